Background: an optimization exercise with open tools, aiming at small area. Do not read the settings as production practice.
The RTL was checked by simulation tests, not by an equivalence proof against the original design.
The runs stand in the order in which they began. Some may have run side by side, so a run need not build on the results above it, and the first need not be the original design.
The series may have gaps, and a smaller design here may also do less where the tests do not look.

[flow/run.sh]
#!/bin/bash
# synth_recipe.tcl (not shown) runs the flow's synth.tcl, then flattens the netlist and writes it again
# the make line also repeats each setting of config.mk as NAME=value (left out here)
make -C /OpenROAD-flow-scripts/flow DESIGN_CONFIG=/design/flow/config.mk WORK_HOME=/design/flow/orfs CLKGATE_MAP_FILE= SYNTH_SCRIPT=/design/flow/synth_recipe.tcl finish
[flow/design.v]
module ram_1r1w_sync
  #(parameter [31:0] width_p = 8
  ,parameter [31:0] depth_p = 512
  /*verilator lint_off UNUSEDPARAM*/
  ,parameter filename_p = "memory_init_file.bin")
  /*verilator lint_on UNUSEDPARAM*/
  (input [0:0] clk_i
  ,input [0:0] reset_i
  ,input [0:0] wr_valid_i
  ,input [width_p-1:0] wr_data_i
  ,input [$clog2(depth_p) - 1 : 0] wr_addr_i
  ,input [0:0] rd_valid_i
  ,input [$clog2(depth_p) - 1 : 0] rd_addr_i
  ,output [width_p-1:0] rd_data_o);
  logic [width_p-1:0] ram [depth_p-1:0];
  logic [width_p-1:0] rd_data_l;
  always_ff @(posedge clk_i) begin
    if (~reset_i && rd_valid_i)
      rd_data_l <= ram[rd_addr_i];
    if (~reset_i && wr_valid_i) 
      ram[wr_addr_i] <= wr_data_i;
  end
  assign rd_data_o = rd_data_l;
endmodule
module delaybuffer
  #(parameter [31:0] width_p = 16
   ,parameter [31:0] delay_p = 64
   )
  (input [0:0] clk_i
  ,input [0:0] reset_i
  ,input [width_p-1:0] data_i
  ,input [0:0] ready_i
  ,input [0:0] valid_i
  ,output [0:0] ready_o 
  ,output [0:0] valid_o 
  ,output [width_p-1:0] data_o 
  );
  localparam depth_log2_p = $clog2(delay_p + 2);
  localparam [depth_log2_p-1:0] delay_lp = delay_p[depth_log2_p-1:0];
  logic [depth_log2_p-1:0] wr_ptr;
  logic [depth_log2_p-1:0] rd_ptr;
  logic valid_l;
  assign ready_o = ready_i | ~valid_l;
  logic wr_en;  
  assign wr_en = ready_o & valid_i;
  logic rd_en;
  assign rd_en = ready_i & valid_o;
  always_ff @(posedge clk_i) begin
  if (reset_i) begin
    wr_ptr <= delay_lp;
  end
  else if (wr_en) begin
      wr_ptr <= wr_ptr + 1;
    end
  end
  always_ff @(posedge clk_i) begin
  if (reset_i) begin
    rd_ptr <= '0;
  end
  else if (rd_en) begin
      rd_ptr <= rd_ptr + 1;
    end
  end
  always_ff @(posedge clk_i) begin
  if (reset_i) begin
    valid_l <= '0;
  end
  else if (wr_en)
    valid_l <= 1'b1;
  else if (ready_o & ~valid_i)
    valid_l <= '0;
  end
  assign valid_o = valid_l;
  logic [depth_log2_p-1:0] mux;
  assign mux = (rd_en) ? (rd_ptr + 1) : rd_ptr;
  logic [width_p-1:0] rd_addr_l;
  ram_1r1w_sync #(
    .width_p(width_p),
    .depth_p(1 << depth_log2_p),
    .filename_p("")
  ) ram_inst (
    .clk_i(clk_i),
    .reset_i(reset_i),
    .wr_valid_i(wr_en),
    .wr_data_i(data_i),
    .wr_addr_i(wr_ptr),
    .rd_valid_i(1'b1),
    .rd_addr_i(mux),
    .rd_data_o(rd_addr_l)
  );  
  assign data_o = rd_addr_l;
endmodule
[flow/constraint.sdc]
create_clock -name core_clock -period 5.0 [get_ports {clk_i}]
set_input_delay 1.0000 -clock core_clock [delete_from_list [all_inputs] [get_ports {clk_i}]]
set_output_delay 1.0000 -clock core_clock [all_outputs]
set_load 0.01 [all_outputs]
[flow/config.mk]
export PLATFORM = sky130hd
export DESIGN_NAME = delaybuffer
export DESIGN_NICKNAME = delaybuffer
export VERILOG_FILES = /design/flow/design.v
export SDC_FILE = /design/flow/constraint.sdc
export NUM_CORES = 4
export LEC_CHECK = 0
export CAP_MARGIN = 20
export CORE_MARGIN = 2
export CORE_UTILIZATION = 50
export SLEW_MARGIN = 20
==> run notes, run 1 <==
The run finished with no timing, DRC or antenna violations. The data arrival time of the worst path came out at 5230 ps. The number of different library cells used by synthesis comes to 86.

Among all stages on the critical path, the largest delay is contributed by sky130_fd_sc_hd__o221ai_1. For this run, global-route usage on met2 was measured as 43.8%. The number of antenna violations at the first check in global routing came out at 6. For this run, design rule violations remaining after detail routing come to 0. The worst setup path is of the flop to flop kind. Global routing consumed, over all layers together, 27.6% of the routing resources. After synthesis, the most frequently instantiated cells are 2064 x sky130_fd_sc_hd__edfxtp_1, 755 x sky130_fd_sc_hd__mux2i_1, 404 x sky130_fd_sc_hd__mux4_2, 351 x sky130_fd_sc_hd__nand2_1, 150 x sky130_fd_sc_hd__nor2_1. The chip width is 423 microns. The number of vias per cell after detailed routing came out at 6.35. The aggregate negative setup slack is 0 ps.

The area of the mapped netlist is 87900 sq um. The area of the die came out at 179000 sq um. The clock net in this run drives a total of 2079 sinks.

The area of the multi-input gates is 24200 sq um. Entering global routing, the biggest net connects 129 pins. No sink is reached through more buffers than the 3 on the longest clock path.

Counting I/O delays and the setup requirement, the final critical path takes 4640 ps. The synthesized design spends more area on one cell type than any other, namely sky130_fd_sc_hd__edfxtp_1. The first-pass GRT wire length came out at 352000 microns. Setup repair after global routing left no endpoint under its margin. The mean area per synthesized cell is 18.3 sq um.

The net count reported at finish came out at 5161. The initial utilization of the core area, before any placement, comes to 50.4%. The area of the core region is 174000 sq um.

The worst setup path is captured at a flop. The final estimated routing congestion in global placement is 0.920. The instance count of the mapped netlist is 4816. The maximum fanout along the worst path is 75. The via count came out at 48600. For this run, asynchronously set or reset flops after synthesis account for 0%. The worst setup slack before clock tree synthesis is -325 ps. After clock tree synthesis, the clock-pin slew on the worst setup and hold paths is 60 ps. The final layout contains routed wiring with a total length of 247000 microns. Cells fill 57.5% of the core in the end. The start of the worst register-to-register path is rd_ptr[1]. Once placement completed, the tool counted placed cells totaling 7250.

In this run the worst setup path begins at rd_ptr[1]. The area share of the largest cell type after synthesis is 70.5%. In this run, synthesis produced a sequential element count of 2079.

After detailed routing, the average wire length per cell comes to 32.3 microns. The fraction of layout instances using a drive strength above 1 is 23.5%. For the worst-skew pair, the clock arrives at the later sink with an insertion delay of 860 ps.

The number of synthesis warnings came out at 2. Yosys attributes the largest share of cell area to sky130_fd_sc_hd__edfxtp_1 70%, sky130_fd_sc_hd__mux4_2 10%, sky130_fd_sc_hd__mux2i_1 8.6%. The dominant register cell in the synthesized netlist is sky130_fd_sc_hd__edfxtp_1. CTS built an H-tree with a depth of 4.

The startpoint of the lowest-slack hold path is data_i[8]. The signal on the critical path passes through buf_12, a21bo_1, nand2_8, buf_12, buf_4, mux4_2, nand2_1, a31oi_1, o221ai_1, buf_4, o31ai_2. The buffer and inverter count on the worst path is 4. After layout, the worst path uses 92.7% of the clock period. When the netlist entered floorplanning its net count stood at 4838.

The worst min-delay path category is input pin to flop. For this run, the top clock speed supported by timing is 216 MHz. The relative slew slack is 24.2%. The detail route stage leaves a number of antenna-violating nets equal to 0. The global routing met3 resource utilization is 4.22%. Across all register-to-register paths, the minimum setup slack is 360 ps. The final number of max-transition violations is 0. The number of search-and-repair iterations in the first detailed-routing pass came out at 7. At the worst endpoint, the required time is 5600 ps. The layer flagged by global routing as most heavily used is met2. The setup slack of the critical path after layout came out at 363 ps. After floorplanning, the core was divided into 153 placement rows. The startpoint type of the worst setup path is a flop.

The top-level port count came out at 38. The via count of the first global-routing pass came out at 47800. The height of the chip came out at 423 microns. TritonCTS built the clock tree. The half-perimeter wire length after detailed placement is 153000 microns. On the worst path, the slowest cell contributes a delay of 860 ps.

The total congestion overflow after global routing is 0. The clock tree root buffer cell is sky130_fd_sc_hd__clkbuf_16. Global routing used 38.7% of the available met1 tracks. Among cell families on the critical path, the largest total delay comes from compound AO/OA/AOI/OAI gates. Buffers placed on the I/O ports in this run total 37. The transition time at the pin with the least slew margin is 1130 ps. Yosys mapped a number of flops with a built-in enable equal to 2064. By instance count, the leading cell after synthesis is sky130_fd_sc_hd__edfxtp_1. The post-route non-filler standard cell count is 7653. The final-report setup violation count is 0. The layout filler cell count came out at 13100. The max-capacitance violation count is 0. The number of hold buffers added after CTS was 0. The part of the Yosys area used for sequential elements is 70.8%. The number of buffers created by CTS came out at 212. The hold violation total from the final report came out at 0. In this run the post-CTS setup repair buffer count came out at 0. The count of instances resized after the clock tree is built came out at 0.

The worst clock skew on the final layout came out at 41.2 ps. The footprint of the flip-flops and latches came out at 62300 sq um. The area growth from synthesis to layout is 13.9%. The iteration-0 DRC count of the detailed router came out at 6073.
## per-layer routing
layer,vias to the layer above,wire length (microns)
met1,25700,101000
met4,2,10400
met5,-,10
met2,2161,118000
li1,20300,-
met3,424,18600
## worst paths after layout
check / end / cells after the start
setup reg to reg: ram_inst.rd_data_l[10] / 11
hold / removal: ram_inst.ram[65][8] / 1
hold reg to reg: wr_ptr[2] / 2
setup / recovery: ram_inst.rd_data_l[10] / 11
## cells by family (layout without fill, tap and decap cells)
| logic type | after synthesis | count (layout) | share of synthesized area [%] |
|---|---|---|---|
| AOI/OAI and AO/OA | 389 | 389 | 3.23 |
| buffers and inverters | 319 | 830 | 2.05 |
| xor gates and xnor gates | 11 | 11 | 0.139 |
| and+or+nand+nor | 826 | 826 | 4.32 |
| adders and majority gates | 2 | 2 | 0.0285 |
| other | 0 | 1 | 0 |
| DFF | 2079 | 2079 | 70.8 |
| muxes | 1190 | 1190 | 19.4 |
## metrics by stage
stage	hold slack (ps)	cell area (sq um)
finish	406	100000
detailed placement	539	93300
global route	374	100000
CTS	355	100000
global placement	524	93300
floorplan	494	87900
## state kept, by name, summed over array words and instances, names as in the netlist
register and cells:
rd_ptr 7, wr_ptr 7, ram_inst.rd_data_l 16, ram_inst.ram 2048
valid_l 1
## area by class of cell
cell class | count | share of cell area, %
inverters | 4 | 0.0150
flip-flops and latches | 2079 | 62.2
diodes | 1 | 0.00250
repair buffers | 424 | 3.85
multi-input cells | 2418 | 24.2
clock inverters | 142 | 1.38
clock buffers | 260 | 5.50
well taps | 2325 | 2.90
## layout by cell type, fill, tap and decap left out, types with 50 or more instances in the layout
master                         n
sky130_fd_sc_hd__clkinv_1     50
sky130_fd_sc_hd__nor2_1      131
sky130_fd_sc_hd__mux2i_1     755
sky130_fd_sc_hd__o21ai_0      54
sky130_fd_sc_hd__nand3_1     130
sky130_fd_sc_hd__a21oi_1      55
sky130_fd_sc_hd__nand2_1     348
sky130_fd_sc_hd__nor3_2       53
sky130_fd_sc_hd__buf_4       353
sky130_fd_sc_hd__edfxtp_1   2064
sky130_fd_sc_hd__mux4_2      404
sky130_fd_sc_hd__clkinv_2     52
sky130_fd_sc_hd__buf_12       50
sky130_fd_sc_hd__clkbuf_16   213
Power of run 1 is not shown: the default activity estimate is doubtful for this run.
==> run 2: changes to the inputs <==
==> flow/design.v (replaced) <==
module ram_1r1w_sync
  #(parameter [31:0] width_p = 8
  ,parameter [31:0] depth_p = 512
  /*verilator lint_off UNUSEDPARAM*/
  ,parameter filename_p = "memory_init_file.bin")
  /*verilator lint_on UNUSEDPARAM*/
  (input [0:0] clk_i
  ,input [0:0] reset_i
  ,input [0:0] wr_valid_i
  ,input [width_p-1:0] wr_data_i
  ,input [$clog2(depth_p) - 1 : 0] wr_addr_i
  ,input [0:0] rd_valid_i
  ,input [$clog2(depth_p) - 1 : 0] rd_addr_i
  ,output [width_p-1:0] rd_data_o);
  logic [width_p-1:0] ram [depth_p-1:0];
  logic [width_p-1:0] rd_data_l;
  always_ff @(posedge clk_i) begin
    if (~reset_i && rd_valid_i)
      rd_data_l <= ram[rd_addr_i];
    if (~reset_i && wr_valid_i) 
      ram[wr_addr_i] <= wr_data_i;
  end
  assign rd_data_o = rd_data_l;
endmodule
module delaybuffer
  #(parameter [31:0] width_p = 16
   ,parameter [31:0] delay_p = 64
   )
  (input [0:0] clk_i
  ,input [0:0] reset_i
  ,input [width_p-1:0] data_i
  ,input [0:0] ready_i
  ,input [0:0] valid_i
  ,output [0:0] ready_o 
  ,output [0:0] valid_o 
  ,output [width_p-1:0] data_o 
  );
  logic valid_l;
  assign ready_o = ready_i | ~valid_l;
  logic wr_en;
  assign wr_en = ready_o & valid_i;
  always_ff @(posedge clk_i) begin
    if (reset_i)
      valid_l <= 1'b0;
    else if (ready_o)
      valid_l <= valid_i;
  end
  assign valid_o = valid_l;
  logic [width_p-1:0] sr_r [0:delay_p];
  always_ff @(posedge clk_i) begin
    if (wr_en) begin
      sr_r[0] <= data_i;
      for (int i = 1; i <= delay_p; i++)
        sr_r[i] <= sr_r[i-1];
    end
  end
  assign data_o = sr_r[delay_p];
endmodule
==> run notes, run 2 <==
The flow ran to the end and the layout has no timing, DRC or antenna violations. The layout overhead on the synthesized area came out at 15.2%. The number of search-and-repair iterations in the first detailed-routing pass came out at 6 (-1).

The aggregate routed wire length is 32800 microns (-87%). The biggest area contributor in the post-synthesis netlist is sky130_fd_sc_hd__edfxtp_1. The async set-reset flop share out of synthesis is 0% (unchanged). The top cell types in the final layout, fill and taps aside, are 1040 x sky130_fd_sc_hd__edfxtp_1, 102 x sky130_fd_sc_hd__clkbuf_16, 37 x sky130_fd_sc_hd__clkdlybuf4s50_1. The count of standard-cell rows came out at 91 (-41%). The via count is 10000 (-79%). The initial cell density of the core is 50.6% (+0.18 points).

The hold violation total from the final report is 0 (unchanged). The depth of the CTS H-tree is 3 (-1). The shortest clock period the worst path allows after layout is 3120 ps (-1520 ps).

The number of flops mapped to enable cells by yosys is 1040 (-50%). The number of buffers added on ports came to 37 (unchanged). The number of synthesis warnings is 2 (unchanged). The height of the chip is 254 microns (-40%). The count of instances resized after the clock tree is built is 0 (unchanged). The data required time at the worst endpoint came to 4000 ps (-1600 ps).

The number of antenna violations at the first check in global routing was 0 (-6). The area share of the largest cell type after synthesis came out at 99.8% (+29 points). The count of inserted antenna diode cells is 0 (-1).

The relative slew slack came out at 48.0% (+24 points). The transition time at the pin with the least slew margin came out at 780 ps (-353 ps). The number of synthesized register bits is 1041 (-50%). The maximum fanout along the worst path came out at 3 (-96%). The insertion delay to the later sink of the worst-skew pair is 630 ps (-230 ps). The iteration-0 DRC count of the detailed router came to 783 (-87%). Setup repair after global routing left no endpoint under its margin. The area of the mapped netlist came out at 31300 sq um (-64%). The portion of the clock cycle consumed by the worst path in the final layout is 62.4% (-30 points). In the final layout, the registers with the most flip-flops are sr_r (1040), valid_l (1). The count of buffers added by post-CTS timing repair for setup came out at 0 (unchanged).

The count of cell types in the netlist came out at 6 (-93%). The root buffer cell chosen for the clock tree is sky130_fd_sc_hd__clkbuf_16. The number of nets in the synthesized netlist came out at 1065 (-78%).

The part of the Yosys area used for sequential elements came out at 99.9% (+29 points). The number of flip-flops in the largest register came to 1040 (-49%). The dominant register cell in the synthesized netlist is sky130_fd_sc_hd__edfxtp_1. The via count of the first global-routing pass is 10000 (-79%). The most critical setup path has its endpoint at ready_o[0]. The first-pass GRT wire length is 52300 microns (-85%). The data arrival time of the worst path is 2120 ps (-3110 ps). The critical path is of the input pin to output port type.

The mean area per synthesized cell is 29.9 sq um (+64%). By area the synthesized netlist is led by sky130_fd_sc_hd__edfxtp_1 100%, sky130_fd_sc_hd__dfxtp_1 0.064%, sky130_fd_sc_hd__nand2b_4 0.044%. The largest register by flop count is sr_r. The count of antenna-violating nets left after detailed routing came to 0 (unchanged). The area of the die came out at 64600 sq um (-64%). The number of cell instances on the worst register-to-register path is 3 (-8). The net count reported at finish came out at 1229 (-76%).

The flop-to-flop setup slack came to 2860 ps (+2500 ps). The final number of max-transition violations was 0 (unchanged). The maximum clock frequency came out at 320 MHz (+49%). The path class of the tightest hold or removal check is flop to flop. The final-report setup violation count came to 0 (unchanged). The final estimated routing congestion in global placement is 0.648 (-30%).

The end-of-flow core utilization came to 58.3% (+0.86 points). In this run the critical register-to-register path is captured at sr_r[12][6]. The number of buffers inserted by hold repair at cts came out at 0 (unchanged).

The half-perimeter wire length after detailed placement came out at 13400 microns (-91%). The top-level port count is 38 (unchanged). The area of the core region is 61800 sq um (-65%). The total number of clock tree sinks is 1041 (-50%). The final routed DRC violation total came out at 0 (unchanged). The number of buffers created by CTS came out at 100 (-53%).

The most instantiated library cell after synthesis is sky130_fd_sc_hd__edfxtp_1. The startpoint type of the worst setup path is an input pin. The instance count of the mapped netlist was 1045 (-78%).

In this run the worst setup path begins at ready_i[0]. The clock tree from TritonCTS is done. The largest buffer count on any clock path came out at 3 (unchanged). The maximum number of pins on one net before global-route repair came out at 159 (+23%). The nature of the critical path endpoint is an output port. The total congestion overflow after global routing is 0 (unchanged). The start of the worst register-to-register path is valid_l.

The worst clock skew on the final layout came out at 14.3 ps (-26.8 ps). The number of vias per cell after detailed routing was 4.73 (-25%). The fraction of layout instances using a drive strength above 1 was 12.8% (-11 points). The most frequent standard cell in the layout excluding fill and tap cells is sky130_fd_sc_hd__edfxtp_1.

The chip width came out at 254 microns (-40%). The global router's overall resource usage came out at 10.2% (-17 points). The layout filler cell count came out at 4336 (-67%). The post-CTS clock slew at the launch and capture registers of the worst setup and hold paths came to 60 ps (about the same).

The routed wirelength normalized by instance count came out at 15.5 microns (-52%). The max-capacitance violation count came out at 0 (unchanged).
==> run 2: changes by cell type in the layout (fill, tap and decap cells not counted), sizes merged, moves of 134 or more <==
| cell | delta |
|---|---|
| edfxtp | -1024 |
| mux4 | -408 |
| nand2 | -354 |
| buf | -379 |
| nor2 | -153 |
| mux2i | -755 |
| nand3 | -134 |
| clkbuf | -138 |
==> run 2: cells by family (layout without fill, tap and decap cells) <==
group	after synthesis	after routing	synth area share [%]
compound gates	1	1	0.0280
simple gates	2	2	0.0720
flops	1041	1041	99.9
buf+inv	1	238	0.0120
==> run 2: worst max-delay path, cell delays in order <==
cell and delay, ps:
sky130_fd_sc_hd__clkdlybuf4s50_1 460, sky130_fd_sc_hd__nand2b_4 130, sky130_fd_sc_hd__clkdlybuf4s50_1 530
==> run 2: final cells by class <==
type,instances,area [sq um],share of cell area (%)
flip-flops and latches,1041,31300,86.7
clock buffers,122,2630,7.29
well taps,837,1050,2.90
repair buffers,62,696,1.93
clock inverters,53,398,1.10
multi-input cells,3,31.3,0.0868
inverters,1,3.75,0.0104
==> run 2: metrics by stage <==
step	cells	TNS [ps]	instance area, sq um	setup WS [ps]	hold slack [ps]
after floorplan	1045	-3934330	31300	-3780	400
after global placement	1944	0	33000	1710	400
after detailed placement	1944	0	33000	1660	405
after CTS	2119	0	36100	1870	409
after global routing	2119	0	36100	1850	417
final	2119	0	36100	1880	408
==> run 2: how the worst min path moves through the flow <==
stage	startpoint	endpoint	slack [ps]	cells past startpoint
floorplan	sr_r[9][0]	sr_r[10][0]	400	0
global placement	sr_r[17][4]	sr_r[18][4]	400	0
detailed placement	sr_r[9][15]	sr_r[10][15]	400	0
CTS	sr_r[33][9]	sr_r[34][9]	410	0
global route	sr_r[9][15]	sr_r[10][15]	420	0
finish	sr_r[9][15]	sr_r[10][15]	410	0
==> run 2: metal layers <==
metal / vias to the layer above / track usage (%) / share of wire, %
met2: 154 / 13.3 / 41
met1: 5167 / 15.8 / 52
li1: 4618 / - / -
met4: 0 / 4.91 / 3.1
met5: - / 0 / 0
met3: 86 / 3.24 / 4.3
Power of run 2 is not shown: the default activity estimate is doubtful for this run.
==> run 3: changes to the inputs <==
--- a/flow/config.mk
+++ b/flow/config.mk
@@ -9,3 +9,6 @@
 export CORE_MARGIN = 2
-export CORE_UTILIZATION = 50
+export CORE_UTILIZATION = 70
+export CTS_BUF_LIST = sky130_fd_sc_hd__clkbuf_16
+export CTS_CLUSTER_DIAMETER = 80
+export CTS_CLUSTER_SIZE = 40
 export SLEW_MARGIN = 20
==> run notes, run 3 <==
The part of the Yosys area used for sequential elements is 99.9% (unchanged). The number of cells after detailed placement came to 1692 (-13%). The fraction of layout instances using a drive strength above 1 is 7.14% (-5.7 points).

The count of inserted antenna diode cells is 0 (unchanged). The total number of clock tree sinks was 1041 (unchanged). The aggregate routed wire length is 29500 microns (-10%). TritonCTS built the clock tree. The max-capacitance violation count was 0 (unchanged). The flow ran to the end and the layout has no timing, DRC or antenna violations. From synthesis to final layout, the design area changed by 8.11%. The async set-reset flop share out of synthesis is 0% (unchanged).

The maximum number of pins on one net before global-route repair is 151 (-5.0%). The top cell types in the final layout, fill and taps aside, are 1040 x sky130_fd_sc_hd__edfxtp_1, 37 x sky130_fd_sc_hd__clkbuf_16, 37 x sky130_fd_sc_hd__clkdlybuf4s50_1. The data arrival time of the worst path is 2120 ps (about the same). The half-perimeter wire length after detailed placement is 12900 microns (-3.8%). The dominant register cell in the synthesized netlist is sky130_fd_sc_hd__edfxtp_1. The total congestion overflow after global routing is 0 (unchanged). The final-report setup violation count came out at 0 (unchanged). The portion of the clock cycle consumed by the worst path in the final layout is 62.5% (about the same). The first-pass GRT wire length came to 46600 microns (-11%). The number of buffers added on ports came out at 37 (unchanged).

The net count reported at finish came to 1159 (-5.7%). The maximum fanout along the worst path is 3 (unchanged). The critical path in this run is classified as input pin to output port. The number of buffers inserted by hold repair at cts came out at 0 (unchanged). The number of search-and-repair iterations in the first detailed-routing pass is 4 (-2).

The iteration-0 DRC count of the detailed router came to 811 (+3.6%). The count of standard-cell rows came out at 77 (-15%). The final routed DRC violation total is 0 (unchanged). The area of the multi-input gates was 31.3 sq um (unchanged). The chip width is 215 microns (-15%). The largest registers in the layout are sr_r (1040), valid_l (1). The library cell used most frequently in the layout, excluding fill and tap cells, is sky130_fd_sc_hd__edfxtp_1. The number of synthesis warnings is 2 (unchanged). The number of synthesized register bits is 1041 (unchanged). The number of buffers created by CTS is 37 (-63%).

The largest register by flop count is sr_r. The largest buffer count on any clock path came out at 3 (unchanged). The tightest min-delay check is of the flop to flop type.

The most instantiated library cell after synthesis is sky130_fd_sc_hd__edfxtp_1. The final number of max-transition violations is 0 (unchanged). In the post-synthesis netlist, the biggest area contributors are sky130_fd_sc_hd__edfxtp_1 100%, sky130_fd_sc_hd__dfxtp_1 0.064%, sky130_fd_sc_hd__nand2b_4 0.044%. The area share of the largest cell type after synthesis is 99.8% (unchanged). The insertion delay to the later sink of the worst-skew pair was 590 ps (-40 ps). The number of flip-flops in the largest register came out at 1040 (unchanged). The number of antenna violations at the first check in global routing came out at 0 (unchanged). The data required time at the worst endpoint is 4000 ps (about the same).

The area of the core region is 44100 sq um (-29%). The nature of the critical path endpoint is an output port. The routed wirelength normalized by instance count came out at 16.8 microns (+8.6%).

The mean area per synthesized cell is 29.9 sq um (unchanged). The worst setup path is launched from an input pin. The worst clock skew on the final layout is 15.0 ps (+0.645 ps). The count of cell types in the netlist is 6 (unchanged). The number of vias per cell after detailed routing came out at 5.32 (+13%).

The via count of the first global-routing pass was 8772 (-13%). The aggregate negative setup slack is 0 ps (unchanged). In this run the clock root is driven by a sky130_fd_sc_hd__clkbuf_16. The height of the chip is 215 microns (-15%). The count of antenna-violating nets left after detailed routing is 0 (unchanged). The final estimated routing congestion in global placement came out at 0.668 (+3.1%). Setup repair after global routing left no endpoint under its margin. The leading area contributor after synthesis is sky130_fd_sc_hd__edfxtp_1. The number of nets in the synthesized netlist is 1065 (unchanged). The shortest clock period the worst path allows after layout is 3120 ps (+2.70 ps). The area of the mapped netlist came out at 31300 sq um (unchanged). The transition time at the pin with the least slew margin came out at 755 ps (-25.9 ps). The area of the die is 46400 sq um (-28%). The count of buffers added by post-CTS timing repair for setup is 0 (unchanged). The footprint of the flip-flops and latches is 31300 sq um (unchanged). The post-route non-filler standard cell count came out at 1755 (-17%). The top-level port count came out at 38 (unchanged).

The maximum clock frequency came out at 320 MHz (about the same). The global router's overall resource usage came out at 12.8% (+2.6 points). The initial cell density of the core came to 70.9% (+20 points). The post-CTS clock slew at the launch and capture registers of the worst setup and hold paths was 120 ps (+60 ps). The via count is 9343 (-6.8%). The number of flops mapped to enable cells by yosys came out at 1040 (unchanged). The hold violation total from the final report is 0 (unchanged). The worst hold-check slack came out at 419 ps (+11.4 ps). The relative slew slack came out at 49.7% (+1.7 points). The count of instances resized after the clock tree is built came out at 0 (unchanged).

The layout filler cell count came out at 2338 (-46%). The instance count of the mapped netlist is 1045 (unchanged). The depth of the CTS H-tree came to 2 (-1).
-- run 3: layout make-up --
| type | count | share of cell area, % |
|---|---|---|
| repair buffers | 55 | 1.83 |
| multi-input cells | 3 | 0.0925 |
| inverters | 1 | 0.0111 |
| clock inverters | 26 | 0.747 |
| flip-flops and latches | 1041 | 92.4 |
| well taps | 592 | 2.19 |
| clock buffers | 37 | 2.74 |
-- run 3: logic make-up after synthesis --
kind of cell / Yosys count / share of synthesized area, %
and+or+nand+nor: 2 / 0.0720
DFF: 1041 / 99.9
buffers and inverters: 1 / 0.0120
AOI/OAI and AO/OA: 1 / 0.0280
-- run 3: worst paths after layout --
kind                     start      endpoint  slack [ps]  depth (start not counted)
setup / recovery    ready_i[0]    ready_o[0]        1880                          3
hold / removal    sr_r[16][15]  sr_r[17][15]         420                          0
setup reg to reg       valid_l  sr_r[11][15]        2920                          3
hold reg to reg   sr_r[16][15]  sr_r[17][15]         420                          0
-- run 3: per-stage QoR --
| stage | util [%] | worst slack, ps | instance area (sq um) |
|---|---|---|---|
| floorplan | - | -3780 | 31300 |
| global placement | 74.0 | 1780 | 32600 |
| detailed placement | 74.0 | 1740 | 32600 |
| CTS | 76.7 | 1870 | 33800 |
| global route | 76.7 | 1840 | 33800 |
| finish | 76.7 | 1880 | 33800 |
-- run 3: critical path, stage by stage --
cell	delay [ps]
sky130_fd_sc_hd__clkdlybuf4s50_1	460
sky130_fd_sc_hd__nand2b_4	130
sky130_fd_sc_hd__clkdlybuf4s50_1	530
-- run 3: metal layers --
| layer | global-route usage [%] | routed length [microns] | up-vias |
|---|---|---|---|
| li1 | - | - | 4414 |
| met1 | 22.1 | 15700 | 4798 |
| met2 | 16.8 | 12200 | 86 |
| met3 | 3.06 | 1040 | 45 |
| met4 | 3.82 | 653 | 0 |
| met5 | 0 | 0 | - |
Power of run 3 is not shown: the default activity estimate is doubtful for this run.
==> run 4: changes to the inputs <==
--- a/flow/config.mk
+++ b/flow/config.mk
@@ -10,5 +10,5 @@
 export CORE_UTILIZATION = 70
-export CTS_BUF_LIST = sky130_fd_sc_hd__clkbuf_16
-export CTS_CLUSTER_DIAMETER = 80
-export CTS_CLUSTER_SIZE = 40
+export CTS_BUF_LIST = sky130_fd_sc_hd__clkbuf_8
+export CTS_CLUSTER_DIAMETER = 60
+export CTS_CLUSTER_SIZE = 20
 export SLEW_MARGIN = 20
==> run notes, run 4 <==
The run finished with no timing, DRC or antenna violations. STA classifies the critical path endpoint as an output port. The dominant register cell in the synthesized netlist is sky130_fd_sc_hd__edfxtp_1. The via count came out at 9447 (+1.1%). The shortest clock period the worst path allows after layout came to 3120 ps (+0.490 ps).

The initial cell density of the core was 70.9% (unchanged). The first-pass GRT wire length is 47400 microns (+1.6%). The cell sitting at the root of the clock tree is a sky130_fd_sc_hd__clkbuf_8. The hold violation total from the final report came out at 0 (unchanged).

The cell family contributing the most delay on the critical path is buffers and inverters. The routed wirelength normalized by instance count was 17.0 microns (+1.2%). The data arrival time of the worst path is 2120 ps (about the same). The area of the mapped netlist is 31300 sq um (unchanged). The largest buffer count on any clock path came to 3 (unchanged). The layout filler cell count is 2337 (-0.043%). The number of search-and-repair iterations in the first detailed-routing pass came out at 5 (+1). Traced cell by cell, the critical path runs through clkdlybuf4s50_1, nand2b_4, clkdlybuf4s50_1.

In the final layout, the registers with the most flip-flops are sr_r (1040), valid_l (1). The number of synthesis warnings is 2 (unchanged). The number of flops mapped to enable cells by yosys is 1040 (unchanged). In the layout the commonest cells are 1040 x sky130_fd_sc_hd__edfxtp_1, 59 x sky130_fd_sc_hd__clkbuf_8, 37 x sky130_fd_sc_hd__clkdlybuf4s50_1.

sky130_fd_sc_hd__edfxtp_1 takes more of the synthesized area than any other cell. The total number of clock tree sinks came out at 1041 (unchanged). The relative slew slack came out at 46.9% (-2.8 points).

The count of inserted antenna diode cells is 0 (unchanged). The buffer and inverter count on the worst path was 2 (unchanged). The worst setup slack before clock tree synthesis is 1740 ps (unchanged). The aggregate routed wire length came out at 30100 microns (+1.9%).

The number of buffers added on ports is 37 (unchanged). The count of antenna-violating nets left after detailed routing is 0 (unchanged). The number of nets in the synthesized netlist came out at 1065 (unchanged). The worst hold-check slack came to 414 ps (-5.54 ps). The insertion delay to the later sink of the worst-skew pair was 680 ps (+90 ps).

From synthesis to final layout, the design area changed by 7.27%. Setup repair after global routing left no endpoint under its margin. The final-report setup violation count came out at 0 (unchanged).

The number of synthesized register bits was 1041 (unchanged). The area of the core region came out at 44100 sq um (unchanged). The number of buffers created by CTS was 58 (+57%).

The count of standard-cell rows came out at 77 (unchanged). The flop-to-flop setup slack is 2900 ps (-20 ps). The worst clock skew on the final layout came out at 22.2 ps (+7.23 ps). The count of cell types in the netlist came out at 6 (unchanged). The async set-reset flop share out of synthesis came out at 0% (unchanged).

The depth of the CTS H-tree was 2 (unchanged). The total congestion overflow after global routing was 0 (unchanged). The maximum number of pins on one net before global-route repair came out at 151 (unchanged). The max-capacitance violation count came to 0 (unchanged). The delay contributed by the slowest stage of the critical path came out at 530 ps (about the same). The data required time at the worst endpoint came to 4000 ps (about the same). By area the synthesized netlist is led by sky130_fd_sc_hd__edfxtp_1 100%, sky130_fd_sc_hd__dfxtp_1 0.064%, sky130_fd_sc_hd__nand2b_4 0.044%.

The transition time at the pin with the least slew margin came out at 797 ps (+41.9 ps). The top-level port count is 38 (unchanged). The setup path with the least slack is of type input pin to output port. The global router's overall resource usage was 13.0% (+0.20 points). The post-CTS clock slew at the launch and capture registers of the worst setup and hold paths was 110 ps (about the same).

The area of the die is 46400 sq um (unchanged). The area share of the largest cell type after synthesis came out at 99.8% (unchanged). The area of the multi-input gates is 31.3 sq um (unchanged).

The fraction of layout instances using a drive strength above 1 is 7.15% (+0.012 points). The footprint of the flip-flops and latches is 31300 sq um (unchanged). The worst hold path belongs to the class flop to flop. The number of flip-flops in the largest register came out at 1040 (unchanged). The iteration-0 DRC count of the detailed router came to 843 (+3.9%). The maximum clock frequency came out at 320 MHz (about the same). The setup slack of the critical path after layout is 1880 ps (-0.490 ps). The final number of max-transition violations is 0 (unchanged). The largest individual stage delay along the critical path comes from the cell sky130_fd_sc_hd__clkdlybuf4s50_1. Among the stages of the critical path, the cell type that occurs most often is sky130_fd_sc_hd__clkdlybuf4s50_1.

The worst setup path is launched from an input pin. The net count reported at finish was 1180 (+1.8%). The count of buffers added by post-CTS timing repair for setup is 0 (unchanged). The portion of the clock cycle consumed by the worst path in the final layout was 62.5% (about the same).

The largest register by flop count is sr_r. The instance count of the mapped netlist is 1045 (unchanged). The count of instances resized after the clock tree is built is 0 (unchanged). The via count of the first global-routing pass came out at 8987 (+2.5%). The maximum fanout along the worst path came to 3 (unchanged). The number of antenna violations at the first check in global routing is 0 (unchanged).

The final routed DRC violation total came out at 0 (unchanged). The part of the Yosys area used for sequential elements came to 99.9% (unchanged). The chip width came to 215 microns (unchanged). The number of buffers inserted by hold repair at cts is 0 (unchanged).

The number of vias per cell after detailed routing came out at 5.35 (+0.43%). The final estimated routing congestion in global placement was 0.668 (unchanged). The half-perimeter wire length after detailed placement came out at 12900 microns (unchanged). The mean area per synthesized cell is 29.9 sq um (unchanged).

Yosys instantiated no cell more often than sky130_fd_sc_hd__edfxtp_1. The height of the chip is 215 microns (unchanged). The clock tree from TritonCTS is done. The library cell used most frequently in the layout, excluding fill and tap cells, is sky130_fd_sc_hd__edfxtp_1.
==> run 4: changes by cell type in the layout (fill, tap and decap cells not counted), moves of 4 or more <==
cell and change:
sky130_fd_sc_hd__inv_1 +11, sky130_fd_sc_hd__inv_8 -4, sky130_fd_sc_hd__clkinv_4 -6, sky130_fd_sc_hd__clkbuf_16 -37, sky130_fd_sc_hd__clkinvlp_4 -5, sky130_fd_sc_hd__clkbuf_8 +59
==> run 4: per-stage QoR <==
stage | setup TNS, ps | cell area [sq um] | utilization (%) | cells
after detailed placement | 0 | 32600 | 74.0 | 1692
final | 0 | 33600 | 76.1 | 1767
after floorplan | -3934330 | 31300 | - | 1045
after global routing | 0 | 33600 | 76.1 | 1767
after global placement | 0 | 32600 | 74.0 | 1692
after CTS | 0 | 33600 | 76.1 | 1767
==> run 4: logic make-up after synthesis <==
group | Yosys count | share of synthesized area (%)
flip-flops | 1041 | 99.9
AND/OR/NAND/NOR | 2 | 0.0720
AO/OA/AOI/OAI | 1 | 0.0280
buffers and inverters | 1 | 0.0120
==> run 4: path summary, 6_finish.rpt <==
kind                      from            to  depth (start not counted)
setup / recovery    ready_i[0]    ready_o[0]                          3
hold / removal    sr_r[49][13]  sr_r[50][13]                          0
setup reg to reg       valid_l  sr_r[10][15]                          3
hold reg to reg   sr_r[49][13]  sr_r[50][13]                          0
==> run 4: routing by layer <==
metal,wire [microns],up-vias,track usage (%)
met2,12000,134,16.6
met4,706,0,4.28
met1,16100,4827,22.5
li1,-,4427,-
met3,1280,59,3.48
met5,0,-,0
==> run 4: final cells by class <==
| cell class | instances | share of cell area, % |
|---|---|---|
| inverters | 1 | 0.0112 |
| clock buffers | 59 | 2.42 |
| repair buffers | 55 | 1.84 |
| flip-flops and latches | 1041 | 93.1 |
| clock inverters | 16 | 0.309 |
| well taps | 592 | 2.21 |
| multi-input cells | 3 | 0.0932 |
==> run 4: worst register-to-register path: stages, from the launching register on <==
cell and delay, ps:
sky130_fd_sc_hd__dfxtp_1 350, sky130_fd_sc_hd__nand2b_4 90, sky130_fd_sc_hd__and2_4 510, sky130_fd_sc_hd__buf_12 610
Power of run 4 is not shown: the default activity estimate is doubtful for this run.
==> run 5: changes to the inputs <==
--- a/flow/config.mk
+++ b/flow/config.mk
@@ -9,6 +9,7 @@
 export CORE_MARGIN = 2
-export CORE_UTILIZATION = 70
+export CORE_UTILIZATION = 85
 export CTS_BUF_LIST = sky130_fd_sc_hd__clkbuf_8
-export CTS_CLUSTER_DIAMETER = 60
-export CTS_CLUSTER_SIZE = 20
+export CTS_CLUSTER_DIAMETER = 50
+export CTS_CLUSTER_SIZE = 22
+export PLACE_DENSITY = 0.9
 export SLEW_MARGIN = 20
==> run notes, run 5 <==
The number of nets in the synthesized netlist came to 1065 (unchanged). The tool reported: "Error: detail_place.tcl, 38 bad optional access". The biggest area contributor in the post-synthesis netlist is sky130_fd_sc_hd__edfxtp_1. The async set-reset flop share out of synthesis came out at 0% (unchanged). The initial cell density of the core came to 85.9% (+15 points).

The number of synthesis warnings is 2 (unchanged). The number of buffers added on ports is 37 (unchanged). The number of flops mapped to enable cells by yosys is 1040 (unchanged).

The part of the Yosys area used for sequential elements came to 99.9% (unchanged). The count of standard-cell rows came out at 70 (-9.1%). The mean area per synthesized cell was 29.9 sq um (unchanged). The top-level port count is 38 (unchanged).

The area of the mapped netlist was 31300 sq um (unchanged). The most used flip-flop cell after synthesis is sky130_fd_sc_hd__edfxtp_1. The final estimated routing congestion in global placement came out at 0.685 (+2.6%). The height of the chip came out at 196 microns (-9.1%). The chip width is 196 microns (-9.1%). The terminating stage of the flow is detailed placement (3_5_place_dp). The number of synthesized register bits came out at 1041 (unchanged). The count of cell types in the netlist came out at 6 (unchanged). The most instantiated library cell after synthesis is sky130_fd_sc_hd__edfxtp_1. By area the synthesized netlist is led by sky130_fd_sc_hd__edfxtp_1 100%, sky130_fd_sc_hd__dfxtp_1 0.064%, sky130_fd_sc_hd__nand2b_4 0.044%.

The run stopped with a tool error. The instance count of the mapped netlist is 1045 (unchanged). The area share of the largest cell type after synthesis is 99.8% (unchanged).
[run 5: how the worst max path moves through the flow]
stage,startpoint,to,slack [ps],cells after the start
global placement,ready_i[0],sr_r[64][6],1650,4
floorplan,ready_i[0],sr_r[0][0],-3780,2
[run 5: kinds of logic after synthesis]
| logic type | share of synthesized area [%] |
|---|---|
| compound gates | 0.0280 |
| buf+inv | 0.0120 |
| flops | 99.9 |
| simple gates | 0.0720 |
[run 5: stage by stage]
| stage | cell area [sq um] | setup WS [ps] | instances | hold slack (ps) | setup TNS [ps] |
|---|---|---|---|---|---|
| 3_3_place_gp | 32500 | 1650 | 1567 | 401 | 0 |
| 2_1_floorplan | 31300 | -3780 | 1045 | 400 | -3934330 |
==> run 6: changes to the inputs <==
--- a/flow/config.mk
+++ b/flow/config.mk
@@ -9,7 +9,6 @@
 export CORE_MARGIN = 2
-export CORE_UTILIZATION = 85
-export CTS_BUF_LIST = sky130_fd_sc_hd__clkbuf_8
+export CORE_UTILIZATION = 70
+export CTS_BUF_LIST = sky130_fd_sc_hd__clkbuf_16
 export CTS_CLUSTER_DIAMETER = 50
-export CTS_CLUSTER_SIZE = 22
-export PLACE_DENSITY = 0.9
+export CTS_CLUSTER_SIZE = 30
 export SLEW_MARGIN = 20
==> run notes, run 6 <==
The run finished with no timing, DRC or antenna violations. The hold violation total from the final report came out at 0. The area of the mapped netlist is 31300 sq um (unchanged).

Of all nets on the critical path, the largest fanout is 3. The part of the Yosys area used for sequential elements is 99.9% (unchanged). The final number of max-transition violations is 0.

The final route contains 9573 vias. For the final database, setup skew stands at 15.0 ps. The worst setup path is of the input pin to output port kind. The total congestion overflow after global routing is 0. The number of flip-flops in the largest register is 1040. The number of antenna violations at the first check in global routing was 0. The number of vias per cell after detailed routing is 5.33. The number of buffers added on ports was 37 (unchanged).

Among all stages on the critical path, the largest delay is contributed by sky130_fd_sc_hd__clkdlybuf4s50_1. The net count reported at finish came out at 1178. The count of buffers added by post-CTS timing repair for setup is 0. The top cell types in the final layout, fill and taps aside, are 1040 x sky130_fd_sc_hd__edfxtp_1, 57 x sky130_fd_sc_hd__clkbuf_16, 37 x sky130_fd_sc_hd__clkdlybuf4s50_1. The worst hold-check slack came out at 413 ps. After legalization and detailed placement, the total HPWL measured 12900 microns. The end-of-flow core utilization came out at 78.7%. The count of standard-cell rows came out at 77 (+10%).

Compared with the post-synthesis result, the final layout area differs by 10.9%. The area share of the largest cell type after synthesis was 99.8% (unchanged). The placed instance area is 32600 sq um. After synthesis, the largest family of logic cells by area is simple AND/OR/NAND/NOR gates. The initial cell density of the core came out at 70.9% (-15 points). The number of synthesis warnings came out at 2 (unchanged). The largest register by flop count is sr_r.

The height of the chip came out at 215 microns (+10%). The final estimated routing congestion in global placement was 0.668 (-2.5%). sky130_fd_sc_hd__edfxtp_1 is the most common cell in the netlist. In this run the number of H-tree levels came out at 2. Traced cell by cell, the critical path runs through clkdlybuf4s50_1, nand2b_4, clkdlybuf4s50_1.

For this run, the leading register cell type out of synthesis is sky130_fd_sc_hd__edfxtp_1. The largest buffer count on any clock path came out at 3. The worst hold path belongs to the class flop to flop. The number of nets in the synthesized netlist is 1065 (unchanged). The routed design has 31300 microns of wire. The multiplexer fraction of the synthesized cell area is 0% (unchanged). The flop-to-flop setup slack is 2930 ps. The mean area per synthesized cell came out at 29.9 sq um (unchanged). The area of the multi-input gates came out at 31.3 sq um. The critical path ends at ready_o[0]. The data required time at the worst endpoint is 4000 ps. The largest total area in the synthesized netlist belongs to sky130_fd_sc_hd__edfxtp_1. The basic-gate share of the synthesized area counting and, or, nand and nor cells came to 0.0720% (unchanged). The total number of clock tree sinks is 1041. The count of antenna-violating nets left after detailed routing came out at 0. The instance count of the mapped netlist is 1045 (unchanged).

After routing the design area is 34700 sq um. The number of hold buffers added after CTS was 0. The adder and majority gate portion of the synthesized area came out at 0% (unchanged).

The number of flops mapped to enable cells by yosys is 1040 (unchanged). The library cell used most frequently in the layout, excluding fill and tap cells, is sky130_fd_sc_hd__edfxtp_1. The first TritonRoute pass finished after 4 iterations. The maximum clock frequency is 320 MHz. The transition time at the pin with the least slew margin came out at 743 ps. The worst setup path is launched from an input pin. TritonCTS built the clock tree. The number of synthesized register bits is 1041 (unchanged). The start of the worst register-to-register path is valid_l. STA classifies the critical path endpoint as an output port.

The smallest clock period supported by the final layout is computed as 3130 ps. The area fraction in compound gates after synthesis is 0.0280% (unchanged). After the first detailed-routing iteration, the DRC count stood at 902. On the worst path, the slowest cell contributes a delay of 530 ps.

The number of buffers created by CTS is 56. Measured against its own limit, the worst slew margin works out to 50.5%. The layout filler cell count came out at 2204.

After synthesis, the cell types taking the most area are sky130_fd_sc_hd__edfxtp_1 100%, sky130_fd_sc_hd__dfxtp_1 0.064%, sky130_fd_sc_hd__nand2b_4 0.044%. The startpoint of the lowest-slack hold path is sr_r[46][15]. After detailed routing, the average wire length per cell comes to 17.4 microns. The via count of the first global-routing pass came out at 9125. The die covers 46400 sq um. The async set-reset flop share out of synthesis was 0% (unchanged). The final routed DRC violation total is 0.

The launching element of the worst setup path is ready_i[0]. Setup repair after global routing left no endpoint under its margin. The worst setup slack before clock tree synthesis is 1740 ps.

The xor/xnor cell area share of the yosys netlist is 0% (unchanged). The data arrival time of the worst path came out at 2130 ps. The worst hold path passes through 0 cells. The area of the core region came out at 44100 sq um.

The top-level port count is 38 (unchanged). Clock tree synthesis selected as its root buffer the cell sky130_fd_sc_hd__clkbuf_16. The count of cell types in the netlist is 6 (unchanged). The maximum number of pins on one net before global-route repair is 151. The setup slack of the critical path after layout came out at 1870 ps.

The count of instances resized after the clock tree is built is 0. The first global-routing pass estimated 49300 microns of wire. Setup violations remaining at the end of the flow were counted as 0. The largest registers in the layout are sr_r (1040), valid_l (1). The chip width came out at 215 microns (+10%). The portion of the clock cycle consumed by the worst path in the final layout came out at 62.5%. By instance count, the cell type seen most on the critical path is sky130_fd_sc_hd__clkdlybuf4s50_1. For the worst-skew pair, the clock arrives at the later sink with an insertion delay of 630 ps. The fraction of layout instances using a drive strength above 1 is 10.3%. The number of cell instances on the worst register-to-register path came out at 3. The max-capacitance violation count came out at 0. The count of inserted antenna diode cells is 0. The post-CTS clock slew at the launch and capture registers of the worst setup and hold paths is 90 ps. Global routing used 13.7% of the available tracks across all layers. The end of the worst register-to-register path is sr_r[13][15]. The sequential cells in the finished layout cover a total of 31300 sq um.
## run 6: cell counts after synthesis
No cell type changed its count.
## run 6: area by class of cell
class,count,share of cell area (%)
flip-flops and latches,1041,90.0
clock buffers,57,4.11
well taps,592,2.13
clock inverters,46,1.84
repair buffers,55,1.78
multi-input cells,3,0.0901
inverters,1,0.0108
## run 6: how the worst min path moves through the flow
| stage | slack (ps) | to |
|---|---|---|
| 6_report | 410 | sr_r[47][15] |
| 5_1_grt | 420 | sr_r[39][4] |
| 4_1_cts | 410 | sr_r[39][4] |
| 3_5_place_dp | 400 | sr_r[10][12] |
| 3_3_place_gp | 400 | sr_r[2][11] |
| 2_1_floorplan | 400 | sr_r[10][0] |
## run 6: kinds of logic (layout without fill, tap and decap cells)
kind of cell | count (synthesis) | in the layout
simple gates | 2 | 2
compound gates | 1 | 1
buf+inv | 1 | 159
flops | 1041 | 1041
## run 6: critical path, delay by kind of cell
| family | cells | cell delay, ps |
|---|---|---|
| buf+inv | 2 | 990 |
| simple gates | 1 | 130 |
## run 6: through the flow
step | std cells | TNS, ps
floorplan | 1045 | -3934330
global placement | 1692 | 0
detailed placement | 1692 | 0
CTS | 1795 | 0
global route | 1795 | 0
finish | 1795 | 0
## run 6: layer usage
metal	GRT usage (%)	up-vias	wire, microns
met5	0	-	0
met4	4.46	0	699
met3	3.58	52	1300
met2	18.6	119	13400
met1	22.5	4910	15900
li1	-	4492	-
Power of run 6 is not shown: the default activity estimate is doubtful for this run.
==> run 7: changes to the inputs <==
--- a/flow/config.mk
+++ b/flow/config.mk
@@ -9,6 +9,6 @@
 export CORE_MARGIN = 2
-export CORE_UTILIZATION = 70
-export CTS_BUF_LIST = sky130_fd_sc_hd__clkbuf_16
-export CTS_CLUSTER_DIAMETER = 50
-export CTS_CLUSTER_SIZE = 30
+export CORE_UTILIZATION = 78
+export CTS_BUF_LIST = sky130_fd_sc_hd__clkbuf_8
+export CTS_CLUSTER_DIAMETER = 60
+export CTS_CLUSTER_SIZE = 20
 export SLEW_MARGIN = 20
==> run notes, run 7 <==
The flow did not finish. The terminating stage of the flow is detailed placement (3_5_place_dp). The tool reported: "[ERROR DPL-0033] detailed placement checks failed during check placement". The count of standard-cell rows is 73 (-5.2%).

The most used flip-flop cell after synthesis is sky130_fd_sc_hd__edfxtp_1. The number of nets in the synthesized netlist came out at 1065 (unchanged). The count of cell types in the netlist is 6 (unchanged). The async set-reset flop share out of synthesis is 0% (unchanged). The number of buffers added on ports is 37 (unchanged). The part of the Yosys area used for sequential elements is 99.9% (unchanged). The number of synthesis warnings is 2 (unchanged). The mean area per synthesized cell is 29.9 sq um (unchanged).

Ranked by total cell area, the synthesized netlist is headed by sky130_fd_sc_hd__edfxtp_1 100%, sky130_fd_sc_hd__dfxtp_1 0.064%, sky130_fd_sc_hd__nand2b_4 0.044%. The instance count of the mapped netlist came out at 1045 (unchanged). The chip width came out at 204 microns (-5.2%).

The number of flops mapped to enable cells by yosys came out at 1040 (unchanged). The area share of the largest cell type after synthesis came out at 99.8% (unchanged). The final estimated routing congestion in global placement is 0.668 (unchanged). The half-perimeter wire length after detailed placement is 22000 microns (+71%). The area of the mapped netlist came to 31300 sq um (unchanged). The height of the chip came out at 204 microns (-5.2%). The initial cell density of the core is 78.9% (+8.0 points). The largest total area in the synthesized netlist belongs to sky130_fd_sc_hd__edfxtp_1. The number of synthesized register bits came out at 1041 (unchanged). The most instantiated library cell after synthesis is sky130_fd_sc_hd__edfxtp_1. The top-level port count is 38 (unchanged).
[run 7: cell counts after synthesis]
Identical to the previous run, type by type.
[run 7: logic make-up after synthesis]
logic type             synth area share, %
flip-flops                            99.9
AND/OR/NAND/NOR                     0.0720
AO/OA/AOI/OAI                       0.0280
buffers and inverters               0.0120
[run 7: through the flow]
stage                   hold WS (ps)   TNS, ps
after floorplan                  400  -3934330
after global placement           401         0
[run 7: how the worst max path moves through the flow]
stage	slack [ps]	from	end
floorplan	-3780	ready_i[0]	sr_r[0][0]
global placement	1830	ready_i[0]	sr_r[63][15]
==> run 8: changes to the inputs <==
--- a/flow/config.mk
+++ b/flow/config.mk
@@ -9,4 +9,4 @@
 export CORE_MARGIN = 2
-export CORE_UTILIZATION = 78
-export CTS_BUF_LIST = sky130_fd_sc_hd__clkbuf_8
+export CORE_UTILIZATION = 70
+export CTS_BUF_LIST = sky130_fd_sc_hd__clkbuf_4 sky130_fd_sc_hd__clkbuf_8
 export CTS_CLUSTER_DIAMETER = 60
==> run notes, run 8 <==
In this run the deepest clock path goes through 3 buffers. The first global-routing pass estimated 47400 microns of wire. The maximum number of pins on one net before global-route repair came out at 151.

The final route contains 9480 vias. The routed wirelength normalized by instance count is 16.9 microns. The worst hold-check slack is 416 ps. The delay contributed by the slowest stage of the critical path is 530 ps. The number of buffers inserted by hold repair at cts came out at 0. The number of buffers added on ports is 37 (unchanged).

The fraction of layout instances using a drive strength above 1 came out at 8.17%. The count of instances resized after the clock tree is built is 0. CTS saw 1041 sinks. At the end of the flow, the number of nets in the layout was 1180. The shortest clock period the worst path allows after layout is 3120 ps. The relative slew slack came out at 49.1%. The count of standard-cell rows is 77 (+5.5%). The nature of the critical path endpoint is an output port. The number of nets in the synthesized netlist came out at 1065 (unchanged). At the worst endpoint, the arrival time is 2120 ps. The met2 demand-to-capacity share in global routing is 16.6%. The height of the chip is 215 microns (+5.5%). The area of the die came out at 46400 sq um.

The initial cell density of the core was 70.9% (-8.0 points). The final layout contains routed wiring with a total length of 29900 microns. The hold violation total from the final report came out at 0.

The final estimated routing congestion in global placement came out at 0.668 (unchanged). The global routing met3 resource utilization is 3.48%. The run finished with no timing, DRC or antenna violations.

For the pin with the worst max-slew slack, the measured transition is 764 ps. The depth of the CTS H-tree came out at 2. The portion of the clock cycle consumed by the worst path in the final layout came out at 62.5%. The async set-reset flop share out of synthesis is 0% (unchanged).

The number of antenna violations at the first check in global routing came to 0. The library cell used most frequently in the layout, excluding fill and tap cells, is sky130_fd_sc_hd__edfxtp_1. The maximum clock frequency is 320 MHz. At the later pin of the worst-skew pair, clock insertion delay measures 680 ps. Setup repair after global routing left no endpoint under its margin. For the worst setup path, the data required time is 4000 ps. The chip width is 215 microns (+5.5%).

After floorplanning, the core was sized to cover 44100 sq um. The count of buffers added by post-CTS timing repair for setup came out at 0. The top-level port count came to 38 (unchanged). The instance count of the mapped netlist came out at 1045 (unchanged). The count of antenna-violating nets left after detailed routing is 0. The top cell types in the final layout, fill and taps aside, are 1040 x sky130_fd_sc_hd__edfxtp_1, 59 x sky130_fd_sc_hd__clkbuf_8, 37 x sky130_fd_sc_hd__clkdlybuf4s50_1.

Along the worst path, the maximum fanout reaches 3. The number of synthesis warnings came out at 2 (unchanged). The number of flops mapped to enable cells by yosys came to 1040 (unchanged). The area share of the largest cell type after synthesis is 99.8% (unchanged).

The part of the Yosys area used for sequential elements was 99.9% (unchanged). The worst clock skew on the final layout is 22.0 ps. The max-capacitance violation count is 0. The layout overhead on the synthesized area is 7.41%. The area of the mapped netlist came out at 31300 sq um (unchanged).

The total congestion overflow after global routing came out at 0. Across every metal layer, demand over resource in global routing totals 13.0%. The iteration-0 DRC count of the detailed router came out at 796.

In the post-synthesis netlist, the biggest area contributors are sky130_fd_sc_hd__edfxtp_1 100%, sky130_fd_sc_hd__dfxtp_1 0.064%, sky130_fd_sc_hd__nand2b_4 0.044%. STA classifies the critical path startpoint as an input pin. The number of synthesized register bits came out at 1041 (unchanged). The number of flip-flops in the largest register came out at 1040. CTS placed an instance of sky130_fd_sc_hd__clkbuf_8 at the clock tree root. Setup violations remaining at the end of the flow were counted as 0.

The count of cell types in the netlist is 6 (unchanged). Buffers inserted during clock tree synthesis total 58. The most used routing layer in global routing is met1. The most instantiated library cell after synthesis is sky130_fd_sc_hd__edfxtp_1.

The met1 track demand over resource is 22.5%. The cell repeated most along the worst path is sky130_fd_sc_hd__clkdlybuf4s50_1. The largest registers in the layout are sr_r (1040), valid_l (1).

The leading area contributor after synthesis is sky130_fd_sc_hd__edfxtp_1. TritonCTS built the clock tree. For this design, the slowest cell found on the critical path is sky130_fd_sc_hd__clkdlybuf4s50_1. The signal on the critical path passes through clkdlybuf4s50_1, nand2b_4, clkdlybuf4s50_1.

The final number of max-transition violations came out at 0. The mean area per synthesized cell is 29.9 sq um (unchanged). Clock-pin slew was measured on the worst setup and hold paths at 110 ps. The via count of the first global-routing pass is 8988. The half-perimeter wire length after detailed placement is 12900 microns (-41%). After detailed routing, the number of remaining DRC violations is 0.

The number of search-and-repair iterations in the first detailed-routing pass is 5. Counting flops per register, the top entry is sr_r. In this run the worst hold path is classified as flop to flop. The count of inserted antenna diode cells came out at 0. For this run, the leading register cell type out of synthesis is sky130_fd_sc_hd__edfxtp_1. After detailed routing, the number of vias per cell comes to 5.37. The critical path class is input pin to output port.
## run 8: worst max-delay path, delay by kind of cell
| kind | cells | cell delay (ps) |
|---|---|---|
| buf+inv | 2 | 990 |
| simple gates | 1 | 130 |
## run 8: kinds of logic after synthesis
| logic type | after synthesis | share of synthesized area, % |
|---|---|---|
| flops | 1041 | 99.9 |
| compound gates | 1 | 0.0280 |
| buf+inv | 1 | 0.0120 |
| simple gates | 2 | 0.0720 |
## run 8: path summary, 6_finish.rpt
kind | from | slack (ps) | cells past startpoint | endpoint
min reg2reg | sr_r[49][13] | 420 | 0 | sr_r[50][13]
min | sr_r[49][13] | 420 | 0 | sr_r[50][13]
max | ready_i[0] | 1880 | 3 | ready_o[0]
max reg2reg | valid_l | 2920 | 3 | sr_r[10][15]
## run 8: per-layer routing
layer	vias to the layer above	part of all wire, %
met3	59	4.3
li1	4426	-
met2	129	41
met1	4866	53
met5	-	0
met4	0	2.4
## run 8: area by class of cell
cell class,count,area [sq um]
Sequential cell,1041,31300
Timing Repair Buffer,55,618
Inverter,1,3.75
Clock buffer,71,902
Multi-Input combinational cell,3,31.3
Fill cell,2330,10500
Tap cell,592,741
Clock inverter,4,58.8
## run 8: metrics by stage
stage,instances,util [%],TNS [ps],cell area (sq um),worst slack (ps)
final,1767,76.2,0,33600,1880
after global routing,1767,76.2,0,33600,1840
after CTS,1767,76.2,0,33600,1870
after detailed placement,1692,74.0,0,32600,1740
after global placement,1692,74.0,0,32600,1780
after floorplan,1045,-,-3934330,31300,-3780
Power of run 8 is not shown: the default activity estimate is doubtful for this run.
==> run 9: changes to the inputs <==
--- a/flow/config.mk
+++ b/flow/config.mk
@@ -10,5 +10,5 @@
 export CORE_UTILIZATION = 70
-export CTS_BUF_LIST = sky130_fd_sc_hd__clkbuf_4 sky130_fd_sc_hd__clkbuf_8
-export CTS_CLUSTER_DIAMETER = 60
-export CTS_CLUSTER_SIZE = 20
+export CTS_BUF_LIST = sky130_fd_sc_hd__clkbuf_8
+export CTS_CLUSTER_DIAMETER = 45
+export CTS_CLUSTER_SIZE = 25
 export SLEW_MARGIN = 20
==> run notes, run 9 <==
The global routing met3 resource utilization came out at 3.74% (+0.25 points). The run finished with no timing, DRC or antenna violations. The height of the chip was 215 microns (unchanged). The count of inserted antenna diode cells was 0 (unchanged).

The maximum number of pins on one net before global-route repair is 151 (unchanged). The portion of the clock cycle consumed by the worst path in the final layout was 62.5% (about the same). The dominant register cell in the synthesized netlist is sky130_fd_sc_hd__edfxtp_1. The min-delay analysis places its worst path in the category flop to flop. The net count reported at finish came out at 1194 (+1.2%). The data arrival time of the worst path is 2130 ps (about the same). The layout filler cell count is 2240 (-3.9%). The number of synthesized register bits came out at 1041 (unchanged). The startpoint type of the worst setup path is an input pin. The number of buffers inserted by hold repair at cts came to 0 (unchanged).

In the layout the commonest cells are 1040 x sky130_fd_sc_hd__edfxtp_1, 73 x sky130_fd_sc_hd__clkbuf_8, 37 x sky130_fd_sc_hd__clkdlybuf4s50_1. The first-pass GRT wire length came out at 47900 microns (+1.0%). The final-report setup violation count came out at 0 (unchanged).

The via count is 9609 (+1.4%). The chip width is 215 microns (unchanged). The half-perimeter wire length after detailed placement came to 12900 microns (unchanged). The largest buffer count on any clock path is 3 (unchanged). The routed wirelength normalized by instance count is 16.7 microns (-1.2%). The startpoint of the lowest-slack hold path is sr_r[39][15]. The data required time at the worst endpoint is 4000 ps (about the same). The depth of the CTS H-tree is 3 (+1). The met2 demand-to-capacity share in global routing came out at 16.9% (+0.33 points). The end of the worst register-to-register path is sr_r[23][1]. The global router's overall resource usage is 13.2% (+0.23 points).

The area of the core region is 44100 sq um (unchanged). The total congestion overflow after global routing was 0 (unchanged). The number of search-and-repair iterations in the first detailed-routing pass came to 4 (-1).

The max-capacitance violation count was 0 (unchanged). The adder and majority gate portion of the synthesized area was 0% (unchanged). The combinational family with the most area after synthesis is simple AND/OR/NAND/NOR gates. The transition time at the pin with the least slew margin came out at 752 ps (-11.8 ps). The hold path depth came out at 0 (unchanged). The xor/xnor cell area share of the yosys netlist came to 0% (unchanged). The final estimated routing congestion in global placement came out at 0.668 (unchanged). The area share of the largest cell type after synthesis is 99.8% (unchanged).

The count of instances resized after the clock tree is built came out at 0 (unchanged). The layout overhead on the synthesized area came out at 9.43%. The shortest clock period the worst path allows after layout came to 3130 ps (+0.660 ps). The tree is rooted in a sky130_fd_sc_hd__clkbuf_8.

For hold timing, the worst endpoint is sr_r[40][15]. The maximum clock frequency is 320 MHz (about the same). The number of buffers created by CTS is 72 (+24%). The area of the die came out at 46400 sq um (unchanged). The mean area per synthesized cell is 29.9 sq um (unchanged). The fraction of layout instances using a drive strength above 1 is 11.4% (+3.2 points).

The insertion delay to the later sink of the worst-skew pair came to 660 ps (-20 ps). The met1 track demand over resource came out at 22.3% (-0.22 points). The instance count of the mapped netlist came out at 1045 (unchanged). The total number of clock tree sinks is 1041 (unchanged). The initial cell density of the core came to 70.9% (unchanged). The part of the Yosys area used for sequential elements came to 99.9% (unchanged). The number of buffers added on ports was 37 (unchanged).

The final routed DRC violation total came out at 0 (unchanged). The cell repeated most along the worst path is sky130_fd_sc_hd__clkdlybuf4s50_1. The number of synthesis warnings came out at 2 (unchanged).

The count of cell types in the netlist came to 6 (unchanged). The post-CTS clock slew at the launch and capture registers of the worst setup and hold paths is 120 ps (about the same). The worst setup path is captured at an output port. Setup repair after global routing left no endpoint under its margin. The worst hold-check slack came out at 410 ps (-6.10 ps). In the final layout, the registers with the most flip-flops are sr_r (1040), valid_l (1). In this run the critical register-to-register path is launched from valid_l. The area fraction in compound gates after synthesis came out at 0.0280% (unchanged). The number of vias per cell after detailed routing came out at 5.29 (-1.5%). TritonCTS built the clock tree.

The count of buffers added by post-CTS timing repair for setup is 0 (unchanged). After synthesis, the cell types taking the most area are sky130_fd_sc_hd__edfxtp_1 100%, sky130_fd_sc_hd__dfxtp_1 0.064%, sky130_fd_sc_hd__nand2b_4 0.044%. The leading area contributor after synthesis is sky130_fd_sc_hd__edfxtp_1.

The flop-to-flop setup slack came out at 2940 ps (+20 ps). The iteration-0 DRC count of the detailed router is 786 (-1.3%). The final number of max-transition violations came to 0 (unchanged). The async set-reset flop share out of synthesis came out at 0% (unchanged). The worst clock skew on the final layout came out at 24.0 ps (+2.04 ps). The area of the mapped netlist came out at 31300 sq um (unchanged). The largest individual stage delay along the critical path comes from the cell sky130_fd_sc_hd__clkdlybuf4s50_1. The top-level port count is 38 (unchanged). The number of flops mapped to enable cells by yosys is 1040 (unchanged). The number of antenna violations at the first check in global routing is 0 (unchanged). The count of antenna-violating nets left after detailed routing came out at 0 (unchanged). Ranked by flip-flop count, first place goes to sr_r. The maximum fanout along the worst path came out at 3 (unchanged).

The delay contributed by the slowest stage of the critical path came out at 530 ps (about the same). The number of nets in the synthesized netlist came out at 1065 (unchanged). The hold violation total from the final report came out at 0 (unchanged).

The number of cell instances on the worst register-to-register path is 3 (unchanged). The critical path class is input pin to output port. The aggregate routed wire length is 30400 microns (+1.7%). The via count of the first global-routing pass came to 9181 (+2.1%). The global routing stage identified its most utilized layer as met1. sky130_fd_sc_hd__edfxtp_1 is the most common cell in the netlist.

The critical path goes through clkdlybuf4s50_1, nand2b_4, clkdlybuf4s50_1. The basic-gate share of the synthesized area counting and, or, nand and nor cells is 0.0720% (unchanged). The number of flip-flops in the largest register came out at 1040 (unchanged). The multiplexer fraction of the synthesized cell area came out at 0% (unchanged). The relative slew slack is 49.9% (+0.78 points). Leaving out fill and tap cells, the most frequent cell in the layout is sky130_fd_sc_hd__edfxtp_1. The count of standard-cell rows is 77 (unchanged).
## run 9: worst max path at each step
stage,slack [ps],to,cells past startpoint,from
2_1_floorplan,-3780,sr_r[0][0],2,ready_i[0]
3_3_place_gp,1780,sr_r[26][7],5,ready_i[0]
3_5_place_dp,1740,sr_r[64][5],5,ready_i[0]
4_1_cts,1870,ready_o[0],3,ready_i[0]
5_1_grt,1840,ready_o[0],3,ready_i[0]
6_report,1870,ready_o[0],3,ready_i[0]
## run 9: routing by layer
metal / share of wire [%] / vias to the layer above
met5: 0 / -
met4: 2.9 / 0
met3: 4.0 / 67
met2: 40 / 114
met1: 53 / 4906
li1: - / 4522
## run 9: cells by family (layout without fill, tap and decap cells)
| logic type | count (synthesis) | in the layout |
|---|---|---|
| simple gates | 2 | 2 |
| buf+inv | 1 | 182 |
| flops | 1041 | 1041 |
| compound gates | 1 | 1 |
## run 9: cell type report
| class | instances | area, sq um | area share, % |
|---|---|---|---|
| clock inverter | 53 | 587 | 1.71 |
| clock buffer | 73 | 1000 | 2.93 |
| tap | 592 | 741 | 2.16 |
| inverter | 1 | 3.75 | 0.0110 |
| multi-input combinational | 3 | 31.3 | 0.0914 |
| sequential | 1041 | 31300 | 91.3 |
| timing repair buffer | 55 | 618 | 1.81 |
## run 9: critical path: cells and delay by family
kind / cells / cell delay (ps)
simple gates: 1 / 130
buf+inv: 2 / 990
## run 9: through the flow
step | utilization [%] | TNS (ps) | cell area (sq um) | worst slack (ps) | instances
finish | 77.6 | 0 | 34200 | 1870 | 1818
global route | 77.6 | 0 | 34200 | 1840 | 1818
CTS | 77.6 | 0 | 34200 | 1870 | 1818
detailed placement | 74.0 | 0 | 32600 | 1740 | 1692
global placement | 74.0 | 0 | 32600 | 1780 | 1692
floorplan | - | -3934330 | 31300 | -3780 | 1045
Power of run 9 is not shown: the default activity estimate is doubtful for this run.
==> run 10: changes to the inputs <==
--- a/flow/config.mk
+++ b/flow/config.mk
@@ -11,4 +11,4 @@
 export CTS_BUF_LIST = sky130_fd_sc_hd__clkbuf_8
-export CTS_CLUSTER_DIAMETER = 45
-export CTS_CLUSTER_SIZE = 25
+export CTS_CLUSTER_DIAMETER = 40
+export CTS_CLUSTER_SIZE = 22
 export SLEW_MARGIN = 20
==> run notes, run 10 <==
The count of buffers added by post-CTS timing repair for setup came out at 0 (unchanged). The first-pass GRT wire length came out at 49200 microns (+2.9%). The fraction of layout instances using a drive strength above 1 came out at 14.1% (+2.7 points).

The area of the multi-input gates is 31.3 sq um (unchanged). The final estimated routing congestion in global placement is 0.668 (unchanged). The routed wirelength normalized by instance count is 16.8 microns (+0.28%).

The delay contributed by the slowest stage of the critical path came out at 530 ps (about the same). The maximum clock frequency came out at 320 MHz (-0.11%). The area of the die came out at 46400 sq um (unchanged).

The footprint of the flip-flops and latches is 31300 sq um (unchanged). The async set-reset flop share out of synthesis came to 0% (unchanged). The instance count of the mapped netlist is 1045 (unchanged). The maximum number of pins on one net before global-route repair was 151 (unchanged).

The aggregate routed wire length is 31200 microns (+2.5%). The buffer and inverter count on the worst path is 2 (unchanged). The number of buffers inserted by hold repair at cts is 0 (unchanged). The total congestion overflow after global routing was 0 (unchanged). The category of cells accounting for the largest share of critical-path delay is buffers and inverters. Counting flops per register, the top entry is sr_r. By area the synthesized netlist is led by sky130_fd_sc_hd__edfxtp_1 100%, sky130_fd_sc_hd__dfxtp_1 0.064%, sky130_fd_sc_hd__nand2b_4 0.044%. The largest registers in the layout are sr_r (1040), valid_l (1). The final number of max-transition violations came out at 0 (unchanged). In this run the clock root is driven by a sky130_fd_sc_hd__clkbuf_8. The iteration-0 DRC count of the detailed router is 856 (+8.9%). The net count reported at finish is 1212 (+1.5%). The count of inserted antenna diode cells came to 0 (unchanged). The critical path class is input pin to output port. The library cell used most frequently in the layout, excluding fill and tap cells, is sky130_fd_sc_hd__edfxtp_1. The largest buffer count on any clock path came out at 3 (unchanged). The transition time at the pin with the least slew margin is 775 ps (+23.4 ps). The count of cell types in the netlist came out at 6 (unchanged). The number of synthesis warnings came out at 2 (unchanged). The largest individual stage delay along the critical path comes from the cell sky130_fd_sc_hd__clkdlybuf4s50_1. The portion of the clock cycle consumed by the worst path in the final layout is 62.6% (+0.071 points).

The global router's overall resource usage came out at 13.7% (+0.42 points). The post-route non-filler standard cell count came out at 1859 (+2.3%). The hold violation total from the final report is 0 (unchanged). The insertion delay to the later sink of the worst-skew pair is 690 ps (+30 ps). The area of the core region came out at 44100 sq um (unchanged). The count of antenna-violating nets left after detailed routing came out at 0 (unchanged). The top-level port count came out at 38 (unchanged). The clock tree from TritonCTS is done. The count of standard-cell rows came out at 77 (unchanged). The depth of the CTS H-tree is 3 (unchanged). For this run, the leading register cell type out of synthesis is sky130_fd_sc_hd__edfxtp_1.

The worst setup path is captured at an output port. The layout overhead on the synthesized area is 11.1%. The chip width is 215 microns (unchanged).

The via count is 9747 (+1.4%). The count of instances resized after the clock tree is built came out at 0 (unchanged). The number of flip-flops in the largest register was 1040 (unchanged). The min-delay analysis places its worst path in the category flop to flop. The number of buffers added on ports came to 37 (unchanged).

The leading area contributor after synthesis is sky130_fd_sc_hd__edfxtp_1. The worst clock skew on the final layout is 32.1 ps (+8.13 ps). The number of nets in the synthesized netlist came out at 1065 (unchanged). The library cells used most frequently in the layout, excluding fill and tap cells, are 1040 x sky130_fd_sc_hd__edfxtp_1, 92 x sky130_fd_sc_hd__clkbuf_8, 37 x sky130_fd_sc_hd__clkdlybuf4s50_1. The number of flops mapped to enable cells by yosys came to 1040 (unchanged). Setup repair after global routing left no endpoint under its margin. The number of vias per cell after detailed routing is 5.24 (-0.80%).

The final routed DRC violation total came to 0 (unchanged). The max-capacitance violation count is 0 (unchanged). The number of cells after detailed placement is 1692 (unchanged). The data arrival time of the worst path came out at 2130 ps (about the same).

The number of antenna violations at the first check in global routing came out at 0 (unchanged). The maximum fanout along the worst path came out at 3 (unchanged). The area of the mapped netlist was 31300 sq um (unchanged). The height of the chip came out at 215 microns (unchanged). The relative slew slack came out at 48.3% (-1.6 points).

The half-perimeter wire length after detailed placement is 12900 microns (unchanged). The initial cell density of the core is 70.9% (unchanged). The worst hold-check slack came out at 402 ps (-7.04 ps).

The startpoint type of the worst setup path is an input pin. The cell repeated most along the worst path is sky130_fd_sc_hd__clkdlybuf4s50_1. The data required time at the worst endpoint came out at 4000 ps (about the same).

The number of synthesized register bits is 1041 (unchanged). The post-CTS clock slew at the launch and capture registers of the worst setup and hold paths is 110 ps (about the same). The most instantiated library cell after synthesis is sky130_fd_sc_hd__edfxtp_1. The part of the Yosys area used for sequential elements came out at 99.9% (unchanged). The area share of the largest cell type after synthesis came out at 99.8% (unchanged). The via count of the first global-routing pass is 9396 (+2.3%). The total number of clock tree sinks came out at 1041 (unchanged). The final-report setup violation count came to 0 (unchanged). The flow ran to the end and the layout has no timing, DRC or antenna violations. Walking the worst path, the cells encountered are clkdlybuf4s50_1, nand2b_4, clkdlybuf4s50_1. The layout filler cell count is 2200 (-1.8%). The number of buffers created by CTS came out at 90 (+25%). The shortest clock period the worst path allows after layout came out at 3130 ps (+3.56 ps). The number of search-and-repair iterations in the first detailed-routing pass is 4 (unchanged).

The mean area per synthesized cell was 29.9 sq um (unchanged).
run 10: cell counts after synthesis:
No cell type changed its count.
run 10: logic make-up after synthesis:
kind of cell,share of synthesized area [%]
flip-flops,99.9
buffers and inverters,0.0120
AO/OA/AOI/OAI,0.0280
AND/OR/NAND/NOR,0.0720
run 10: cell type report:
class | instances | share of cell area, %
well taps | 592 | 2.13
clock inverters | 75 | 2.48
flip-flops and latches | 1041 | 89.9
clock buffers | 92 | 3.64
inverters | 1 | 0.0108
repair buffers | 55 | 1.78
multi-input cells | 3 | 0.0900
run 10: per-layer routing:
metal | wire length (microns) | GRT usage (%) | vias to the layer above
li1 | - | - | 4576
met1 | 16400 | 23.2 | 4959
met2 | 12600 | 17.1 | 138
met3 | 1140 | 3.83 | 74
met4 | 989 | 5.77 | 0
met5 | 0 | 0 | -
run 10: final timing paths:
check	startpoint	slack (ps)	to	depth (start not counted)
worst min register to register	sr_r[18][5]	400	sr_r[19][5]	0
worst min-delay path	sr_r[18][5]	400	sr_r[19][5]	0
worst max-delay path	ready_i[0]	1870	ready_o[0]	3
worst max register to register	valid_l	2930	sr_r[59][1]	3
run 10: per-stage QoR:
stage,area [sq um],setup TNS (ps),setup WS (ps),utilization [%]
after global routing,34800,0,1840,78.8
after floorplan,31300,-3934330,-3780,-
after CTS,34800,0,1870,78.8
after global placement,32600,0,1780,74.0
after detailed placement,32600,0,1740,74.0
final,34800,0,1870,78.8
Power of run 10 is not shown: the default activity estimate is doubtful for this run.
==> run 11: changes to the inputs <==
--- a/flow/config.mk
+++ b/flow/config.mk
@@ -7,3 +7,3 @@
 export LEC_CHECK = 0
-export CAP_MARGIN = 20
+export CAP_MARGIN = 0
 export CORE_MARGIN = 2
@@ -11,4 +11,4 @@
 export CTS_BUF_LIST = sky130_fd_sc_hd__clkbuf_8
-export CTS_CLUSTER_DIAMETER = 40
-export CTS_CLUSTER_SIZE = 22
-export SLEW_MARGIN = 20
+export CTS_CLUSTER_DIAMETER = 60
+export CTS_CLUSTER_SIZE = 20
+export SLEW_MARGIN = 0
==> run notes, run 11 <==
The number of buffers inserted by hold repair at cts was 0 (unchanged). The multiplexer fraction of the synthesized cell area is 0% (unchanged). The number of buffers created by CTS was 58 (-36%).

The async set-reset flop share out of synthesis came out at 0% (unchanged). The area of the mapped netlist came out at 31300 sq um (unchanged). The number of antenna violations at the first check in global routing is 0 (unchanged).

The transition time at the pin with the least slew margin was 797 ps (+21.3 ps). The count of buffers added by post-CTS timing repair for setup came out at 0 (unchanged). The worst clock skew on the final layout came to 22.2 ps (-9.93 ps). The depth of the CTS H-tree is 2 (-1). The insertion delay to the later sink of the worst-skew pair was 680 ps (about the same). The count of inserted antenna diode cells is 0 (unchanged). The aggregate routed wire length is 30100 microns (-3.4%).

The worst min-delay path category is flop to flop. The largest buffer count on any clock path came out at 3 (unchanged). TritonCTS built the clock tree. The most instantiated library cell after synthesis is sky130_fd_sc_hd__edfxtp_1. The post-CTS clock slew at the launch and capture registers of the worst setup and hold paths is 110 ps (about the same). The nature of the critical path endpoint is an output port. The layout filler cell count is 2337 (+6.2%).

The portion of the clock cycle consumed by the worst path in the final layout came out at 62.5% (-0.086 points). The routed wirelength normalized by instance count is 17.0 microns (+1.6%). The top-level port count was 38 (unchanged). The area fraction in compound gates after synthesis came to 0.0280% (unchanged). The flop-to-flop setup slack came out at 2900 ps (-30 ps). The data arrival time of the worst path came out at 2120 ps (about the same). The data required time at the worst endpoint is 4000 ps (about the same). The number of synthesized register bits is 1041 (unchanged).

The iteration-0 DRC count of the detailed router was 843 (-1.5%). The area of the core region came out at 44100 sq um (unchanged). The count of antenna-violating nets left after detailed routing is 0 (unchanged).

The initial cell density of the core came out at 70.9% (unchanged). The number of nets in the synthesized netlist came out at 1065 (unchanged). The area share of the largest cell type after synthesis came out at 99.8% (unchanged). The height of the chip came out at 215 microns (unchanged). Setup repair after global routing left no endpoint under its margin. The global router's overall resource usage came to 13.0% (-0.65 points).

Leaving out fill and tap cells, the most frequent cell in the layout is sky130_fd_sc_hd__edfxtp_1. The half-perimeter wire length after detailed placement is 12900 microns (unchanged). The number of search-and-repair iterations in the first detailed-routing pass is 5 (+1). The number of flops mapped to enable cells by yosys is 1040 (unchanged).

The setup slack of the critical path after layout came to 1880 ps (+4.30 ps). The final estimated routing congestion in global placement is 0.668 (unchanged). The maximum number of pins on one net before global-route repair came out at 151 (unchanged). The number of flip-flops in the largest register is 1040 (unchanged).

The final routed DRC violation total came out at 0 (unchanged). The net count reported at finish is 1180 (-2.6%). The root buffer cell chosen for the clock tree is sky130_fd_sc_hd__clkbuf_8. The number of vias per cell after detailed routing is 5.35 (+2.0%). The final-report setup violation count is 0 (unchanged).

The count of standard-cell rows came out at 77 (unchanged). The total number of clock tree sinks is 1041 (unchanged). The maximum clock frequency is 320 MHz (+0.14%). The critical path class is input pin to output port. The via count of the first global-routing pass is 8987 (-4.4%). The count of cell types in the netlist is 6 (unchanged). The total congestion overflow after global routing is 0 (unchanged). The adder and majority gate portion of the synthesized area came out at 0% (unchanged). The mean area per synthesized cell is 29.9 sq um (unchanged). The xor/xnor cell area share of the yosys netlist came to 0% (unchanged).

The area of the die came to 46400 sq um (unchanged). The part of the Yosys area used for sequential elements came out at 99.9% (unchanged). The largest registers in the layout are sr_r (1040), valid_l (1). The shortest clock period the worst path allows after layout was 3120 ps (-4.30 ps).

STA classifies the critical path startpoint as an input pin. The relative slew slack came out at 46.9% (-1.4 points). The aggregate negative setup slack came out at 0 ps (unchanged). In the synthesized netlist the dominant register cell turns out to be sky130_fd_sc_hd__edfxtp_1.

The number of synthesis warnings came to 2 (unchanged). The chip width came out at 215 microns (unchanged). The final number of max-transition violations came out at 0 (unchanged).

Leaving out fill and tap cells, the most frequent cells in the layout are 1040 x sky130_fd_sc_hd__edfxtp_1, 59 x sky130_fd_sc_hd__clkbuf_8, 37 x sky130_fd_sc_hd__clkdlybuf4s50_1. The first-pass GRT wire length is 47400 microns (-3.8%). The register with the most flip-flops in the final layout is sr_r. The via count is 9447 (-3.1%).

By area the synthesized netlist is led by sky130_fd_sc_hd__edfxtp_1 100%, sky130_fd_sc_hd__dfxtp_1 0.064%, sky130_fd_sc_hd__nand2b_4 0.044%. The number of buffers added on ports was 37 (unchanged). The count of instances resized after the clock tree is built came to 0 (unchanged). The basic-gate share of the synthesized area counting and, or, nand and nor cells came out at 0.0720% (unchanged). By area, the combinational part of the netlist is dominated by simple AND/OR/NAND/NOR gates. The run finished with no timing, DRC or antenna violations. The max-capacitance violation count is 0 (unchanged). The fraction of layout instances using a drive strength above 1 was 7.15% (-7.0 points). The layout overhead on the synthesized area is 7.27%. The synthesized design spends more area on one cell type than any other, namely sky130_fd_sc_hd__edfxtp_1.

The maximum fanout along the worst path is 3 (unchanged). The instance count of the mapped netlist came out at 1045 (unchanged). The worst setup slack before clock tree synthesis is 1740 ps (unchanged). The hold violation total from the final report was 0 (unchanged).
==> run 11: cell counts after synthesis <==
No cell type changed its count.
==> run 11: kinds of logic after synthesis <==
| group | count (synthesis) |
|---|---|
| DFF | 1041 |
| and+or+nand+nor | 2 |
| AOI/OAI and AO/OA | 1 |
| buffers and inverters | 1 |
==> run 11: layer usage <==
layer	GRT usage, %	routed length [microns]
met1	22.5	16100
met2	16.6	12000
met3	3.48	1280
met4	4.28	706
met5	0	0
==> run 11: area by class of cell <==
| type | count | area (sq um) | share of cell area [%] |
|---|---|---|---|
| Sequential cell | 1041 | 31300 | 93.1 |
| Clock buffer | 59 | 812 | 2.42 |
| Tap cell | 592 | 741 | 2.21 |
| Timing Repair Buffer | 55 | 618 | 1.84 |
| Clock inverter | 16 | 104 | 0.309 |
| Multi-Input combinational cell | 3 | 31.3 | 0.0932 |
| Inverter | 1 | 3.75 | 0.0112 |
==> run 11: final timing paths <==
| check | start | to | cells past startpoint |
|---|---|---|---|
| max reg2reg | valid_l | sr_r[10][15] | 3 |
| max | ready_i[0] | ready_o[0] | 3 |
| min reg2reg | sr_r[49][13] | sr_r[50][13] | 0 |
| min | sr_r[49][13] | sr_r[50][13] | 0 |
==> run 11: critical path, cell delays in order <==
cell,delay (ps)
sky130_fd_sc_hd__clkdlybuf4s50_1,460
sky130_fd_sc_hd__nand2b_4,130
sky130_fd_sc_hd__clkdlybuf4s50_1,530
==> run 11: through the flow <==
stage | cells | cell area (sq um) | hold slack (ps) | utilization [%]
after floorplan | 1045 | 31300 | 400 | -
after global routing | 1767 | 33600 | 423 | 76.1
final | 1767 | 33600 | 414 | 76.1
after global placement | 1692 | 32600 | 401 | 74.0
after detailed placement | 1692 | 32600 | 405 | 74.0
after CTS | 1767 | 33600 | 415 | 76.1
Power of run 11 is not shown: the default activity estimate is doubtful for this run.
==> run 12: changes to the inputs <==
--- a/flow/config.mk
+++ b/flow/config.mk
@@ -7,3 +7,3 @@
 export LEC_CHECK = 0
-export CAP_MARGIN = 0
+export CAP_MARGIN = 20
 export CORE_MARGIN = 2
@@ -11,4 +11,4 @@
 export CTS_BUF_LIST = sky130_fd_sc_hd__clkbuf_8
-export CTS_CLUSTER_DIAMETER = 60
+export CTS_CLUSTER_DIAMETER = 80
 export CTS_CLUSTER_SIZE = 20
-export SLEW_MARGIN = 0
+export SLEW_MARGIN = 20
==> run notes, run 12 <==
By area, the combinational part of the netlist is dominated by simple AND/OR/NAND/NOR gates. The count of antenna-violating nets left after detailed routing came out at 0 (unchanged). The count of inserted antenna diode cells is 0 (unchanged). The top-level port count came to 38 (unchanged).

The net count reported at finish came out at 1180 (unchanged). The depth of the CTS H-tree is 2 (unchanged). The worst setup path is launched from an input pin. The largest buffer count on any clock path is 3 (unchanged). The area share of the largest cell type after synthesis came out at 99.8% (unchanged). The number of search-and-repair iterations in the first detailed-routing pass came out at 4 (-1).

The hold violation total from the final report is 0 (unchanged). The met1 track demand over resource is 22.3% (-0.14 points). The total congestion overflow after global routing came out at 0 (unchanged).

The end-of-flow core utilization is 76.0% (about the same). The worst hold-check slack is 414 ps (+0.272 ps). The critical path class is input pin to output port. Setup repair after global routing left no endpoint under its margin. Leaving out fill and tap cells, the most frequent cell in the layout is sky130_fd_sc_hd__edfxtp_1. The clock tree root buffer cell is sky130_fd_sc_hd__clkbuf_8. The area of the mapped netlist was 31300 sq um (unchanged). The adder and majority gate portion of the synthesized area was 0% (unchanged). The worst register-to-register path ends at sr_r[11][15]. The number of buffers created by CTS came to 58 (unchanged).

The global routing met3 resource utilization was 2.83% (-0.65 points). The worst clock skew on the final layout is 21.9 ps (-0.341 ps). The number of vias per cell after detailed routing came out at 5.33 (-0.35%). The fraction of layout instances using a drive strength above 1 is 6.98% (-0.17 points). The multiplexer fraction of the synthesized cell area is 0% (unchanged). The critical path depth is 3 (unchanged).

The synthesized design spends more area on one cell type than any other, namely sky130_fd_sc_hd__edfxtp_1. The tightest min-delay check is of the flop to flop type. The global router's overall resource usage is 13.0% (about the same). The final estimated routing congestion in global placement is 0.668 (unchanged).

The count of cell types in the netlist is 6 (unchanged). The height of the chip came out at 215 microns (unchanged). The placed instance area came out at 32600 sq um (unchanged). The startpoint of the lowest-slack hold path is sr_r[49][13]. The count of instances resized after the clock tree is built was 0 (unchanged).

The number of antenna violations at the first check in global routing came to 0 (unchanged). The number of nets in the synthesized netlist came to 1065 (unchanged). The basic-gate share of the synthesized area counting and, or, nand and nor cells came to 0.0720% (unchanged). The start of the worst register-to-register path is valid_l. The shortest clock period the worst path allows after layout is 3120 ps (+0.130 ps).

The maximum clock frequency came out at 320 MHz (about the same). The flow ran to the end and the layout has no timing, DRC or antenna violations. The routed wirelength normalized by instance count is 17.0 microns (-0.17%). The number of synthesized register bits is 1041 (unchanged). In the layout the commonest cells are 1040 x sky130_fd_sc_hd__edfxtp_1, 59 x sky130_fd_sc_hd__clkbuf_8, 37 x sky130_fd_sc_hd__clkdlybuf4s50_1. The initial cell density of the core came out at 70.9% (unchanged). The final routed DRC violation total is 0 (unchanged). The number of flops mapped to enable cells by yosys is 1040 (unchanged).

The portion of the clock cycle consumed by the worst path in the final layout came out at 62.5% (about the same). The number of synthesis warnings is 2 (unchanged). The number of flip-flops in the largest register was 1040 (unchanged).

met1 is the most crowded layer. The number of cell instances on the worst register-to-register path is 3 (unchanged). The data required time at the worst endpoint is 4000 ps (about the same). TritonCTS built the clock tree. The post-CTS clock slew at the launch and capture registers of the worst setup and hold paths came to 110 ps (about the same). The dominant register cell in the synthesized netlist is sky130_fd_sc_hd__edfxtp_1. sr_r holds more flip-flops than any other register. The buffer and inverter count on the worst path came to 2 (unchanged). The chip width was 215 microns (unchanged). The data arrival time of the worst path is 2120 ps (about the same).

The category of cells accounting for the largest share of critical-path delay is buffers and inverters. The mean area per synthesized cell is 29.9 sq um (unchanged). The final-report setup violation count was 0 (unchanged). Traced cell by cell, the critical path runs through clkdlybuf4s50_1, nand2b_4, clkdlybuf4s50_1. The flop-to-flop setup slack came out at 2940 ps (+40 ps). The max-capacitance violation count came out at 0 (unchanged).

The first-pass GRT wire length came to 47400 microns (about the same). The area fraction in compound gates after synthesis is 0.0280% (unchanged). The maximum number of pins on one net before global-route repair came out at 151 (unchanged).

Among the stages of the critical path, the cell type that occurs most often is sky130_fd_sc_hd__clkdlybuf4s50_1. The area of all placed cells without fillers was 33500 sq um (about the same). STA classifies the critical path endpoint as an output port.

The async set-reset flop share out of synthesis came out at 0% (unchanged). The met2 demand-to-capacity share in global routing came out at 16.8% (+0.20 points). The total number of clock tree sinks was 1041 (unchanged). The number of buffers inserted by hold repair at cts came to 0 (unchanged). The via count came to 9414 (-0.35%). The largest registers in the layout are sr_r (1040), valid_l (1). sky130_fd_sc_hd__edfxtp_1 is the most common cell in the netlist. The slowest cell on the critical path is sky130_fd_sc_hd__clkdlybuf4s50_1. The number of buffers added on ports is 37 (unchanged).

The delay contributed by the slowest stage of the critical path came to 530 ps (about the same). The insertion delay to the later sink of the worst-skew pair is 680 ps (about the same). The iteration-0 DRC count of the detailed router is 864 (+2.5%). The area of the core region came to 44100 sq um (unchanged). The instance count of the mapped netlist is 1045 (unchanged). Ranked by total cell area, the synthesized netlist is headed by sky130_fd_sc_hd__edfxtp_1 100%, sky130_fd_sc_hd__dfxtp_1 0.064%, sky130_fd_sc_hd__nand2b_4 0.044%. The count of standard-cell rows is 77 (unchanged). The via count of the first global-routing pass is 9029 (+0.47%). The aggregate routed wire length is 30100 microns (-0.17%).

The path with the worst hold slack has its endpoint at sr_r[50][13]. The xor/xnor cell area share of the yosys netlist is 0% (unchanged). The count of buffers added by post-CTS timing repair for setup is 0 (unchanged). The half-perimeter wire length after detailed placement is 12900 microns (unchanged). The maximum fanout along the worst path came out at 3 (unchanged).

The hold path depth came to 0 (unchanged). The part of the Yosys area used for sequential elements came out at 99.9% (unchanged). The area of the die was 46400 sq um (unchanged). The layout overhead on the synthesized area is 7.19% (about the same). The transition time at the pin with the least slew margin is 741 ps (-55.1 ps).

The relative slew slack is 50.6% (+3.7 points). The final number of max-transition violations was 0 (unchanged).
run 12: changes by cell type in the layout (fill, tap and decap cells not counted), sizes merged:
cell / delta
bufinv: -1
clkinv: -2
inv: +3
run 12: stage by stage:
stage	cells	setup WS, ps	setup TNS (ps)
global placement	1692	1780	0
detailed placement	1692	1740	0
global route	1767	1840	0
finish	1767	1880	0
CTS	1767	1870	0
floorplan	1045	-3780	-3934330
run 12: per-layer routing:
metal / vias up / wire (microns) / part of all wire [%]
li1: 4427 / - / -
met1: 4809 / 16000 / 53
met2: 120 / 12200 / 41
met3: 58 / 1120 / 3.7
met4: 0 / 739 / 2.5
met5: - / 0 / 0
run 12: cell families (layout without fill, tap and decap cells):
kind of cell	count (synthesis)	after routing
compound gates	1	1
flops	1041	1041
buf+inv	1	131
simple gates	2	2
run 12: worst max path at each step:
stage / from / to
floorplan: ready_i[0] / sr_r[0][0]
global placement: ready_i[0] / sr_r[26][7]
detailed placement: ready_i[0] / sr_r[64][5]
CTS: ready_i[0] / ready_o[0]
global route: ready_i[0] / ready_o[0]
finish: ready_i[0] / ready_o[0]
run 12: layout make-up:
cell class / count / area [sq um]
clock buffer: 59 / 812
clock inverter: 16 / 80.1
fill: 2339 / 10600
inverter: 1 / 3.75
multi-input combinational: 3 / 31.3
sequential: 1041 / 31300
tap: 592 / 741
timing repair buffer: 55 / 618
Power of run 12 is not shown: the default activity estimate is doubtful for this run.
==> run 13: changes to the inputs <==
--- a/flow/config.mk
+++ b/flow/config.mk
@@ -12,3 +12,3 @@
 export CTS_CLUSTER_DIAMETER = 80
-export CTS_CLUSTER_SIZE = 20
+export CTS_CLUSTER_SIZE = 18
 export SLEW_MARGIN = 20
==> run notes, run 13 <==
Among all flip-flop cells after synthesis, the most frequent one is sky130_fd_sc_hd__edfxtp_1. The count of cell types in the netlist was 6 (unchanged). The height of the chip is 215 microns (unchanged).

The maximum number of pins on one net before global-route repair is 151 (unchanged). The count of instances resized after the clock tree is built was 0 (unchanged). The kind of cell with the highest combined delay along the critical path is buffers and inverters. Among all stages on the critical path, the largest delay is contributed by sky130_fd_sc_hd__clkdlybuf4s50_1. The total congestion overflow after global routing came out at 0 (unchanged). The startpoint of the lowest-slack hold path is sr_r[3][1]. The final-report setup violation count is 0 (unchanged). The run finished with no timing, DRC or antenna violations.

The count of buffers added by post-CTS timing repair for setup was 0 (unchanged). The post-route non-filler standard cell count is 1772 (+0.28%). The portion of the clock cycle consumed by the worst path in the final layout was 62.5% (about the same).

The worst hold-check slack came out at 414 ps (-0.463 ps). The data arrival time of the worst path was 2120 ps (about the same). The adder and majority gate portion of the synthesized area is 0% (unchanged).

The buffer and inverter count on the worst path is 2 (unchanged). The number of synthesis warnings came to 2 (unchanged). The half-perimeter wire length after detailed placement came out at 12900 microns (unchanged). The net count reported at finish came out at 1189 (+0.76%).

The area of the core region came to 44100 sq um (unchanged). The initial cell density of the core is 70.9% (unchanged). The async set-reset flop share out of synthesis is 0% (unchanged). The flop-to-flop setup slack is 2920 ps (-20 ps). The number of flip-flops in the largest register was 1040 (unchanged). Setup repair after global routing left no endpoint under its margin. The min-delay analysis places its worst path in the category flop to flop. The number of vias per cell after detailed routing is 5.35 (+0.51%).

The count of antenna-violating nets left after detailed routing is 0 (unchanged). The number of cells after detailed placement is 1692 (unchanged). The maximum fanout along the worst path is 3 (unchanged).

The basic-gate share of the synthesized area counting and, or, nand and nor cells is 0.0720% (unchanged). The number of cell instances on the worst register-to-register path is 3 (unchanged). The number of buffers added on ports is 37 (unchanged). The number of antenna violations at the first check in global routing came out at 0 (unchanged).

TritonCTS built the clock tree. The relative slew slack came out at 49.8% (-0.81 points). The count of inserted antenna diode cells came out at 0 (unchanged). The iteration-0 DRC count of the detailed router is 904 (+4.6%). The insertion delay to the later sink of the worst-skew pair is 630 ps (-50 ps). The instance count of the mapped netlist is 1045 (unchanged). By instance count, the leading cell after synthesis is sky130_fd_sc_hd__edfxtp_1. The post-CTS clock slew at the launch and capture registers of the worst setup and hold paths came out at 100 ps (about the same).

The hold path depth came to 0 (unchanged). The first-pass GRT wire length is 47700 microns (+0.68%). The routed wirelength normalized by instance count came out at 17.0 microns (-0.29%). The number of search-and-repair iterations in the first detailed-routing pass is 4 (unchanged). The part of the Yosys area used for sequential elements was 99.9% (unchanged).

The number of buffers created by CTS came out at 67 (+16%). The xor/xnor cell area share of the yosys netlist came out at 0% (unchanged). The aggregate routed wire length was 30000 microns (about the same).

Yosys attributes the largest share of cell area to sky130_fd_sc_hd__edfxtp_1 100%, sky130_fd_sc_hd__dfxtp_1 0.064%, sky130_fd_sc_hd__nand2b_4 0.044%. The multiplexer fraction of the synthesized cell area came out at 0% (unchanged). The largest buffer count on any clock path came to 3 (unchanged). The final number of max-transition violations came out at 0 (unchanged). The number of nets in the synthesized netlist was 1065 (unchanged). The via count was 9489 (+0.80%). In the layout the commonest cells are 1040 x sky130_fd_sc_hd__edfxtp_1, 73 x sky130_fd_sc_hd__clkbuf_8, 37 x sky130_fd_sc_hd__clkdlybuf4s50_1. The count of standard-cell rows came out at 77 (unchanged).

The fraction of layout instances using a drive strength above 1 is 8.05% (+1.1 points). The number of flops mapped to enable cells by yosys was 1040 (unchanged). The critical path class is input pin to output port. The area share of the largest cell type after synthesis is 99.8% (unchanged).

The global router's overall resource usage is 13.2% (+0.22 points). The signal on the critical path passes through clkdlybuf4s50_1, nand2b_4, clkdlybuf4s50_1. The nature of the critical path endpoint is an output port. The transition time at the pin with the least slew margin is 754 ps (+12.2 ps). The worst hold path terminates at sr_r[4][1].

The area fraction in compound gates after synthesis was 0.0280% (unchanged). The via count of the first global-routing pass is 9131 (+1.1%). The worst clock skew on the final layout came out at 11.5 ps (-10.4 ps). The leading area contributor after synthesis is sky130_fd_sc_hd__edfxtp_1.

The start of the worst register-to-register path is valid_l. The maximum clock frequency is 320 MHz (about the same). The mean area per synthesized cell came out at 29.9 sq um (unchanged).

The data required time at the worst endpoint is 4000 ps (about the same). The number of buffers inserted by hold repair at cts is 0 (unchanged). The chip width is 215 microns (unchanged). The total number of clock tree sinks came out at 1041 (unchanged). The top-level port count is 38 (unchanged).

The largest registers in the layout are sr_r (1040), valid_l (1). The end of the worst register-to-register path is sr_r[11][15]. The library cell used most frequently in the layout, excluding fill and tap cells, is sky130_fd_sc_hd__edfxtp_1.

The area of the die was 46400 sq um (unchanged). The area of the mapped netlist came out at 31300 sq um (unchanged). The number of synthesized register bits came out at 1041 (unchanged). The depth of the CTS H-tree is 3 (+1). In this design, the critical path's most frequently occurring cell is sky130_fd_sc_hd__clkdlybuf4s50_1.

The layout filler cell count came out at 2346 (+0.30%). The final routed DRC violation total is 0 (unchanged). The largest register by flop count is sr_r. The tree is rooted in a sky130_fd_sc_hd__clkbuf_8.

The layout overhead on the synthesized area is 7.64%. After synthesis, the largest family of logic cells by area is simple AND/OR/NAND/NOR gates. The hold violation total from the final report is 0 (unchanged). The final estimated routing congestion in global placement was 0.668 (unchanged).

The shortest clock period the worst path allows after layout came out at 3120 ps (-0.730 ps). The max-capacitance violation count was 0 (unchanged). STA classifies the critical path startpoint as an input pin.

The delay contributed by the slowest stage of the critical path came out at 530 ps (about the same).
==> run 13: cell counts after synthesis <==
No cell type changed its count.
==> run 13: final cells by class <==
cell class              count  area, sq um  share of cell area, %
repair buffers             55          618                   1.84
multi-input cells           3         31.3                 0.0929
clock buffers              73         1000                   2.98
well taps                 592          741                   2.20
inverters                   1         3.75                 0.0111
clock inverters             7         27.5                 0.0817
flip-flops and latches   1041        31300                   92.8
==> run 13: worst max path at each step <==
stage                     from          end  cells after the start
finish              ready_i[0]   ready_o[0]                      3
CTS                 ready_i[0]   ready_o[0]                      3
floorplan           ready_i[0]   sr_r[0][0]                      2
global placement    ready_i[0]  sr_r[26][7]                      5
detailed placement  ready_i[0]  sr_r[64][5]                      5
global route        ready_i[0]   ready_o[0]                      3
==> run 13: layer usage <==
layer	up-vias	wire length, microns	track usage (%)
li1	4447	-	-
met1	4871	16000	22.4
met2	111	12100	16.7
met3	60	1120	3.13
met4	0	838	6.34
met5	-	0	0
==> run 13: kinds of logic (layout without fill, tap and decap cells) <==
kind of cell           after synthesis  after routing
AO/OA/AOI/OAI                        1              1
AND/OR/NAND/NOR                      2              2
buffers and inverters                1            136
flip-flops                        1041           1041
==> run 13: through the flow <==
| stage | setup WS, ps | util (%) | cell area (sq um) | setup TNS [ps] |
|---|---|---|---|---|
| floorplan | -3780 | - | 31300 | -3934330 |
| global placement | 1780 | 74.0 | 32600 | 0 |
| detailed placement | 1740 | 74.0 | 32600 | 0 |
| CTS | 1870 | 76.3 | 33700 | 0 |
| global route | 1840 | 76.3 | 33700 | 0 |
| finish | 1880 | 76.3 | 33700 | 0 |
==> run 13: worst register-to-register path, delay by kind of cell, from the launching register on <==
family | cells | cell delay [ps]
buffers and inverters | 1 | 660
AND/OR/NAND/NOR | 2 | 600
flip-flops | 1 | 350
Power of run 13 is not shown: the default activity estimate is doubtful for this run.
==> run 14: changes to the inputs <==
--- a/flow/config.mk
+++ b/flow/config.mk
@@ -9,6 +9,6 @@
 export CORE_MARGIN = 2
-export CORE_UTILIZATION = 70
+export CORE_UTILIZATION = 75
 export CTS_BUF_LIST = sky130_fd_sc_hd__clkbuf_8
-export CTS_CLUSTER_DIAMETER = 80
-export CTS_CLUSTER_SIZE = 18
+export CTS_CLUSTER_DIAMETER = 60
+export CTS_CLUSTER_SIZE = 20
 export SLEW_MARGIN = 20
==> run notes, run 14 <==
The hold violation total from the final report is 0 (unchanged). The number of flip-flops in the largest register came out at 1040 (unchanged). The shortest clock period the worst path allows after layout was 3130 ps (+10.5 ps). The number of vias per cell after detailed routing is 5.60 (+4.5%).

The chip width is 208 microns (-3.3%). The transition time at the pin with the least slew margin was 689 ps (-64.4 ps). The critical path ends at ready_o[0]. The maximum clock frequency came out at 319 MHz (-0.33%). The fraction of layout instances using a drive strength above 1 was 7.43% (-0.62 points).

The area fraction in compound gates after synthesis is 0.0280% (unchanged). The async set-reset flop share out of synthesis is 0% (unchanged). The top-level port count is 38 (unchanged). The signal on the critical path passes through clkdlybuf4s50_1, nand2b_4, clkdlybuf4s50_1. The register with the most flip-flops in the final layout is sr_r. The count of buffers added by post-CTS timing repair for setup was 0 (unchanged). The most frequent standard cell in the layout excluding fill and tap cells is sky130_fd_sc_hd__edfxtp_1. The via count was 9606 (+1.2%).

The final estimated routing congestion in global placement came out at 0.655 (-2.0%). The dominant register cell in the synthesized netlist is sky130_fd_sc_hd__edfxtp_1. The final-report setup violation count is 0 (unchanged). The end of the worst register-to-register path is sr_r[13][6]. The initial cell density of the core is 76.3% (+5.4 points).

The count of cell types in the netlist came out at 6 (unchanged). The mean area per synthesized cell is 29.9 sq um (unchanged). The via count of the first global-routing pass is 9258 (+1.4%). The number of synthesis warnings is 2 (unchanged). The part of the Yosys area used for sequential elements is 99.9% (unchanged). TritonCTS built the clock tree. The basic-gate share of the synthesized area counting and, or, nand and nor cells was 0.0720% (unchanged). The setup slack of the critical path after layout is 1870 ps (-10.5 ps). In the final layout, the registers with the most flip-flops are sr_r (1040), valid_l (1). The startpoint type of the worst setup path is an input pin. The area of the core region came out at 41000 sq um (-7.0%). The placed instance area is 32700 sq um (about the same). The number of nets in the synthesized netlist came out at 1065 (unchanged). The launching element of the worst setup path is ready_i[0]. The maximum fanout along the worst path is 3 (unchanged).

The flop-to-flop setup slack came out at 2870 ps (-50 ps). The critical path depth is 3 (unchanged). The top cell types in the final layout, fill and taps aside, are 1040 x sky130_fd_sc_hd__edfxtp_1, 59 x sky130_fd_sc_hd__clkbuf_8, 37 x sky130_fd_sc_hd__clkdlybuf4s50_1.

The buffer and inverter count on the worst path came out at 2 (unchanged). The total number of clock tree sinks came to 1041 (unchanged). The combinational family with the most area after synthesis is simple AND/OR/NAND/NOR gates. The largest buffer count on any clock path came out at 3 (unchanged). STA classifies the critical path endpoint as an output port. The routed wirelength normalized by instance count is 19.1 microns (+13%). The adder and majority gate portion of the synthesized area came to 0% (unchanged).

The portion of the clock cycle consumed by the worst path in the final layout was 62.7% (+0.21 points). The total congestion overflow after global routing is 0 (unchanged). The count of inserted antenna diode cells is 0 (unchanged). The worst setup slack before clock tree synthesis came out at 1660 ps (-81.8 ps). The max-capacitance violation count came out at 0 (unchanged). The data required time at the worst endpoint was 4000 ps (about the same). The multiplexer fraction of the synthesized cell area came out at 0% (unchanged).

The number of antenna violations at the first check in global routing is 0 (unchanged). The iteration-0 DRC count of the detailed router is 918 (+1.5%). The first-pass GRT wire length came out at 50200 microns (+5.3%). The final number of max-transition violations came out at 0 (unchanged). The insertion delay to the later sink of the worst-skew pair came out at 680 ps (+50 ps). The height of the chip is 208 microns (-3.3%). The instance count of the mapped netlist came to 1045 (unchanged). The global router's overall resource usage is 15.2% (+2.0 points). The xor/xnor cell area share of the yosys netlist is 0% (unchanged). Setup repair after global routing left no endpoint under its margin.

The count of standard-cell rows is 74 (-3.9%). The depth of the CTS H-tree came out at 2 (-1). The area of all placed cells without fillers was 33600 sq um (-0.36%).

In the post-synthesis netlist, the biggest area contributors are sky130_fd_sc_hd__edfxtp_1 100%, sky130_fd_sc_hd__dfxtp_1 0.064%, sky130_fd_sc_hd__nand2b_4 0.044%. The run finished with no timing, DRC or antenna violations. The net count reported at finish came out at 1185 (-0.34%).

The worst min-delay path category is flop to flop. The maximum number of pins on one net before global-route repair came out at 132 (-13%). The number of cell instances on the worst register-to-register path is 4 (+1). The number of buffers inserted by hold repair at cts was 0 (unchanged). The most common cell in the synthesized netlist is sky130_fd_sc_hd__edfxtp_1. The area of the mapped netlist came out at 31300 sq um (unchanged). The slowest stage of the critical path is the sky130_fd_sc_hd__clkdlybuf4s50_1 cell.

The delay contributed by the slowest stage of the critical path came out at 540 ps (about the same). The number of flops mapped to enable cells by yosys is 1040 (unchanged). The half-perimeter wire length after detailed placement came to 15200 microns (+18%).

The area growth from synthesis to layout is 7.25%. The number of search-and-repair iterations in the first detailed-routing pass is 4 (unchanged). The data arrival time of the worst path is 2130 ps (about the same).

The count of antenna-violating nets left after detailed routing is 0 (unchanged). The area of the die is 43400 sq um (-6.5%). The relative slew slack came out at 54.1% (+4.3 points). The number of buffers created by CTS came to 58 (-13%). The number of buffers added on ports is 37 (unchanged). The worst register-to-register path begins at valid_l. Counting stages on the worst path, the most repeated cell is sky130_fd_sc_hd__clkdlybuf4s50_1.

The aggregate routed wire length was 32800 microns (+9.1%). The tree is rooted in a sky130_fd_sc_hd__clkbuf_8. The area share of the largest cell type after synthesis came to 99.8% (unchanged). The worst setup path is of the input pin to output port kind. The final routed DRC violation total is 0 (unchanged).

The number of synthesized register bits came out at 1041 (unchanged). The worst clock skew on the final layout is 33.4 ps (+21.9 ps). The synthesized design spends more area on one cell type than any other, namely sky130_fd_sc_hd__edfxtp_1. The post-CTS clock slew at the launch and capture registers of the worst setup and hold paths came to 100 ps (about the same). The cell family contributing the most delay on the critical path is buffers and inverters.

The count of instances resized after the clock tree is built came to 0 (unchanged).
-- run 14: cell types whose count changed in the layout (fill, tap and decap cells not counted) --
cell	delta
sky130_fd_sc_hd__buf_12	+4
sky130_fd_sc_hd__buf_4	+1
sky130_fd_sc_hd__clkbuf_8	-14
sky130_fd_sc_hd__clkinv_1	+3
sky130_fd_sc_hd__clkinvlp_4	+1
sky130_fd_sc_hd__inv_1	+8
sky130_fd_sc_hd__inv_6	+1
-- run 14: kinds of logic (layout without fill, tap and decap cells) --
group	after synthesis	count (layout)
compound gates	1	1
flops	1041	1041
buf+inv	1	140
simple gates	2	2
-- run 14: per-layer routing --
metal / global-route usage, % / part of all wire [%]
met3: 3.50 / 4.4
met1: 24.3 / 49
met2: 22.0 / 45
met4: 4.29 / 1.6
met5: 0 / 0
-- run 14: worst min-delay path by stage --
stage               cells past startpoint  slack, ps            to          from
floorplan                               0        400   sr_r[10][0]    sr_r[9][0]
detailed placement                      0        400  sr_r[18][10]  sr_r[17][10]
finish                                  0        400  sr_r[33][13]  sr_r[32][13]
global placement                        0        400    sr_r[4][5]    sr_r[3][5]
CTS                                     0        400  sr_r[33][13]  sr_r[32][13]
global route                            0        410  sr_r[33][13]  sr_r[32][13]
-- run 14: stage by stage --
stage / setup TNS [ps] / hold slack [ps] / utilization [%] / std cells
2_1_floorplan: -3934330 / 400 / - / 1045
3_3_place_gp: 0 / 401 / 79.6 / 1637
3_5_place_dp: 0 / 405 / 79.6 / 1637
4_1_cts: 0 / 400 / 81.8 / 1716
5_1_grt: 0 / 411 / 81.8 / 1716
6_report: 0 / 401 / 81.8 / 1716
-- run 14: layout make-up --
class	instances	area (sq um)
clock buffers	59	812
flip-flops and latches	1041	31300
fillers	1704	7460
inverters	1	3.75
clock inverters	20	85.1
well taps	532	666
multi-input cells	3	31.3
repair buffers	60	706
Power of run 14 is not shown: the default activity estimate is doubtful for this run.
==> run 15: changes to the inputs <==
--- a/flow/config.mk
+++ b/flow/config.mk
@@ -9,6 +9,6 @@
 export CORE_MARGIN = 2
-export CORE_UTILIZATION = 75
-export CTS_BUF_LIST = sky130_fd_sc_hd__clkbuf_8
-export CTS_CLUSTER_DIAMETER = 60
-export CTS_CLUSTER_SIZE = 20
+export CORE_UTILIZATION = 70
+export CTS_BUF_LIST = sky130_fd_sc_hd__clkbuf_16
+export CTS_CLUSTER_DIAMETER = 120
+export CTS_CLUSTER_SIZE = 38
 export SLEW_MARGIN = 20
==> run notes, run 15 <==
The run finished with no timing, DRC or antenna violations. The chip width came to 215 microns (+3.4%). The part of the Yosys area used for sequential elements is 99.9% (unchanged).

The portion of the clock cycle consumed by the worst path in the final layout came out at 62.5% (-0.21 points). Among all flip-flop cells after synthesis, the most frequent one is sky130_fd_sc_hd__edfxtp_1. The count of cell types in the netlist is 6 (unchanged).

In this design, the critical path's most frequently occurring cell is sky130_fd_sc_hd__clkdlybuf4s50_1. The critical path in this run is classified as input pin to output port. The number of search-and-repair iterations in the first detailed-routing pass came to 4 (unchanged). The maximum number of pins on one net before global-route repair is 151 (+14%). The number of antenna violations at the first check in global routing came out at 0 (unchanged).

The library cell used most frequently in the layout, excluding fill and tap cells, is sky130_fd_sc_hd__edfxtp_1. The global router's overall resource usage was 12.4% (-2.8 points). STA classifies the critical path endpoint as an output port.

Setup repair after global routing left no endpoint under its margin. The net count reported at finish came out at 1153 (-2.7%). The routed wirelength normalized by instance count is 16.7 microns (-13%).

The maximum fanout along the worst path came out at 3 (unchanged). The hold violation total from the final report came to 0 (unchanged). The first-pass GRT wire length came to 46100 microns (-8.3%). The footprint of the flip-flops and latches is 31300 sq um (unchanged). The basic-gate share of the synthesized area counting and, or, nand and nor cells is 0.0720% (unchanged). The iteration-0 DRC count of the detailed router is 847 (-7.7%). The xor/xnor cell area share of the yosys netlist came out at 0% (unchanged). The count of instances resized after the clock tree is built is 0 (unchanged). The area of the multi-input gates is 31.3 sq um (unchanged). The data arrival time of the worst path is 2120 ps (about the same). The final estimated routing congestion in global placement came to 0.668 (+2.1%). The maximum clock frequency is 320 MHz (+0.33%). The fraction of layout instances using a drive strength above 1 is 4.63% (-2.8 points). The worst clock skew on the final layout came to 21.0 ps (-12.4 ps). The mean area per synthesized cell came out at 29.9 sq um (unchanged). The number of buffers added on ports is 37 (unchanged).

TritonCTS built the clock tree. The worst setup path is launched from an input pin. The number of synthesized register bits came to 1041 (unchanged).

The total congestion overflow after global routing came to 0 (unchanged). The top-level port count came out at 38 (unchanged). The number of buffers created by CTS came to 31 (-47%). The final routed DRC violation total is 0 (unchanged).

The transition time at the pin with the least slew margin came out at 762 ps (+72.8 ps). The area of the die is 46400 sq um (+7.0%). The final-report setup violation count is 0 (unchanged). The placed instance area is 32600 sq um (about the same). The largest buffer count on any clock path is 3 (unchanged). The insertion delay to the later sink of the worst-skew pair came to 620 ps (-60 ps). The number of cell instances on the worst register-to-register path came out at 3 (-1). The final number of max-transition violations is 0 (unchanged).

The depth of the CTS H-tree is 1 (-1). The number of flops mapped to enable cells by yosys came to 1040 (unchanged). The aggregate routed wire length came out at 29000 microns (-12%). The initial cell density of the core was 70.9% (-5.4 points). The register with the most flip-flops in the final layout is sr_r. The max-capacitance violation count came out at 0 (unchanged). The count of inserted antenna diode cells is 0 (unchanged). The half-perimeter wire length after detailed placement is 12900 microns (-15%). The adder and majority gate portion of the synthesized area was 0% (unchanged). The relative slew slack came to 49.2% (-4.9 points). The path class of the tightest hold or removal check is flop to flop. The shortest clock period the worst path allows after layout is 3120 ps (-10.4 ps). The delay contributed by the slowest stage of the critical path came out at 530 ps (about the same).

The largest individual stage delay along the critical path comes from the cell sky130_fd_sc_hd__clkdlybuf4s50_1. The total number of clock tree sinks is 1041 (unchanged). The hold path depth was 0 (unchanged). The number of nets in the synthesized netlist is 1065 (unchanged). The area of the core region is 44100 sq um (+7.6%). The via count of the first global-routing pass came out at 8678 (-6.3%). The instance count of the mapped netlist came to 1045 (unchanged). The multiplexer fraction of the synthesized cell area came out at 0% (unchanged). The clock tree root buffer cell is sky130_fd_sc_hd__clkbuf_16. The area fraction in compound gates after synthesis is 0.0280% (unchanged). The critical path goes through clkdlybuf4s50_1, nand2b_4, clkdlybuf4s50_1.

The number of vias per cell after detailed routing was 5.35 (-4.5%). The height of the chip was 215 microns (+3.4%). After synthesis, the cell types taking the most area are sky130_fd_sc_hd__edfxtp_1 100%, sky130_fd_sc_hd__dfxtp_1 0.064%, sky130_fd_sc_hd__nand2b_4 0.044%. The number of buffers inserted by hold repair at cts came out at 0 (unchanged). The aggregate negative setup slack was 0 ps (unchanged). The post-CTS clock slew at the launch and capture registers of the worst setup and hold paths is 120 ps (+20 ps). The largest registers in the layout are sr_r (1040), valid_l (1).

In the post-synthesis netlist, the cell with the most instances is sky130_fd_sc_hd__edfxtp_1. The count of buffers added by post-CTS timing repair for setup came out at 0 (unchanged). The number of synthesis warnings is 2 (unchanged). The count of antenna-violating nets left after detailed routing is 0 (unchanged). The data required time at the worst endpoint came out at 4000 ps (about the same). The layout overhead on the synthesized area came out at 7.06%. In the layout the commonest cells are 1040 x sky130_fd_sc_hd__edfxtp_1, 37 x sky130_fd_sc_hd__clkdlybuf4s50_1, 31 x sky130_fd_sc_hd__clkbuf_16.

The area of all placed cells without fillers came out at 33500 sq um (-0.18%). The count of standard-cell rows is 77 (+4.1%). By area, the combinational part of the netlist is dominated by simple AND/OR/NAND/NOR gates. The async set-reset flop share out of synthesis came out at 0% (unchanged). The area share of the largest cell type after synthesis came out at 99.8% (unchanged). The via count is 9284 (-3.4%). The area of the mapped netlist came out at 31300 sq um (unchanged). The layout filler cell count came out at 2376 (+39%).

The biggest area contributor in the post-synthesis netlist is sky130_fd_sc_hd__edfxtp_1. The number of flip-flops in the largest register was 1040 (unchanged).
[run 15: layout make-up]
type / instances / area share [%]
clock buffer: 31 / 2.32
timing repair buffer: 55 / 1.85
tap: 592 / 2.21
clock inverter: 13 / 0.224
inverter: 1 / 0.0112
sequential: 1041 / 93.3
multi-input combinational: 3 / 0.0934
[run 15: cell families after synthesis]
| kind of cell | Yosys count |
|---|---|
| simple gates | 2 |
| flops | 1041 |
| buf+inv | 1 |
| compound gates | 1 |
[run 15: worst paths after layout]
kind / from / endpoint / slack [ps]
setup / recovery: ready_i[0] / ready_o[0] / 1880
hold / removal: sr_r[11][6] / sr_r[12][6] / 410
setup reg to reg: valid_l / sr_r[12][1] / 2920
hold reg to reg: sr_r[11][6] / sr_r[12][6] / 410
[run 15: layer usage]
metal	wire [microns]	vias up	track usage (%)
met2	12000	70	16.6
met5	0	-	0
met4	653	0	3.15
met1	15600	4792	22.1
li1	-	4381	-
met3	791	41	2.06
[run 15: critical path, delay by kind of cell]
family / cells / cell delay [ps]
buffers and inverters: 2 / 990
AND/OR/NAND/NOR: 1 / 130
[run 15: through the flow]
| stage | std cells | worst slack [ps] | hold slack, ps | utilization, % |
|---|---|---|---|---|
| floorplan | 1045 | -3780 | 400 | - |
| global placement | 1692 | 1780 | 401 | 74.0 |
| detailed placement | 1692 | 1740 | 405 | 74.0 |
| CTS | 1736 | 1870 | 406 | 75.9 |
| global route | 1736 | 1840 | 402 | 75.9 |
| finish | 1736 | 1880 | 407 | 75.9 |
Power of run 15 is not shown: the default activity estimate is doubtful for this run.
==> run 16: changes to the inputs <==
--- a/flow/config.mk
+++ b/flow/config.mk
@@ -11,4 +11,4 @@
 export CTS_BUF_LIST = sky130_fd_sc_hd__clkbuf_16
-export CTS_CLUSTER_DIAMETER = 120
-export CTS_CLUSTER_SIZE = 38
+export CTS_CLUSTER_DIAMETER = 150
+export CTS_CLUSTER_SIZE = 35
 export SLEW_MARGIN = 20
==> run notes, run 16 <==
The flow ran to the end and the layout has no timing, DRC or antenna violations. The count of instances resized after the clock tree is built is 0 (unchanged). The final number of max-transition violations came out at 0 (unchanged). The nature of the critical path endpoint is an output port. The via count is 9328 (+0.47%). The aggregate routed wire length came out at 29600 microns (+2.0%). The chip width is 215 microns (unchanged).

The shortest clock period the worst path allows after layout is 3130 ps (+1.47 ps). The top-level port count is 38 (unchanged). The area of the core region came out at 44100 sq um (unchanged). The total number of clock tree sinks is 1041 (unchanged).

By instance count, the leading cell after synthesis is sky130_fd_sc_hd__edfxtp_1. CTS placed an instance of sky130_fd_sc_hd__clkbuf_16 at the clock tree root. The number of buffers inserted by hold repair at cts was 0 (unchanged). The transition time at the pin with the least slew margin came to 742 ps (-20.3 ps). The area of the mapped netlist came to 31300 sq um (unchanged). The largest buffer count on any clock path came out at 3 (unchanged). Setup repair after global routing left no endpoint under its margin. The worst hold-check slack was 416 ps (+9.23 ps). The number of buffers added on ports came out at 37 (unchanged). The data arrival time of the worst path is 2130 ps (about the same). The part of the Yosys area used for sequential elements is 99.9% (unchanged). The worst clock skew on the final layout came out at 18.6 ps (-2.43 ps). Compared with the post-synthesis result, the final layout area differs by 7.42%. The relative slew slack came out at 50.6% (+1.4 points).

The synthesized design spends more area on one cell type than any other, namely sky130_fd_sc_hd__edfxtp_1. The number of vias per cell after detailed routing came out at 5.37 (+0.42%). The max-capacitance violation count is 0 (unchanged). The layout filler cell count is 2365 (-0.46%). The maximum clock frequency came out at 320 MHz (about the same). By startpoint and endpoint, the worst setup path is classified as input pin to output port.

The hold path depth came out at 0 (unchanged). The number of cell instances on the worst register-to-register path came out at 3 (unchanged). The number of synthesized register bits was 1041 (unchanged). The count of buffers added by post-CTS timing repair for setup came to 0 (unchanged). The worst setup slack before clock tree synthesis is 1740 ps (unchanged). The post-CTS clock slew at the launch and capture registers of the worst setup and hold paths is 120 ps (about the same).

The most used flip-flop cell after synthesis is sky130_fd_sc_hd__edfxtp_1. Counting flops per register, the top entry is sr_r. The final routed DRC violation total came out at 0 (unchanged). STA classifies the critical path startpoint as an input pin. The worst hold path belongs to the class flop to flop.

The hold-critical path endpoint is sr_r[39][10]. The async set-reset flop share out of synthesis came out at 0% (unchanged). The number of buffers created by CTS came out at 35 (+13%). The number of search-and-repair iterations in the first detailed-routing pass is 4 (unchanged). The half-perimeter wire length after detailed placement came out at 12900 microns (unchanged). The flop-to-flop setup slack is 2930 ps (about the same). The count of antenna-violating nets left after detailed routing is 0 (unchanged).

The aggregate negative setup slack is 0 ps (unchanged). The area of the die came out at 46400 sq um (unchanged). The routed wirelength normalized by instance count was 17.0 microns (+2.0%). The final-report setup violation count was 0 (unchanged). The number of antenna violations at the first check in global routing is 0 (unchanged). The via count of the first global-routing pass came out at 8748 (+0.81%). Leaving out fill and tap cells, the most frequent cells in the layout are 1040 x sky130_fd_sc_hd__edfxtp_1, 37 x sky130_fd_sc_hd__clkbuf_16, 37 x sky130_fd_sc_hd__clkdlybuf4s50_1.

The mean area per synthesized cell is 29.9 sq um (unchanged). The data required time at the worst endpoint came out at 4000 ps (about the same). The number of nets in the synthesized netlist came out at 1065 (unchanged). The count of inserted antenna diode cells came to 0 (unchanged). The global router's overall resource usage was 12.7% (+0.31 points). The depth of the CTS H-tree was 2 (+1). TritonCTS built the clock tree. The fraction of layout instances using a drive strength above 1 came out at 5.15% (+0.52 points). The hold violation total from the final report came out at 0 (unchanged). The instance count of the mapped netlist came out at 1045 (unchanged).

The endpoint identified for the worst register-to-register timing path is sr_r[13][15]. The area share of the largest cell type after synthesis came to 99.8% (unchanged). The count of cell types in the netlist came to 6 (unchanged). The height of the chip is 215 microns (unchanged). In the final layout, the registers with the most flip-flops are sr_r (1040), valid_l (1). The total congestion overflow after global routing came out at 0 (unchanged).

The final estimated routing congestion in global placement is 0.668 (unchanged). The startpoint identified for the worst hold timing path is sr_r[38][10]. The insertion delay to the later sink of the worst-skew pair is 580 ps (-40 ps). The setup slack of the critical path after layout was 1870 ps (-1.47 ps). The portion of the clock cycle consumed by the worst path in the final layout came out at 62.5% (about the same).

The net count reported at finish is 1157 (+0.35%). By area the synthesized netlist is led by sky130_fd_sc_hd__edfxtp_1 100%, sky130_fd_sc_hd__dfxtp_1 0.064%, sky130_fd_sc_hd__nand2b_4 0.044%. The count of standard-cell rows is 77 (unchanged). The number of flip-flops in the largest register is 1040 (unchanged). The first-pass GRT wire length came out at 46500 microns (+0.82%). The number of flops mapped to enable cells by yosys is 1040 (unchanged).

The maximum fanout along the worst path is 3 (unchanged). The worst register-to-register path begins at valid_l. The number of synthesis warnings is 2 (unchanged). The maximum number of pins on one net before global-route repair is 151 (unchanged).

The most frequent standard cell in the layout excluding fill and tap cells is sky130_fd_sc_hd__edfxtp_1. The iteration-0 DRC count of the detailed router is 942 (+11%). The initial cell density of the core is 70.9% (unchanged).
[run 16: cell counts after synthesis]
No cell type changed its count.
[run 16: critical path, stage by stage]
cell	delay (ps)
sky130_fd_sc_hd__clkdlybuf4s50_1	460
sky130_fd_sc_hd__nand2b_4	130
sky130_fd_sc_hd__clkdlybuf4s50_1	530
[run 16: routing by layer]
metal,GRT usage [%],wire length [microns],up-vias
li1,-,-,4392
met1,22.2,16000,4806
met2,16.5,12000,86
met3,2.34,860,44
met4,4.62,709,0
met5,0,0,-
[run 16: layout make-up]
type,instances,area [sq um],share of cell area (%)
inverters,1,3.75,0.0112
clock inverters,8,37.5,0.112
flip-flops and latches,1041,31300,93.0
clock buffers,37,926,2.76
multi-input cells,3,31.3,0.0931
repair buffers,55,618,1.84
well taps,592,741,2.20
[run 16: logic make-up (layout without fill, tap and decap cells)]
family                 count (synthesis)  after routing  share of synthesized area [%]
AOI/OAI and AO/OA                      1              1                         0.0280
buffers and inverters                  1            101                         0.0120
DFF                                 1041           1041                           99.9
and+or+nand+nor                        2              2                         0.0720
[run 16: worst max path at each step]
stage	from	end	slack, ps	cells past startpoint
after floorplan	ready_i[0]	sr_r[0][0]	-3780	2
after global placement	ready_i[0]	sr_r[26][7]	1780	5
after detailed placement	ready_i[0]	sr_r[64][5]	1740	5
after CTS	ready_i[0]	ready_o[0]	1870	3
after global routing	ready_i[0]	ready_o[0]	1840	3
final	ready_i[0]	ready_o[0]	1870	3
[run 16: through the flow]
step / area (sq um) / cells / util (%)
after global placement: 32600 / 1692 / 74.0
after global routing: 33600 / 1737 / 76.2
final: 33600 / 1737 / 76.2
after detailed placement: 32600 / 1692 / 74.0
after CTS: 33600 / 1737 / 76.2
after floorplan: 31300 / 1045 / -
Power of run 16 is not shown: the default activity estimate is doubtful for this run.
==> run 17: changes to the inputs <==
--- a/flow/config.mk
+++ b/flow/config.mk
@@ -10,5 +10,5 @@
 export CORE_UTILIZATION = 70
-export CTS_BUF_LIST = sky130_fd_sc_hd__clkbuf_16
-export CTS_CLUSTER_DIAMETER = 150
-export CTS_CLUSTER_SIZE = 35
+export CTS_BUF_LIST = sky130_fd_sc_hd__clkbuf_8 sky130_fd_sc_hd__clkbuf_16
+export CTS_CLUSTER_DIAMETER = 100
+export CTS_CLUSTER_SIZE = 30
 export SLEW_MARGIN = 20
==> run notes, run 17 <==
The via count came out at 9344 (+0.17%). The layout filler cell count came to 2340 (-1.1%). The area share of the largest cell type after synthesis came to 99.8% (unchanged). The final routed DRC violation total is 0 (unchanged). The post-CTS clock slew at the launch and capture registers of the worst setup and hold paths came to 100 ps (-20 ps). The largest registers in the layout are sr_r (1040), valid_l (1). The number of cells after detailed placement was 1692 (unchanged). The met1 track demand over resource came to 22.3% (+0.063 points). The final-report setup violation count came out at 0 (unchanged). The first-pass GRT wire length was 46800 microns (+0.65%). In the layout the commonest cells are 1040 x sky130_fd_sc_hd__edfxtp_1, 41 x sky130_fd_sc_hd__clkbuf_16, 37 x sky130_fd_sc_hd__clkdlybuf4s50_1.

The area of the mapped netlist was 31300 sq um (unchanged). The number of synthesized register bits was 1041 (unchanged). The number of search-and-repair iterations in the first detailed-routing pass was 8 (+4). The count of buffers added by post-CTS timing repair for setup came out at 0 (unchanged). The number of nets in the synthesized netlist came out at 1065 (unchanged).

The data required time at the worst endpoint came out at 4000 ps (about the same). The half-perimeter wire length after detailed placement came out at 12900 microns (unchanged). The worst setup path is launched from an input pin. The critical path in this run is classified as input pin to output port. The instance count of the mapped netlist came to 1045 (unchanged). The met2 demand-to-capacity share in global routing is 16.7% (+0.16 points). The total number of clock tree sinks came out at 1041 (unchanged).

The clock tree root buffer cell is sky130_fd_sc_hd__clkbuf_16. The count of standard-cell rows came out at 77 (unchanged). The xor/xnor cell area share of the yosys netlist came out at 0% (unchanged). The clock tree from TritonCTS is done. The number of synthesis warnings came out at 2 (unchanged). The maximum clock frequency was 320 MHz (about the same). The number of buffers created by CTS is 40 (+14%). The final number of max-transition violations is 0 (unchanged). The adder and majority gate portion of the synthesized area came out at 0% (unchanged). The max-capacitance violation count came to 0 (unchanged).

The shortest clock period the worst path allows after layout came out at 3120 ps (-1.09 ps). The number of antenna violations at the first check in global routing came out at 0 (unchanged). The run finished with no timing, DRC or antenna violations. The mean area per synthesized cell was 29.9 sq um (unchanged). The transition time at the pin with the least slew margin is 763 ps (+21.0 ps). The most common cell in the synthesized netlist is sky130_fd_sc_hd__edfxtp_1.

The part of the Yosys area used for sequential elements is 99.9% (unchanged). The portion of the clock cycle consumed by the worst path in the final layout came out at 62.5% (about the same). The maximum fanout along the worst path was 3 (unchanged). Ranked by total cell area, the synthesized netlist is headed by sky130_fd_sc_hd__edfxtp_1 100%, sky130_fd_sc_hd__dfxtp_1 0.064%, sky130_fd_sc_hd__nand2b_4 0.044%. The worst hold-check slack was 415 ps (-1.31 ps).

The aggregate routed wire length is 29600 microns (about the same). The async set-reset flop share out of synthesis came to 0% (unchanged). The setup slack of the critical path after layout is 1880 ps (+1.09 ps).

The depth of the CTS H-tree is 2 (unchanged). The maximum number of pins on one net before global-route repair is 151 (unchanged). The count of cell types in the netlist came out at 6 (unchanged). The basic-gate share of the synthesized area counting and, or, nand and nor cells is 0.0720% (unchanged). The top-level port count came out at 38 (unchanged). The chip width is 215 microns (unchanged).

The number of vias per cell after detailed routing came out at 5.36 (-0.12%). The iteration-0 DRC count of the detailed router is 853 (-9.4%). The end-of-flow core utilization is 76.4% (+0.24 points). The area of the core region came out at 44100 sq um (unchanged). The number of buffers added on ports is 37 (unchanged). The largest register by flop count is sr_r.

The worst min-delay path category is flop to flop. The largest buffer count on any clock path came to 3 (unchanged). The worst clock skew on the final layout came out at 14.8 ps (-3.79 ps). The data arrival time of the worst path came out at 2120 ps (about the same).

The layer flagged by global routing as most heavily used is met1. The hold violation total from the final report came out at 0 (unchanged). Leaving out fill and tap cells, the most frequent cell in the layout is sky130_fd_sc_hd__edfxtp_1. The insertion delay to the later sink of the worst-skew pair came out at 580 ps (about the same). The post-route non-filler standard cell count is 1742 (+0.29%). In the synthesized netlist the dominant register cell turns out to be sky130_fd_sc_hd__edfxtp_1. The worst setup slack before clock tree synthesis is 1740 ps (unchanged).

The layout overhead on the synthesized area came out at 7.75%. The total congestion overflow after global routing came out at 0 (unchanged). After synthesis, the largest family of logic cells by area is simple AND/OR/NAND/NOR gates.

The fraction of layout instances using a drive strength above 1 was 5.48% (+0.33 points). The count of instances resized after the clock tree is built came out at 0 (unchanged). The number of buffers inserted by hold repair at cts is 0 (unchanged). The final estimated routing congestion in global placement came out at 0.668 (unchanged).

The multiplexer fraction of the synthesized cell area is 0% (unchanged). The initial cell density of the core is 70.9% (unchanged). The net count reported at finish is 1162 (+0.43%).

The via count of the first global-routing pass came out at 8829 (+0.93%). The routed wirelength normalized by instance count came to 17.0 microns (-0.29%). The area fraction in compound gates after synthesis was 0.0280% (unchanged). The leading area contributor after synthesis is sky130_fd_sc_hd__edfxtp_1. The number of flip-flops in the largest register came out at 1040 (unchanged). The count of antenna-violating nets left after detailed routing is 0 (unchanged). The number of flops mapped to enable cells by yosys was 1040 (unchanged). The area of the die is 46400 sq um (unchanged).

The global router's overall resource usage is 12.8% (+0.067 points). The nature of the critical path endpoint is an output port. The relative slew slack came out at 49.2% (-1.4 points).

Setup repair after global routing left no endpoint under its margin. The footprint of the flip-flops and latches is 31300 sq um (unchanged). The count of inserted antenna diode cells is 0 (unchanged). The height of the chip came to 215 microns (unchanged). The area of the multi-input gates came out at 31.3 sq um (unchanged).

The global routing met3 resource utilization was 2.35% (+0.014 points).
-- run 17: cell counts after synthesis --
No cell type changed its count.
-- run 17: cell type report --
class,instances,area share (%)
Timing Repair Buffer,55,1.83
Clock buffer,41,3.04
Multi-Input combinational cell,3,0.0928
Tap cell,592,2.20
Inverter,1,0.0111
Clock inverter,9,0.122
Sequential cell,1041,92.7
-- run 17: kinds of logic after synthesis --
kind of cell           after synthesis
buffers and inverters                1
flip-flops                        1041
AO/OA/AOI/OAI                        1
AND/OR/NAND/NOR                      2
-- run 17: through the flow --
step / cell area, sq um / setup TNS [ps]
2_1_floorplan: 31300 / -3934330
3_5_place_dp: 32600 / 0
4_1_cts: 33700 / 0
5_1_grt: 33700 / 0
6_report: 33700 / 0
3_3_place_gp: 32600 / 0
-- run 17: layer usage --
metal  routed length (microns)  vias to the layer above
li1                          -                     4403
met1                     15800                     4794
met2                     12100                      104
met3                       969                       43
met4                       709                        0
met5                         0                        -
-- run 17: final timing paths --
check	to	slack, ps	from	depth (start not counted)
max	ready_o[0]	1880	ready_i[0]	3
min	sr_r[27][10]	410	sr_r[26][10]	0
max reg2reg	sr_r[11][15]	2920	valid_l	3
min reg2reg	sr_r[27][10]	410	sr_r[26][10]	0
-- run 17: worst max-delay path: stages --
cell and delay [ps]:
sky130_fd_sc_hd__clkdlybuf4s50_1 460, sky130_fd_sc_hd__nand2b_4 130, sky130_fd_sc_hd__clkdlybuf4s50_1 530
Power of run 17 is not shown: the default activity estimate is doubtful for this run.
==> run 18: changes to the inputs <==
--- a/flow/config.mk
+++ b/flow/config.mk
@@ -10,5 +10,6 @@
 export CORE_UTILIZATION = 70
-export CTS_BUF_LIST = sky130_fd_sc_hd__clkbuf_8 sky130_fd_sc_hd__clkbuf_16
-export CTS_CLUSTER_DIAMETER = 100
-export CTS_CLUSTER_SIZE = 30
+export CTS_BUF_LIST = sky130_fd_sc_hd__clkbuf_8
+export CTS_CLUSTER_DIAMETER = 80
+export CTS_CLUSTER_SIZE = 20
+export PLACE_DENSITY = 0.8
 export SLEW_MARGIN = 20
==> run notes, run 18 <==
The run finished with no timing, DRC or antenna violations. More flip-flops sit in one register than any other, and that register is sr_r. The number of vias per cell after detailed routing is 5.38 (+0.25%). The net count reported at finish came out at 1177 (+1.3%).

The layout filler cell count came to 2237 (-4.4%). The max-capacitance violation count was 0 (unchanged). The final routed DRC violation total was 0 (unchanged). The area of all placed cells without fillers was 33500 sq um (-0.65%). The largest buffer count on any clock path was 3 (unchanged). The post-CTS clock slew at the launch and capture registers of the worst setup and hold paths is 110 ps (about the same). The relative slew slack came out at 50.9% (+1.7 points). The data arrival time of the worst path came to 2110 ps (about the same). Setup repair after global routing left no endpoint under its margin.

Leaving out fill and tap cells, the most frequent cells in the layout are 1040 x sky130_fd_sc_hd__edfxtp_1, 61 x sky130_fd_sc_hd__clkbuf_8, 37 x sky130_fd_sc_hd__clkdlybuf4s50_1. The number of synthesis warnings is 2 (unchanged). The first-pass GRT wire length is 46400 microns (-0.72%). The part of the Yosys area used for sequential elements came out at 99.9% (unchanged).

The total number of clock tree sinks came out at 1041 (unchanged). TritonCTS built the clock tree. The count of antenna-violating nets left after detailed routing was 0 (unchanged).

The area share of the largest cell type after synthesis is 99.8% (unchanged). The async set-reset flop share out of synthesis came out at 0% (unchanged). The portion of the clock cycle consumed by the worst path in the final layout is 62.2% (-0.28 points). The iteration-0 DRC count of the detailed router was 917 (+7.5%). The shortest clock period the worst path allows after layout is 3110 ps (-14.0 ps). The number of flops mapped to enable cells by yosys is 1040 (unchanged). The chip width came out at 215 microns (unchanged). The count of instances resized after the clock tree is built is 0 (unchanged). The half-perimeter wire length after detailed placement was 12200 microns (-4.9%). The critical path class is input pin to output port. The count of buffers added by post-CTS timing repair for setup is 0 (unchanged). The area of the die came to 46400 sq um (unchanged).

The flop-to-flop setup slack is 2880 ps (-40 ps). The area of the multi-input gates is 31.3 sq um (unchanged). The height of the chip came out at 215 microns (unchanged). The number of buffers inserted by hold repair at cts is 0 (unchanged). The transition time at the pin with the least slew margin is 737 ps (-25.8 ps).

The count of standard-cell rows came out at 77 (unchanged). The worst clock skew on the final layout came out at 20.1 ps (+5.34 ps). The initial cell density of the core came out at 70.9% (unchanged). The most used flip-flop cell after synthesis is sky130_fd_sc_hd__edfxtp_1. The aggregate negative setup slack is 0 ps (unchanged). The number of search-and-repair iterations in the first detailed-routing pass is 4 (-4). The number of synthesized register bits was 1041 (unchanged). The global router's overall resource usage is 12.6% (-0.14 points).

The routed wirelength normalized by instance count came out at 16.6 microns (-2.1%). The hold violation total from the final report came to 0 (unchanged). The worst hold-check slack is 423 ps (+8.21 ps). The number of buffers created by CTS is 58 (+45%). The fraction of layout instances using a drive strength above 1 is 6.83% (+1.3 points). The data required time at the worst endpoint is 4000 ps (about the same). The most frequent standard cell in the layout excluding fill and tap cells is sky130_fd_sc_hd__edfxtp_1.

The number of antenna violations at the first check in global routing is 0 (unchanged). The placed instance area came out at 32600 sq um (-0.18%). The tightest min-delay check is of the flop to flop type. The largest registers in the layout are sr_r (1040), valid_l (1). The depth of the CTS H-tree is 2 (unchanged). The number of flip-flops in the largest register is 1040 (unchanged). The via count came out at 9486 (+1.5%).

The count of inserted antenna diode cells came to 0 (unchanged). The most common cell in the synthesized netlist is sky130_fd_sc_hd__edfxtp_1. The maximum clock frequency came out at 322 MHz (+0.45%).

The count of cell types in the netlist is 6 (unchanged). The instance count of the mapped netlist was 1045 (unchanged). STA classifies the critical path startpoint as an input pin.

The layout overhead on the synthesized area came out at 7.05%. The area of the mapped netlist is 31300 sq um (unchanged). The final number of max-transition violations came out at 0 (unchanged). The leading area contributor after synthesis is sky130_fd_sc_hd__edfxtp_1.

The total congestion overflow after global routing is 0 (unchanged). The final-report setup violation count was 0 (unchanged). By area the synthesized netlist is led by sky130_fd_sc_hd__edfxtp_1 100%, sky130_fd_sc_hd__dfxtp_1 0.064%, sky130_fd_sc_hd__nand2b_4 0.044%.

The cell sitting at the root of the clock tree is a sky130_fd_sc_hd__clkbuf_8. The footprint of the flip-flops and latches was 31300 sq um (unchanged). The maximum number of pins on one net before global-route repair came out at 149 (-1.3%).

The setup slack of the critical path after layout is 1890 ps (+14.0 ps). The aggregate routed wire length is 29300 microns (-0.88%). The maximum fanout along the worst path is 3 (unchanged). The insertion delay to the later sink of the worst-skew pair came out at 680 ps (+100 ps). The number of buffers added on ports was 37 (unchanged). The worst setup slack before clock tree synthesis is 1710 ps (-26.5 ps).

The top-level port count came to 38 (unchanged). The mean area per synthesized cell came out at 29.9 sq um (unchanged). The number of nets in the synthesized netlist came out at 1065 (unchanged).

The worst setup path is captured at an output port. The final estimated routing congestion in global placement is 0.668 (about the same). The area of the core region came out at 44100 sq um (unchanged). The via count of the first global-routing pass came out at 8963 (+1.5%).
==> run 18: cell counts after synthesis <==
No cell type changed its count.
==> run 18: worst paths after layout <==
check,from,end,cells after the start
max,ready_i[0],ready_o[0],3
min,sr_r[32][5],sr_r[33][5],0
max reg2reg,valid_l,sr_r[0][15],3
min reg2reg,sr_r[32][5],sr_r[33][5],0
==> run 18: layer usage <==
metal  vias to the layer above  global-route usage [%]  share of wire [%]
met5                         -                       0                  0
met4                         0                    5.38                2.8
met3                        57                    2.59                3.5
met2                       133                    16.9                 42
met1                      4866                    21.0                 52
li1                       4430                       -                  -
==> run 18: area by class of cell <==
class	count	area share (%)
Sequential cell	1041	93.3
Clock buffer	61	2.51
Tap cell	592	2.21
Timing Repair Buffer	52	1.67
Clock inverter	14	0.205
Multi-Input combinational cell	3	0.0934
Inverter	1	0.0112
==> run 18: kinds of logic after synthesis <==
family                 Yosys count  share of synthesized area [%]
flip-flops                    1041                           99.9
buffers and inverters            1                         0.0120
AND/OR/NAND/NOR                  2                         0.0720
AO/OA/AOI/OAI                    1                         0.0280
==> run 18: per-stage QoR <==
stage	std cells	utilization (%)
2_1_floorplan	1045	-
3_3_place_gp	1689	73.8
3_5_place_dp	1689	73.8
4_1_cts	1764	75.9
5_1_grt	1764	75.9
6_report	1764	75.9
==> run 18: critical path, stage by stage <==
cell and delay, ps:
sky130_fd_sc_hd__clkdlybuf4s50_1 450, sky130_fd_sc_hd__nand2b_4 130, sky130_fd_sc_hd__clkdlybuf4s50_1 530
Power of run 18 is not shown: the default activity estimate is doubtful for this run.
==> run 19: changes to the inputs <==
--- a/flow/config.mk
+++ b/flow/config.mk
@@ -11,5 +11,4 @@
 export CTS_BUF_LIST = sky130_fd_sc_hd__clkbuf_8
-export CTS_CLUSTER_DIAMETER = 80
-export CTS_CLUSTER_SIZE = 20
-export PLACE_DENSITY = 0.8
+export CTS_CLUSTER_DIAMETER = 90
+export CTS_CLUSTER_SIZE = 21
 export SLEW_MARGIN = 20
==> run notes, run 19 <==
The top cell types in the final layout, fill and taps aside, are 1040 x sky130_fd_sc_hd__edfxtp_1, 57 x sky130_fd_sc_hd__clkbuf_8, 37 x sky130_fd_sc_hd__clkdlybuf4s50_1. The count of buffers added by post-CTS timing repair for setup came out at 0 (unchanged). The transition time at the pin with the least slew margin is 753 ps (+16.4 ps). The hold path depth is 0 (unchanged). The layout filler cell count came out at 2367 (+5.8%). The async set-reset flop share out of synthesis came out at 0% (unchanged). The largest buffer count on any clock path was 3 (unchanged). STA classifies the critical path startpoint as an input pin. The count of instances resized after the clock tree is built is 0 (unchanged). The count of cell types in the netlist came out at 6 (unchanged). The number of synthesis warnings is 2 (unchanged). The depth of the CTS H-tree came out at 2 (unchanged). The area of all placed cells without fillers came out at 33500 sq um (about the same). The number of vias per cell after detailed routing is 5.37 (about the same). The layout overhead on the synthesized area came out at 7.02% (about the same). The clock tree from TritonCTS is done. The worst min-delay path category is flop to flop. Setup repair after global routing left no endpoint under its margin.

The part of the Yosys area used for sequential elements is 99.9% (unchanged). The hold violation total from the final report is 0 (unchanged). The area of the multi-input gates came out at 31.3 sq um (unchanged). The portion of the clock cycle consumed by the worst path in the final layout is 62.5% (+0.27 points). The first-pass GRT wire length was 47500 microns (+2.3%). The area of the die is 46400 sq um (unchanged).

The number of antenna violations at the first check in global routing came out at 0 (unchanged). The shortest clock period the worst path allows after layout came out at 3120 ps (+13.5 ps). The area share of the largest cell type after synthesis is 99.8% (unchanged). STA classifies the critical path endpoint as an output port. The total number of clock tree sinks is 1041 (unchanged).

The worst clock skew on the final layout is 17.6 ps (-2.59 ps). The area of the mapped netlist is 31300 sq um (unchanged). The global router's overall resource usage came to 13.1% (+0.43 points).

The number of flip-flops in the largest register is 1040 (unchanged). The maximum fanout along the worst path is 3 (unchanged). The post-route non-filler standard cell count is 1761 (-0.17%). The area of the core region came out at 44100 sq um (unchanged).

For this run, the leading register cell type out of synthesis is sky130_fd_sc_hd__edfxtp_1. Among all cell types in the netlist, the one instantiated most often is sky130_fd_sc_hd__edfxtp_1. The number of buffers created by CTS came to 55 (-5.2%). The final estimated routing congestion in global placement came to 0.668 (about the same). Routed signal wires occupy layers up through met4. The post-route met1 wirelength is 15900 microns (+4.5%). The initial cell density of the core was 70.9% (unchanged). The maximum number of pins on one net before global-route repair came out at 151 (+1.3%). The run finished with no timing, DRC or antenna violations. Of all cell types, the one taking the most synthesized area is sky130_fd_sc_hd__edfxtp_1. The instance count of the mapped netlist is 1045 (unchanged). The detailed-routed wire length on met2 is 12100 microns (-0.88%). The total congestion overflow after global routing came out at 0 (unchanged). The placed instance area came out at 32600 sq um (+0.18%). The via count of the first global-routing pass came out at 9004 (+0.46%). The data arrival time of the worst path is 2120 ps (about the same). The data required time at the worst endpoint came out at 4000 ps (about the same). The count of antenna-violating nets left after detailed routing is 0 (unchanged). The largest register by flop count is sr_r. The number of buffers added on ports is 37 (unchanged). The cell sitting at the root of the clock tree is a sky130_fd_sc_hd__clkbuf_8. The chip width came out at 215 microns (unchanged).

The aggregate routed wire length is 30100 microns (+2.6%). The post-CTS clock slew at the launch and capture registers of the worst setup and hold paths was 130 ps (+20 ps). The final routed DRC violation total was 0 (unchanged). The number of search-and-repair iterations in the first detailed-routing pass came to 4 (unchanged). The net count reported at finish came out at 1177 (unchanged). The count of standard-cell rows is 77 (unchanged). The insertion delay to the later sink of the worst-skew pair came out at 660 ps (-20 ps). The height of the chip is 215 microns (unchanged).

The final-report setup violation count came out at 0 (unchanged). The max-capacitance violation count came out at 0 (unchanged). The maximum clock frequency came out at 320 MHz (-0.43%). The top-level port count came to 38 (unchanged).

The aggregate negative setup slack was 0 ps (unchanged). The count of inserted antenna diode cells was 0 (unchanged). After synthesis, the cell types taking the most area are sky130_fd_sc_hd__edfxtp_1 100%, sky130_fd_sc_hd__dfxtp_1 0.064%, sky130_fd_sc_hd__nand2b_4 0.044%.

The number of synthesized register bits came out at 1041 (unchanged). The number of cell instances on the worst register-to-register path is 3 (unchanged). The largest registers in the layout are sr_r (1040), valid_l (1).

The critical path class is input pin to output port. The number of buffers inserted by hold repair at cts is 0 (unchanged). The via count is 9461 (-0.26%).

The half-perimeter wire length after detailed placement came to 12900 microns (+5.2%). The wire length on met3 is 1180 microns (+14%). The library cell used most frequently in the layout, excluding fill and tap cells, is sky130_fd_sc_hd__edfxtp_1.

The end-of-flow core utilization is 75.9% (about the same). The iteration-0 DRC count of the detailed router came out at 894 (-2.5%). The mean area per synthesized cell was 29.9 sq um (unchanged). The fraction of layout instances using a drive strength above 1 is 6.76% (-0.068 points). The footprint of the flip-flops and latches is 31300 sq um (unchanged). The relative slew slack was 49.8% (-1.1 points). The number of nets in the synthesized netlist came out at 1065 (unchanged). The number of cells after detailed placement is 1692 (+0.18%). The final number of max-transition violations came out at 0 (unchanged). The number of flops mapped to enable cells by yosys came to 1040 (unchanged).

The routed wirelength normalized by instance count came out at 17.1 microns (+2.7%).
==> run 19: cell types whose count changed in the layout (fill, tap and decap cells not counted), sizes merged <==
cell / change
clkbuf: -4
buf: +3
inv: -2
==> run 19: path summary, 6_finish.rpt <==
check	startpoint	end	slack, ps
setup / recovery	ready_i[0]	ready_o[0]	1880
hold reg to reg	sr_r[15][13]	sr_r[16][13]	410
setup reg to reg	valid_l	sr_r[2][15]	2930
hold / removal	sr_r[15][13]	sr_r[16][13]	410
==> run 19: cell type report <==
type	instances	share of cell area, %
Clock buffer	57	2.34
Tap cell	592	2.21
Multi-Input combinational cell	3	0.0934
Clock inverter	12	0.157
Timing Repair Buffer	55	1.85
Inverter	1	0.0112
Sequential cell	1041	93.3
==> run 19: metal layers <==
metal / GRT usage, % / vias up
li1: - / 4417
met1: 22.6 / 4862
met2: 16.6 / 120
met3: 2.73 / 62
met4: 5.43 / 0
met5: 0 / -
==> run 19: worst max-delay path, cell delays in order <==
cell and delay [ps]:
sky130_fd_sc_hd__clkdlybuf4s50_1 460, sky130_fd_sc_hd__nand2b_4 130, sky130_fd_sc_hd__clkdlybuf4s50_1 530
==> run 19: kinds of logic after synthesis <==
group	Yosys count	share of synthesized area [%]
simple gates	2	0.0720
buf+inv	1	0.0120
compound gates	1	0.0280
flops	1041	99.9
==> run 19: stage by stage <==
step	setup slack (ps)	hold slack, ps
6_report	1880	415
5_1_grt	1840	417
4_1_cts	1870	419
3_5_place_dp	1740	405
3_3_place_gp	1780	401
2_1_floorplan	-3780	400
Power of run 19 is not shown: the default activity estimate is doubtful for this run.
==> run 20: changes to the inputs <==
--- a/flow/config.mk
+++ b/flow/config.mk
@@ -9,6 +9,6 @@
 export CORE_MARGIN = 2
-export CORE_UTILIZATION = 70
+export CORE_UTILIZATION = 60
 export CTS_BUF_LIST = sky130_fd_sc_hd__clkbuf_8
-export CTS_CLUSTER_DIAMETER = 90
-export CTS_CLUSTER_SIZE = 21
+export CTS_CLUSTER_DIAMETER = 80
+export CTS_CLUSTER_SIZE = 20
 export SLEW_MARGIN = 20
==> run notes, run 20 <==
The worst clock skew on the final layout is 24.1 ps (+6.57 ps). The instance count of the mapped netlist is 1045 (unchanged). The final routed DRC violation total came out at 0 (unchanged). The area of the core region is 51400 sq um (+17%). The count of antenna-violating nets left after detailed routing is 0 (unchanged).

The maximum number of pins on one net before global-route repair is 166 (+9.9%). The net count reported at finish is 1174 (-0.25%). The data required time at the worst endpoint is 4000 ps (about the same).

The via count is 9467 (+0.063%). The portion of the clock cycle consumed by the worst path in the final layout is 62.3% (-0.17 points). After synthesis, the largest family of logic cells by area is simple AND/OR/NAND/NOR gates. The number of buffers added on ports is 37 (unchanged). The number of synthesis warnings is 2 (unchanged).

Sorting the synthesized cells by area gives the leading types as sky130_fd_sc_hd__edfxtp_1 100%, sky130_fd_sc_hd__dfxtp_1 0.064%, sky130_fd_sc_hd__nand2b_4 0.044%. The async set-reset flop share out of synthesis came out at 0% (unchanged). The shortest clock period the worst path allows after layout came out at 3120 ps (-8.57 ps).

The count of inserted antenna diode cells is 0 (unchanged). The end-of-flow core utilization was 65.3% (-11 points). The final-report setup violation count is 0 (unchanged). The relative slew slack is 45.7% (-4.0 points). The area of all placed cells without fillers came out at 33600 sq um (+0.33%). The number of flops mapped to enable cells by yosys came to 1040 (unchanged). Ranked by flip-flop count, first place goes to sr_r. The number of synthesized register bits came out at 1041 (unchanged).

The clock tree root buffer cell is sky130_fd_sc_hd__clkbuf_8. The height of the chip is 232 microns (+7.9%). The run finished with no timing, DRC or antenna violations. Setup repair after global routing left no endpoint under its margin. Of all cell types, the one taking the most synthesized area is sky130_fd_sc_hd__edfxtp_1. The chip width is 232 microns (+7.9%). The largest buffer count on any clock path is 3 (unchanged). The transition time at the pin with the least slew margin is 814 ps (+60.6 ps). The half-perimeter wire length after detailed placement came out at 11800 microns (-8.2%). The multiplexer fraction of the synthesized cell area came to 0% (unchanged). met1 is the most crowded layer.

The maximum clock frequency came out at 321 MHz (+0.28%). The count of instances resized after the clock tree is built is 0 (unchanged). The total congestion overflow after global routing is 0 (unchanged). The met2 demand-to-capacity share in global routing came to 13.7% (-3.0 points).

The final number of max-transition violations is 0 (unchanged). The count of cell types in the netlist is 6 (unchanged). The global router's overall resource usage came out at 11.1% (-2.0 points). The layout overhead on the synthesized area is 7.37%. The area fraction in compound gates after synthesis is 0.0280% (unchanged). The area share of the largest cell type after synthesis came to 99.8% (unchanged). The hold path depth was 0 (unchanged).

The number of flip-flops in the largest register is 1040 (unchanged). The number of search-and-repair iterations in the first detailed-routing pass came out at 5 (+1). TritonCTS built the clock tree. The area of the mapped netlist came out at 31300 sq um (unchanged). The final estimated routing congestion in global placement came out at 0.631 (-5.5%). The mean area per synthesized cell is 29.9 sq um (unchanged). The worst hold path belongs to the class flop to flop. The xor/xnor cell area share of the yosys netlist is 0% (unchanged). The fraction of layout instances using a drive strength above 1 is 6.59% (-0.17 points). The depth of the CTS H-tree came to 2 (unchanged). The placed instance area was 32700 sq um (+0.12%). The basic-gate share of the synthesized area counting and, or, nand and nor cells came out at 0.0720% (unchanged). The first-pass GRT wire length came out at 47600 microns (+0.23%).

The number of vias per cell after detailed routing is 5.12 (-4.7%). The dominant register cell in the synthesized netlist is sky130_fd_sc_hd__edfxtp_1. The post-CTS clock slew at the launch and capture registers of the worst setup and hold paths was 100 ps (-30 ps). The largest registers in the layout are sr_r (1040), valid_l (1). The routed wirelength normalized by instance count came out at 16.2 microns (-4.9%). The top-level port count is 38 (unchanged). The area of the die came out at 54000 sq um (+16%). The count of standard-cell rows was 83 (+7.8%). The aggregate negative setup slack is 0 ps (unchanged).

The part of the Yosys area used for sequential elements is 99.9% (unchanged). The total number of clock tree sinks is 1041 (unchanged). The insertion delay to the later sink of the worst-skew pair is 670 ps (about the same). The global routing met3 resource utilization is 2.53% (-0.20 points). In the layout the commonest cells are 1040 x sky130_fd_sc_hd__edfxtp_1, 61 x sky130_fd_sc_hd__clkbuf_8, 37 x sky130_fd_sc_hd__clkdlybuf4s50_1. The maximum fanout along the worst path is 3 (unchanged).

The critical path in this run is classified as input pin to output port. The data arrival time of the worst path came to 2120 ps (about the same). The iteration-0 DRC count of the detailed router is 963 (+7.7%).

The max-capacitance violation count came out at 0 (unchanged). The number of antenna violations at the first check in global routing came out at 0 (unchanged). The number of buffers inserted by hold repair at cts is 0 (unchanged).

The library cell used most frequently in the layout, excluding fill and tap cells, is sky130_fd_sc_hd__edfxtp_1. The via count of the first global-routing pass came out at 8896 (-1.2%). The hold violation total from the final report is 0 (unchanged). The number of nets in the synthesized netlist was 1065 (unchanged). STA classifies the critical path endpoint as an output port. The aggregate routed wire length is 30000 microns (-0.15%). The most instantiated library cell after synthesis is sky130_fd_sc_hd__edfxtp_1. The startpoint type of the worst setup path is an input pin.

The initial cell density of the core was 60.9% (-10 points). The count of buffers added by post-CTS timing repair for setup came out at 0 (unchanged). The number of buffers created by CTS is 58 (+5.5%). The number of cell instances on the worst register-to-register path came out at 3 (unchanged). The adder and majority gate portion of the synthesized area is 0% (unchanged). The met1 track demand over resource is 18.9% (-3.8 points).
## run 20: cell counts after synthesis
No cell type changed its count.
## run 20: final cells by class
type	count	area, sq um
flip-flops and latches	1041	31300
fillers	3267	17800
clock inverters	14	68.8
clock buffers	61	840
repair buffers	49	548
well taps	680	851
multi-input cells	3	31.3
inverters	1	3.75
## run 20: per-layer routing
metal / share of wire [%] / routed length (microns)
met4: 3.1 / 936
met2: 40 / 11900
met5: 0 / 0
met1: 53 / 16000
met3: 4.0 / 1190
## run 20: worst paths after layout
kind | from | to | slack, ps
max | ready_i[0] | ready_o[0] | 1880
max reg2reg | valid_l | sr_r[7][11] | 2880
min | sr_r[7][11] | sr_r[8][11] | 410
min reg2reg | sr_r[7][11] | sr_r[8][11] | 410
## run 20: cells by family (layout without fill, tap and decap cells)
| family | Yosys count | count (layout) |
|---|---|---|
| buffers and inverters | 1 | 125 |
| AOI/OAI and AO/OA | 1 | 1 |
| and+or+nand+nor | 2 | 2 |
| DFF | 1041 | 1041 |
## run 20: metrics by stage
step	hold slack (ps)	worst slack (ps)	std cells
floorplan	400	-3780	1045
global placement	400	1730	1774
detailed placement	405	1700	1774
CTS	409	1880	1849
global route	414	1870	1849
finish	412	1880	1849
## run 20: worst max-delay path, stage by stage
cell and delay, ps:
sky130_fd_sc_hd__clkdlybuf4s50_1 450, sky130_fd_sc_hd__nand2b_4 130, sky130_fd_sc_hd__clkdlybuf4s50_1 540
Power of run 20 is not shown: the default activity estimate is doubtful for this run.
==> run 21: changes to the inputs <==
--- a/flow/config.mk
+++ b/flow/config.mk
@@ -9,3 +9,3 @@
 export CORE_MARGIN = 2
-export CORE_UTILIZATION = 60
+export CORE_UTILIZATION = 50
 export CTS_BUF_LIST = sky130_fd_sc_hd__clkbuf_8
==> run notes, run 21 <==
The layout filler cell count came out at 4516 (+38%). The final number of max-transition violations was 0 (unchanged). The number of flops mapped to enable cells by yosys came out at 1040 (unchanged). The tree is rooted in a sky130_fd_sc_hd__clkbuf_8. The total number of clock tree sinks came to 1041 (unchanged).

The instance count of the mapped netlist came to 1045 (unchanged). The number of buffers created by CTS came to 58 (unchanged). The chip width is 254 microns (+9.4%).

The maximum number of pins on one net before global-route repair came out at 159 (-4.2%). The via count of the first global-routing pass is 9431 (+6.0%). The area of all placed cells without fillers came out at 34000 sq um (+1.1%). The mean area per synthesized cell was 29.9 sq um (unchanged). The count of standard-cell rows is 91 (+9.6%). The area share of the largest cell type after synthesis came to 99.8% (unchanged). The via count came out at 9695 (+2.4%). After synthesis, the cell types taking the most area are sky130_fd_sc_hd__edfxtp_1 100%, sky130_fd_sc_hd__dfxtp_1 0.064%, sky130_fd_sc_hd__nand2b_4 0.044%. The data arrival time of the worst path is 2120 ps (about the same).

The leading area contributor after synthesis is sky130_fd_sc_hd__edfxtp_1. The number of nets in the synthesized netlist came out at 1065 (unchanged). The transition time at the pin with the least slew margin is 795 ps (-18.7 ps). The final routed DRC violation total came out at 0 (unchanged). The max-capacitance violation count is 0 (unchanged). The number of cells after detailed placement is 1944 (+9.6%). The count of instances resized after the clock tree is built is 0 (unchanged). The first-pass GRT wire length came out at 50400 microns (+6.0%). The library cell used most frequently in the layout, excluding fill and tap cells, is sky130_fd_sc_hd__edfxtp_1. The routed wirelength normalized by instance count is 15.8 microns (-2.6%). The iteration-0 DRC count of the detailed router is 791 (-18%). The net count reported at finish came out at 1187 (+1.1%). The worst setup path is captured at an output port.

The register with the most flip-flops in the final layout is sr_r. The post-CTS clock slew at the launch and capture registers of the worst setup and hold paths is 110 ps (about the same). The count of antenna-violating nets left after detailed routing came out at 0 (unchanged). The startpoint type of the worst setup path is an input pin. The global router's overall resource usage was 9.77% (-1.3 points).

The number of buffers added on ports came out at 37 (unchanged). The relative slew slack came out at 47.0% (+1.2 points). The height of the chip came out at 254 microns (+9.4%). The maximum clock frequency came out at 321 MHz (-0.11%).

The shortest clock period the worst path allows after layout was 3120 ps (+3.56 ps). The number of flip-flops in the largest register is 1040 (unchanged). The layout overhead on the synthesized area is 8.56%. The fraction of layout instances using a drive strength above 1 came out at 7.78% (+1.2 points). TritonCTS built the clock tree. The worst clock skew on the final layout came out at 15.5 ps (-8.60 ps). The data required time at the worst endpoint came out at 4000 ps (about the same).

The part of the Yosys area used for sequential elements is 99.9% (unchanged). The async set-reset flop share out of synthesis came to 0% (unchanged). The final-report setup violation count was 0 (unchanged). The top-level port count is 38 (unchanged). The number of synthesized register bits was 1041 (unchanged).

The largest buffer count on any clock path came out at 3 (unchanged). The post-route non-filler standard cell count is 2020 (+9.2%). The area of the core region was 61800 sq um (+20%). The area of the mapped netlist came out at 31300 sq um (unchanged). The maximum fanout along the worst path came to 3 (unchanged). The portion of the clock cycle consumed by the worst path in the final layout is 62.4% (+0.071 points). The count of buffers added by post-CTS timing repair for setup came out at 0 (unchanged). The largest registers in the layout are sr_r (1040), valid_l (1). The hold violation total from the final report came out at 0 (unchanged).

The count of cell types in the netlist is 6 (unchanged). The final estimated routing congestion in global placement is 0.648 (+2.6%). The critical path class is input pin to output port.

The number of synthesis warnings is 2 (unchanged). The initial cell density of the core came out at 50.6% (-10 points). The min-delay analysis places its worst path in the category flop to flop. The dominant register cell in the synthesized netlist is sky130_fd_sc_hd__edfxtp_1. The count of inserted antenna diode cells came out at 0 (unchanged). The aggregate routed wire length came out at 31900 microns (+6.4%). The depth of the CTS H-tree is 2 (unchanged). The total congestion overflow after global routing came out at 0 (unchanged). The insertion delay to the later sink of the worst-skew pair came out at 690 ps (+20 ps). The half-perimeter wire length after detailed placement is 13400 microns (+13%).

In the layout the commonest cells are 1040 x sky130_fd_sc_hd__edfxtp_1, 61 x sky130_fd_sc_hd__clkbuf_8, 37 x sky130_fd_sc_hd__clkdlybuf4s50_1. The number of search-and-repair iterations in the first detailed-routing pass is 7 (+2). The run finished with no timing, DRC or antenna violations.

The placed instance area came out at 33000 sq um (+1.1%). In the post-synthesis netlist, the cell with the most instances is sky130_fd_sc_hd__edfxtp_1. The number of buffers inserted by hold repair at cts is 0 (unchanged). The area of the die came to 64600 sq um (+20%). The number of vias per cell after detailed routing is 4.80 (-6.3%). The number of antenna violations at the first check in global routing is 0 (unchanged). Setup repair after global routing left no endpoint under its margin.
## run 21: cell counts after synthesis
Identical to the previous run, type by type.
## run 21: final timing paths
path	to	from	slack, ps	cells past startpoint
hold reg to reg	sr_r[51][1]	sr_r[50][1]	420	0
hold / removal	sr_r[51][1]	sr_r[50][1]	420	0
setup reg to reg	sr_r[8][1]	valid_l	2870	3
setup / recovery	ready_o[0]	ready_i[0]	1880	3
## run 21: area by class of cell
cell class / instances / area, sq um / share of cell area [%]
flip-flops and latches: 1041 / 31300 / 92.0
well taps: 837 / 1050 / 3.08
clock buffers: 61 / 840 / 2.47
repair buffers: 62 / 696 / 2.05
clock inverters: 15 / 96.3 / 0.284
multi-input cells: 3 / 31.3 / 0.0921
inverters: 1 / 3.75 / 0.0111
## run 21: cells by family after synthesis
kind of cell | share of synthesized area, %
compound gates | 0.0280
buf+inv | 0.0120
simple gates | 0.0720
flops | 99.9
## run 21: through the flow
stage               setup slack [ps]   TNS, ps  util (%)  hold slack, ps
floorplan                      -3780  -3934330         -             400
global placement                1710         0      53.4             400
detailed placement              1660         0      53.4             405
CTS                             1870         0      54.9             420
global route                    1850         0      54.9             430
finish                          1880         0      54.9             420
## run 21: critical path, stage by stage
cell and delay (ps):
sky130_fd_sc_hd__clkdlybuf4s50_1 460, sky130_fd_sc_hd__nand2b_4 130, sky130_fd_sc_hd__clkdlybuf4s50_1 530
## run 21: layer usage
metal / vias to the layer above / part of all wire [%] / GRT usage (%)
met5: - / 0 / 0
met4: 0 / 2.7 / 3.70
met3: 64 / 4.3 / 2.65
met2: 118 / 40 / 12.8
li1: 4452 / - / -
met1: 5061 / 53 / 15.7
Power of run 21 is not shown: the default activity estimate is doubtful for this run.
==> run 22: changes to the inputs <==
--- a/flow/config.mk
+++ b/flow/config.mk
@@ -9,3 +9,3 @@
 export CORE_MARGIN = 2
-export CORE_UTILIZATION = 50
+export CORE_UTILIZATION = 60
 export CTS_BUF_LIST = sky130_fd_sc_hd__clkbuf_8
@@ -13,2 +13,3 @@
 export CTS_CLUSTER_SIZE = 20
+export GPL_TIMING_DRIVEN = 0
 export SLEW_MARGIN = 20
==> run notes, run 22 <==
The run finished with no timing, DRC or antenna violations. The net count reported at finish is 1193 (+0.51%). The data arrival time of the worst path is 5030 ps (+2910 ps). The count of standard-cell rows was 83 (-8.8%). The hold violation total from the final report is 0 (unchanged). The count of cell types in the netlist is 6 (unchanged). The aggregate routed wire length is 32700 microns (+2.3%). The initial cell density of the core was 60.9% (+10 points). The number of synthesized register bits is 1041 (unchanged). The async set-reset flop share out of synthesis came out at 0% (unchanged).

The routed wirelength normalized by instance count came out at 17.5 microns (+11%). The depth of the CTS H-tree is 2 (unchanged). The height of the chip was 232 microns (-8.6%).

The portion of the clock cycle consumed by the worst path in the final layout came out at 92.6% (+30 points). The largest registers in the layout are sr_r (1040), valid_l (1). The total number of clock tree sinks is 1041 (unchanged). The post-CTS clock slew at the launch and capture registers of the worst setup and hold paths came out at 110 ps (about the same). The via count of the first global-routing pass is 9573 (+1.5%). The shortest clock period the worst path allows after layout came out at 4630 ps (+1510 ps).

The worst clock skew on the final layout is 16.2 ps (+0.718 ps). The final-report setup violation count is 0 (unchanged). The global router's overall resource usage is 12.2% (+2.4 points). The delay contributed by the slowest stage of the critical path came out at 450 ps (-80 ps). The final routed DRC violation total came out at 0 (unchanged). met1 is the most crowded layer. The number of search-and-repair iterations in the first detailed-routing pass is 4 (-3).

The top-level port count is 38 (unchanged). The relative slew slack came to 75.2% (+28 points). The number of buffers inserted by hold repair at cts is 0 (unchanged). The flop-to-flop setup slack came out at 840 ps (-2030 ps). Setup repair after global routing left no endpoint under its margin. Walking the worst path, the cells encountered are clkdlybuf4s50_1, nand2b_4, and2_4, buf_16, buf_16, buf_16, buf_16, buf_16, buf_16, buf_16, buf_16, buf_16, buf_16, buf_16, bufbuf_16. The iteration-0 DRC count of the detailed router came to 832 (+5.2%).

The chip width came out at 232 microns (-8.6%). The setup slack of the critical path after layout is 371 ps (-1510 ps). The layout filler cell count came out at 3150 (-30%).

The area share of the largest cell type after synthesis was 99.8% (unchanged). The critical path is of the input pin to flop type. The tree is rooted in a sky130_fd_sc_hd__clkbuf_8. The fraction of layout instances using a drive strength above 1 was 8.08% (+0.30 points). The met2 demand-to-capacity share in global routing is 15.5% (+2.6 points).

The number of vias per cell after detailed routing is 5.27 (+9.8%). The layout overhead on the synthesized area came out at 9.39%. The max-capacitance violation count came out at 0 (unchanged).

The largest total area in the synthesized netlist belongs to sky130_fd_sc_hd__edfxtp_1. The final number of max-transition violations is 0 (unchanged). By area the synthesized netlist is led by sky130_fd_sc_hd__edfxtp_1 100%, sky130_fd_sc_hd__dfxtp_1 0.064%, sky130_fd_sc_hd__nand2b_4 0.044%.

The largest buffer count on any clock path was 3 (unchanged). The final estimated routing congestion in global placement came out at 0.652 (+0.63%). The global routing met3 resource utilization is 3.13% (+0.48 points). On the critical path, the stage with the largest delay is an instance of sky130_fd_sc_hd__clkdlybuf4s50_1. The number of synthesis warnings is 2 (unchanged). The insertion delay to the later sink of the worst-skew pair is 680 ps (about the same).

The number of flops mapped to enable cells by yosys came out at 1040 (unchanged). The half-perimeter wire length after detailed placement came out at 13800 microns (+3.0%). The worst min-delay path category is flop to flop.

The clock tree from TritonCTS is done. The startpoint type of the worst setup path is an input pin. The mean area per synthesized cell is 29.9 sq um (unchanged). The count of inserted antenna diode cells came out at 0 (unchanged). The number of buffers created by CTS was 58 (unchanged). The via count came to 9845 (+1.5%). In the layout the commonest cells are 1040 x sky130_fd_sc_hd__edfxtp_1, 61 x sky130_fd_sc_hd__clkbuf_8, 37 x sky130_fd_sc_hd__clkdlybuf4s50_1. The number of nets in the synthesized netlist is 1065 (unchanged). The area of the core region came out at 51400 sq um (-17%). The data required time at the worst endpoint came out at 5400 ps (+1400 ps). The worst setup slack before clock tree synthesis is -1960 ps (-3620 ps). The total congestion overflow after global routing was 0 (unchanged). The met1 track demand over resource was 20.8% (+5.2 points). The maximum clock frequency came out at 216 MHz (-33%).

The first-pass GRT wire length was 52000 microns (+3.1%). The area of the multi-input gates came out at 38.8 sq um (+24%). The number of buffers added on ports is 37 (unchanged). The most common cell in the synthesized netlist is sky130_fd_sc_hd__edfxtp_1.

The maximum fanout along the worst path came out at 73 (+70). The buffer and inverter count on the worst path is 13 (+11). The instance count of the mapped netlist is 1045 (unchanged). The nature of the critical path endpoint is a flop.

The largest register by flop count is sr_r. Broken down by cell family, the worst path's largest delay share belongs to buffers and inverters. The maximum number of pins on one net before global-route repair came to 68 (-57%). The count of antenna-violating nets left after detailed routing was 0 (unchanged).

Counting stages on the worst path, the most repeated cell is sky130_fd_sc_hd__buf_16. The area of the die is 54000 sq um (-16%). The number of flip-flops in the largest register is 1040 (unchanged). The footprint of the flip-flops and latches came out at 31300 sq um (unchanged).

The part of the Yosys area used for sequential elements is 99.9% (unchanged). The transition time at the pin with the least slew margin came to 372 ps (-424 ps). The number of antenna violations at the first check in global routing is 0 (unchanged). The most frequent standard cell in the layout excluding fill and tap cells is sky130_fd_sc_hd__edfxtp_1. The dominant register cell in the synthesized netlist is sky130_fd_sc_hd__edfxtp_1. The area of the mapped netlist is 31300 sq um (unchanged).
## run 22: layout make-up
cell class / count / share of cell area (%)
inverter: 1 / 0.0110
multi-input combinational: 4 / 0.113
sequential: 1041 / 91.3
clock inverter: 14 / 0.201
clock buffer: 61 / 2.45
tap: 680 / 2.49
timing repair buffer: 67 / 3.42
## run 22: stage by stage
stage / cells / setup TNS, ps / hold WS, ps / util, % / cell area, sq um
2_1_floorplan: 1045 / -3934330 / 400 / - / 31300
3_3_place_gp: 1762 / -5942860 / 404 / 63.2 / 32500
3_5_place_dp: 1781 / -377010 / 405 / 64.1 / 33000
4_1_cts: 1866 / 0 / 416 / 66.6 / 34200
5_1_grt: 1868 / 0 / 419 / 66.6 / 34200
6_report: 1868 / 0 / 421 / 66.6 / 34200
## run 22: routing by layer
metal | share of wire (%) | vias to the layer above
met5 | 0 | -
met4 | 2.2 | 0
met3 | 4.1 | 54
met2 | 41 | 139
met1 | 53 | 5173
li1 | - | 4479
## run 22: timing repair
action,in CTS,in global routing
setup buffers,0,3
hold endpoints to repair,0,0
setup endpoints to repair,224,65
cloned,11,0
gates resized for setup,4,0
## run 22: final timing paths
check,startpoint,end,cells after the start
worst max register to register,valid_l,sr_r[18][1],14
worst max-delay path,ready_i[0],sr_r[18][1],15
worst min-delay path,sr_r[2][15],sr_r[3][15],0
worst min register to register,sr_r[2][15],sr_r[3][15],0
## run 22: cell families after synthesis
kind of cell | after synthesis | synth area share [%]
compound gates | 1 | 0.0280
buf+inv | 1 | 0.0120
flops | 1041 | 99.9
simple gates | 2 | 0.0720
Power of run 22 is not shown: the default activity estimate is doubtful for this run.
==> run 23: changes to the inputs <==
--- a/flow/config.mk
+++ b/flow/config.mk
@@ -9,3 +9,3 @@
 export CORE_MARGIN = 2
-export CORE_UTILIZATION = 60
+export CORE_UTILIZATION = 65
 export CTS_BUF_LIST = sky130_fd_sc_hd__clkbuf_8
@@ -13,3 +13,2 @@
 export CTS_CLUSTER_SIZE = 20
-export GPL_TIMING_DRIVEN = 0
 export SLEW_MARGIN = 20
==> run notes, run 23 <==
The flow ran to the end and the layout has no timing, DRC or antenna violations. The area share of the largest cell type after synthesis came to 99.8% (unchanged). The iteration-0 DRC count of the detailed router is 895 (+7.6%).

The number of cells after detailed placement came out at 1711 (-3.9%). The instance count of the mapped netlist came to 1045 (unchanged). The number of cell instances on the worst register-to-register path is 3 (-11). The maximum number of pins on one net before global-route repair came out at 120 (+76%).

The data arrival time of the worst path was 2130 ps (-2900 ps). The number of search-and-repair iterations in the first detailed-routing pass came out at 4 (unchanged). The flop-to-flop setup slack came out at 2980 ps (+2140 ps). The transition time at the pin with the least slew margin is 700 ps (+329 ps). The shortest clock period the worst path allows after layout came to 3130 ps (-1500 ps). The count of cell types in the netlist came out at 6 (unchanged). The top-level port count is 38 (unchanged). The number of flip-flops in the largest register was 1040 (unchanged). The height of the chip was 223 microns (-3.9%). The library cells used most frequently in the layout, excluding fill and tap cells, are 1040 x sky130_fd_sc_hd__edfxtp_1, 61 x sky130_fd_sc_hd__clkbuf_8, 37 x sky130_fd_sc_hd__clkdlybuf4s50_1. The count of buffers added by post-CTS timing repair for setup is 0 (unchanged). The mean area per synthesized cell is 29.9 sq um (unchanged). Leaving out fill and tap cells, the most frequent cell in the layout is sky130_fd_sc_hd__edfxtp_1. STA classifies the critical path endpoint as an output port. The total number of clock tree sinks is 1041 (unchanged). The post-route non-filler standard cell count is 1786 (-4.4%). The first-pass GRT wire length came out at 47300 microns (-9.0%). The number of synthesized register bits is 1041 (unchanged).

The count of instances resized after the clock tree is built came out at 0 (-4). The number of vias per cell after detailed routing is 5.31 (+0.81%). The final estimated routing congestion in global placement is 0.649 (-0.52%). The largest total area in the synthesized netlist belongs to sky130_fd_sc_hd__edfxtp_1. The via count is 9489 (-3.6%). The worst clock skew on the final layout was 19.1 ps (+2.87 ps). The fraction of layout instances using a drive strength above 1 came out at 6.75% (-1.3 points).

The area of the mapped netlist came out at 31300 sq um (unchanged). The data required time at the worst endpoint came out at 4000 ps (-1400 ps). The number of buffers added on ports came to 37 (unchanged). The footprint of the flip-flops and latches came out at 31300 sq um (unchanged). The destination of the critical timing path is ready_o[0]. The relative slew slack was 53.3% (-22 points). The hold violation total from the final report is 0 (unchanged). The number of flops mapped to enable cells by yosys is 1040 (unchanged).

In the synthesized netlist the dominant register cell turns out to be sky130_fd_sc_hd__edfxtp_1. The aggregate routed wire length is 30500 microns (-6.8%). The half-perimeter wire length after detailed placement came to 12800 microns (-7.1%). The end of the worst register-to-register path is sr_r[24][13]. The final-report setup violation count was 0 (unchanged). The part of the Yosys area used for sequential elements is 99.9% (unchanged). The largest buffer count on any clock path is 3 (unchanged).

The number of buffers inserted by hold repair at cts came to 0 (unchanged). The global router's overall resource usage is 12.1% (-0.091 points). By area the synthesized netlist is led by sky130_fd_sc_hd__edfxtp_1 100%, sky130_fd_sc_hd__dfxtp_1 0.064%, sky130_fd_sc_hd__nand2b_4 0.044%. The critical path class is input pin to output port. In the final layout, the registers with the most flip-flops are sr_r (1040), valid_l (1).

The clock tree from TritonCTS is done. The number of nets in the synthesized netlist was 1065 (unchanged). The start of the worst register-to-register path is valid_l. The count of antenna-violating nets left after detailed routing is 0 (unchanged). The initial cell density of the core came out at 65.7% (+4.8 points). The maximum fanout along the worst path came to 3 (-96%). The routed wirelength normalized by instance count is 17.1 microns (-2.5%). The total congestion overflow after global routing was 0 (unchanged). The maximum clock frequency came to 319 MHz (+48%). Setup repair after global routing left no endpoint under its margin. The number of buffers created by CTS is 58 (unchanged). The final routed DRC violation total came out at 0 (unchanged). The depth of the CTS H-tree is 2 (unchanged).

The net count reported at finish is 1176 (-1.4%). STA classifies the critical path startpoint as an input pin. The async set-reset flop share out of synthesis came out at 0% (unchanged). The post-CTS clock slew at the launch and capture registers of the worst setup and hold paths is 110 ps (about the same). The chip width came to 223 microns (-3.9%). The worst hold-check slack came out at 415 ps (-6.50 ps). The portion of the clock cycle consumed by the worst path in the final layout is 62.6% (-30 points). The number of synthesis warnings is 2 (unchanged).

The number of antenna violations at the first check in global routing came out at 0 (unchanged). The launching element of the worst setup path is ready_i[0]. More flip-flops sit in one register than any other, and that register is sr_r.

The worst min-delay path category is flop to flop. Relative to the synthesized area, the layout overhead comes to 7.28%. The count of standard-cell rows is 80 (-3.6%). The max-capacitance violation count came out at 0 (unchanged). The insertion delay to the later sink of the worst-skew pair came to 680 ps (about the same). The count of inserted antenna diode cells is 0 (unchanged). Among all cell types in the netlist, the one instantiated most often is sky130_fd_sc_hd__edfxtp_1. The clock tree root buffer cell is sky130_fd_sc_hd__clkbuf_8. The area of the die is 49900 sq um (-7.6%). The via count of the first global-routing pass came out at 8854 (-7.5%). The final number of max-transition violations is 0 (unchanged).

The area of the core region came out at 47600 sq um (-7.3%). The area of the multi-input gates came to 31.3 sq um (-19%). The layout filler cell count was 2746 (-13%).
-- run 23: cell counts after synthesis --
No cell type changed its count.
-- run 23: final cells by class --
cell class | instances | area share [%]
sequential | 1041 | 93.1
clock buffer | 61 | 2.50
tap | 615 | 2.29
timing repair buffer | 51 | 1.79
clock inverter | 14 | 0.205
multi-input combinational | 3 | 0.0932
inverter | 1 | 0.0112
-- run 23: how the worst min path moves through the flow --
stage	from	to	cells after the start
finish	sr_r[9][12]	sr_r[10][12]	0
global route	sr_r[32][9]	sr_r[33][9]	0
CTS	sr_r[32][9]	sr_r[33][9]	0
detailed placement	sr_r[13][3]	sr_r[14][3]	0
global placement	sr_r[49][12]	sr_r[50][12]	0
floorplan	sr_r[9][0]	sr_r[10][0]	0
-- run 23: cell families after synthesis --
family,after synthesis,share of synthesized area (%)
flops,1041,99.9
compound gates,1,0.0280
simple gates,2,0.0720
buf+inv,1,0.0120
-- run 23: metrics by stage --
| step | setup TNS (ps) | cell area (sq um) | worst slack [ps] | util, % |
|---|---|---|---|---|
| floorplan | -3934330 | 31300 | -3780 | - |
| global placement | 0 | 32700 | 1800 | 68.5 |
| detailed placement | 0 | 32700 | 1760 | 68.5 |
| CTS | 0 | 33600 | 1850 | 70.4 |
| global route | 0 | 33600 | 1820 | 70.4 |
| finish | 0 | 33600 | 1870 | 70.4 |
-- run 23: per-layer routing --
metal  routed length, microns  GRT usage, %  up-vias
li1                         -             -     4421
met1                    16400          21.0     4896
met2                    12200          15.1      109
met3                     1110          2.66       63
met4                      741          5.01        0
met5                        0             0        -
-- run 23: critical path: stages --
cell	delay, ps
sky130_fd_sc_hd__clkdlybuf4s50_1	450
sky130_fd_sc_hd__nand2b_4	130
sky130_fd_sc_hd__clkdlybuf4s50_1	550
Power of run 23 is not shown: the default activity estimate is doubtful for this run.
==> run 24: changes to the inputs <==
--- a/flow/config.mk
+++ b/flow/config.mk
@@ -9,6 +9,6 @@
 export CORE_MARGIN = 2
-export CORE_UTILIZATION = 65
+export CORE_UTILIZATION = 60
 export CTS_BUF_LIST = sky130_fd_sc_hd__clkbuf_8
-export CTS_CLUSTER_DIAMETER = 80
-export CTS_CLUSTER_SIZE = 20
+export CTS_CLUSTER_DIAMETER = 90
+export CTS_CLUSTER_SIZE = 21
 export SLEW_MARGIN = 20
==> run notes, run 24 <==
The end-of-flow core utilization is 65.2% (-5.2 points). The data arrival time of the worst path is 2110 ps (-20 ps). The portion of the clock cycle consumed by the worst path in the final layout is 62.3% (-0.35 points). The area of the mapped netlist came out at 31300 sq um (unchanged). The maximum number of pins on one net before global-route repair came out at 166 (+38%). The cell sitting at the root of the clock tree is a sky130_fd_sc_hd__clkbuf_8. The worst clock skew on the final layout came out at 11.1 ps (-8.00 ps). The number of buffers inserted by hold repair at cts is 0 (unchanged). The iteration-0 DRC count of the detailed router is 901 (+0.67%). The number of vias per cell after detailed routing came out at 5.15 (-3.1%). The number of synthesis warnings came out at 2 (unchanged). The area of the core region is 51400 sq um (+7.9%). The half-perimeter wire length after detailed placement is 11800 microns (-7.7%). The count of inserted antenna diode cells came to 0 (unchanged). Leaving out fill and tap cells, the most frequent cell in the layout is sky130_fd_sc_hd__edfxtp_1.

The count of buffers added by post-CTS timing repair for setup came out at 0 (unchanged). TritonCTS built the clock tree. The number of flops mapped to enable cells by yosys came to 1040 (unchanged). The number of cell instances on the worst register-to-register path is 3 (unchanged). The destination of the critical timing path is ready_o[0]. The largest registers in the layout are sr_r (1040), valid_l (1). The height of the chip came out at 232 microns (+4.0%). Traced cell by cell, the critical path runs through clkdlybuf4s50_1, nand2b_4, clkdlybuf4s50_1. The number of synthesized register bits is 1041 (unchanged). The post-CTS clock slew at the launch and capture registers of the worst setup and hold paths is 120 ps (about the same). The count of instances resized after the clock tree is built came out at 0 (unchanged). The data required time at the worst endpoint is 4000 ps (about the same).

The area share of the largest cell type after synthesis is 99.8% (unchanged). The part of the Yosys area used for sequential elements came out at 99.9% (unchanged). The insertion delay to the later sink of the worst-skew pair came out at 670 ps (about the same). The transition time at the pin with the least slew margin is 809 ps (+109 ps).

The maximum clock frequency came out at 321 MHz (+0.57%). The worst min-delay path category is flop to flop. The number of cells after detailed placement came out at 1774 (+3.7%). The most common cell in the synthesized netlist is sky130_fd_sc_hd__edfxtp_1. The mean area per synthesized cell came to 29.9 sq um (unchanged). Among all flip-flop cells after synthesis, the most frequent one is sky130_fd_sc_hd__edfxtp_1. The final routed DRC violation total was 0 (unchanged). The chip width is 232 microns (+4.0%). The async set-reset flop share out of synthesis came out at 0% (unchanged). The post-route non-filler standard cell count came to 1844 (+3.2%).

The count of standard-cell rows is 83 (+3.8%). The first-pass GRT wire length came out at 47900 microns (+1.2%). The number of buffers created by CTS is 55 (-5.2%). The final-report setup violation count came out at 0 (unchanged). The relative slew slack came to 46.0% (-7.3 points). The layout overhead on the synthesized area is 7.16%. The aggregate negative setup slack came out at 0 ps (unchanged). The depth of the CTS H-tree is 2 (unchanged). The maximum fanout along the worst path came out at 3 (unchanged). The routed wirelength normalized by instance count is 16.4 microns (-4.1%). The via count of the first global-routing pass is 8937 (+0.94%). The total number of clock tree sinks came to 1041 (unchanged).

Setup repair after global routing left no endpoint under its margin. The number of nets in the synthesized netlist is 1065 (unchanged). The end of the worst register-to-register path is sr_r[54][9].

The startpoint identified for the worst register-to-register timing path is valid_l. The startpoint identified for the worst hold timing path is sr_r[57][1]. The top-level port count came out at 38 (unchanged). The most numerous cell type found on the critical path is sky130_fd_sc_hd__clkdlybuf4s50_1. The slowest stage of the critical path is the sky130_fd_sc_hd__clkdlybuf4s50_1 cell. The largest buffer count on any clock path is 3 (unchanged).

The final estimated routing congestion in global placement was 0.631 (-2.7%). The instance count of the mapped netlist came to 1045 (unchanged). The via count is 9489 (unchanged). The fraction of layout instances using a drive strength above 1 is 6.27% (-0.47 points). Counting flops per register, the top entry is sr_r. The leading area contributor after synthesis is sky130_fd_sc_hd__edfxtp_1. The area of the die came out at 54000 sq um (+8.2%). In the layout the commonest cells are 1040 x sky130_fd_sc_hd__edfxtp_1, 57 x sky130_fd_sc_hd__clkbuf_8, 37 x sky130_fd_sc_hd__clkdlybuf4s50_1. The count of antenna-violating nets left after detailed routing came out at 0 (unchanged).

The nature of the critical path endpoint is an output port. The number of flip-flops in the largest register is 1040 (unchanged). The number of buffers added on ports is 37 (unchanged). The number of search-and-repair iterations in the first detailed-routing pass is 4 (unchanged). The total congestion overflow after global routing is 0 (unchanged).

The final number of max-transition violations came to 0 (unchanged). In this run the worst setup path begins at ready_i[0]. The net count reported at finish was 1171 (-0.43%). The run finished with no timing, DRC or antenna violations. The number of antenna violations at the first check in global routing came out at 0 (unchanged).

The worst setup path is launched from an input pin. By area the synthesized netlist is led by sky130_fd_sc_hd__edfxtp_1 100%, sky130_fd_sc_hd__dfxtp_1 0.064%, sky130_fd_sc_hd__nand2b_4 0.044%. The initial cell density of the core came out at 60.9% (-4.8 points).

The flop-to-flop setup slack came to 2900 ps (-80 ps). The global router's overall resource usage came out at 11.1% (-0.99 points). The shortest clock period the worst path allows after layout is 3110 ps (-17.6 ps). The delay contributed by the slowest stage of the critical path came out at 540 ps (about the same). The count of cell types in the netlist is 6 (unchanged). The hold violation total from the final report is 0 (unchanged). The critical path class is input pin to output port. The aggregate routed wire length came out at 30200 microns (-0.98%).

The max-capacitance violation count came out at 0 (unchanged).
-- run 24: cell counts after synthesis --
Identical to the previous run, type by type.
-- run 24: cells by family (layout without fill, tap and decap cells) --
group	count (synthesis)	count (layout)	synth area share (%)
buffers and inverters	1	120	0.0120
AND/OR/NAND/NOR	2	2	0.0720
flip-flops	1041	1041	99.9
AO/OA/AOI/OAI	1	1	0.0280
-- run 24: worst min path at each step --
stage	endpoint	slack, ps	depth (start not counted)
2_1_floorplan	sr_r[10][0]	400	0
3_3_place_gp	sr_r[1][14]	400	0
3_5_place_dp	sr_r[10][5]	400	0
4_1_cts	sr_r[5][15]	420	0
5_1_grt	sr_r[8][1]	420	0
6_report	sr_r[58][1]	420	0
-- run 24: metrics by stage --
step                area, sq um  hold slack (ps)  worst slack (ps)
CTS                       33500              420              1880
global placement          32700              400              1730
finish                    33500              423              1890
floorplan                 31300              400             -3780
global route              33500              419              1870
detailed placement        32700              405              1700
-- run 24: final cells by class --
class                      instances  area [sq um]
multi-input combinational          3          31.3
clock inverter                    13          56.3
timing repair buffer              49           548
tap                              680           851
sequential                      1041         31300
fill                            3277         17900
clock buffer                      57           785
inverter                           1          3.75
-- run 24: critical path, delay by kind of cell --
| family | cells | cell delay [ps] |
|---|---|---|
| buffers and inverters | 2 | 990 |
| AND/OR/NAND/NOR | 1 | 130 |
-- run 24: metal layers --
layer / global-route usage (%) / share of wire [%] / vias up
met5: 0 / 0 / -
met4: 4.09 / 2.8 / 0
met3: 3.01 / 4.0 / 65
met2: 13.8 / 39 / 102
met1: 18.9 / 54 / 4910
li1: - / - / 4412
Power of run 24 is not shown: the default activity estimate is doubtful for this run.
